Context: an optimization exercise on an open-source flow, tuned for small area. The choices shown serve that exercise and are no tape-out recipe. At most, simulation tests tie the RTL to the original design; equivalence was not proved. Runs are listed by start time; runs that overlapped did not see each other's results, and the first one shown may already differ from the original design. Some runs may be left out. An edit can pass the tests and still lose a function that they never use. Function not checked in runs 4 to 6, 10 and 16 to 18: the RTL went through the layout flow alone. The clock cells of runs 14 to 30 come from the design's own scripts or RTL, not from TritonCTS. The clock port is modelled as an ideal driver, which makes a skipped or thinned clock tree look cheaper than it is; a real chip needs a root buffer or a tree. No activity file was given, so power comes from the tool's default toggle rates.

==> flow/design.v <==
module axi4_master
(
    input  logic          clk,
    input  logic          arst,
    input  logic          io_interrupt,
    input  logic          i_write_req,
    input  logic          i_read_req,
    input  logic [ 31:0 ] i_addr,
    input  logic [ 63:0 ] i_write_data,
    input  logic [  7:0 ] i_axi_len,
    input  logic [  2:0 ] i_axi_size,
    input  logic [  1:0 ] i_axi_burst,
    input  logic [  7:0 ] i_axi_strb,
    output logic [ 63:0 ] o_read_data,
    output logic          o_axi_done,
    output logic          o_axi_handshake,
    input  logic          i_awready,
    output logic          o_awvalid,
    output logic [  3:0 ] o_awid,
    output logic [ 31:0 ] o_awaddr,
    output logic [  7:0 ] o_awlen,
    output logic [  2:0 ] o_awsize,
    output logic [  1:0 ] o_awburst,
    input  logic          i_wready,
    output logic          o_wvalid,
    output logic [ 63:0 ] o_wdata,
    output logic [  7:0 ] o_wstrb, 
    output logic          o_wlast,
    output logic          o_bready,
    input  logic          i_bvalid,
    input  logic [  3:0 ] i_bid,
    input  logic [  1:0 ] i_bresp,
    input  logic          i_arready,
    output logic          o_arvalid,
    output logic [  3:0 ] o_arid,
    output logic [ 31:0 ] o_araddr,
    output logic [  7:0 ] o_arlen,
    output logic [  2:0 ] o_arsize,
    output logic [  1:0 ] o_arburst,
    output logic          o_rready,
    input  logic          i_rvalid,
    input  logic [  3:0 ] i_rid, 
    input  logic [  1:0 ] i_rresp,
    input  logic [ 63:0 ] i_rdata,
    input  logic          i_rlast
);
    logic s_wlast;
    assign o_read_data = i_rdata;
    assign o_arlen     = i_axi_len;
    assign o_arsize    = i_axi_size;
    assign o_arburst   = i_axi_burst;
    assign o_awlen     = i_axi_len;
    assign o_awsize    = i_axi_size;
    assign o_awburst   = i_axi_burst;
    assign o_wdata     = i_write_data;
    typedef enum logic [ 2:0 ] {
        IDLE      = 3'b000,
        AW_WRITE  = 3'b001,
        WRITE     = 3'b010,
        BRESP     = 3'b011,
        AR_READ   = 3'b100,
        READ      = 3'b101
    } t_state;
    t_state PS;
    t_state NS;
    always_ff @( posedge clk, posedge arst ) begin 
        if ( arst ) begin
            PS <= IDLE;
        end
        else PS <= NS;
    end
    always_comb begin
        NS = PS;
        case ( PS )
            IDLE    : if ( i_write_req           ) NS = AW_WRITE;
                 else if ( i_read_req            ) NS = AR_READ;
            AW_WRITE: if ( o_awvalid & i_awready ) NS = WRITE;
            WRITE   : if ( o_wlast & i_wready    ) NS = BRESP;
            BRESP   : if ( i_bvalid & o_bready   ) NS = IDLE;
            AR_READ : if ( o_arvalid & i_arready ) NS = READ;
            READ    : if ( s_rlast               ) NS = IDLE;
            default : NS = PS;
        endcase
    end
    always_ff @( posedge clk, posedge arst ) begin
        if ( arst ) begin
            o_awvalid <= 1'b0;
            o_awid    <= '0;
            o_awaddr  <= '0;
            o_wvalid  <= 1'b0;
            o_wstrb   <= '0;
            o_bready  <= 1'b0;
            o_arvalid <= 1'b0;
            o_arid    <= '0;
            o_araddr  <= '0;
            o_rready  <= 1'b0;
        end
        else begin
            case ( PS )
                IDLE: begin
                    o_awvalid <= 1'b0;
                    o_awaddr  <= '0;
                    o_wvalid  <= 1'b0;
                    o_wstrb   <= i_axi_strb;
                    o_bready  <= 1'b0;
                    o_arvalid <= 1'b0;
                    o_araddr  <= '0;
                    o_rready  <= 1'b0;
                    if ( i_write_req ) begin
                        o_awvalid <= 1'b1;
                        o_awaddr  <= i_addr;
                    end
                    else if  ( i_read_req ) begin
                        o_arvalid <= 1'b1;
                        o_araddr  <= i_addr; 
                    end 
                end
                AW_WRITE: begin
                    if ( i_awready ) o_awvalid <= 1'b0;
                    o_wvalid  <= 1'b1;
                end 
                WRITE: begin
                    if ( o_wlast & i_wready ) begin
                        o_wvalid <= 1'b0;
                        o_bready <= 1'b1;
                    end
                end 
                BRESP: if ( i_bvalid ) begin 
                    o_bready <= 1'b0;
                    o_awid   <= o_awid + 4'b1;
                end
                AR_READ: begin
                    if ( i_arready ) o_arvalid <= 1'b0;
                    o_rready  <= 1'b1;
                end
                READ: if ( s_rlast ) begin
                    o_rready  <= 1'b0; 
                    o_arid    <= o_arid + 4'b1; 
                end
                default: begin
                    o_awvalid <= 1'b0;
                    o_awid    <= '0;
                    o_awaddr  <= '0;
                    o_wvalid  <= 1'b0;
                    o_wstrb   <= '0;
                    o_bready  <= 1'b0;
                    o_arvalid <= 1'b0;
                    o_arid    <= '0;
                    o_araddr  <= '0;
                    o_rready  <= 1'b0;
                end
            endcase
        end
    end
    logic [ 7:0 ] s_count;
    always_ff @( posedge clk ) begin
        if      (PS == AW_WRITE) s_count <= i_axi_len + 8'd0;
        else if (i_wready & o_wvalid) s_count <= s_count - 8'b1;
    end
    assign s_wlast = ( s_count == 8'b0 ) & ( PS == WRITE );
    assign o_wlast = s_wlast | ( ( i_axi_len == 8'b0 ) & ( PS == WRITE ) );
    assign o_axi_done = ( ( i_bvalid ) & ( i_bresp == 2'b0 ) & ( o_bready ) ) | ( ( s_rlast ) );
    assign o_axi_handshake = ( i_wready & o_wvalid ) | ( o_rready & i_rvalid );
    logic s_rlast;
    always_ff @( posedge clk ) begin
        s_rlast <= i_rlast;
    end
endmodule
==> flow/run.sh <==
#!/bin/bash
# synth_recipe.tcl (not shown) runs the flow's synth.tcl, then flattens the netlist and writes it again
# the make line also repeats each setting of config.mk as NAME=value (left out here)
make -C /OpenROAD-flow-scripts/flow DESIGN_CONFIG=/design/flow/config.mk WORK_HOME=/design/flow/orfs CLKGATE_MAP_FILE= SYNTH_SCRIPT=/design/flow/synth_recipe.tcl finish
==> flow/config.mk <==
export PLATFORM = sky130hd
export DESIGN_NAME = axi4_master
export DESIGN_NICKNAME = axi4_master
export VERILOG_FILES = /design/flow/design.v
export SDC_FILE = /design/flow/constraint.sdc
export NUM_CORES = 4
export LEC_CHECK = 0
export CAP_MARGIN = 20
export CORE_AREA = 5 5 175 175
export DIE_AREA = 0 0 180 180
export SLEW_MARGIN = 20
==> flow/constraint.sdc <==
create_clock -name core_clock -period 5.0 [get_ports {clk}]
set_input_delay 1.0000 -clock core_clock [delete_from_list [all_inputs] [get_ports {clk}]]
set_output_delay 1.0000 -clock core_clock [all_outputs]
set_load 0.01 [all_outputs]
==> results of run 1 <==
[where the power goes]
group	internal, mW	switching, mW	leakage, nW
Sequential	1.14	0.257	1.23
Combinational	0.900	0.776	1.27
Clock	0.451	0.354	0.164
Total	2.49	1.39	2.66
[synthesized netlist by cell type (all sizes together)]
cell type | n | area share [%]
and2 | 1 | 0.12
dfrtp | 88 | 42
nor2b | 2 | 0.24
ha | 4 | 0.96
or4b | 1 | 0.19
nand2 | 22 | 1.6
a311o | 1 | 0.22
o22ai | 8 | 0.96
mux2i | 1 | 0.19
a32o | 1 | 0.19
o41ai | 1 | 0.17
buf | 165 | 23
nor3 | 5 | 0.48
clkbuf | 14 | 1.0
dfxtp | 1 | 0.39
or3 | 1 | 0.12
nand3 | 3 | 0.29
xor2 | 3 | 0.51
o21ai | 17 | 1.7
or4 | 3 | 0.51
o31ai | 2 | 0.29
nor3b | 4 | 0.67
nor4 | 2 | 0.24
mux2 | 1 | 0.22
o21a | 1 | 0.14
nand2b | 2 | 0.24
xnor2 | 3 | 0.51
edfxtp | 8 | 4.6
a21o | 2 | 0.29
a22o | 74 | 12
and3 | 2 | 0.24
o32ai | 1 | 0.17
nor4b | 1 | 0.46
nor2 | 12 | 0.87
o211a | 1 | 0.19
and3b | 1 | 0.17
inv | 15 | 1.1
a21oi | 13 | 1.3
a22oi | 2 | 0.29
[area by class of cell]
class                           count  area (um2)  share of cell area, %
Clock buffer                        9         225                   3.49
Clock inverter                      7         109                   1.69
Inverter                           15        57.6                  0.892
Multi-Input combinational cell    198        1430                   22.1
Sequential cell                    97        2460                   38.1
Tap cell                          384         480                   7.44
Timing Repair Buffer              171        1690                   26.2
[cell families after synthesis]
kind of cell,after synthesis,share of synthesized area [%]
fa+ha+maj,4,0.964
buf+inv,194,25.4
xor+xnor,6,1.01
flops,97,47.4
simple gates,62,6.43
compound gates,124,18.4
mux,2,0.410
[cells in the final DEF (no fill, tap or decap), types with 3 or more instances in the layout]
| master | Yosys | layout |
|---|---|---|
| a21oi_1 | 13 | 12 |
| xor2_1 | 3 | 3 |
| nor3_1 | 5 | 4 |
| nand3_1 | 3 | 3 |
| nor3b_1 | 3 | 3 |
| nor2_1 | 12 | 12 |
| clkbuf_16 | 0 | 9 |
| clkdlybuf4s50_1 | 0 | 163 |
| a22o_1 | 74 | 74 |
| nand2_1 | 22 | 22 |
| o21ai_0 | 16 | 16 |
| buf_4 | 154 | 8 |
| dfrtp_1 | 88 | 88 |
| xnor2_1 | 3 | 3 |
| inv_1 | 15 | 14 |
| o22ai_1 | 8 | 8 |
| ha_1 | 4 | 4 |
| edfxtp_1 | 8 | 8 |
[metal layers]
layer / track usage (%) / up-vias / wire length (um)
li1: - / 1560 / -
met1: 10.2 / 1698 / 6120
met2: 14.0 / 167 / 6710
met3: 3.98 / 57 / 1340
met4: 4.48 / 0 / 585
met5: 0 / - / 0
[worst max path at each step]
| stage | cells after the start | from | slack, ns | to |
|---|---|---|---|---|
| global route | 6 | i_axi_len[2] | 0.76 | o_wlast |
| finish | 6 | i_axi_len[2] | 0.98 | o_wlast |
| global placement | 6 | i_axi_len[2] | 0.96 | o_wlast |
| CTS | 6 | i_axi_len[2] | 0.94 | o_wlast |
| floorplan | 1 | arst | 1.72 | PS[0]$_DFFE_PP0P_ |
| detailed placement | 6 | i_axi_len[2] | 0.95 | o_wlast |
[sequential cells by signal, indices dropped and copies added (netlist names)]
register   cells
PS             3
o_araddr      32
o_arid         4
o_arvalid      1
o_awaddr      32
o_awid         4
o_awvalid      1
o_bready       1
o_rready       1
o_wstrb        8
o_wvalid       1
s_count        8
s_rlast        1
==> out/metrics.yaml, run 1 <==
outcome:
  status: "timing/DRC/antenna clean"
pwr:
  ir_worst_vdd_mv: 0.244
  powerDensity_mw_per_mm2: 601
  power.total_mw: 3.88
  p_leak_nw: 2.66
logic_synthesis:
  ys_ff_latch: 97
  netlist_instances: 489
  synth_nets: 697
  yosys_warnings: 1
  ys_types: 44
  ys_seq_area_share_pct: 47.4
  syn_avg_cell_area_um2: 10.6
  netlist_area_mm2: 0.00519
worst_setup_path:
  worstSetupPathType: "input pin to primary output"
  slowest_stage: "or4_1"
  reg2reg_depth: 4
  r2r-end: "o_araddr[2]$_DFFE_PP0N_"
  startpoint_type: "input pin"
  path_delay_family: "buffers and inverters"
  cp-end-kind: "primary output"
  cp.required_ns: 4.00
  r2r_slack_ns: 2.29
  cpPeakStageDelay_ns: 0.61
  cp_cell_sequence: "clkdlybuf4s50_1 > or4_1 > nor2_1 > nor2_1 > nor2_1 > clkdlybuf4s50_1"
  cp_num_buf_inv: 2
  rr_startpoint: "PS[1]$_DFFE_PP0P_"
  crit_fanout: 4
  cpMostUsedCell: "nor2_1"
  cp.arrival_ns: 3.02
timing:
  maxSlewHeadroom_pct: 29.6
  clock_skew_ns: 0.0118
  tightest_slew_ns: 1.05
  finalSetupTns_ns: 0
  timing.fmax_ghz: 0.249
  finalHoldViolCount: 0
  fin_crit_ns: 4.02
  setup_violations: 0
  grt_setup_unrepaired: "no"
  worst_slack_ns: 0.976
  slew_viol_final: 0
  timing.final.crit_share_pct: 80.5
  whs_ns: 0.508
hold_path:
  hold_path.class: "flip-flop to flip-flop"
  worstHoldPathCells: 1
  min_to: "o_wstrb[5]$_DFFE_PP0N_"
  hp-start: "o_wstrb[5]$_DFFE_PP0N_"
floorplan:
  die-area_mm2: 0.0324
  fp.dieW_um: 180
  start_util_pct: 18.1
  pin_count: 446
  die_h_um: 180
  core_mm2: 0.0286
  rows: 62
clocking:
  root_buffer: "clkbuf_16"
  cts-resized-gates: 0
  cts_max_path_buffers: 2
  numCtsBuffers: 9
  postCtsHoldBufs: 0
  cts_tree: "built"
  clk_pin_slew_ns: 0.07
  post-cts-setup-buffers: 0
  h-tree-depth: 3
  worstSkewPairLatency_ns: 0.36
  cts_num_sinks: 97
placed_design:
  dpl_cell_area_mm2: 0.00612
  portBuffers: 163
  post-place-ws_ns: 0.949
  post-place-cells: 865
  dpl.hpwl_um: 10300
  routabilityCongestion: 0.729
route:
  drt_iter0_markers: 128
  drc: 0
  vias_per_cell: 3.95
  vias: 3482
  drt_first_pass_iters: 4
  finalWirelength_um: 14800
  antenna_left: 0
  wire_per_inst_um: 16.7
job:
  drv_cap: 0
finish:
  fin_util_pct: 22.6
  finalNonFillerCells: 881
  fin_area_mm2: 0.00645
  n_fill_cell: 3018
  syn_to_final_growth_pct: 24.3
  diodes: 0
  drive_gt1_share_pct: 6.84
  fin_nets: 700
global_route:
  grt_pass1_wl_um: 22600
  gr-usage-all-layers_pct: 8.86
  grt_max_degree: 36
  overflow: 0
  grt_antenna_before_repair: 0
  grt_pass1_vias: 3796
==> run 2, diff against run 1 <==
==> flow/design.v (replaced) <==
module axi4_master
(
    input  logic          clk,
    input  logic          arst,
    input  logic          io_interrupt,
    input  logic          i_write_req,
    input  logic          i_read_req,
    input  logic [ 31:0 ] i_addr,
    input  logic [ 63:0 ] i_write_data,
    input  logic [  7:0 ] i_axi_len,
    input  logic [  2:0 ] i_axi_size,
    input  logic [  1:0 ] i_axi_burst,
    input  logic [  7:0 ] i_axi_strb,
    output logic [ 63:0 ] o_read_data,
    output logic          o_axi_done,
    output logic          o_axi_handshake,
    input  logic          i_awready,
    output logic          o_awvalid,
    output logic [  3:0 ] o_awid,
    output logic [ 31:0 ] o_awaddr,
    output logic [  7:0 ] o_awlen,
    output logic [  2:0 ] o_awsize,
    output logic [  1:0 ] o_awburst,
    input  logic          i_wready,
    output logic          o_wvalid,
    output logic [ 63:0 ] o_wdata,
    output logic [  7:0 ] o_wstrb, 
    output logic          o_wlast,
    output logic          o_bready,
    input  logic          i_bvalid,
    input  logic [  3:0 ] i_bid,
    input  logic [  1:0 ] i_bresp,
    input  logic          i_arready,
    output logic          o_arvalid,
    output logic [  3:0 ] o_arid,
    output logic [ 31:0 ] o_araddr,
    output logic [  7:0 ] o_arlen,
    output logic [  2:0 ] o_arsize,
    output logic [  1:0 ] o_arburst,
    output logic          o_rready,
    input  logic          i_rvalid,
    input  logic [  3:0 ] i_rid, 
    input  logic [  1:0 ] i_rresp,
    input  logic [ 63:0 ] i_rdata,
    input  logic          i_rlast
);
    assign o_read_data = i_rdata;
    assign o_arlen     = i_axi_len;
    assign o_arsize    = i_axi_size;
    assign o_arburst   = i_axi_burst;
    assign o_awlen     = i_axi_len;
    assign o_awsize    = i_axi_size;
    assign o_awburst   = i_axi_burst;
    assign o_wdata     = i_write_data;
    logic s_idle;
    logic s_write;
    logic s_read;
    logic s_rlast;
    logic [ 7:0 ] s_count;
    logic [ 31:0 ] s_addr;
    assign s_idle  = ~( o_awvalid | o_wvalid | o_bready | o_arvalid | o_rready );
    assign s_write = o_wvalid & ~o_awvalid;
    assign s_read  = o_rready & ~o_arvalid;
    always_ff @( posedge clk, posedge arst ) begin
        if ( arst ) begin
            o_awvalid <= 1'b0;
            o_wvalid  <= 1'b0;
            o_bready  <= 1'b0;
            o_arvalid <= 1'b0;
            o_rready  <= 1'b0;
            o_awid    <= '0;
            o_arid    <= '0;
        end
        else begin
            o_awvalid <= ( s_idle & i_write_req ) | ( o_awvalid & ~i_awready );
            o_arvalid <= ( s_idle & ~i_write_req & i_read_req ) | ( o_arvalid & ~i_arready );
            o_wvalid  <= o_awvalid | ( o_wvalid & ~( o_wlast & i_wready ) );
            o_bready  <= ( o_wlast & i_wready ) | ( o_bready & ~i_bvalid );
            o_rready  <= o_arvalid | ( o_rready & ~s_rlast );
            if ( o_bready & i_bvalid ) o_awid <= o_awid + 4'b1;
            if ( s_read & s_rlast    ) o_arid <= o_arid + 4'b1;
        end
    end
    always_ff @( posedge clk ) begin
        if ( s_idle ) begin
            s_addr  <= i_addr;
            o_wstrb <= i_axi_strb;
        end
    end
    assign o_awaddr = s_addr;
    assign o_araddr = s_addr;
    always_ff @( posedge clk ) begin
        if      ( o_awvalid           ) s_count <= i_axi_len;
        else if ( i_wready & o_wvalid ) s_count <= s_count - 8'b1;
    end
    assign o_wlast = s_write & ( s_count == 8'b0 );
    assign o_axi_done = ( ( i_bvalid ) & ( i_bresp == 2'b0 ) & ( o_bready ) ) | ( ( s_rlast ) );
    assign o_axi_handshake = ( i_wready & o_wvalid ) | ( o_rready & i_rvalid );
    always_ff @( posedge clk ) begin
        s_rlast <= i_rlast;
    end
endmodule
==> run 2 against run 1 <==
  * Register-to-register slack gained 0.71 ns
  * Core utilization decreased by 6.0 points
  * Total power decreased by 39%
  * First-iteration DRC count shrank 84%
  * Sequential share of layout area is 0.35 points lower
  * Cell area shrank 27%
  * Hold slack got worse by 0.033 ns
==> out/metrics.yaml, run 2 <==
outcome:
  status: "timing/DRC/antenna clean"
hold_path:
  worstHoldPathCells: 1
  hold_path.class: "flip-flop to flip-flop"
finish:
  largest_reg_flops: 32
  final_cell_mix: "163 x clkdlybuf4s50_1, 48 x edfxtp_1, 13 x dfrtp_1"
  reg.largest.list: "s_addr (32), o_wstrb (8), s_count (8)"
  regArea_mm2: 0.00179
  regMostFlops: "s_addr"
  syn_to_final_growth_pct: 28.2
  fin_nets: 522
  drive_gt1_share_pct: 6.58
  fin_util_pct: 16.5
  n_fill_cell: 3142
  layout_commonest_cell: "clkdlybuf4s50_1"
  diodes: 0
  multi_input_area_um2: 457
logic_synthesis:
  synth_edf_count: 48
  synth_flop_cell: "edfxtp_1"
  synth_nets: 534
  ys_types: 29
  yosysTopAreaCellShare_pct: 39.1
  async_reset_ff_share_pct: 21.0
  ys_ff_latch: 62
  syn_avg_cell_area_um2: 11.3
  synth_most_common_cell: "buf_4"
  netlist_instances: 326
  yosysTopAreaCell: "edfxtp_1"
  yosys_warnings: 1
  ys_top_cells_by_count: "186 x buf_4, 48 x edfxtp_1, 13 x dfrtp_1"
  netlist_area_mm2: 0.00369
  ys_seq_area_share_pct: 48.4
  synth_area_leaders: "edfxtp_1 39%, buf_4 38%, dfrtp_1 8.8%, xnor2_1 1.7%, ha_1 1.4%"
route:
  drt_first_pass_iters: 4
  vias: 1994
  vias_per_cell: 2.84
  drt_iter0_markers: 20
  wire_per_inst_um: 14.5
  drc: 0
  antenna_left: 0
  finalWirelength_um: 10200
pwr:
  powerDensity_mw_per_mm2: 496
  ir_worst_vdd_mv: 0.152
  p_leak_nw: 1.65
timing:
  finalSetupTns_ns: 0
  fin_crit_ns: 3.54
  slew_viol_final: 0
  setup_violations: 0
  finalHoldViolCount: 0
  maxSlewHeadroom_pct: 58.5
  grt_setup_unrepaired: "no"
  timing.final.crit_share_pct: 70.9
  clock_skew_ns: 0.00682
  timing.fmax_ghz: 0.282
  tightest_slew_ns: 0.623
global_route:
  grt_antenna_before_repair: 0
  gr-usage-all-layers_pct: 6.22
  grt_max_degree: 42
  overflow: 0
  grt_pass1_vias: 2165
  grt_pass1_wl_um: 14500
floorplan:
  pin_count: 446
  die_h_um: 180
  start_util_pct: 12.9
  fp.dieW_um: 180
  rows: 62
  die-area_mm2: 0.0324
  core_mm2: 0.0286
clocking:
  cts_num_sinks: 62
  h-tree-depth: 3
  cts_tree: "built"
  root_buffer: "clkbuf_16"
  cts_max_path_buffers: 2
  numCtsBuffers: 9
  cts-resized-gates: 0
  worstSkewPairLatency_ns: 0.34
  clk_pin_slew_ns: 0.06
  post-cts-setup-buffers: 0
  postCtsHoldBufs: 0
placed_design:
  portBuffers: 163
  routabilityCongestion: 0.653
  dpl.hpwl_um: 8050
worst_setup_path:
  crit_fanout: 4
  cp.arrival_ns: 2.54
  cp.required_ns: 4.00
  cp-end-kind: "primary output"
  reg2reg_depth: 3
  worstSetupPathType: "input pin to primary output"
  startpoint_type: "input pin"
job:
  drv_cap: 0
## run 2: power breakdown
| part | internal, mW | switching (mW) |
|---|---|---|
| clock | 0.436 | 0.251 |
| combinational | 0.429 | 0.351 |
| sequential | 0.765 | 0.114 |
## run 2: final timing paths
kind	startpoint	endpoint	slack (ns)
min in group asynchronous	arst	o_arid[3]$_DFFE_PP0P_	1.01
worst max register to register	o_wvalid$_DFF_PP0_	s_addr[16]$_DFFE_PN_	3.00
worst min-delay path	o_arid[3]$_DFFE_PP0P_	o_arid[3]$_DFFE_PP0P_	0.47
max in group asynchronous	arst	o_awvalid$_DFF_PP0_	3.62
worst min register to register	o_arid[3]$_DFFE_PP0P_	o_arid[3]$_DFFE_PP0P_	0.47
worst max-delay path	i_bvalid	o_axi_done	1.46
## run 2: final cells by class
class,count,area share (%)
Tap cell,384,10.2
Timing Repair Buffer,165,34.8
Multi-Input combinational cell,65,9.66
Inverter,11,0.873
Sequential cell,62,37.8
Clock inverter,6,1.83
Clock buffer,10,4.84
## run 2: worst max-delay path, cell delays in order
cell and delay, ns:
clkdlybuf4s50_1 0.50, nand2_1 0.19, o31ai_1 0.26, clkdlybuf4s50_1 0.58
## run 2: cell families (layout without fill, tap and decap cells)
kind of cell / count (synthesis) / after routing / share of synthesized area (%)
flip-flops: 62 / 62 / 48.4
multiplexers: 2 / 2 / 0.611
AND/OR/NAND/NOR: 34 / 34 / 5.19
AO/OA/AOI/OAI: 16 / 16 / 3.09
XOR/XNOR: 9 / 9 / 2.14
buffers and inverters: 199 / 192 / 39.2
adder cells (fa/ha/maj): 4 / 4 / 1.36
## run 2: per-layer routing
metal	wire length [um]	global-route usage [%]	share of wire, %
met2	4250	8.71	42
met1	3770	6.28	37
met3	1630	4.83	16
met5	0	0	0
met4	545	4.42	5.3
## run 2: stage by stage
step	std cells	cell area (um2)	setup slack (ns)	power [mW]	hold slack, ns
2_1_floorplan	326	3690	2.56	1.39	0.471
3_3_place_gp	687	4410	1.45	1.68	0.462
3_5_place_dp	687	4410	1.45	1.70	0.465
4_1_cts	703	4730	1.44	2.42	0.474
5_1_grt	703	4730	1.40	2.51	0.486
6_report	703	4730	1.46	2.35	0.474
==> run 3, diff against run 2 <==
==> flow/flow/run.sh (new file) <==
#!/bin/bash
# Standard layout, with the port buffers made from the smallest buffer cell.
cp standard.sh standard.sh.txt
export BUFFER_PORTS_ARGS="-buffer_cell sky130_fd_sc_hd__buf_1"
bash standard.sh > standard.log 2>&1
==> flow/standard.sh (new file) <==
#!/bin/bash
# synth_recipe.tcl (not shown) runs the flow's synth.tcl, then flattens the netlist and writes it again
# the make line also repeats each setting of config.mk as NAME=value (left out here)
make -C /OpenROAD-flow-scripts/flow DESIGN_CONFIG=/design/flow/config.mk WORK_HOME=/design/flow/orfs CLKGATE_MAP_FILE= SYNTH_SCRIPT=/design/flow/synth_recipe.tcl "${@:-finish}"
removed: flow/run.sh
==> run 3 against run 2 <==
  * Still clean
  * Clock skew rose by 0.0036 ns
  * Maximum frequency is 29% higher
  * Sequential share of layout area increased by 11 points
  * Count of clock-buffer cells in the layout is 4 higher
  * Synthesized cell count unchanged
  * Critical path type unchanged
  * Critical endpoint unchanged
  * Highest routed layer unchanged
==> out/metrics.yaml, run 3 <==
worst_setup_path:
  worstSetupPathType: "input pin to primary output"
  cp.arrival_ns: 1.74
  cp.required_ns: 4.00
  cp-end-kind: "primary output"
  startpoint_type: "input pin"
  crit_fanout: 4
clocking:
  worstSkewPairLatency_ns: 0.34
  numCtsBuffers: 9
  cts_max_path_buffers: 2
  post-cts-setup-buffers: 0
  postCtsHoldBufs: 0
  root_buffer: "clkbuf_16"
  cts-resized-gates: 0
  clk_pin_slew_ns: 0.05
  h-tree-depth: 3
  cts_num_sinks: 62
  cts_tree: "built"
logic_synthesis:
  yosysTopAreaCellShare_pct: 39.1
  async_reset_ff_share_pct: 21.0
  synth_flop_cell: "edfxtp_1"
  synth_nets: 534
  netlist_instances: 326
  synth_edf_count: 48
  netlist_area_mm2: 0.00369
  yosysTopAreaCell: "edfxtp_1"
  ys_ff_latch: 62
  yosys_warnings: 1
  ys_top_cells_by_count: "186 x buf_4, 48 x edfxtp_1, 13 x dfrtp_1"
  ys_types: 29
  synth_area_leaders: "edfxtp_1 39%, buf_4 38%, dfrtp_1 8.8%, xnor2_1 1.7%, ha_1 1.4%"
  ys_seq_area_share_pct: 48.4
  synth_most_common_cell: "buf_4"
  syn_avg_cell_area_um2: 11.3
pwr:
  pwr-share-clk_pct: 28.5
  p_comb_share_pct: 27.2
  swShare_pct: 34.9
  p_leak_nw: 1.18
  sequentialPowerShare_pct: 44.3
  cell_internal_pwr_mw: 1.29
  switchingPower_mw: 0.691
  ir_worst_vdd_mv: 0.216
  powerDensity_mw_per_mm2: 544
route:
  vias_per_cell: 2.83
  wire_per_inst_um: 14.1
  drt_iter0_markers: 35
  vias: 1992
  finalWirelength_um: 9900
  antenna_left: 0
  drc: 0
  drt_first_pass_iters: 4
finish:
  regMostFlops: "s_addr"
  drive_gt1_share_pct: 5.02
  reg.largest.list: "s_addr (32), o_wstrb (8), s_count (8)"
  fin_nets: 522
  diodes: 0
  n_fill_cell: 3255
  layout_commonest_cell: "buf_1"
  final_cell_mix: "163 x buf_1, 48 x edfxtp_1, 13 x dfrtp_1"
  largest_reg_flops: 32
  syn_to_final_growth_pct: -1.19
  fin_area_mm2: 0.00364
global_route:
  grt_pass1_vias: 1978
  overflow: 0
  grt_pass1_wl_um: 13600
  grt_antenna_before_repair: 0
  grt_max_degree: 42
  gr-usage-all-layers_pct: 5.97
placed_design:
  dpl_cell_area_mm2: 0.00339
  portBuffers: 163
  routabilityCongestion: 0.641
  post-place-ws_ns: 2.22
  dpl.hpwl_um: 7900
floorplan:
  fp.dieW_um: 180
  start_util_pct: 12.9
  pin_count: 446
  die-area_mm2: 0.0324
  core_mm2: 0.0286
  rows: 62
  die_h_um: 180
timing:
  finalHoldViolCount: 0
  slew_viol_final: 0
  maxSlewHeadroom_pct: 59.0
  timing.final.crit_share_pct: 54.8
  setup_violations: 0
  grt_setup_unrepaired: "no"
  clock_skew_ns: 0.0105
  worst_slack_ns: 2.26
  finalSetupTns_ns: 0
  tightest_slew_ns: 0.615
  timing.fmax_ghz: 0.365
  fin_crit_ns: 2.74
job:
  drv_cap: 0
outcome:
  status: "timing/DRC/antenna clean"
hold_path:
  hold_path.class: "flip-flop to flip-flop"
run 3: cells by family (layout without fill, tap and decap cells):
family                   count (synthesis)  in the layout  synth area share (%)
adder cells (fa/ha/maj)                  4              4                  1.36
AND/OR/NAND/NOR                         34             34                  5.19
flip-flops                              62             62                  48.4
AO/OA/AOI/OAI                           16             16                  3.09
XOR/XNOR                                 9              9                  2.14
buffers and inverters                  199            192                  39.2
multiplexers                             2              2                 0.611
run 3: layer usage:
| layer | up-vias | share of wire [%] | global-route usage [%] |
|---|---|---|---|
| met5 | - | 0 | 0 |
| met4 | 0 | 5.1 | 4.05 |
| met3 | 45 | 18 | 5.34 |
| met2 | 190 | 41 | 8.00 |
| met1 | 894 | 35 | 5.96 |
| li1 | 863 | - | - |
run 3: power by group through the flow:
stage,Clock [mW],Sequential (mW),Combinational (mW)
after floorplan,0,0.924,0.468
after global placement,0,0.887,0.551
after detailed placement,0,0.891,0.559
after CTS,0.604,0.882,0.561
after global routing,0.619,0.902,0.605
final,0.564,0.878,0.539
run 3: per-stage QoR:
step | hold WS [ns] | total power [mW] | utilization (%) | cells
floorplan | 0.471 | 1.39 | - | 326
global placement | 0.468 | 1.44 | 11.8 | 687
detailed placement | 0.473 | 1.45 | 11.8 | 687
CTS | 0.480 | 2.05 | 12.7 | 703
global route | 0.508 | 2.13 | 12.7 | 703
finish | 0.472 | 1.98 | 12.7 | 703
run 3: worst max-delay path, stage by stage:
cell and delay [ns]:
buf_1 0.12, nand2_1 0.19, o31ai_1 0.24, buf_1 0.18
run 3: final cells by class:
| cell class | count | area, um2 | share of cell area (%) |
|---|---|---|---|
| Multi-Input combinational cell | 65 | 457 | 12.5 |
| Timing Repair Buffer | 165 | 627 | 17.2 |
| Sequential cell | 62 | 1790 | 49.0 |
| Clock buffer | 14 | 244 | 6.69 |
| Tap cell | 384 | 480 | 13.2 |
| Clock inverter | 2 | 8.76 | 0.240 |
| Inverter | 11 | 41.3 | 1.13 |
run 3: worst paths after layout:
check / start / endpoint / slack [ns] / depth (start not counted)
min: o_arid[3]$_DFFE_PP0P_ / o_arid[3]$_DFFE_PP0P_ / 0.47 / 1
max reg2reg: o_wvalid$_DFF_PP0_ / s_addr[15]$_DFFE_PN_ / 2.97 / 3
min reg2reg: o_arid[3]$_DFFE_PP0P_ / o_arid[3]$_DFFE_PP0P_ / 0.47 / 1
min in group asynchronous: arst / o_awid[0]$_DFFE_PP0P_ / 0.69 / 2
max: i_bvalid / o_axi_done / 2.26 / 4
max in group asynchronous: arst / o_arid[2]$_DFFE_PP0P_ / 3.92 / 2
==> run 4, diff against run 3 <==
--- a/flow/design.v
+++ b/flow/design.v
@@ -82,17 +82,19 @@
         end
     end
     always_ff @( posedge clk ) begin
-        if ( s_idle ) begin
-            s_addr  <= i_addr;
-            o_wstrb <= i_axi_strb;
-        end
+        if ( s_idle ) o_wstrb <= i_axi_strb;
+    end
+    always_ff @( posedge clk ) begin
+        if ( s_idle ) s_addr[ 31:8 ] <= i_addr[ 31:8 ];
+    end
+    always_ff @( posedge clk ) begin
+        if      ( s_idle                ) s_addr[ 7:0 ] <= i_addr[ 7:0 ];
+        else if ( o_awvalid & i_awready ) s_addr[ 7:0 ] <= i_axi_len;
+        else if ( i_wready & o_wvalid   ) s_addr[ 7:0 ] <= s_addr[ 7:0 ] - 8'b1;
     end
     assign o_awaddr = s_addr;
     assign o_araddr = s_addr;
-    always_ff @( posedge clk ) begin
-        if      ( o_awvalid           ) s_count <= i_axi_len;
-        else if ( i_wready & o_wvalid ) s_count <= s_count - 8'b1;
-    end
+    assign s_count  = s_addr[ 7:0 ];
     assign o_wlast = s_write & ( s_count == 8'b0 );
     assign o_axi_done = ( ( i_bvalid ) & ( i_bresp == 2'b0 ) & ( o_bready ) ) | ( ( s_rlast ) );
     assign o_axi_handshake = ( i_wready & o_wvalid ) | ( o_rready & i_rvalid );
--- a/flow/config.mk
+++ b/flow/config.mk
@@ -7,5 +7,6 @@
 export LEC_CHECK = 0
 export CAP_MARGIN = 20
 export CORE_AREA = 5 5 175 175
+export CTS_BUF_LIST = sky130_fd_sc_hd__clkbuf_8
 export DIE_AREA = 0 0 180 180
 export SLEW_MARGIN = 20
==> run 4 against run 3 <==
  * Hold slack improved by 0.0091 ns
  * Cell count decreased by 0.14%
  * Setup slack got worse by 0.48 ns
  * Largest power group unchanged
==> out/metrics.yaml, run 4 <==
finish:
  fin_nets: 525
  final_cell_mix: "163 x buf_1, 40 x edfxtp_1, 18 x nand2_1"
  drive_gt1_share_pct: 4.10
  regMostFlops: "s_addr"
  layout_commonest_cell: "buf_1"
  syn_to_final_growth_pct: -6.13
  largest_reg_flops: 32
  finalNonFillerCells: 702
  reg.largest.list: "s_addr (32), o_wstrb (8)"
route:
  vias_per_cell: 2.92
  drt_first_pass_iters: 4
  wire_per_inst_um: 14.6
  drt_iter0_markers: 68
  vias: 2048
  antenna_left: 0
  drc: 0
  finalWirelength_um: 10300
floorplan:
  fp.dieW_um: 180
  start_util_pct: 12.3
  core_mm2: 0.0286
  rows: 62
  die_h_um: 180
  pin_count: 446
  die-area_mm2: 0.0324
timing:
  setup_violations: 0
  fin_crit_ns: 3.22
  whs_ns: 0.482
  finalHoldViolCount: 0
  clock_skew_ns: 0.0168
  tightest_slew_ns: 0.515
  finalSetupTns_ns: 0
  timing.fmax_ghz: 0.310
  timing.final.crit_share_pct: 64.4
  slew_viol_final: 0
  grt_setup_unrepaired: "no"
  maxSlewHeadroom_pct: 65.6
logic_synthesis:
  synth_most_common_cell: "buf_4"
  synth_nets: 541
  ys_types: 29
  yosys_warnings: 1
  ys_ff_latch: 54
  netlist_area_mm2: 0.00351
  yosysTopAreaCellShare_pct: 39.8
  netlist_instances: 333
  synth_edf_count: 40
  synth_area_leaders: "buf_4 40%, edfxtp_1 34%, dfrtp_1 9.3%, xnor2_1 2.2%, nand2_1 1.9%"
  yosysTopAreaCell: "buf_4"
  syn_avg_cell_area_um2: 10.5
  ys_seq_area_share_pct: 44.0
  ys_top_cells_by_count: "186 x buf_4, 40 x edfxtp_1, 18 x nand2_1"
  async_reset_ff_share_pct: 24.1
  synth_flop_cell: "edfxtp_1"
job:
  drv_cap: 0
global_route:
  grt_antenna_before_repair: 2
  grt_pass1_wl_um: 14200
  grt_pass1_vias: 2110
  gr-usage-all-layers_pct: 6.10
  grt_max_degree: 39
  overflow: 0
placed_design:
  portBuffers: 163
  dpl.hpwl_um: 8660
  post-place-cells: 694
  routabilityCongestion: 0.733
clocking:
  postCtsHoldBufs: 0
  worstSkewPairLatency_ns: 0.32
  post-cts-setup-buffers: 0
  clk_pin_slew_ns: 0.10
  cts-resized-gates: 0
  h-tree-depth: 2
  cts_num_sinks: 54
  root_buffer: "clkbuf_8"
  cts_tree: "built"
  numCtsBuffers: 5
  cts_max_path_buffers: 2
worst_setup_path:
  worstSetupPathType: "flip-flop to primary output"
  cp.arrival_ns: 2.22
  startpoint: "s_addr[4]$_DFFE_PP_"
  cp.required_ns: 4.00
  cp-end-kind: "primary output"
  crit_fanout: 5
  startpoint_type: "flip-flop"
  rr_startpoint: "o_awvalid$_DFF_PP0_"
outcome:
  status: "timing/DRC/antenna clean"
pwr:
  powerDensity_mw_per_mm2: 437
  p_leak_nw: 1.01
  ir_worst_vdd_mv: 0.0740
hold_path:
  hp-start: "o_arid[3]$_DFFE_PP0P_"
  hold_path.class: "flip-flop to flip-flop"
-- run 4: cell count changes in the layout (fill, tap and decap cells not counted), moves of 6 or more --
cell       before  now
clkbuf_16       9    0
a21oi_1         0    7
o21ai_1         6    0
edfxtp_1       48   40
nand2_1        10   18
o21ai_0         0   10
-- run 4: stage by stage --
step | worst slack [ns] | cell area (um2) | utilization [%] | power (mW)
floorplan | 2.48 | 3510 | - | 1.19
global placement | 2.04 | 3210 | 11.2 | 1.23
detailed placement | 2.02 | 3210 | 11.2 | 1.24
finish | 1.78 | 3300 | 11.5 | 1.44
global route | 1.61 | 3290 | 11.5 | 1.57
CTS | 1.64 | 3290 | 11.5 | 1.50
-- run 4: routing by layer --
layer / share of wire [%] / track usage [%]
met5: 0.13 / 0
met4: 5.6 / 3.96
met3: 16 / 4.14
met2: 46 / 10.1
met1: 32 / 5.42
-- run 4: worst max-delay path, cell delays in order, from the launching register on --
cell and delay (ns):
edfxtp_1 0.52, or4_4 0.63, nor4_4 0.37, and2_2 0.20, buf_1 0.19
-- run 4: worst paths after layout --
kind / end / slack, ns / cells past startpoint
max in group asynchronous: o_wvalid$_DFF_PP0_ / 3.99 / 2
setup / recovery: o_wlast / 1.78 / 4
hold reg to reg: o_arid[3]$_DFFE_PP0P_ / 0.48 / 1
min in group asynchronous: o_arid[3]$_DFFE_PP0P_ / 0.67 / 2
setup reg to reg: s_addr[6]$_DFFE_PP_ / 2.96 / 6
hold / removal: o_arid[3]$_DFFE_PP0P_ / 0.48 / 1
-- run 4: final cells by class --
cell class | count | area (um2)
diodes | 1 | 2.50
clock buffers | 5 | 68.8
clock inverters | 2 | 11.3
fillers | 3307 | 25300
inverters | 10 | 37.5
multi-input cells | 81 | 522
flip-flops and latches | 54 | 1550
well taps | 384 | 480
repair buffers | 165 | 627
-- run 4: cell families after synthesis --
kind of cell,Yosys count,synth area share [%]
compound gates,25,4.06
xor+xnor,11,2.74
fa+ha+maj,4,1.43
buf+inv,198,41.1
flops,54,44.0
mux,1,0.321
simple gates,40,6.31
-- run 4: power breakdown --
part	total (mW)	switching (mW)	internal [mW]
Clock	0.238	0.143	0.0944
Combinational	0.466	0.295	0.171
Sequential	0.738	0.118	0.620
Total	1.44	0.557	0.885
==> run 5, diff against run 4 <==
--- a/flow/config.mk
+++ b/flow/config.mk
@@ -6,7 +6,7 @@
 export NUM_CORES = 4
 export LEC_CHECK = 0
 export CAP_MARGIN = 20
-export CORE_AREA = 5 5 175 175
-export CTS_BUF_LIST = sky130_fd_sc_hd__clkbuf_8
-export DIE_AREA = 0 0 180 180
+export CORE_AREA = 5 5 95 95
+export CTS_BUF_LIST = sky130_fd_sc_hd__clkbuf_4
+export DIE_AREA = 0 0 100 100
 export SLEW_MARGIN = 20
==> run 5 against run 4 <==
  * The flow now stops in I/O pin placement
  * Synthesized cell count unchanged
  * Area after synthesis unchanged
==> out/metrics.yaml, run 5 <==
outcome:
  stop_stage: "I/O pin placement"
  status: "aborted with a tool error"
  error_line: "[ERROR PPL-0024] Number of IO pins (446) exceeds maximum number of available positions (354). Increase the die perimeter from 400.00um to 606.56um."
logic_synthesis:
  yosysTopAreaCell: "buf_4"
  ys_ff_latch: 54
  netlist_instances: 333
  synth_nets: 541
  synth_edf_count: 40
  ys_seq_area_share_pct: 44.0
  yosysTopAreaCellShare_pct: 39.8
  ys_top_cells_by_count: "186 x buf_4, 40 x edfxtp_1, 18 x nand2_1"
  yosys_warnings: 1
  syn_avg_cell_area_um2: 10.5
  async_reset_ff_share_pct: 24.1
  synth_most_common_cell: "buf_4"
  synth_flop_cell: "edfxtp_1"
  netlist_area_mm2: 0.00351
  ys_types: 29
  synth_area_leaders: "buf_4 40%, edfxtp_1 34%, dfrtp_1 9.3%, xnor2_1 2.2%, nand2_1 1.9%"
floorplan:
  fp.dieW_um: 100
  die_h_um: 100
  rows: 32
  start_util_pct: 45.0
[run 5: cell counts after synthesis]
No cell type changed its count.
[run 5: cells by family after synthesis]
logic type,after synthesis,synth area share (%)
buffers and inverters,198,41.1
xor gates and xnor gates,11,2.74
and+or+nand+nor,40,6.31
adders and majority gates,4,1.43
AOI/OAI and AO/OA,25,4.06
muxes,1,0.321
DFF,54,44.0
==> run 6, diff against run 5 <==
--- a/flow/config.mk
+++ b/flow/config.mk
@@ -6,7 +6,7 @@
 export NUM_CORES = 4
 export LEC_CHECK = 0
 export CAP_MARGIN = 20
-export CORE_AREA = 5 5 95 95
+export CORE_AREA = 5 5 115 115
 export CTS_BUF_LIST = sky130_fd_sc_hd__clkbuf_4
-export DIE_AREA = 0 0 100 100
+export DIE_AREA = 0 0 120 120
 export SLEW_MARGIN = 20
==> run 6 against run 5 <==
  * The run again fails in I/O pin placement
  * Area after synthesis unchanged
  * Synthesized cell count unchanged
==> out/metrics.yaml, run 6 <==
logic_synthesis:
  synth_nets: 541
  ys_seq_area_share_pct: 44.0
  synth_most_common_cell: "buf_4"
  ys_top_cells_by_count: "186 x buf_4, 40 x edfxtp_1, 18 x nand2_1"
  synth_flop_cell: "edfxtp_1"
  ys_ff_latch: 54
  yosys_warnings: 1
  async_reset_ff_share_pct: 24.1
  synth_area_leaders: "buf_4 40%, edfxtp_1 34%, dfrtp_1 9.3%, xnor2_1 2.2%, nand2_1 1.9%"
  syn_avg_cell_area_um2: 10.5
  synth_edf_count: 40
  ys_types: 29
  netlist_instances: 333
  yosysTopAreaCell: "buf_4"
  netlist_area_mm2: 0.00351
  yosysTopAreaCellShare_pct: 39.8
outcome:
  stop_stage: "I/O pin placement"
  error_line: "[ERROR PPL-0024] Number of IO pins (446) exceeds maximum number of available positions (426). Increase the die perimeter from 480.00um to 606.56um."
  status: "aborted with a tool error"
floorplan:
  fp.dieW_um: 120
  rows: 40
  start_util_pct: 29.4
  die_h_um: 120
run 6: cell counts after synthesis:
Identical to the previous run, type by type.
run 6: cells by family after synthesis:
family	count (synthesis)	synth area share [%]
buffers and inverters	198	41.1
flip-flops	54	44.0
AND/OR/NAND/NOR	40	6.31
AO/OA/AOI/OAI	25	4.06
XOR/XNOR	11	2.74
adder cells (fa/ha/maj)	4	1.43
multiplexers	1	0.321
==> run 7, diff against run 6 <==
--- a/flow/design.v
+++ b/flow/design.v
@@ -52,33 +52,35 @@
     assign o_awsize    = i_axi_size;
     assign o_awburst   = i_axi_burst;
     assign o_wdata     = i_write_data;
+    logic s_w;
+    logic s_a;
+    logic s_d;
     logic s_idle;
     logic s_write;
-    logic s_read;
     logic s_rlast;
     logic [ 7:0 ] s_count;
     logic [ 31:0 ] s_addr;
-    assign s_idle  = ~( o_awvalid | o_wvalid | o_bready | o_arvalid | o_rready );
-    assign s_write = o_wvalid & ~o_awvalid;
-    assign s_read  = o_rready & ~o_arvalid;
+    assign s_idle    = ~( s_w | s_a | s_d );
+    assign s_write   = s_w & ~s_a & s_d;
+    assign o_awvalid = s_w & s_a;
+    assign o_wvalid  = s_w & s_d;
+    assign o_bready  = s_w & ~s_a & ~s_d;
+    assign o_arvalid = ~s_w & s_a;
+    assign o_rready  = ~s_w & s_d;
     always_ff @( posedge clk, posedge arst ) begin
         if ( arst ) begin
-            o_awvalid <= 1'b0;
-            o_wvalid  <= 1'b0;
-            o_bready  <= 1'b0;
-            o_arvalid <= 1'b0;
-            o_rready  <= 1'b0;
-            o_awid    <= '0;
-            o_arid    <= '0;
+            s_w    <= 1'b0;
+            s_a    <= 1'b0;
+            s_d    <= 1'b0;
+            o_awid <= '0;
+            o_arid <= '0;
         end
         else begin
-            o_awvalid <= ( s_idle & i_write_req ) | ( o_awvalid & ~i_awready );
-            o_arvalid <= ( s_idle & ~i_write_req & i_read_req ) | ( o_arvalid & ~i_arready );
-            o_wvalid  <= o_awvalid | ( o_wvalid & ~( o_wlast & i_wready ) );
-            o_bready  <= ( o_wlast & i_wready ) | ( o_bready & ~i_bvalid );
-            o_rready  <= o_arvalid | ( o_rready & ~s_rlast );
-            if ( o_bready & i_bvalid ) o_awid <= o_awid + 4'b1;
-            if ( s_read & s_rlast    ) o_arid <= o_arid + 4'b1;
+            s_w <= ( s_idle & i_write_req ) | ( s_w & ~( o_bready & i_bvalid ) );
+            s_a <= ( s_idle & ( i_write_req | i_read_req ) ) | ( s_a & ~( s_w ? i_awready : i_arready ) );
+            s_d <= s_a | ( s_d & ~( s_w ? ( o_wlast & i_wready ) : s_rlast ) );
+            if ( o_bready & i_bvalid          ) o_awid <= o_awid + 4'b1;
+            if ( o_rready & ~s_a & s_rlast    ) o_arid <= o_arid + 4'b1;
         end
     end
     always_ff @( posedge clk ) begin
--- a/flow/config.mk
+++ b/flow/config.mk
@@ -6,7 +6,7 @@
 export NUM_CORES = 4
 export LEC_CHECK = 0
 export CAP_MARGIN = 20
-export CORE_AREA = 5 5 115 115
-export CTS_BUF_LIST = sky130_fd_sc_hd__clkbuf_4
-export DIE_AREA = 0 0 120 120
+export CORE_AREA = 5 5 175 175
+export CTS_BUF_LIST = sky130_fd_sc_hd__clkbuf_8
+export DIE_AREA = 0 0 180 180
 export SLEW_MARGIN = 20
==> run 7 against run 6 <==
  * Now clean on timing, DRC and antenna
  * Area after synthesis up 0.18%
  * Synthesized cell count unchanged
==> out/metrics.yaml, run 7 <==
outcome:
  status: "timing/DRC/antenna clean"
logic_synthesis:
  synth_compound_area_share_pct: 3.49
  async_reset_ff_share_pct: 21.2
  synth_edf_count: 40
  syn_avg_cell_area_um2: 10.6
  synth_area_leaders: "buf_4 40%, edfxtp_1 34%, dfrtp_1 7.8%, xor2_1 1.5%, ha_1 1.4%"
  ys_seq_area_share_pct: 42.5
  synthXorXnorAreaFrac_pct: 2.74
  synth_top_family_by_area: "buffers and inverters"
  synth_flop_cell: "edfxtp_1"
  netlist_instances: 333
  yosys_warnings: 1
  synthSimpleGateAreaFrac_pct: 6.76
  synthAdderAreaFrac_pct: 1.42
  synthMuxAreaShare_pct: 1.49
  ys_ff_latch: 52
  ys_top_cells_by_count: "186 x buf_4, 40 x edfxtp_1, 13 x nand2_1"
  synth_nets: 541
  synth_most_common_cell: "buf_4"
  netlist_area_mm2: 0.00352
  yosysTopAreaCell: "buf_4"
  ys_types: 36
  yosysTopAreaCellShare_pct: 39.7
pwr:
  powerDensity_mw_per_mm2: 524
  ir_worst_vdd_mv: 0.152
  p_leak_nw: 1.01
global_route:
  grt_antenna_before_repair: 0
  grt_pass1_vias: 1908
  met1_usage_pct: 6.23
  grt_max_degree: 40
  busiest_layer: "met2"
  gr-usage-all-layers_pct: 5.78
  grt_pass1_wl_um: 13400
  overflow: 0
  use_met3_pct: 3.33
  use_met2_pct: 8.42
timing:
  setup_violations: 0
  fin_crit_ns: 2.97
  tightest_slew_ns: 0.680
  timing.final.crit_share_pct: 59.3
  grt_setup_unrepaired: "no"
  maxSlewHeadroom_pct: 54.6
  finalHoldViolCount: 0
  clock_skew_ns: 0.0208
  finalSetupTns_ns: 0
  slew_viol_final: 0
  timing.fmax_ghz: 0.337
clocking:
  post-cts-setup-buffers: 0
  cts-resized-gates: 0
  clk_pin_slew_ns: 0.12
  cts_tree: "built"
  numCtsBuffers: 5
  cts_max_path_buffers: 2
  worstSkewPairLatency_ns: 0.33
  h-tree-depth: 2
  cts_num_sinks: 52
  root_buffer: "clkbuf_8"
  postCtsHoldBufs: 0
worst_setup_path:
  crit_fanout: 5
  cp.required_ns: 4.00
  cp.arrival_ns: 1.97
  cp_cell_sequence: "nor4_2 > nand3_1 > nor3b_1 > buf_1"
  worstSetupPathType: "flip-flop to primary output"
  startpoint_type: "flip-flop"
  cp-end-kind: "primary output"
  slowest_stage: "nor4_2"
  cpPeakStageDelay_ns: 0.50
  r2r_slack_ns: 2.50
placed_design:
  dpl.hpwl_um: 7930
  portBuffers: 163
  routabilityCongestion: 0.713
  dpl_cell_area_mm2: 0.00318
route:
  drc: 0
  finalWirelength_um: 9830
  drt_iter0_markers: 56
  vias_per_cell: 2.81
  drt_first_pass_iters: 4
  wire_per_inst_um: 14.1
  antenna_left: 0
  vias: 1963
hold_path:
  hold_path.class: "flip-flop to flip-flop"
finish:
  n_fill_cell: 3299
  diodes: 0
  layout_commonest_cell: "buf_1"
  drive_gt1_share_pct: 3.82
  syn_to_final_growth_pct: -7.11
  fin_area_mm2: 0.00327
  regMostFlops: "s_addr"
  reg.largest.list: "s_addr (32), o_wstrb (8)"
  largest_reg_flops: 32
  fin_nets: 521
  final_cell_mix: "163 x buf_1, 40 x edfxtp_1, 13 x nand2_1"
floorplan:
  fp.dieW_um: 180
  core_mm2: 0.0286
  pin_count: 446
  rows: 62
  die_h_um: 180
  start_util_pct: 12.3
  die-area_mm2: 0.0324
job:
  drv_cap: 0
[run 7: cell types whose count changed after synthesis, moves of 3 or more]
cell / change
nand2_1: -5
xor2_1: +4
nand3_1: -3
inv_1: -7
nor2_1: +3
and2_1: +3
xnor2_1: -4
mux2i_1: +3
[run 7: final cells by class]
class                           count  area [um2]  area share [%]
Inverter                            4        27.5           0.843
Clock inverter                      3        15.0           0.460
Timing Repair Buffer              164         619            19.0
Multi-Input combinational cell     86         559            17.1
Clock buffer                        5        68.8            2.11
Tap cell                          384         480            14.7
Sequential cell                    52        1500            45.8
[run 7: path summary, 6_finish.rpt]
check,start,endpoint,depth (start not counted)
setup / recovery,s_addr[4]$_DFFE_PP_,o_wlast,4
hold / removal,o_arid[3]$_DFFE_PP0P_,o_arid[3]$_DFFE_PP0P_,1
setup reg to reg,s_a$_DFF_PP0_,s_addr[2]$_DFFE_PP_,4
hold reg to reg,o_arid[3]$_DFFE_PP0P_,o_arid[3]$_DFFE_PP0P_,1
max in group asynchronous,arst,s_w$_DFF_PP0_,2
min in group asynchronous,arst,o_awid[1]$_DFFE_PP0P_,2
[run 7: per-stage QoR]
step / setup WS, ns / hold slack, ns / power [mW] / util [%] / std cells
after floorplan: 2.54 / 0.508 / 1.39 / - / 333
after global placement: 2.20 / 0.460 / 1.49 / 11.1 / 690
after detailed placement: 2.24 / 0.469 / 1.50 / 11.1 / 690
after CTS: 1.82 / 0.487 / 1.78 / 11.4 / 698
after global routing: 1.77 / 0.512 / 1.87 / 11.4 / 698
final: 2.03 / 0.485 / 1.71 / 11.4 / 698
[run 7: per-layer routing]
layer	wire length, um	share of wire, %
met5	0	0
met4	622	6.3
met3	1280	13
met2	4140	42
met1	3790	39
[run 7: report_power, final]
group	switching, mW	internal (mW)	leakage (nW)
clock network	0.167	0.0961	0.0430
registers	0.142	0.651	0.512
logic	0.424	0.231	0.453
[run 7: kinds of logic (layout without fill, tap and decap cells)]
family,Yosys count,count (layout)
compound gates,21,21
flops,52,52
buf+inv,195,176
mux,5,5
simple gates,45,45
fa+ha+maj,4,4
xor+xnor,11,11
[run 7: worst max-delay path: cells and delay by family, from the launching register on]
| family | cells | cell delay, ns |
|---|---|---|
| buffers and inverters | 1 | 0.18 |
| AND/OR/NAND/NOR | 3 | 0.96 |
| flip-flops | 1 | 0.49 |
==> run 8, diff against run 7 <==
==> flow/flow/run.sh (replaced) <==
#!/bin/bash
# Standard layout with: port buffers of the smallest buffer cell, logic cells downsized after
# placement, and a clock tree built from one buffer size without dummy loads.
export BUFFER_PORTS_ARGS="-buffer_cell sky130_fd_sc_hd__buf_1"
export POST_RESIZE_TCL=$PWD/flow/downsize.tcl
export CTS_ARGS="-sink_clustering_enable -repair_clock_nets -buf_list sky130_fd_sc_hd__clkbuf_8 -dont_use_dummy_load"
bash standard.sh > standard.log 2>&1
==> flow/flow/downsize.tcl (new file) <==
# Swap each logic cell for the smallest-area cell of the same function (same name, lowest drive),
# then let repair_design fix any slew or capacitance limit this breaks.
proc my_downsize {} {
  set db [ord::get_db]
  set block [ord::get_db_block]
  set n 0
  foreach inst [$block getInsts] {
    set master [$inst getMaster]
    set name [$master getName]
    if {![regexp {^(sky130_fd_sc_hd__[a-z0-9]+)_([0-9]+)$} $name -> base drive]} { continue }
    if {[regexp {clkbuf|clkinv|clkdly|dly|tap|fill|decap|conb|diode} $base]} { continue }
    if {[$inst isFixed]} { continue }
    set best $master
    set best_area [expr {[$master getWidth] * [$master getHeight]}]
    foreach d {0 1 2 4} {
      set m [$db findMaster ${base}_$d]
      if {$m eq "NULL" || $m eq ""} { continue }
      set a [expr {[$m getWidth] * [$m getHeight]}]
      if {$a < $best_area} { set best $m; set best_area $a }
    }
    if {$best ne $master} {
      replace_cell [$inst getName] [$best getName]
      incr n
    }
  }
  puts "my_downsize: replaced $n cells"
}
my_downsize
estimate_parasitics -placement
repair_design
report_worst_slack -max
report_worst_slack -min
==> run 8 against run 7 <==
  * Combinational power shrank 0.9%
  * Largest power group unchanged
  * Count of clock-buffer cells in the layout is the same
  * Via count shrank 0.51%
  * Register-to-register slack lost 0.21 ns
  * Critical path depth is the same
  * Still clean
  * Critical path type unchanged
==> out/metrics.yaml, run 8 <==
outcome:
  status: "timing/DRC/antenna clean"
global_route:
  gr-usage-all-layers_pct: 5.82
  overflow: 0
  grt_pass1_wl_um: 13500
  grt_antenna_before_repair: 0
  grt_pass1_vias: 1955
  grt_max_degree: 40
clocking:
  postCtsHoldBufs: 0
  post-cts-setup-buffers: 0
  cts_tree: "built"
  h-tree-depth: 2
  clk_pin_slew_ns: 0.12
  cts_num_sinks: 52
  root_buffer: "clkbuf_8"
  cts_max_path_buffers: 2
  worstSkewPairLatency_ns: 0.33
  numCtsBuffers: 5
  cts-resized-gates: 0
finish:
  diodes: 0
  n_fill_cell: 3296
  drive_gt1_share_pct: 1.93
  regMostFlops: "s_addr"
  reg.largest.list: "s_addr (32), o_wstrb (8)"
  layout_commonest_cell: "buf_1"
  final_cell_mix: "164 x buf_1, 40 x edfxtp_1, 13 x nand2_1"
  largest_reg_flops: 32
  fin_nets: 521
  syn_to_final_growth_pct: -8.15
timing:
  setup_violations: 0
  timing.fmax_ghz: 0.317
  finalHoldViolCount: 0
  whs_ns: 0.484
  maxSlewHeadroom_pct: 49.4
  tightest_slew_ns: 0.760
  timing.final.crit_share_pct: 63.1
  slew_viol_final: 0
  grt_setup_unrepaired: "no"
  finalSetupTns_ns: 0
  clock_skew_ns: 0.0223
  fin_crit_ns: 3.16
placed_design:
  routabilityCongestion: 0.713
  dpl.hpwl_um: 7920
  portBuffers: 163
route:
  vias_per_cell: 2.81
  finalWirelength_um: 9830
  antenna_left: 0
  drt_first_pass_iters: 4
  wire_per_inst_um: 14.1
  drt_iter0_markers: 48
  vias: 1953
  drc: 0
pwr:
  ir_worst_vdd_mv: 0.142
  power.total_mw: 1.68
  p_leak_nw: 0.994
  powerDensity_mw_per_mm2: 521
worst_setup_path:
  cp.required_ns: 4.00
  reg2reg_depth: 4
  worstSetupPathType: "flip-flop to primary output"
  rr_startpoint: "s_a$_DFF_PP0_"
  crit_fanout: 7
  cp.arrival_ns: 2.16
  r2r-end: "s_addr[2]$_DFFE_PP_"
  r2r_slack_ns: 2.29
  cpPeakStageDelay_ns: 0.63
  slowest_stage: "nor4_1"
  startpoint_type: "flip-flop"
  cp_cell_sequence: "nor4_1 > nand3_1 > nor3b_1 > buf_1"
  cp-end-kind: "primary output"
hold_path:
  hold_path.class: "flip-flop to flip-flop"
  min_to: "o_arid[3]$_DFFE_PP0P_"
  worstHoldPathCells: 1
  hp-start: "o_arid[3]$_DFFE_PP0P_"
logic_synthesis:
  ys_top_cells_by_count: "186 x buf_4, 40 x edfxtp_1, 13 x nand2_1"
  netlist_instances: 333
  synth_edf_count: 40
  synth_most_common_cell: "buf_4"
  synth_nets: 541
  yosys_warnings: 1
  syn_avg_cell_area_um2: 10.6
  yosysTopAreaCellShare_pct: 39.7
  synth_flop_cell: "edfxtp_1"
  ys_seq_area_share_pct: 42.5
  ys_ff_latch: 52
  synth_area_leaders: "buf_4 40%, edfxtp_1 34%, dfrtp_1 7.8%, xor2_1 1.5%, ha_1 1.4%"
  yosysTopAreaCell: "buf_4"
  ys_types: 36
  netlist_area_mm2: 0.00352
  async_reset_ff_share_pct: 21.2
job:
  drv_cap: 0
floorplan:
  die_h_um: 180
  pin_count: 446
  core_mm2: 0.0286
  die-area_mm2: 0.0324
  start_util_pct: 12.3
  rows: 62
  fp.dieW_um: 180
-- run 8: logic make-up (layout without fill, tap and decap cells) --
logic type / count (synthesis) / in the layout / synth area share, %
xor gates and xnor gates: 11 / 11 / 2.74
buffers and inverters: 195 / 173 / 41.6
DFF: 52 / 52 / 42.5
and+or+nand+nor: 45 / 45 / 6.76
AOI/OAI and AO/OA: 21 / 21 / 3.49
adders and majority gates: 4 / 4 / 1.42
muxes: 5 / 5 / 1.49
-- run 8: worst max path at each step --
stage,start,endpoint,slack [ns],cells past startpoint
final,s_addr[2]$_DFFE_PP_,o_wlast,1.84,4
after global routing,s_addr[4]$_DFFE_PP_,o_wlast,1.49,4
after CTS,s_addr[2]$_DFFE_PP_,o_wlast,1.58,4
after detailed placement,s_addr[2]$_DFFE_PP_,o_wlast,1.98,4
after global placement,s_addr[4]$_DFFE_PP_,o_wlast,2.20,4
after floorplan,i_bvalid,o_axi_done,2.54,3
-- run 8: metal layers --
metal  routed length, um  GRT usage [%]  vias up
met2                4100           8.53      194
met1                3800           6.25      845
met3                1310           3.38       51
li1                    -              -      863
met5                   0              0        -
met4                 622           4.18        0
-- run 8: final cells by class --
class	count	area, um2	share of cell area (%)
Sequential cell	52	1500	46.3
Clock buffer	5	68.8	2.13
Inverter	4	27.5	0.852
Multi-Input combinational cell	86	542	16.8
Tap cell	384	480	14.9
Timing Repair Buffer	164	616	19.1
-- run 8: power breakdown --
group | leakage, nW | total (mW) | switching [mW] | internal [mW]
registers | 0.512 | 0.790 | 0.139 | 0.651
clock network | 0.0359 | 0.246 | 0.154 | 0.0914
logic | 0.447 | 0.649 | 0.425 | 0.223
-- run 8: worst max-delay path: cells and delay by family, from the launching register on --
family / cells / cell delay (ns)
AND/OR/NAND/NOR: 3 / 1.13
flip-flops: 1 / 0.52
buffers and inverters: 1 / 0.18
-- run 8: per-stage QoR --
stage / std cells / util (%) / setup WS, ns / instance area, um2
final: 695 / 11.3 / 1.84 / 3230
after detailed placement: 690 / 11.0 / 1.98 / 3160
after CTS: 695 / 11.3 / 1.58 / 3230
after global routing: 695 / 11.3 / 1.49 / 3230
after floorplan: 333 / - / 2.54 / 3520
after global placement: 690 / 11.1 / 2.20 / 3180
==> run 9, diff against run 8 <==
--- a/flow/flow/downsize.tcl
+++ b/flow/flow/downsize.tcl
@@ -8,7 +8,7 @@
     set master [$inst getMaster]
     set name [$master getName]
     if {![regexp {^(sky130_fd_sc_hd__[a-z0-9]+)_([0-9]+)$} $name -> base drive]} { continue }
-    if {[regexp {clkbuf|clkinv|clkdly|dly|tap|fill|decap|conb|diode} $base]} { continue }
+    if {[regexp {clkdly|dly|tap|fill|decap|conb|diode} $base]} { continue }
     if {[$inst isFixed]} { continue }
     set best $master
     set best_area [expr {[$master getWidth] * [$master getHeight]}]
==> run 9 against run 8 <==
  * Core utilization is essentially flat
  * Critical path depth unchanged
  * Largest power group unchanged
  * Combinational power down 1%
  * Hold slack barely moved
  * Non-clock buffer count unchanged
  * Register-to-register slack lost 0.24 ns
  * Via count grew 1.7%
  * First-iteration DRC count up 46%
  * Die area did not move
  * Still clean on timing, DRC and antenna
  * Cell area shrank 0.39%
  * Total power down 0.31%
  * Cell count unchanged
==> out/metrics.yaml, run 9 <==
outcome:
  status: "timing/DRC/antenna clean"
logic_synthesis:
  ys_seq_area_share_pct: 42.5
  syn_avg_cell_area_um2: 10.6
  netlist_instances: 333
  yosys_warnings: 1
  synth_area_leaders: "buf_4 40%, edfxtp_1 34%, dfrtp_1 7.8%, xor2_1 1.5%, ha_1 1.4%"
  synth_nets: 541
  synth_top_family_by_area: "buffers and inverters"
  synthXorXnorAreaFrac_pct: 2.74
  synthSimpleGateAreaFrac_pct: 6.76
  synthAdderAreaFrac_pct: 1.42
  synth_flop_cell: "edfxtp_1"
  synth_compound_area_share_pct: 3.49
  async_reset_ff_share_pct: 21.2
  ys_top_cells_by_count: "186 x buf_4, 40 x edfxtp_1, 13 x nand2_1"
  ys_ff_latch: 52
  ys_types: 36
  yosysTopAreaCellShare_pct: 39.7
  synth_most_common_cell: "buf_4"
  yosysTopAreaCell: "buf_4"
  netlist_area_mm2: 0.00352
  synth_edf_count: 40
  synthMuxAreaShare_pct: 1.49
clocking:
  postCtsHoldBufs: 0
  cts_max_path_buffers: 2
  cts_num_sinks: 52
  h-tree-depth: 2
  cts_tree: "built"
  post-cts-setup-buffers: 0
  cts-resized-gates: 0
  root_buffer: "clkbuf_8"
  clk_pin_slew_ns: 0.12
  numCtsBuffers: 5
  worstSkewPairLatency_ns: 0.33
timing:
  fin_crit_ns: 3.16
  timing.fmax_ghz: 0.316
  timing.final.crit_share_pct: 63.3
  worst_slack_ns: 1.84
  grt_setup_unrepaired: "no"
  finalHoldViolCount: 0
  slew_viol_final: 0
  finalSetupTns_ns: 0
  clock_skew_ns: 0.0200
  setup_violations: 0
  tightest_slew_ns: 0.867
  maxSlewHeadroom_pct: 42.2
global_route:
  grt_pass1_vias: 1959
  grt_max_degree: 40
  gr-usage-all-layers_pct: 5.85
  grt_antenna_before_repair: 0
  overflow: 0
  grt_pass1_wl_um: 13600
pwr:
  p_comb_share_pct: 38.2
  p_leak_nw: 0.993
  powerDensity_mw_per_mm2: 522
  power.total_mw: 1.68
  ir_worst_vdd_mv: 0.143
  switchingPower_mw: 0.714
  swShare_pct: 42.5
  pwr-share-clk_pct: 14.7
  cell_internal_pwr_mw: 0.965
  sequentialPowerShare_pct: 47.1
route:
  drt_first_pass_iters: 4
  vias: 1986
  antenna_left: 0
  vias_per_cell: 2.86
  drc: 0
  finalWirelength_um: 9820
  wire_per_inst_um: 14.1
  drt_iter0_markers: 70
placed_design:
  portBuffers: 163
  dpl.hpwl_um: 7930
  routabilityCongestion: 0.713
  dpl_cell_area_mm2: 0.00315
  post-place-ws_ns: 1.83
finish:
  syn_to_final_growth_pct: -8.50
  diodes: 0
  regArea_mm2: 0.00150
  n_fill_cell: 3314
  fin_util_pct: 11.2
  multi_input_area_um2: 542
  drive_gt1_share_pct: 1.93
  fin_area_mm2: 0.00322
  largest_reg_flops: 32
  layout_commonest_cell: "buf_1"
  regMostFlops: "s_addr"
  reg.largest.list: "s_addr (32), o_wstrb (8)"
  fin_nets: 521
  final_cell_mix: "164 x buf_1, 40 x edfxtp_1, 13 x nand2_1"
worst_setup_path:
  startpoint_type: "flip-flop"
  cp.required_ns: 4.00
  worstSetupPathType: "flip-flop to primary output"
  crit_fanout: 7
  cp-end-kind: "primary output"
  cp.arrival_ns: 2.16
floorplan:
  core_mm2: 0.0286
  rows: 62
  start_util_pct: 12.3
  die_h_um: 180
  die-area_mm2: 0.0324
  pin_count: 446
  fp.dieW_um: 180
job:
  drv_cap: 0
hold_path:
  hold_path.class: "flip-flop to flip-flop"
## run 9: cell counts after synthesis
No cell type changed its count.
## run 9: power by group through the flow
stage / clock, mW / sequential, mW / combinational [mW]
6_report: 0.246 / 0.790 / 0.642
4_1_cts: 0.275 / 0.795 / 0.673
3_5_place_dp: 0 / 0.806 / 0.671
2_1_floorplan: 0 / 0.823 / 0.567
5_1_grt: 0.288 / 0.821 / 0.727
3_3_place_gp: 0 / 0.801 / 0.684
## run 9: routing by layer
metal	vias up	track usage (%)	wire length, um
met5	-	0	0
met4	0	4.18	621
met3	51	3.31	1280
met2	197	8.59	4160
met1	874	6.33	3760
li1	864	-	-
## run 9: cell families (layout without fill, tap and decap cells)
group,Yosys count,in the layout
AO/OA/AOI/OAI,21,21
XOR/XNOR,11,11
adder cells (fa/ha/maj),4,4
buffers and inverters,195,173
flip-flops,52,52
multiplexers,5,5
AND/OR/NAND/NOR,45,45
## run 9: worst paths after layout
check	start	slack [ns]	cells past startpoint	endpoint
setup / recovery	s_addr[2]$_DFFE_PP_	1.84	4	o_wlast
hold / removal	o_arid[3]$_DFFE_PP0P_	0.48	1	o_arid[3]$_DFFE_PP0P_
setup reg to reg	s_a$_DFF_PP0_	2.05	4	s_addr[2]$_DFFE_PP_
hold reg to reg	o_arid[3]$_DFFE_PP0P_	0.48	1	o_arid[3]$_DFFE_PP0P_
max in group asynchronous	arst	4.02	2	s_w$_DFF_PP0_
min in group asynchronous	arst	0.65	2	o_awid[1]$_DFFE_PP0P_
## run 9: worst max-delay path: stages, from the launching register on
cell	delay, ns
edfxtp_1	0.52
nor4_1	0.64
nand3_1	0.26
nor3b_1	0.24
buf_1	0.19
## run 9: final cells by class
class | count | share of cell area, %
Inverter | 4 | 0.467
Tap cell | 384 | 14.9
Clock buffer | 5 | 2.14
Timing Repair Buffer | 164 | 19.1
Multi-Input combinational cell | 86 | 16.8
Sequential cell | 52 | 46.5
## run 9: per-stage QoR
step                      hold WS (ns)  instances
after floorplan                  0.508        333
after global placement           0.460        690
after detailed placement         0.469        690
after CTS                        0.486        695
after global routing             0.513        695
final                            0.484        695
==> run 10, diff against run 9 <==
--- a/flow/design.v
+++ b/flow/design.v
@@ -56,12 +56,10 @@
     logic s_a;
     logic s_d;
     logic s_idle;
-    logic s_write;
     logic s_rlast;
     logic [ 7:0 ] s_count;
     logic [ 31:0 ] s_addr;
     assign s_idle    = ~( s_w | s_a | s_d );
-    assign s_write   = s_w & ~s_a & s_d;
     assign o_awvalid = s_w & s_a;
     assign o_wvalid  = s_w & s_d;
     assign o_bready  = s_w & ~s_a & ~s_d;
@@ -76,11 +74,11 @@
             o_arid <= '0;
         end
         else begin
-            s_w <= ( s_idle & i_write_req ) | ( s_w & ~( o_bready & i_bvalid ) );
+            s_w <= ( s_idle & i_write_req ) | ( s_w & ~i_bvalid );
             s_a <= ( s_idle & ( i_write_req | i_read_req ) ) | ( s_a & ~( s_w ? i_awready : i_arready ) );
-            s_d <= s_a | ( s_d & ~( s_w ? ( o_wlast & i_wready ) : s_rlast ) );
-            if ( o_bready & i_bvalid          ) o_awid <= o_awid + 4'b1;
-            if ( o_rready & ~s_a & s_rlast    ) o_arid <= o_arid + 4'b1;
+            s_d <= s_a | ( s_d & ~( ( s_count == 8'b0 ) & i_wready ) & ~s_rlast );
+            if ( i_bvalid ) o_awid <= o_awid + 4'b1;
+            if ( s_rlast  ) o_arid <= o_arid + 4'b1;
         end
     end
     always_ff @( posedge clk ) begin
@@ -92,14 +90,14 @@
     always_ff @( posedge clk ) begin
         if      ( s_idle                ) s_addr[ 7:0 ] <= i_addr[ 7:0 ];
         else if ( o_awvalid & i_awready ) s_addr[ 7:0 ] <= i_axi_len;
-        else if ( i_wready & o_wvalid   ) s_addr[ 7:0 ] <= s_addr[ 7:0 ] - 8'b1;
+        else if ( i_wready              ) s_addr[ 7:0 ] <= s_addr[ 7:0 ] - 8'b1;
     end
     assign o_awaddr = s_addr;
     assign o_araddr = s_addr;
     assign s_count  = s_addr[ 7:0 ];
-    assign o_wlast = s_write & ( s_count == 8'b0 );
-    assign o_axi_done = ( ( i_bvalid ) & ( i_bresp == 2'b0 ) & ( o_bready ) ) | ( ( s_rlast ) );
-    assign o_axi_handshake = ( i_wready & o_wvalid ) | ( o_rready & i_rvalid );
+    assign o_wlast = ~s_a & ( s_count == 8'b0 );
+    assign o_axi_done = ( i_bvalid & ( i_bresp == 2'b0 ) ) | s_rlast;
+    assign o_axi_handshake = i_wready | i_rvalid;
     always_ff @( posedge clk ) begin
         s_rlast <= i_rlast;
     end
==> run 10 against run 9 <==
  * Core utilization shrank 0.092 points
  * Combinational power increased by 18%
  * Still clean
  * Non-clock buffer count unchanged
  * Clock power shrank 3%
  * Highest routed layer is now met5
  * Setup slack better by 0.11 ns
  * Sequential power up 12%
  * Clock skew down 0.0069 ns
  * Maximum frequency increased by 3.7%
==> out/metrics.yaml, run 10 <==
outcome:
  status: "timing/DRC/antenna clean"
finish:
  regMostFlops: "s_addr"
  layout_commonest_cell: "buf_1"
  reg.largest.list: "s_addr (32), o_wstrb (8)"
  largest_reg_flops: 32
  fin_nets: 515
  regArea_mm2: 0.00150
  final_cell_mix: "163 x buf_1, 40 x edfxtp_1, 11 x dfrtp_1"
  multi_input_area_um2: 507
  fin_util_pct: 11.2
  drive_gt1_share_pct: 3.61
  finalNonFillerCells: 689
  n_fill_cell: 3272
  diodes: 0
  syn_to_final_growth_pct: -7.81
logic_synthesis:
  netlist_instances: 327
  ys_seq_area_share_pct: 43.2
  async_reset_ff_share_pct: 21.2
  ys_top_cells_by_count: "186 x buf_4, 40 x edfxtp_1, 11 x dfrtp_1"
  synth_nets: 535
  yosysTopAreaCellShare_pct: 40.3
  yosysTopAreaCell: "buf_4"
  netlist_area_mm2: 0.00346
  synth_edf_count: 40
  syn_avg_cell_area_um2: 10.6
  synth_most_common_cell: "buf_4"
  synth_area_leaders: "buf_4 40%, edfxtp_1 35%, dfrtp_1 8.0%, xnor2_1 1.5%, ha_1 1.4%"
  yosys_warnings: 1
  ys_types: 37
  synth_flop_cell: "edfxtp_1"
  ys_ff_latch: 52
route:
  vias: 2006
  vias_per_cell: 2.91
  antenna_left: 0
  drt_first_pass_iters: 4
  drt_iter0_markers: 26
  wire_per_inst_um: 15.0
  drc: 0
  finalWirelength_um: 10300
hold_path:
  hold_path.class: "flip-flop to flip-flop"
timing:
  finalSetupTns_ns: 0
  tightest_slew_ns: 0.831
  clock_skew_ns: 0.0131
  slew_viol_final: 0
  setup_violations: 0
  whs_ns: 0.485
  fin_crit_ns: 3.05
  timing.final.crit_share_pct: 61.0
  maxSlewHeadroom_pct: 44.6
  grt_setup_unrepaired: "no"
  finalHoldViolCount: 0
  timing.fmax_ghz: 0.328
worst_setup_path:
  cp_cell_sequence: "or4_1 > nor4_1 > buf_1"
  cp.arrival_ns: 2.05
  cpPeakStageDelay_ns: 0.65
  cp-end-kind: "primary output"
  cp.required_ns: 4.00
  slowest_stage: "or4_1"
  crit_fanout: 6
  startpoint_type: "flip-flop"
  worstSetupPathType: "flip-flop to primary output"
clocking:
  root_buffer: "clkbuf_8"
  cts_tree: "built"
  numCtsBuffers: 5
  h-tree-depth: 2
  postCtsHoldBufs: 0
  clk_pin_slew_ns: 0.11
  post-cts-setup-buffers: 0
  worstSkewPairLatency_ns: 0.32
  cts-resized-gates: 0
  cts_max_path_buffers: 2
  cts_num_sinks: 52
pwr:
  ir_worst_vdd_mv: 0.104
  powerDensity_mw_per_mm2: 588
  p_leak_nw: 0.969
global_route:
  gr-usage-all-layers_pct: 6.11
  met1_usage_pct: 5.53
  grt_pass1_vias: 2020
  busiest_layer: "met2"
  grt_antenna_before_repair: 2
  use_met2_pct: 9.89
  use_met3_pct: 3.80
  grt_pass1_wl_um: 14200
  overflow: 0
  grt_max_degree: 32
placed_design:
  routabilityCongestion: 0.736
  post-place-cells: 684
  portBuffers: 163
  dpl.hpwl_um: 8530
job:
  drv_cap: 0
floorplan:
  rows: 62
  pin_count: 446
  fp.dieW_um: 180
  die_h_um: 180
  start_util_pct: 12.1
  die-area_mm2: 0.0324
  core_mm2: 0.0286
run 10: cell types whose count changed in the layout (fill, tap and decap cells not counted), moves of 2 or more:
cell | previous run | this run
mux2i_1 | 3 | 1
mux2_2 | 0 | 2
inv_1 | 3 | 5
nor4_1 | 2 | 4
o21ai_1 | 0 | 2
mux2_1 | 2 | 0
nor2_1 | 10 | 6
a31oi_1 | 0 | 2
nand2_1 | 13 | 10
o21ai_0 | 8 | 6
a21oi_1 | 7 | 4
run 10: worst max-delay path, delay by kind of cell (launching register included):
family | cells | cell delay [ns]
flip-flops | 1 | 0.51
buffers and inverters | 1 | 0.28
AND/OR/NAND/NOR | 2 | 0.92
run 10: logic make-up after synthesis:
kind of cell    synth area share, %
buf+inv                        41.6
fa+ha+maj                      1.45
compound gates                 3.58
simple gates                   6.47
xor+xnor                       2.78
flops                          43.2
mux                           0.940
run 10: final timing paths:
path	startpoint	to	slack [ns]	cells after the start
max	s_addr[4]$_DFFE_PP_	o_wlast	1.95	3
min reg2reg	o_awid[3]$_DFFE_PP0P_	o_awid[3]$_DFFE_PP0P_	0.49	1
min in group asynchronous	arst	o_awid[0]$_DFFE_PP0P_	0.63	2
min	o_awid[3]$_DFFE_PP0P_	o_awid[3]$_DFFE_PP0P_	0.49	1
max in group asynchronous	arst	o_arid[2]$_DFFE_PP0P_	4.06	2
max reg2reg	s_a$_DFF_PP0_	s_a$_DFF_PP0_	2.34	5
run 10: cell type report:
cell class                 instances  area share [%]
clock buffer                       5            2.16
sequential                        52            46.9
multi-input combinational         78            15.9
tap                              384            15.1
inverter                           6           0.706
timing repair buffer             164            19.3
run 10: metal layers:
metal / routed length (um) / part of all wire, %
met5: 21 / 0.20
met4: 604 / 5.8
met3: 1450 / 14
met2: 4850 / 47
met1: 3420 / 33
run 10: per-stage QoR:
| step | power [mW] | cell area (um2) | setup slack, ns |
|---|---|---|---|
| 2_1_floorplan | 1.53 | 3460 | 2.51 |
| 3_3_place_gp | 1.68 | 3150 | 2.30 |
| 3_5_place_dp | 1.68 | 3120 | 2.25 |
| 6_report | 1.88 | 3190 | 1.95 |
| 4_1_cts | 1.94 | 3190 | 1.91 |
| 5_1_grt | 2.03 | 3190 | 1.86 |
run 10: where the power goes:
part	total, mW	switching, mW	internal [mW]
combinational	0.756	0.505	0.251
clock	0.238	0.147	0.0910
sequential	0.881	0.176	0.705
==> run 11, diff against run 10 <==
--- a/flow/design.v
+++ b/flow/design.v
@@ -76,7 +76,7 @@
         else begin
             s_w <= ( s_idle & i_write_req ) | ( s_w & ~i_bvalid );
             s_a <= ( s_idle & ( i_write_req | i_read_req ) ) | ( s_a & ~( s_w ? i_awready : i_arready ) );
-            s_d <= s_a | ( s_d & ~( ( s_count == 8'b0 ) & i_wready ) & ~s_rlast );
+            s_d <= s_a | ( s_d & ~( ( s_count == i_axi_len ) & i_wready ) & ~s_rlast );
             if ( i_bvalid ) o_awid <= o_awid + 4'b1;
             if ( s_rlast  ) o_arid <= o_arid + 4'b1;
         end
@@ -89,13 +89,13 @@
     end
     always_ff @( posedge clk ) begin
         if      ( s_idle                ) s_addr[ 7:0 ] <= i_addr[ 7:0 ];
-        else if ( o_awvalid & i_awready ) s_addr[ 7:0 ] <= i_axi_len;
-        else if ( i_wready              ) s_addr[ 7:0 ] <= s_addr[ 7:0 ] - 8'b1;
+        else if ( o_awvalid & i_awready ) s_addr[ 7:0 ] <= 8'b0;
+        else if ( i_wready              ) s_addr[ 7:0 ] <= s_addr[ 7:0 ] + 8'b1;
     end
     assign o_awaddr = s_addr;
     assign o_araddr = s_addr;
     assign s_count  = s_addr[ 7:0 ];
-    assign o_wlast = ~s_a & ( s_count == 8'b0 );
+    assign o_wlast = ~s_a & ( s_count == i_axi_len );
     assign o_axi_done = ( i_bvalid & ( i_bresp == 2'b0 ) ) | s_rlast;
     assign o_axi_handshake = i_wready | i_rvalid;
     always_ff @( posedge clk ) begin
==> run 11 against run 10 <==
  * Still clean on timing, DRC and antenna
  * Clock skew increased by 0.0056 ns
  * Core utilization about the same
  * Global-route usage decreased by 0.25 points
  * Sequential share of layout area about the same
  * Non-clock buffer count increased by 1
  * Setup slack got worse by 0.43 ns
  * Synthesized cell count decreased by 3.1%
  * Hold slack got worse by 0.0086 ns
  * Total power about the same
  * Maximum frequency decreased by 12%
  * Critical path type is now input pin to primary output
  * Largest power group unchanged
  * Highest routed layer unchanged
==> out/metrics.yaml, run 11 <==
clocking:
  post-cts-setup-buffers: 0
  numCtsBuffers: 5
  worstSkewPairLatency_ns: 0.32
  cts_num_sinks: 52
  cts_tree: "built"
  h-tree-depth: 2
  root_buffer: "clkbuf_8"
  clk_pin_slew_ns: 0.09
  cts_max_path_buffers: 2
  postCtsHoldBufs: 0
  cts-resized-gates: 0
timing:
  clock_skew_ns: 0.0187
  tightest_slew_ns: 0.613
  fin_crit_ns: 3.48
  slew_viol_final: 0
  maxSlewHeadroom_pct: 59.1
  finalSetupTns_ns: 0
  setup_violations: 0
  timing.fmax_ghz: 0.287
  whs_ns: 0.477
  grt_setup_unrepaired: "no"
  finalHoldViolCount: 0
  timing.final.crit_share_pct: 69.6
  worst_slack_ns: 1.52
finish:
  fin_area_mm2: 0.00319
  layout_commonest_cell: "buf_1"
  largest_reg_flops: 32
  fin_nets: 508
  multi_input_area_um2: 489
  final_cell_mix: "163 x buf_1, 40 x edfxtp_1, 12 x nand2_1"
  finalNonFillerCells: 683
  regMostFlops: "s_addr"
  reg.largest.list: "s_addr (32), o_wstrb (8)"
  regArea_mm2: 0.00150
  fin_util_pct: 11.1
  n_fill_cell: 3292
  syn_to_final_growth_pct: -6.63
  drive_gt1_share_pct: 3.68
  diodes: 0
logic_synthesis:
  synth_flop_cell: "edfxtp_1"
  ys_top_cells_by_count: "186 x buf_4, 40 x edfxtp_1, 12 x nand2_1"
  yosysTopAreaCellShare_pct: 40.9
  ys_seq_area_share_pct: 43.8
  yosys_warnings: 1
  syn_avg_cell_area_um2: 10.8
  synth_area_leaders: "buf_4 41%, edfxtp_1 35%, dfrtp_1 8.1%, xor2_1 2.6%, xnor2_1 2.3%"
  synth_nets: 524
  async_reset_ff_share_pct: 21.2
  ys_ff_latch: 52
  yosysTopAreaCell: "buf_4"
  ys_types: 31
  netlist_area_mm2: 0.00342
  netlist_instances: 317
  synth_edf_count: 40
  synth_most_common_cell: "buf_4"
pwr:
  ir_worst_vdd_mv: 0.180
  powerDensity_mw_per_mm2: 588
  power.total_mw: 1.88
  p_leak_nw: 0.963
route:
  drt_iter0_markers: 40
  drc: 0
  drt_first_pass_iters: 3
  wire_per_inst_um: 14.7
  vias: 1903
  antenna_left: 0
  vias_per_cell: 2.79
  finalWirelength_um: 10100
floorplan:
  pin_count: 446
  fp.dieW_um: 180
  core_mm2: 0.0286
  die_h_um: 180
  die-area_mm2: 0.0324
  start_util_pct: 11.9
  rows: 62
global_route:
  grt_max_degree: 26
  grt_pass1_wl_um: 13700
  gr-usage-all-layers_pct: 5.86
  grt_pass1_vias: 1889
  overflow: 0
  grt_antenna_before_repair: 2
placed_design:
  dpl_cell_area_mm2: 0.00312
  routabilityCongestion: 0.727
  portBuffers: 163
  post-place-ws_ns: 1.34
  dpl.hpwl_um: 8370
  post-place-cells: 678
job:
  drv_cap: 0
worst_setup_path:
  worstSetupPathType: "input pin to primary output"
  startpoint_type: "input pin"
  cp.arrival_ns: 2.48
  cp.required_ns: 4.00
  cp-end-kind: "primary output"
  crit_fanout: 3
hold_path:
  hold_path.class: "flip-flop to flip-flop"
outcome:
  status: "timing/DRC/antenna clean"
==> run 11: report_power, final <==
part / total [mW] / leakage (nW) / switching, mW / internal (mW)
Combinational: 0.749 / 0.405 / 0.485 / 0.265
Clock: 0.247 / 0.0359 / 0.156 / 0.0915
Sequential: 0.881 / 0.522 / 0.180 / 0.700
==> run 11: routing by layer <==
layer / share of wire, % / wire, um / vias up / global-route usage (%)
met1: 36 / 3680 / 864 / 6.04
met5: 0.25 / 25 / - / 0
li1: - / - / 812 / -
met4: 4.8 / 486 / 4 / 3.23
met2: 45 / 4490 / 168 / 9.00
met3: 14 / 1400 / 55 / 3.88
==> run 11: layout make-up <==
class                      count  area share, %
timing repair buffer         165           20.0
tap                          384           15.1
multi-input combinational     72           15.3
sequential                    52           46.9
clock buffer                   5           2.16
inverter                       5          0.588
==> run 11: cell families (layout without fill, tap and decap cells) <==
family	after synthesis	count (layout)	synth area share, %
xor gates and xnor gates	19	19	4.87
adders and majority gates	3	3	1.10
buffers and inverters	193	175	41.7
and+or+nand+nor	31	31	4.80
DFF	52	52	43.8
AOI/OAI and AO/OA	16	16	2.82
muxes	3	3	0.952
==> run 11: worst paths after layout <==
check | start | to | slack [ns] | cells past startpoint
max | i_axi_len[1] | o_wlast | 1.52 | 5
min | o_awid[3]$_DFFE_PP0P_ | o_awid[3]$_DFFE_PP0P_ | 0.48 | 1
max reg2reg | s_a$_DFF_PP0_ | s_addr[3]$_DFFE_PP_ | 2.61 | 4
min reg2reg | o_awid[3]$_DFFE_PP0P_ | o_awid[3]$_DFFE_PP0P_ | 0.48 | 1
max in group asynchronous | arst | s_d$_DFF_PP0_ | 4.01 | 2
min in group asynchronous | arst | o_arid[1]$_DFFE_PP0P_ | 0.67 | 2
==> run 11: worst max-delay path, cell delays in order <==
cell and delay [ns]:
buf_1 0.12, xor2_1 0.15, a2111o_1 0.41, nor4_1 0.53, buf_1 0.27
==> run 12, diff against run 11 <==
--- a/flow/flow/run.sh
+++ b/flow/flow/run.sh
@@ -4,4 +4,6 @@
 export BUFFER_PORTS_ARGS="-buffer_cell sky130_fd_sc_hd__buf_1"
 export POST_RESIZE_TCL=$PWD/flow/downsize.tcl
 export CTS_ARGS="-sink_clustering_enable -repair_clock_nets -buf_list sky130_fd_sc_hd__clkbuf_8 -dont_use_dummy_load"
+export POST_GLOBAL_PLACE_TCL=$PWD/flow/squeeze.tcl
+export FLOW_SQUEEZE=0.3
 bash standard.sh > standard.log 2>&1
==> flow/flow/squeeze.tcl (new file) <==
# Pull the design's own cells (not the port buffers) toward the middle of the core, so that the
# registers sit close together and a small clock tree reaches them all.
set block [ord::get_db_block]
set core [$block getCoreArea]
set cx [expr {([$core xMin] + [$core xMax]) / 2}]
set cy [expr {([$core yMin] + [$core yMax]) / 2}]
set f $::env(FLOW_SQUEEZE)
set n 0
foreach inst [$block getInsts] {
  if {[$inst isFixed]} { continue }
  if {[regexp {^(input|output)[0-9]+$} [$inst getName]]} { continue }
  if {[[$inst getMaster] getType] ne "CORE"} { continue }
  set loc [$inst getLocation]
  set x [expr {int($cx + $f * ([lindex $loc 0] - $cx))}]
  set y [expr {int($cy + $f * ([lindex $loc 1] - $cy))}]
  $inst setLocation $x $y
  incr n
}
puts "squeeze: moved $n cells by $f toward ($cx, $cy)"
==> run 12 against run 11 <==
  * Die area unchanged
  * First-iteration DRC count decreased by 18%
  * Via count increased by 4.7%
  * Non-clock buffer count decreased by 1
  * Routed wire length increased by 41%
  * Global-route usage increased by 2.4 points
  * Register-to-register slack got worse by 0.09 ns
  * Maximum frequency decreased by 2.1%
  * Synthesized cell count unchanged
  * Highest routed layer unchanged
==> out/metrics.yaml, run 12 <==
logic_synthesis:
  async_reset_ff_share_pct: 21.2
  synth_most_common_cell: "buf_4"
  synthXorXnorAreaFrac_pct: 4.87
  netlist_instances: 317
  ys_seq_area_share_pct: 43.8
  synth_nets: 524
  yosysTopAreaCellShare_pct: 40.9
  synthAdderAreaFrac_pct: 1.10
  ys_ff_latch: 52
  yosys_warnings: 1
  synth_top_family_by_area: "buffers and inverters"
  synth_flop_cell: "edfxtp_1"
  synth_area_leaders: "buf_4 41%, edfxtp_1 35%, dfrtp_1 8.1%, xor2_1 2.6%, xnor2_1 2.3%"
  synthSimpleGateAreaFrac_pct: 4.80
  netlist_area_mm2: 0.00342
  syn_avg_cell_area_um2: 10.8
  synth_compound_area_share_pct: 2.82
  yosysTopAreaCell: "buf_4"
  synth_edf_count: 40
  synthMuxAreaShare_pct: 0.952
  ys_types: 31
  ys_top_cells_by_count: "186 x buf_4, 40 x edfxtp_1, 12 x nand2_1"
route:
  vias: 1992
  finalWirelength_um: 14200
  drt_first_pass_iters: 4
  drt_iter0_markers: 33
  wire_per_inst_um: 20.9
  vias_per_cell: 2.92
  antenna_left: 0
  drc: 0
finish:
  largest_reg_flops: 32
  reg.largest.list: "s_addr (32), o_wstrb (8)"
  fin_area_mm2: 0.00317
  layout_commonest_cell: "buf_1"
  final_cell_mix: "163 x buf_1, 40 x edfxtp_1, 12 x nand2_1"
  diodes: 0
  fin_nets: 507
  syn_to_final_growth_pct: -7.21
  drive_gt1_share_pct: 3.36
  regMostFlops: "s_addr"
worst_setup_path:
  worstSetupPathType: "input pin to primary output"
  crit_fanout: 3
  startpoint_type: "input pin"
  cp.required_ns: 4.00
  cp.arrival_ns: 2.55
  r2r_slack_ns: 2.52
  cp-end-kind: "primary output"
clocking:
  cts-resized-gates: 0
  root_buffer: "clkbuf_8"
  post-cts-setup-buffers: 0
  postCtsHoldBufs: 0
  numCtsBuffers: 5
  h-tree-depth: 2
  worstSkewPairLatency_ns: 0.29
  clk_pin_slew_ns: 0.08
  cts_max_path_buffers: 2
  cts_num_sinks: 52
  cts_tree: "built"
timing:
  finalHoldViolCount: 0
  slew_viol_final: 0
  timing.final.crit_share_pct: 71.1
  finalSetupTns_ns: 0
  fin_crit_ns: 3.55
  tightest_slew_ns: 1.01
  setup_violations: 0
  timing.fmax_ghz: 0.281
  clock_skew_ns: 0.00731
  grt_setup_unrepaired: "no"
  maxSlewHeadroom_pct: 32.7
pwr:
  p_leak_nw: 0.954
  switchingPower_mw: 0.837
  power.total_mw: 1.88
  cell_internal_pwr_mw: 1.05
  ir_worst_vdd_mv: 0.143
  swShare_pct: 44.5
  p_comb_share_pct: 38.2
  pwr-share-clk_pct: 11.1
  powerDensity_mw_per_mm2: 594
  sequentialPowerShare_pct: 50.7
floorplan:
  die_h_um: 180
  fp.dieW_um: 180
  rows: 62
  die-area_mm2: 0.0324
  pin_count: 446
  start_util_pct: 11.9
  core_mm2: 0.0286
hold_path:
  hold_path.class: "flip-flop to flip-flop"
global_route:
  grt_pass1_vias: 2114
  grt_antenna_before_repair: 1
  grt_max_degree: 44
  overflow: 0
  grt_pass1_wl_um: 18300
  gr-usage-all-layers_pct: 8.25
placed_design:
  portBuffers: 163
  dpl.hpwl_um: 12700
  dpl_cell_area_mm2: 0.00310
outcome:
  status: "timing/DRC/antenna clean"
job:
  drv_cap: 0
## run 12: cell types whose count changed in the layout (fill, tap and decap cells not counted)
cell    change
buf_12      -1
## run 12: cells by family after synthesis
| kind of cell | Yosys count |
|---|---|
| xor gates and xnor gates | 19 |
| adders and majority gates | 3 |
| AOI/OAI and AO/OA | 16 |
| and+or+nand+nor | 31 |
| muxes | 3 |
| DFF | 52 |
| buffers and inverters | 193 |
## run 12: path summary, 6_finish.rpt
check                                       from  cells past startpoint                     to
setup / recovery                    i_axi_len[1]                      5                o_wlast
hold / removal             o_awid[3]$_DFFE_PP0P_                      1  o_awid[3]$_DFFE_PP0P_
setup reg to reg                   s_a$_DFF_PP0_                      4    s_addr[4]$_DFFE_PP_
hold reg to reg            o_awid[3]$_DFFE_PP0P_                      1  o_awid[3]$_DFFE_PP0P_
max in group asynchronous                   arst                      2          s_a$_DFF_PP0_
min in group asynchronous                   arst                      2  o_arid[2]$_DFFE_PP0P_
## run 12: cell type report
class | count | area (um2)
Clock buffer | 5 | 68.8
Fill cell | 3318 | 25500
Inverter | 5 | 18.8
Multi-Input combinational cell | 72 | 489
Sequential cell | 52 | 1500
Tap cell | 384 | 480
Timing Repair Buffer | 164 | 617
## run 12: worst max-delay path, cell delays in order
cell and delay [ns]:
buf_1 0.20, xor2_1 0.12, a2111o_1 0.39, nor4_1 0.57
buf_1 0.28
## run 12: metrics by stage
stage	util (%)	hold slack (ns)	instances	worst slack, ns
detailed placement	10.8	0.520	677	1.41
finish	11.1	0.526	682	1.45
global placement	10.9	0.464	677	1.58
floorplan	-	0.494	317	2.10
CTS	11.1	0.535	682	1.40
global route	11.1	0.569	682	1.33
## run 12: power groups by stage
stage | Combinational [mW] | Clock (mW) | Sequential, mW
2_1_floorplan | 0.593 | 0 | 0.913
3_3_place_gp | 0.760 | 0 | 0.893
3_5_place_dp | 0.746 | 0 | 0.987
4_1_cts | 0.749 | 0.218 | 0.978
5_1_grt | 0.783 | 0.239 | 0.999
6_report | 0.720 | 0.209 | 0.954
## run 12: per-layer routing
layer	GRT usage [%]	up-vias	wire length, um
met4	3.41	2	525
met2	13.5	172	6710
met1	9.48	953	5630
met3	3.52	56	1360
met5	0	-	13
li1	-	809	-
==> run 13, diff against run 12 <==
--- a/flow/flow/run.sh
+++ b/flow/flow/run.sh
@@ -5,5 +5,5 @@
 export POST_RESIZE_TCL=$PWD/flow/downsize.tcl
 export CTS_ARGS="-sink_clustering_enable -repair_clock_nets -buf_list sky130_fd_sc_hd__clkbuf_8 -dont_use_dummy_load"
 export POST_GLOBAL_PLACE_TCL=$PWD/flow/squeeze.tcl
-export FLOW_SQUEEZE=0.3
+export FLOW_SQUEEZE=0.5
 bash standard.sh > standard.log 2>&1
==> run 13 against run 12 <==
  * Flip-flop and latch count did not move
  * Sequential power shrank 3.7%
  * First-iteration DRC count up 67%
  * Clock power is 5% higher
  * Cell area up 0.95%
  * Area after synthesis is the same
  * Synthesized cell count is the same
  * Global-route usage fell by 0.95 points
  * Non-clock buffer count grew 1
  * Via count down 3.8%
  * Setup slack improved by 0.13 ns
  * Combinational power up 4.6%
  * Critical endpoint unchanged
  * Largest cell class unchanged
==> out/metrics.yaml, run 13 <==
outcome:
  status: "timing/DRC/antenna clean"
worst_setup_path:
  cp-end-kind: "primary output"
  startpoint_type: "input pin"
  cpPeakStageDelay_ns: 0.47
  cp.required_ns: 4.00
  slowest_stage: "nor4_1"
  cp_cell_sequence: "buf_1 > xor2_1 > a2111o_1 > nor4_1 > buf_1"
  cp.arrival_ns: 2.43
  worstSetupPathType: "input pin to primary output"
  cpMostUsedCell: "buf_1"
  crit_fanout: 3
logic_synthesis:
  synth_flop_cell: "edfxtp_1"
  yosys_warnings: 1
  yosysTopAreaCellShare_pct: 40.9
  synth_area_leaders: "buf_4 41%, edfxtp_1 35%, dfrtp_1 8.1%, xor2_1 2.6%, xnor2_1 2.3%"
  netlist_area_mm2: 0.00342
  yosysTopAreaCell: "buf_4"
  ys_top_cells_by_count: "186 x buf_4, 40 x edfxtp_1, 12 x nand2_1"
  async_reset_ff_share_pct: 21.2
  ys_types: 31
  synth_edf_count: 40
  syn_avg_cell_area_um2: 10.8
  ys_seq_area_share_pct: 43.8
  ys_ff_latch: 52
  netlist_instances: 317
  synth_nets: 524
  synth_most_common_cell: "buf_4"
route:
  finalWirelength_um: 12600
  antenna_left: 0
  drt_iter0_markers: 55
  drt_first_pass_iters: 4
  wire_per_inst_um: 18.5
  vias_per_cell: 2.80
  drc: 0
  vias: 1916
global_route:
  grt_pass1_wl_um: 16600
  overflow: 0
  gr-usage-all-layers_pct: 7.31
  grt_antenna_before_repair: 3
  grt_pass1_vias: 2048
  grt_max_degree: 26
timing:
  finalSetupTns_ns: 0
  clock_skew_ns: 0.00856
  maxSlewHeadroom_pct: 63.4
  timing.fmax_ghz: 0.292
  fin_crit_ns: 3.43
  slew_viol_final: 0
  grt_setup_unrepaired: "no"
  timing.final.crit_share_pct: 68.5
  finalHoldViolCount: 0
  setup_violations: 0
  tightest_slew_ns: 0.549
  whs_ns: 0.501
finish:
  fin_nets: 508
  drive_gt1_share_pct: 3.68
  regArea_mm2: 0.00150
  multi_input_area_um2: 489
  reg.largest.list: "s_addr (32), o_wstrb (8)"
  layout_commonest_cell: "buf_1"
  final_cell_mix: "163 x buf_1, 40 x edfxtp_1, 12 x nand2_1"
  finalNonFillerCells: 684
  fin_area_mm2: 0.00320
  n_fill_cell: 3303
  largest_reg_flops: 32
  syn_to_final_growth_pct: -6.33
  regMostFlops: "s_addr"
floorplan:
  pin_count: 446
  core_mm2: 0.0286
  die-area_mm2: 0.0324
  fp.dieW_um: 180
  die_h_um: 180
  rows: 62
  start_util_pct: 11.9
clocking:
  cts-resized-gates: 0
  cts_num_sinks: 52
  h-tree-depth: 2
  root_buffer: "clkbuf_8"
  clk_pin_slew_ns: 0.08
  cts_max_path_buffers: 2
  postCtsHoldBufs: 0
  numCtsBuffers: 5
  cts_tree: "built"
  post-cts-setup-buffers: 0
  worstSkewPairLatency_ns: 0.29
placed_design:
  dpl_cell_area_mm2: 0.00313
  portBuffers: 163
  post-place-cells: 678
  dpl.hpwl_um: 11200
job:
  drv_cap: 0
hold_path:
  hold_path.class: "flip-flop to flip-flop"
pwr:
  p_leak_nw: 0.966
  power.total_mw: 1.89
  powerDensity_mw_per_mm2: 591
  ir_worst_vdd_mv: 0.135
==> run 13: cell counts after synthesis <==
No cell type changed its count.
==> run 13: logic make-up (layout without fill, tap and decap cells) <==
| group | Yosys count | after routing | synth area share (%) |
|---|---|---|---|
| other cells | 0 | 1 | 0 |
| fa+ha+maj | 3 | 3 | 1.10 |
| mux | 3 | 3 | 0.952 |
| buf+inv | 193 | 175 | 41.7 |
| simple gates | 31 | 31 | 4.80 |
| flops | 52 | 52 | 43.8 |
| xor+xnor | 19 | 19 | 4.87 |
| compound gates | 16 | 16 | 2.82 |
==> run 13: final cells by class <==
cell class / count / share of cell area, %
flip-flops and latches: 52 / 46.8
inverters: 5 / 0.586
clock buffers: 5 / 2.15
multi-input cells: 72 / 15.3
diodes: 1 / 0.0782
well taps: 384 / 15.0
repair buffers: 165 / 20.1
==> run 13: worst max-delay path, delay by kind of cell <==
family                    cells  cell delay [ns]
and+or+nand+nor               1             0.47
AOI/OAI and AO/OA             1             0.40
buffers and inverters         2             0.39
xor gates and xnor gates      1             0.16
==> run 13: path summary, 6_finish.rpt <==
path                                            start                    end  slack [ns]  cells past startpoint
worst max register to register          s_a$_DFF_PP0_    s_addr[4]$_DFFE_PP_        2.82                      4
worst min-delay path            o_awid[3]$_DFFE_PP0P_  o_awid[3]$_DFFE_PP0P_        0.50                      1
max in group asynchronous                        arst          s_d$_DFF_PP0_        3.98                      2
worst max-delay path                     i_axi_len[1]                o_wlast        1.57                      5
worst min register to register  o_awid[3]$_DFFE_PP0P_  o_awid[3]$_DFFE_PP0P_        0.50                      1
min in group asynchronous                        arst  o_arid[2]$_DFFE_PP0P_        0.71                      2
==> run 13: routing by layer <==
layer / vias to the layer above / track usage (%) / wire length, um
met5: - / 0 / 27
met4: 4 / 3.38 / 556
met3: 58 / 4.08 / 1450
met2: 168 / 11.6 / 5810
met1: 878 / 7.93 / 4790
li1: 808 / - / -
==> run 13: per-stage QoR <==
step / setup slack (ns) / util [%]
global route: 1.38 / 11.2
floorplan: 2.10 / -
global placement: 1.58 / 10.9
finish: 1.57 / 11.2
CTS: 1.44 / 11.2
detailed placement: 1.44 / 10.9
==> run 13: power breakdown <==
part / total [mW] / switching, mW / internal (mW)
clock network: 0.220 / 0.129 / 0.0909
registers: 0.919 / 0.215 / 0.704
logic: 0.753 / 0.481 / 0.272
==> run 14, diff against run 13 <==
==> flow/flow/run.sh (replaced) <==
#!/bin/bash
# Standard layout (standard.sh) with these changes:
#  - port buffers made from the smallest buffer cell (buf_1);
#  - after global placement the design's own cells are pulled toward the core's centre;
#  - after placement resizing, logic cells are swapped for their smallest-area variant;
#  - the clock reaches the registers through a few clock buffers, one per group of registers,
#    driven from the clock port (clkbuf.tcl), instead of TritonCTS's tree.
export FLOW_FLOW_DIR=$PWD/flow
export BUFFER_PORTS_ARGS="-buffer_cell sky130_fd_sc_hd__buf_1"
export POST_GLOBAL_PLACE_TCL=$FLOW_FLOW_DIR/squeeze.tcl
export FLOW_SQUEEZE=0.3
export POST_RESIZE_TCL=$FLOW_FLOW_DIR/downsize.tcl
export PRE_CTS_TCL=$FLOW_FLOW_DIR/cts_hook.tcl
export FLOW_CLK_CELL=sky130_fd_sc_hd__clkbuf_8
export FLOW_CLK_K=4
bash standard.sh > standard.log 2>&1
==> flow/flow/clkbuf.tcl (new file) <==
proc my_clock_tree {cell k} {
  set db [ord::get_db]
  set block [ord::get_db_block]
  set clknet [$block findNet clk]
  $clknet setSigType CLOCK
  set master [$db findMaster $cell]
  set its {}
  set xs {}
  set ys {}
  foreach it [$clknet getITerms] {
    set loc [[$it getInst] getLocation]
    lappend its $it
    lappend xs [lindex $loc 0]
    lappend ys [lindex $loc 1]
  }
  set n [llength $its]
  # initial centres: spread along the sorted x order
  set order [lsort -integer -indices $xs]
  set cxs {}; set cys {}
  for {set c 0} {$c < $k} {incr c} {
    set i [lindex $order [expr {int(($c + 0.5) * $n / $k)}]]
    lappend cxs [lindex $xs $i]; lappend cys [lindex $ys $i]
  }
  for {set iter 0} {$iter < 50} {incr iter} {
    set asg {}
    for {set i 0} {$i < $n} {incr i} {
      set best 0; set bd 1e30
      for {set c 0} {$c < $k} {incr c} {
        set d [expr {abs([lindex $xs $i] - [lindex $cxs $c]) + abs([lindex $ys $i] - [lindex $cys $c])}]
        if {$d < $bd} { set bd $d; set best $c }
      }
      lappend asg $best
    }
    set ncx {}; set ncy {}
    for {set c 0} {$c < $k} {incr c} {
      set sx 0; set sy 0; set m 0
      for {set i 0} {$i < $n} {incr i} {
        if {[lindex $asg $i] == $c} { set sx [expr {$sx + [lindex $xs $i]}]; set sy [expr {$sy + [lindex $ys $i]}]; incr m }
      }
      if {$m == 0} { lappend ncx [lindex $cxs $c]; lappend ncy [lindex $cys $c] } else { lappend ncx [expr {$sx / $m}]; lappend ncy [expr {$sy / $m}] }
    }
    set cxs $ncx; set cys $ncy
  }
  for {set c 0} {$c < $k} {incr c} {
    set inst [odb::dbInst_create $block $master clkbuf_leaf_$c]
    set net [odb::dbNet_create $block clk_leaf_$c]
    $net setSigType CLOCK
    [$inst findITerm A] connect $clknet
    [$inst findITerm X] connect $net
    $inst setLocation [lindex $cxs $c] [lindex $cys $c]
    $inst setPlacementStatus PLACED
    set m 0
    for {set i 0} {$i < $n} {incr i} {
      if {[lindex $asg $i] == $c} { set it [lindex $its $i]; $it disconnect; $it connect $net; incr m }
    }
    puts "my_clock_tree: $cell clkbuf_leaf_$c drives $m clock pins"
  }
}
==> flow/flow/cts_hook.tcl (new file) <==
# Build the clock distribution with my_clock_tree (clkbuf.tcl) instead of TritonCTS: cts.tcl
# calls clock_tree_synthesis, so that command is replaced here; the rest of cts.tcl (placement
# legalisation and timing repair) runs as usual.
source $::env(FLOW_FLOW_DIR)/clkbuf.tcl
rename clock_tree_synthesis my_tritoncts
proc clock_tree_synthesis {args} {
  my_clock_tree $::env(FLOW_CLK_CELL) $::env(FLOW_CLK_K)
  set_propagated_clock [all_clocks]
}
==> run 14 against run 13 <==
  * Flip-flop and latch count did not move
  * Area after synthesis did not move
  * Core utilization fell by 0.15 points
  * Via count rose by 3.2%
  * Sequential share of layout area rose by 0.65 points
  * Maximum frequency fell by 2.5%
  * Die area did not move
  * Critical path type unchanged
  * Largest cell class unchanged
  * Highest routed layer unchanged
==> out/metrics.yaml, run 14 <==
outcome:
  status: "timing/DRC/antenna clean"
route:
  vias_per_cell: 2.90
  finalWirelength_um: 14100
  route.met2.wl_um: 6690
  top_layer_used: "met5"
  antenna_left: 0
  drt_first_pass_iters: 4
  wl_met1_um: 5540
  dr_wl_met3_um: 1360
  drt_iter0_markers: 32
  drc: 0
  wire_per_inst_um: 20.8
  vias: 1978
worst_setup_path:
  startpoint_type: "input pin"
  cpPeakStageDelay_ns: 0.53
  crit_fanout: 3
  cp.required_ns: 4.00
  cpMostUsedCell: "buf_1"
  cp_num_buf_inv: 2
  cp_cell_sequence: "buf_1 > xor2_1 > a2111o_1 > nor4_1 > buf_1"
  reg2reg_depth: 4
  path_delay_family: "simple AND/OR/NAND/NOR gates"
  cp-end-kind: "primary output"
  cp.arrival_ns: 2.52
  crit_cells: 5
  worstSetupPathType: "input pin to primary output"
  slowest_stage: "nor4_1"
timing:
  finalHoldViolCount: 0
  setup_violations: 0
  finalSetupTns_ns: 0
  grt_setup_unrepaired: "no"
  slew_viol_final: 0
  worst_slack_ns: 1.48
  maxSlewHeadroom_pct: 32.3
  tightest_slew_ns: 1.02
  timing.final.crit_share_pct: 70.3
  fin_crit_ns: 3.52
  timing.fmax_ghz: 0.284
  clock_skew_ns: 0.0232
logic_synthesis:
  synth_edf_count: 40
  yosys_warnings: 1
  synth_flop_cell: "edfxtp_1"
  synthAdderAreaFrac_pct: 1.10
  synthSimpleGateAreaFrac_pct: 4.80
  netlist_instances: 317
  netlist_area_mm2: 0.00342
  syn_avg_cell_area_um2: 10.8
  synth_most_common_cell: "buf_4"
  ys_seq_area_share_pct: 43.8
  ys_top_cells_by_count: "186 x buf_4, 40 x edfxtp_1, 12 x nand2_1"
  synth_area_leaders: "buf_4 41%, edfxtp_1 35%, dfrtp_1 8.1%, xor2_1 2.6%, xnor2_1 2.3%"
  ys_ff_latch: 52
  synth_compound_area_share_pct: 2.82
  yosysTopAreaCellShare_pct: 40.9
  synthXorXnorAreaFrac_pct: 4.87
  synth_nets: 524
  synthMuxAreaShare_pct: 0.952
  ys_types: 31
  async_reset_ff_share_pct: 21.2
  synth_top_family_by_area: "buffers and inverters"
  yosysTopAreaCell: "buf_4"
finish:
  drive_gt1_share_pct: 3.03
  diodes: 0
  reg.largest.list: "s_addr (32), o_wstrb (8)"
  largest_reg_flops: 32
  n_fill_cell: 3315
  regMostFlops: "s_addr"
  final_cell_mix: "163 x buf_1, 40 x edfxtp_1, 12 x nand2_1"
  fin_nets: 506
  layout_commonest_cell: "buf_1"
  syn_to_final_growth_pct: -7.62
floorplan:
  fp.dieW_um: 180
  die-area_mm2: 0.0324
  pin_count: 446
  core_mm2: 0.0286
  start_util_pct: 11.9
  die_h_um: 180
  rows: 62
clocking:
  cts-resized-gates: 0
  post-cts-setup-buffers: 0
  clk_pin_slew_ns: 0.06
  worstSkewPairLatency_ns: 0.15
  postCtsHoldBufs: 0
global_route:
  gr-usage-all-layers_pct: 7.97
  grt_pass1_wl_um: 18100
  grt_pass1_vias: 2086
  grt_antenna_before_repair: 1
  overflow: 0
  grt_max_degree: 44
job:
  drv_cap: 0
pwr:
  p_leak_nw: 0.947
  powerDensity_mw_per_mm2: 584
  ir_worst_vdd_mv: 0.188
placed_design:
  portBuffers: 163
  post-place-ws_ns: 1.41
  dpl.hpwl_um: 12700
hold_path:
  worstHoldPathCells: 1
  hold_path.class: "flip-flop to flip-flop"
[run 14: worst paths after layout]
path / slack, ns / end / startpoint
max reg2reg: 2.53 / s_addr[4]$_DFFE_PP_ / s_a$_DFF_PP0_
min in group asynchronous: 0.87 / o_awid[0]$_DFFE_PP0P_ / arst
min reg2reg: 0.52 / o_awid[3]$_DFFE_PP0P_ / o_awid[3]$_DFFE_PP0P_
max in group asynchronous: 3.83 / s_a$_DFF_PP0_ / arst
min: 0.52 / o_awid[3]$_DFFE_PP0P_ / o_awid[3]$_DFFE_PP0P_
max: 1.48 / o_wlast / i_axi_len[1]
[run 14: final cells by class]
class,instances,area (um2),share of cell area (%)
Sequential cell,52,1500,47.4
Timing Repair Buffer,164,617,19.5
Multi-Input combinational cell,72,489,15.5
Tap cell,384,480,15.2
Buffer,4,55.1,1.74
Inverter,5,18.8,0.595
[run 14: logic make-up after synthesis]
family	Yosys count
compound gates	16
xor+xnor	19
fa+ha+maj	3
buf+inv	193
flops	52
mux	3
simple gates	31
[run 14: where the power goes]
group | total (mW) | switching (mW) | internal (mW)
clock | 0.170 | 0.0968 | 0.0733
sequential | 0.954 | 0.245 | 0.709
combinational | 0.720 | 0.474 | 0.246
total | 1.84 | 0.816 | 1.03
[run 14: worst reg2reg max path, stage by stage (launching register included)]
cell	delay [ns]
dfrtp_1	0.46
nor3_1	0.19
clkbuf_2	0.80
a31o_2	0.34
or2_1	0.35
[run 14: per-layer routing]
layer  GRT usage, %  vias up
met1           9.36      940
met5              0        -
met3           2.87       58
li1               -      805
met2           13.5      173
met4           2.68        2
[run 14: per-stage QoR]
stage / instances / total power, mW / area (um2) / util (%) / hold slack (ns)
floorplan: 317 / 1.51 / 3420 / - / 0.494
detailed placement: 677 / 1.73 / 3100 / 10.8 / 0.520
CTS: 681 / 1.90 / 3160 / 11.0 / 0.532
finish: 681 / 1.84 / 3160 / 11.0 / 0.523
global route: 681 / 1.98 / 3160 / 11.0 / 0.565
global placement: 677 / 1.65 / 3120 / 10.9 / 0.464
==> run 15, diff against run 14 <==
--- a/flow/flow/run.sh
+++ b/flow/flow/run.sh
@@ -11,6 +11,6 @@
 export FLOW_SQUEEZE=0.3
 export POST_RESIZE_TCL=$FLOW_FLOW_DIR/downsize.tcl
 export PRE_CTS_TCL=$FLOW_FLOW_DIR/cts_hook.tcl
-export FLOW_CLK_CELL=sky130_fd_sc_hd__clkbuf_8
-export FLOW_CLK_K=4
+export FLOW_CLK_CELL=sky130_fd_sc_hd__clkbuf_16
+export FLOW_CLK_K=2
 bash standard.sh > standard.log 2>&1
==> run 15 against run 14 <==
  * Still clean
  * Synthesized cell count did not move
  * Cell area fell by 0.16%
  * Sequential power barely moved
  * Setup slack got worse by 0.083 ns
  * Hold slack got worse by 0.0050 ns
  * Register-to-register slack got worse by 0.02 ns
  * Global-route usage barely moved
  * Cell count fell by 0.29%
==> out/metrics.yaml, run 15 <==
outcome:
  status: "timing/DRC/antenna clean"
floorplan:
  fp.dieW_um: 180
  rows: 62
  pin_count: 446
  core_mm2: 0.0286
  die-area_mm2: 0.0324
  die_h_um: 180
  start_util_pct: 11.9
logic_synthesis:
  yosys_warnings: 1
  yosysTopAreaCell: "buf_4"
  syn_avg_cell_area_um2: 10.8
  netlist_instances: 317
  synth_flop_cell: "edfxtp_1"
  ys_seq_area_share_pct: 43.8
  synth_area_leaders: "buf_4 41%, edfxtp_1 35%, dfrtp_1 8.1%, xor2_1 2.6%, xnor2_1 2.3%"
  synth_most_common_cell: "buf_4"
  ys_types: 31
  async_reset_ff_share_pct: 21.2
  synth_nets: 524
  ys_ff_latch: 52
  netlist_area_mm2: 0.00342
  synth_edf_count: 40
  ys_top_cells_by_count: "186 x buf_4, 40 x edfxtp_1, 12 x nand2_1"
  yosysTopAreaCellShare_pct: 40.9
worst_setup_path:
  crit_fanout: 3
  cp.arrival_ns: 2.60
  cpMostUsedCell: "buf_1"
  cp_num_buf_inv: 2
  cp.required_ns: 4.00
  startpoint_type: "input pin"
  path_delay_family: "simple AND/OR/NAND/NOR gates"
  cpPeakStageDelay_ns: 0.60
  cp_cell_sequence: "buf_1 > xor2_1 > a2111o_1 > nor4_1 > buf_1"
  slowest_stage: "nor4_1"
  worstSetupPathType: "input pin to primary output"
  cp-end-kind: "primary output"
timing:
  slew_viol_final: 0
  worst_slack_ns: 1.40
  maxSlewHeadroom_pct: 31.9
  finalSetupTns_ns: 0
  clock_skew_ns: 0.0200
  finalHoldViolCount: 0
  grt_setup_unrepaired: "no"
  setup_violations: 0
  timing.final.crit_share_pct: 72.0
  tightest_slew_ns: 1.02
  timing.fmax_ghz: 0.278
  whs_ns: 0.518
  fin_crit_ns: 3.60
finish:
  finalNonFillerCells: 679
  largest_reg_flops: 32
  n_fill_cell: 3315
  reg.largest.list: "s_addr (32), o_wstrb (8)"
  regMostFlops: "s_addr"
  syn_to_final_growth_pct: -7.76
  final_cell_mix: "163 x buf_1, 40 x edfxtp_1, 12 x nand2_1"
  diodes: 0
  drive_gt1_share_pct: 2.37
  fin_nets: 504
  layout_commonest_cell: "buf_1"
clocking:
  clk_pin_slew_ns: 0.08
  post-cts-setup-buffers: 0
  worstSkewPairLatency_ns: 0.17
  postCtsHoldBufs: 0
  cts-resized-gates: 0
placed_design:
  post-place-cells: 677
  dpl.hpwl_um: 12700
  post-place-ws_ns: 1.41
  portBuffers: 163
route:
  antenna_left: 0
  vias: 1952
  vias_per_cell: 2.87
  drt_first_pass_iters: 4
  drt_iter0_markers: 36
  drc: 0
  finalWirelength_um: 14200
  wire_per_inst_um: 20.8
global_route:
  grt_pass1_vias: 2081
  gr-usage-all-layers_pct: 7.97
  grt_pass1_wl_um: 18200
  overflow: 0
  grt_antenna_before_repair: 0
  grt_max_degree: 44
pwr:
  power.total_mw: 1.85
  p_leak_nw: 0.943
  ir_worst_vdd_mv: 0.165
  powerDensity_mw_per_mm2: 586
hold_path:
  hold_path.class: "flip-flop to flip-flop"
job:
  drv_cap: 0
## run 15: cell counts after synthesis
No cell type changed its count.
## run 15: final cells by class
| type | instances | area, um2 | area share, % |
|---|---|---|---|
| Inverter | 5 | 18.8 | 0.595 |
| Buffer | 2 | 50.0 | 1.59 |
| Timing Repair Buffer | 164 | 617 | 19.6 |
| Tap cell | 384 | 480 | 15.2 |
| Sequential cell | 52 | 1500 | 47.5 |
| Multi-Input combinational cell | 72 | 489 | 15.5 |
## run 15: worst reg2reg max path, stage by stage (launching register included)
cell	delay [ns]
dfrtp_1	0.47
nor3_1	0.19
clkbuf_2	0.80
a31o_2	0.34
or2_1	0.35
## run 15: logic make-up after synthesis
logic type      count (synthesis)  synth area share, %
buf+inv                       193                 41.7
flops                          52                 43.8
simple gates                   31                 4.80
xor+xnor                       19                 4.87
compound gates                 16                 2.82
mux                             3                0.952
fa+ha+maj                       3                 1.10
## run 15: worst paths after layout
path                                        from               endpoint  slack, ns  cells past startpoint
max                                 i_axi_len[1]                o_wlast       1.40                      5
min                        o_awid[3]$_DFFE_PP0P_  o_awid[3]$_DFFE_PP0P_       0.52                      1
max reg2reg                        s_a$_DFF_PP0_    s_addr[3]$_DFFE_PP_       2.51                      4
min reg2reg                o_awid[3]$_DFFE_PP0P_  o_awid[3]$_DFFE_PP0P_       0.52                      1
max in group asynchronous                   arst          s_a$_DFF_PP0_       3.86                      2
min in group asynchronous                   arst  o_arid[2]$_DFFE_PP0P_       0.85                      2
## run 15: metrics by stage
step	util, %	instance area, um2
2_1_floorplan	-	3420
3_3_place_gp	10.9	3120
3_5_place_dp	10.8	3100
4_1_cts	11.0	3150
5_1_grt	11.0	3150
6_report	11.0	3150
## run 15: where the power goes
part	switching (mW)	internal (mW)	leakage (nW)	total, mW
combinational	0.475	0.246	0.396	0.721
sequential	0.245	0.709	0.522	0.953
clock	0.0983	0.0735	0.0246	0.172
## run 15: metal layers
metal  global-route usage [%]  share of wire, %  up-vias  wire (um)
li1                         -                 -      800          -
met3                     2.75               9.6       50       1360
met5                        0                 0        -          0
met1                     9.44                39      936       5560
met2                     13.6                48      166       6740
met4                     2.50               3.5        0        498
==> run 16, diff against run 15 <==
--- a/flow/design.v
+++ b/flow/design.v
@@ -77,8 +77,8 @@
             s_w <= ( s_idle & i_write_req ) | ( s_w & ~i_bvalid );
             s_a <= ( s_idle & ( i_write_req | i_read_req ) ) | ( s_a & ~( s_w ? i_awready : i_arready ) );
             s_d <= s_a | ( s_d & ~( ( s_count == i_axi_len ) & i_wready ) & ~s_rlast );
-            if ( i_bvalid ) o_awid <= o_awid + 4'b1;
-            if ( s_rlast  ) o_arid <= o_arid + 4'b1;
+            o_awid <= o_awid + { 3'b0, i_bvalid };
+            o_arid <= o_arid + { 3'b0, s_rlast };
         end
     end
     always_ff @( posedge clk ) begin
@@ -90,7 +90,7 @@
     always_ff @( posedge clk ) begin
         if      ( s_idle                ) s_addr[ 7:0 ] <= i_addr[ 7:0 ];
         else if ( o_awvalid & i_awready ) s_addr[ 7:0 ] <= 8'b0;
-        else if ( i_wready              ) s_addr[ 7:0 ] <= s_addr[ 7:0 ] + 8'b1;
+        else                              s_addr[ 7:0 ] <= s_addr[ 7:0 ] + { 7'b0, i_wready };
     end
     assign o_awaddr = s_addr;
     assign o_araddr = s_addr;
==> run 16 against run 15 <==
  * Sequential power decreased by 5.5%
  * Cell count fell by 1.8%
  * Flip-flop and latch count is the same
  * Maximum frequency decreased by 0.81%
  * Core utilization decreased by 0.37 points
  * Total power shrank 4.5%
==> out/metrics.yaml, run 16 <==
worst_setup_path:
  startpoint: "i_axi_len[0]"
  rr_startpoint: "s_a$_DFF_PP0_"
  cp_cell_sequence: "buf_1 > xor2_1 > or4_1 > nor4_1 > buf_1"
  r2r_slack_ns: 2.82
  worstSetupPathType: "input pin to primary output"
  cp-end-kind: "primary output"
  startpoint_type: "input pin"
  cpPeakStageDelay_ns: 0.57
  crit_fanout: 3
  cp.arrival_ns: 2.63
  cp.required_ns: 4.00
  slowest_stage: "nor4_1"
  cpMostUsedCell: "buf_1"
global_route:
  overflow: 0
  grt_pass1_vias: 2088
  gr-usage-all-layers_pct: 8.16
  grt_max_degree: 29
  grt_pass1_wl_um: 18400
  grt_antenna_before_repair: 0
hold_path:
  hold_path.class: "flip-flop to flip-flop"
  hp-start: "s_rlast$_DFF_P_"
floorplan:
  die-area_mm2: 0.0324
  core_mm2: 0.0286
  start_util_pct: 11.6
  die_h_um: 180
  rows: 62
  fp.dieW_um: 180
  pin_count: 446
clocking:
  post-cts-setup-buffers: 0
  postCtsHoldBufs: 0
  worstSkewPairLatency_ns: 0.17
  cts-resized-gates: 0
  clk_pin_slew_ns: 0.11
timing:
  setup_violations: 0
  worst_slack_ns: 1.37
  timing.final.crit_share_pct: 72.6
  finalHoldViolCount: 0
  tightest_slew_ns: 0.907
  maxSlewHeadroom_pct: 39.5
  finalSetupTns_ns: 0
  fin_crit_ns: 3.63
  clock_skew_ns: 0.0129
  grt_setup_unrepaired: "no"
  slew_viol_final: 0
  timing.fmax_ghz: 0.276
pwr:
  switchingPower_mw: 0.783
  p_leak_nw: 0.954
  cell_internal_pwr_mw: 0.979
  p_comb_share_pct: 38.7
  swShare_pct: 44.5
  pwr-share-clk_pct: 10.1
  sequentialPowerShare_pct: 51.1
  ir_worst_vdd_mv: 0.155
  powerDensity_mw_per_mm2: 578
route:
  drc: 0
  vias_per_cell: 2.81
  wire_per_inst_um: 21.4
  finalWirelength_um: 14300
  antenna_left: 0
  drt_first_pass_iters: 4
  drt_iter0_markers: 37
  vias: 1877
finish:
  regMostFlops: "s_addr"
  fin_nets: 495
  drive_gt1_share_pct: 1.41
  layout_commonest_cell: "buf_1"
  largest_reg_flops: 32
  syn_to_final_growth_pct: -7.90
  diodes: 0
  final_cell_mix: "164 x buf_1, 32 x edfxtp_1, 11 x dfrtp_1"
  reg.largest.list: "s_addr (32), o_wstrb (8)"
placed_design:
  portBuffers: 163
  dpl.hpwl_um: 12900
  post-place-ws_ns: 1.24
logic_synthesis:
  yosysTopAreaCell: "buf_4"
  yosysTopAreaCellShare_pct: 42.2
  synth_most_common_cell: "buf_4"
  synth_flop_cell: "edfxtp_1"
  syn_avg_cell_area_um2: 10.9
  async_reset_ff_share_pct: 21.2
  netlist_instances: 304
  synth_nets: 514
  netlist_area_mm2: 0.00331
  ys_ff_latch: 52
  yosys_warnings: 1
  synth_edf_count: 32
  ys_top_cells_by_count: "186 x buf_4, 32 x edfxtp_1, 11 x dfrtp_1"
  synth_area_leaders: "buf_4 42%, edfxtp_1 29%, dfrtp_1 8.3%, dfxtp_1 5.4%, xor2_1 2.6%"
  ys_types: 26
  ys_seq_area_share_pct: 42.8
outcome:
  status: "timing/DRC/antenna clean"
job:
  drv_cap: 0
[run 16: final cells by class]
cell class                      instances  area [um2]
Sequential cell                        52        1420
Buffer                                  2        50.0
Multi-Input combinational cell         61         468
Inverter                                3        11.3
Timing Repair Buffer                  165         621
Tap cell                              384         480
Fill cell                            3294       25600
[run 16: power by group through the flow]
stage	Combinational (mW)	Sequential, mW	Clock [mW]
after floorplan	0.557	0.863	0
after global placement	0.704	0.831	0
after detailed placement	0.702	0.933	0
after CTS	0.704	0.925	0.183
after global routing	0.748	0.937	0.197
final	0.682	0.901	0.179
[run 16: cells by family (layout without fill, tap and decap cells)]
| kind of cell | after synthesis | after routing | synth area share (%) |
|---|---|---|---|
| compound gates | 14 | 14 | 3.25 |
| xor+xnor | 18 | 18 | 4.77 |
| fa+ha+maj | 6 | 6 | 2.27 |
| buf+inv | 191 | 170 | 42.9 |
| flops | 52 | 52 | 42.8 |
| mux | 1 | 1 | 0.303 |
| simple gates | 22 | 22 | 3.74 |
[run 16: critical path, delay by kind of cell]
family | cells | cell delay [ns]
XOR/XNOR | 1 | 0.11
AND/OR/NAND/NOR | 2 | 1.04
buffers and inverters | 2 | 0.48
[run 16: stage by stage]
stage | hold WS [ns] | util [%] | instance area [um2] | power (mW) | instances
final | 0.513 | 10.6 | 3050 | 1.76 | 667
after global routing | 0.554 | 10.6 | 3050 | 1.88 | 667
after CTS | 0.521 | 10.6 | 3050 | 1.81 | 667
after detailed placement | 0.493 | 10.5 | 3000 | 1.63 | 665
after global placement | 0.460 | 10.5 | 3010 | 1.54 | 665
after floorplan | 0.449 | - | 3310 | 1.42 | 304
[run 16: worst paths after layout]
check	endpoint	cells after the start
setup / recovery	o_wlast	5
hold / removal	o_arid[0]$_DFF_PP0_	1
setup reg to reg	s_addr[0]$_DFF_P_	4
hold reg to reg	o_arid[0]$_DFF_PP0_	1
max in group asynchronous	o_arid[2]$_DFF_PP0_	2
min in group asynchronous	s_d$_DFF_PP0_	2
[run 16: layer usage]
metal | wire length (um) | up-vias | global-route usage [%] | share of wire (%)
li1 | - | 765 | - | -
met1 | 5660 | 861 | 9.83 | 40
met2 | 6550 | 188 | 13.4 | 46
met3 | 1560 | 63 | 3.23 | 11
met4 | 512 | 0 | 2.56 | 3.6
met5 | 0 | - | 0 | 0
==> run 17, diff against run 16 <==
--- a/flow/flow/run.sh
+++ b/flow/flow/run.sh
@@ -8,9 +8,9 @@
 export FLOW_FLOW_DIR=$PWD/flow
 export BUFFER_PORTS_ARGS="-buffer_cell sky130_fd_sc_hd__buf_1"
 export POST_GLOBAL_PLACE_TCL=$FLOW_FLOW_DIR/squeeze.tcl
-export FLOW_SQUEEZE=0.3
+export FLOW_SQUEEZE=0.15
 export POST_RESIZE_TCL=$FLOW_FLOW_DIR/downsize.tcl
 export PRE_CTS_TCL=$FLOW_FLOW_DIR/cts_hook.tcl
-export FLOW_CLK_CELL=sky130_fd_sc_hd__clkbuf_16
-export FLOW_CLK_K=2
+export FLOW_CLK_CELL=sky130_fd_sc_hd__clkbuf_8
+export FLOW_CLK_K=3
 bash standard.sh > standard.log 2>&1
==> run 17 against run 16 <==
  * Cell area down 0.29%
  * Clock skew down 0.0011 ns
  * Die area unchanged
  * Routed wire length up 7.2%
  * Synthesized cell count unchanged
  * First-iteration DRC count up 95%
  * Via count up 1.4%
  * Area after synthesis unchanged
  * Critical path type unchanged
  * Highest routed layer unchanged
==> out/metrics.yaml, run 17 <==
pwr:
  pwr-share-clk_pct: 8.8
  swShare_pct: 45.2
  power.total_mw: 1.75
  ir_worst_vdd_mv: 0.166
  p_comb_share_pct: 39.0
  cell_internal_pwr_mw: 0.960
  powerDensity_mw_per_mm2: 577
  sequentialPowerShare_pct: 52.3
  p_leak_nw: 0.951
  switchingPower_mw: 0.793
placed_design:
  post-place-ws_ns: 1.17
  dpl_cell_area_mm2: 0.00300
  portBuffers: 163
  dpl.hpwl_um: 14000
  post-place-cells: 665
worst_setup_path:
  cp_num_buf_inv: 2
  crit_cells: 5
  path_delay_family: "simple AND/OR/NAND/NOR gates"
  rr_startpoint: "s_addr[1]$_DFF_P_"
  crit_fanout: 3
  slowest_stage: "nor4_1"
  startpoint_type: "input pin"
  r2r_slack_ns: 2.81
  reg2reg_depth: 4
  r2r-end: "s_d$_DFF_PP0_"
  cp-end-kind: "primary output"
  cpMostUsedCell: "buf_1"
  cp.arrival_ns: 2.81
  worstSetupPathType: "input pin to primary output"
  cp.required_ns: 4.00
  cp_cell_sequence: "buf_1 > xor2_1 > or4_1 > nor4_1 > buf_1"
  cpPeakStageDelay_ns: 0.78
logic_synthesis:
  synth_nets: 514
  synth_edf_count: 32
  synth_flop_cell: "edfxtp_1"
  yosysTopAreaCellShare_pct: 42.2
  yosysTopAreaCell: "buf_4"
  ys_top_cells_by_count: "186 x buf_4, 32 x edfxtp_1, 11 x dfrtp_1"
  ys_types: 26
  ys_ff_latch: 52
  synth_most_common_cell: "buf_4"
  synth_area_leaders: "buf_4 42%, edfxtp_1 29%, dfrtp_1 8.3%, dfxtp_1 5.4%, xor2_1 2.6%"
  netlist_instances: 304
  async_reset_ff_share_pct: 21.2
  yosys_warnings: 1
  netlist_area_mm2: 0.00331
  ys_seq_area_share_pct: 42.8
  syn_avg_cell_area_um2: 10.9
route:
  vias_per_cell: 2.85
  drt_first_pass_iters: 4
  drt_iter0_markers: 72
  antenna_left: 0
  wire_per_inst_um: 22.9
  drc: 0
  finalWirelength_um: 15300
  vias: 1904
finish:
  drive_gt1_share_pct: 1.76
  layout_commonest_cell: "buf_1"
  finalNonFillerCells: 668
  reg.largest.list: "s_addr (32), o_wstrb (8)"
  final_cell_mix: "164 x buf_1, 32 x edfxtp_1, 11 x dfrtp_1"
  regMostFlops: "s_addr"
  multi_input_area_um2: 468
  syn_to_final_growth_pct: -8.17
  diodes: 0
  fin_nets: 496
  largest_reg_flops: 32
  fin_area_mm2: 0.00304
  n_fill_cell: 3317
  regArea_mm2: 0.00142
global_route:
  gr-usage-all-layers_pct: 8.77
  grt_max_degree: 26
  grt_antenna_before_repair: 0
  grt_pass1_vias: 2087
  overflow: 0
  busiest_layer: "met2"
  met1_usage_pct: 10.8
  use_met2_pct: 14.1
  use_met3_pct: 3.25
  grt_pass1_wl_um: 19400
hold_path:
  min_to: "o_arid[0]$_DFF_PP0_"
  hold_path.class: "flip-flop to flip-flop"
  worstHoldPathCells: 1
  hp-start: "s_rlast$_DFF_P_"
clocking:
  post-cts-setup-buffers: 0
  cts-resized-gates: 0
  worstSkewPairLatency_ns: 0.16
  clk_pin_slew_ns: 0.10
  postCtsHoldBufs: 0
timing:
  worst_slack_ns: 1.19
  fin_crit_ns: 3.81
  timing.final.crit_share_pct: 76.2
  setup_violations: 0
  tightest_slew_ns: 1.01
  timing.fmax_ghz: 0.263
  finalSetupTns_ns: 0
  grt_setup_unrepaired: "no"
  maxSlewHeadroom_pct: 31.7
  finalHoldViolCount: 0
  clock_skew_ns: 0.0118
  slew_viol_final: 0
floorplan:
  pin_count: 446
  core_mm2: 0.0286
  start_util_pct: 11.6
  fp.dieW_um: 180
  die-area_mm2: 0.0324
  rows: 62
  die_h_um: 180
outcome:
  status: "timing/DRC/antenna clean"
job:
  drv_cap: 0
[run 17: cell counts after synthesis]
Identical to the previous run, type by type.
[run 17: cells by family (layout without fill, tap and decap cells)]
group | after synthesis | in the layout | share of synthesized area (%)
AO/OA/AOI/OAI | 14 | 14 | 3.25
XOR/XNOR | 18 | 18 | 4.77
buffers and inverters | 191 | 171 | 42.9
AND/OR/NAND/NOR | 22 | 22 | 3.74
flip-flops | 52 | 52 | 42.8
multiplexers | 1 | 1 | 0.303
adder cells (fa/ha/maj) | 6 | 6 | 2.27
[run 17: worst max-delay path by stage]
| stage | start | to |
|---|---|---|
| 6_report | i_axi_len[0] | o_wlast |
| 5_1_grt | i_axi_len[1] | o_wlast |
| 4_1_cts | i_axi_len[0] | o_wlast |
| 3_5_place_dp | i_axi_len[0] | o_wlast |
| 3_3_place_gp | i_axi_len[0] | o_wlast |
| 2_1_floorplan | i_axi_len[1] | o_wlast |
[run 17: per-layer routing]
metal  part of all wire (%)  vias up  wire length, um
li1                       -      764                -
met1                     41      883             6250
met2                     45      193             6940
met3                     10       64             1540
met4                    3.9        0              592
met5                      0        -                0
[run 17: cell type report]
cell class / instances / share of cell area [%]
well taps: 384 / 15.8
plain buffers: 3 / 1.36
multi-input cells: 61 / 15.4
flip-flops and latches: 52 / 46.6
repair buffers: 165 / 20.4
inverters: 3 / 0.371
[run 17: metrics by stage]
step           util, %  hold WS, ns
2_1_floorplan        -        0.449
3_3_place_gp      10.5        0.460
3_5_place_dp      10.5        0.473
4_1_cts           10.6        0.494
5_1_grt           10.6        0.511
6_report          10.6        0.494
[run 17: power groups by stage]
stage / Sequential (mW) / Clock [mW] / Combinational (mW)
2_1_floorplan: 0.863 / 0 / 0.557
3_3_place_gp: 0.831 / 0 / 0.704
3_5_place_dp: 0.951 / 0 / 0.699
4_1_cts: 0.943 / 0.158 / 0.702
5_1_grt: 0.954 / 0.174 / 0.750
6_report: 0.916 / 0.154 / 0.683
==> run 18, diff against run 17 <==
--- a/flow/flow/run.sh
+++ b/flow/flow/run.sh
@@ -8,7 +8,7 @@
 export FLOW_FLOW_DIR=$PWD/flow
 export BUFFER_PORTS_ARGS="-buffer_cell sky130_fd_sc_hd__buf_1"
 export POST_GLOBAL_PLACE_TCL=$FLOW_FLOW_DIR/squeeze.tcl
-export FLOW_SQUEEZE=0.15
+export FLOW_SQUEEZE=0.3
 export POST_RESIZE_TCL=$FLOW_FLOW_DIR/downsize.tcl
 export PRE_CTS_TCL=$FLOW_FLOW_DIR/cts_hook.tcl
 export FLOW_CLK_CELL=sky130_fd_sc_hd__clkbuf_8
==> run 18 against run 17 <==
  * Clock power about the same
  * Routed wire length down 6.7%
  * Global-route usage down 0.62 points
  * Flip-flop and latch count stayed put
  * Register-to-register slack better by 0.02 ns
  * Area after synthesis unchanged
  * Critical path depth unchanged
  * Hold slack improved by 0.020 ns
  * Combinational power barely moved
  * Sequential share of layout area unchanged
  * Core utilization unchanged
  * Setup slack better by 0.18 ns
  * Largest cell class unchanged
==> out/metrics.yaml, run 18 <==
logic_synthesis:
  yosys_warnings: 1
  synth_nets: 514
  ys_top_cells_by_count: "186 x buf_4, 32 x edfxtp_1, 11 x dfrtp_1"
  ys_types: 26
  synth_most_common_cell: "buf_4"
  netlist_instances: 304
  synth_area_leaders: "buf_4 42%, edfxtp_1 29%, dfrtp_1 8.3%, dfxtp_1 5.4%, xor2_1 2.6%"
  netlist_area_mm2: 0.00331
  syn_avg_cell_area_um2: 10.9
  async_reset_ff_share_pct: 21.2
  synth_edf_count: 32
  yosysTopAreaCellShare_pct: 42.2
  ys_ff_latch: 52
  yosysTopAreaCell: "buf_4"
  ys_seq_area_share_pct: 42.8
  synth_flop_cell: "edfxtp_1"
placed_design:
  portBuffers: 163
  post-place-cells: 665
  dpl.hpwl_um: 12900
floorplan:
  fp.dieW_um: 180
  rows: 62
  core_mm2: 0.0286
  pin_count: 446
  die_h_um: 180
  start_util_pct: 11.6
  die-area_mm2: 0.0324
global_route:
  grt_pass1_vias: 2099
  overflow: 0
  grt_max_degree: 26
  grt_antenna_before_repair: 0
  grt_pass1_wl_um: 18400
  gr-usage-all-layers_pct: 8.16
worst_setup_path:
  slowest_stage: "nor4_1"
  cpMostUsedCell: "buf_1"
  cp_cell_sequence: "buf_1 > xor2_1 > or4_1 > nor4_1 > buf_1"
  cp-end-kind: "primary output"
  cp.arrival_ns: 2.63
  startpoint_type: "input pin"
  cpPeakStageDelay_ns: 0.57
  worstSetupPathType: "input pin to primary output"
  crit_fanout: 3
  cp.required_ns: 4.00
route:
  drt_first_pass_iters: 4
  drc: 0
  finalWirelength_um: 14300
  wire_per_inst_um: 21.4
  antenna_left: 0
  vias_per_cell: 2.83
  vias: 1891
  drt_iter0_markers: 38
timing:
  timing.fmax_ghz: 0.276
  clock_skew_ns: 0.0193
  setup_violations: 0
  timing.final.crit_share_pct: 72.6
  grt_setup_unrepaired: "no"
  fin_crit_ns: 3.63
  finalHoldViolCount: 0
  finalSetupTns_ns: 0
  slew_viol_final: 0
  tightest_slew_ns: 0.902
  maxSlewHeadroom_pct: 39.9
pwr:
  pwr-share-clk_pct: 9.0
  p_leak_nw: 0.951
  swShare_pct: 44.7
  switchingPower_mw: 0.775
  powerDensity_mw_per_mm2: 571
  p_comb_share_pct: 39.2
  sequentialPowerShare_pct: 51.8
  cell_internal_pwr_mw: 0.961
  ir_worst_vdd_mv: 0.154
finish:
  diodes: 0
  finalNonFillerCells: 668
  syn_to_final_growth_pct: -8.17
  reg.largest.list: "s_addr (32), o_wstrb (8)"
  fin_nets: 496
  drive_gt1_share_pct: 1.76
  regMostFlops: "s_addr"
  largest_reg_flops: 32
  layout_commonest_cell: "buf_1"
  final_cell_mix: "164 x buf_1, 32 x edfxtp_1, 11 x dfrtp_1"
hold_path:
  hold_path.class: "flip-flop to flip-flop"
clocking:
  clk_pin_slew_ns: 0.11
  worstSkewPairLatency_ns: 0.17
  cts-resized-gates: 0
  post-cts-setup-buffers: 0
  postCtsHoldBufs: 0
outcome:
  status: "timing/DRC/antenna clean"
job:
  drv_cap: 0
[run 18: cell counts after synthesis]
No cell type changed its count.
[run 18: final timing paths]
kind                                      start                  end  slack [ns]  depth (start not counted)
worst min register to register  s_rlast$_DFF_P_  o_arid[0]$_DFF_PP0_        0.51                          1
min in group asynchronous                  arst  o_awid[0]$_DFF_PP0_        0.82                          2
worst max register to register    s_a$_DFF_PP0_    s_addr[0]$_DFF_P_        2.83                          4
worst max-delay path               i_axi_len[0]              o_wlast        1.37                          5
worst min-delay path            s_rlast$_DFF_P_  o_arid[0]$_DFF_PP0_        0.51                          1
max in group asynchronous                  arst  o_arid[2]$_DFF_PP0_        3.88                          2
[run 18: cell type report]
type,instances,area [um2]
fill,3296,25600
sequential,52,1420
tap,384,480
timing repair buffer,165,621
buffer,3,41.3
multi-input combinational,61,468
inverter,3,11.3
[run 18: through the flow]
step | hold slack [ns] | power (mW) | instance area (um2) | utilization [%] | worst slack [ns]
final | 0.514 | 1.74 | 3040 | 10.6 | 1.37
after global routing | 0.557 | 1.86 | 3040 | 10.6 | 1.15
after CTS | 0.524 | 1.79 | 3040 | 10.6 | 1.22
after detailed placement | 0.493 | 1.63 | 3000 | 10.5 | 1.24
after global placement | 0.460 | 1.54 | 3010 | 10.5 | 1.66
after floorplan | 0.449 | 1.42 | 3310 | - | 2.08
[run 18: cells by family (layout without fill, tap and decap cells)]
kind of cell             after synthesis  in the layout  share of synthesized area [%]
AO/OA/AOI/OAI                         14             14                           3.25
flip-flops                            52             52                           42.8
multiplexers                           1              1                          0.303
buffers and inverters                191            171                           42.9
XOR/XNOR                              18             18                           4.77
AND/OR/NAND/NOR                       22             22                           3.74
adder cells (fa/ha/maj)                6              6                           2.27
[run 18: worst max-delay path, delay by kind of cell]
| kind | cells | cell delay, ns |
|---|---|---|
| and+or+nand+nor | 2 | 1.04 |
| buffers and inverters | 2 | 0.39 |
| xor gates and xnor gates | 1 | 0.19 |
[run 18: metal layers]
metal,share of wire [%],global-route usage (%)
met1,40,9.74
met2,46,13.5
met3,11,3.25
met4,3.5,2.50
met5,0,0
[run 18: power groups by stage]
stage	sequential [mW]	clock (mW)	combinational, mW
finish	0.899	0.157	0.681
global route	0.937	0.179	0.748
CTS	0.925	0.163	0.704
detailed placement	0.933	0	0.702
global placement	0.831	0	0.704
floorplan	0.863	0	0.557
==> run 19, diff against run 18 <==
--- a/flow/design.v
+++ b/flow/design.v
@@ -56,10 +56,12 @@
     logic s_a;
     logic s_d;
     logic s_idle;
+    logic s_hold;
     logic s_rlast;
     logic [ 7:0 ] s_count;
     logic [ 31:0 ] s_addr;
     assign s_idle    = ~( s_w | s_a | s_d );
+    assign s_hold    = ~( s_idle & ( i_write_req | i_read_req ) );
     assign o_awvalid = s_w & s_a;
     assign o_wvalid  = s_w & s_d;
     assign o_bready  = s_w & ~s_a & ~s_d;
@@ -82,10 +84,10 @@
         end
     end
     always_ff @( posedge clk ) begin
-        if ( s_idle ) o_wstrb <= i_axi_strb;
+        o_wstrb <= ( i_axi_strb & { 8{ s_idle } } ) | ( o_wstrb & { 8{ s_hold } } );
     end
     always_ff @( posedge clk ) begin
-        if ( s_idle ) s_addr[ 31:8 ] <= i_addr[ 31:8 ];
+        s_addr[ 31:8 ] <= ( i_addr[ 31:8 ] & { 24{ s_idle } } ) | ( s_addr[ 31:8 ] & { 24{ s_hold } } );
     end
     always_ff @( posedge clk ) begin
         if      ( s_idle                ) s_addr[ 7:0 ] <= i_addr[ 7:0 ];
==> run 19 against run 18 <==
  * Sequential share of layout area shrank 10 points
  * Sequential power grew 6.8%
  * Hold slack lost 0.0032 ns
  * Maximum frequency grew 3.7%
  * Combinational power grew 48%
  * Global-route usage grew 0.51 points
  * Cell count grew 5.4%
  * Routed wire length grew 6.7%
  * Cell area shrank 0.78%
  * Critical path depth is the same
  * Flip-flop and latch count is the same
  * First-iteration DRC count grew to 2.9 times the previous value
==> out/metrics.yaml, run 19 <==
outcome:
  status: "timing/DRC/antenna clean"
finish:
  largest_reg_flops: 32
  regMostFlops: "s_addr"
  n_fill_cell: 3343
  reg.largest.list: "s_addr (32), o_wstrb (8)"
  layout_commonest_cell: "buf_1"
  final_cell_mix: "164 x buf_1, 41 x dfxtp_1, 40 x a22o_1"
  syn_to_final_growth_pct: -8.61
  fin_util_pct: 10.5
  diodes: 0
  fin_nets: 532
  drive_gt1_share_pct: 2.19
  regArea_mm2: 0.00110
  multi_input_area_um2: 738
logic_synthesis:
  netlist_area_mm2: 0.00330
  ys_ff_latch: 52
  synth_area_leaders: "buf_4 42%, dfxtp_1 25%, a22o_1 11%, dfrtp_1 8.3%, xnor2_1 2.9%"
  ys_types: 26
  ys_seq_area_share_pct: 33.2
  netlist_instances: 344
  async_reset_ff_share_pct: 21.2
  synth_edf_count: 0
  ys_top_cells_by_count: "186 x buf_4, 41 x dfxtp_1, 40 x a22o_1"
  synth_most_common_cell: "buf_4"
  synth_nets: 554
  syn_avg_cell_area_um2: 9.59
  yosys_warnings: 1
  yosysTopAreaCellShare_pct: 42.3
  synth_flop_cell: "dfxtp_1"
  yosysTopAreaCell: "buf_4"
worst_setup_path:
  rr_startpoint: "s_a$_DFF_PP0_"
  cp.arrival_ns: 2.50
  cp-end-kind: "primary output"
  cpPeakStageDelay_ns: 0.53
  cpMostUsedCell: "buf_1"
  cp.required_ns: 4.00
  startpoint: "i_axi_len[7]"
  cp_cell_sequence: "buf_1 > xor2_1 > a2111o_1 > nor4_1 > buf_1"
  crit_fanout: 3
  slowest_stage: "nor4_1"
  worstSetupPathType: "input pin to primary output"
  startpoint_type: "input pin"
route:
  finalWirelength_um: 15300
  vias_per_cell: 3.11
  vias: 2186
  drt_iter0_markers: 112
  drt_first_pass_iters: 4
  drc: 0
  wire_per_inst_um: 21.7
  antenna_left: 0
timing:
  slew_viol_final: 0
  worst_slack_ns: 1.50
  maxSlewHeadroom_pct: 43.3
  setup_violations: 0
  finalSetupTns_ns: 0
  fin_crit_ns: 3.50
  grt_setup_unrepaired: "no"
  timing.fmax_ghz: 0.286
  finalHoldViolCount: 0
  tightest_slew_ns: 0.851
  clock_skew_ns: 0.0328
  timing.final.crit_share_pct: 70.0
clocking:
  clk_pin_slew_ns: 0.12
  post-cts-setup-buffers: 0
  cts-resized-gates: 0
  postCtsHoldBufs: 0
  worstSkewPairLatency_ns: 0.18
floorplan:
  die_h_um: 180
  core_mm2: 0.0286
  die-area_mm2: 0.0324
  fp.dieW_um: 180
  pin_count: 446
  rows: 62
  start_util_pct: 11.5
pwr:
  power.total_mw: 2.13
  p_leak_nw: 1.08
  powerDensity_mw_per_mm2: 706
  ir_worst_vdd_mv: 0.134
global_route:
  gr-usage-all-layers_pct: 8.67
  grt_pass1_vias: 2309
  use_met2_pct: 15.6
  grt_pass1_wl_um: 19900
  busiest_layer: "met2"
  grt_max_degree: 43
  overflow: 0
  use_met3_pct: 1.96
  grt_antenna_before_repair: 1
  met1_usage_pct: 9.68
job:
  drv_cap: 0
hold_path:
  hold_path.class: "flip-flop to flip-flop"
  hp-start: "s_rlast$_DFF_P_"
placed_design:
  portBuffers: 163
  dpl.hpwl_um: 13600
  post-place-ws_ns: 1.35
==> run 19: cell count changes after synthesis, sizes merged, moves of 2 or more <==
cell and delta:
inv +3, a22o +31, o21ai +2, xor2 -4, clkbuf +4, nand3 +2, dfxtp +32, xnor2 +3
edfxtp -32
==> run 19: per-layer routing <==
layer	wire length [um]	up-vias
li1	-	904
met1	5840	1010
met2	7390	192
met3	1150	78
met4	852	2
met5	13	-
==> run 19: worst paths after layout <==
path | to | slack, ns | cells after the start
worst max-delay path | o_wlast | 1.50 | 5
worst min-delay path | o_arid[0]$_DFF_PP0_ | 0.51 | 1
worst max register to register | s_addr[5]$_DFF_P_ | 2.76 | 5
worst min register to register | o_arid[0]$_DFF_PP0_ | 0.51 | 1
max in group asynchronous | o_awid[2]$_DFF_PP0_ | 3.87 | 2
min in group asynchronous | o_arid[3]$_DFF_PP0_ | 0.84 | 2
==> run 19: area by class of cell <==
cell class                      instances  share of cell area [%]
Buffer                                  3                    1.37
Inverter                                6                   0.747
Multi-Input combinational cell         93                    24.5
Sequential cell                        52                    36.4
Tap cell                              384                    15.9
Timing Repair Buffer                  166                    21.1
==> run 19: power breakdown <==
group	switching, mW	internal, mW	total, mW
Sequential	0.319	0.641	0.960
Clock	0.101	0.0558	0.157
Combinational	0.601	0.410	1.01
==> run 19: through the flow <==
stage	hold slack [ns]	cell area [um2]	std cells
3_5_place_dp	0.475	2970	701
3_3_place_gp	0.456	2990	700
4_1_cts	0.503	3010	704
2_1_floorplan	0.449	3300	344
6_report	0.511	3010	704
5_1_grt	0.538	3010	704
==> run 19: critical path: cells and delay by family <==
kind            cells  cell delay (ns)
compound gates      1             0.39
xor+xnor            1             0.20
buf+inv             2             0.38
simple gates        1             0.53
==> run 19: kinds of logic after synthesis <==
group | Yosys count | synth area share [%]
buffers and inverters | 199 | 43.9
XOR/XNOR | 17 | 4.51
AO/OA/AOI/OAI | 48 | 12.1
adder cells (fa/ha/maj) | 6 | 2.28
AND/OR/NAND/NOR | 22 | 3.91
flip-flops | 52 | 33.2
==> run 20, diff against run 19 <==
--- a/flow/flow/run.sh
+++ b/flow/flow/run.sh
@@ -5,12 +5,15 @@
 #  - after placement resizing, logic cells are swapped for their smallest-area variant;
 #  - the clock reaches the registers through a few clock buffers, one per group of registers,
 #    driven from the clock port (clkbuf.tcl), instead of TritonCTS's tree.
+#  - after placement resizing and after the clock step, cells are downsized further as long as
+#    slew, capacitance and setup keep a margin (downsize2.tcl).
 export FLOW_FLOW_DIR=$PWD/flow
 export BUFFER_PORTS_ARGS="-buffer_cell sky130_fd_sc_hd__buf_1"
 export POST_GLOBAL_PLACE_TCL=$FLOW_FLOW_DIR/squeeze.tcl
 export FLOW_SQUEEZE=0.3
 export POST_RESIZE_TCL=$FLOW_FLOW_DIR/downsize.tcl
 export PRE_CTS_TCL=$FLOW_FLOW_DIR/cts_hook.tcl
+export POST_CTS_TCL=$FLOW_FLOW_DIR/post_cts.tcl
 export FLOW_CLK_CELL=sky130_fd_sc_hd__clkbuf_8
 export FLOW_CLK_K=3
 bash standard.sh > standard.log 2>&1
--- a/flow/flow/downsize.tcl
+++ b/flow/flow/downsize.tcl
@@ -30,3 +30,5 @@
 repair_design
 report_worst_slack -max
 report_worst_slack -min
+source $::env(FLOW_FLOW_DIR)/downsize2.tcl
+my_downsize2
==> flow/flow/downsize2.tcl (new file) <==
# Swap cells for smaller cells of the same function while the design keeps a margin on slew,
# capacitance and setup timing; a swap that breaks the margin is undone.
proc my_margin_ok {} {
  if {[sta::max_slew_check_slack_limit] < 0.25} { return 0 }
  if {[sta::max_capacitance_check_slack_limit] < 0.25} { return 0 }
  if {[worst_slack -max] < 0.5} { return 0 }
  return 1
}
proc my_downsize2 {} {
  set db [ord::get_db]
  set block [ord::get_db_block]
  estimate_parasitics -placement
  set n 0
  set saved 0
  foreach inst [$block getInsts] {
    set master [$inst getMaster]
    if {[$master getType] ne "CORE"} { continue }
    set name [$master getName]
    if {![regexp {^(sky130_fd_sc_hd__[a-z0-9]+)_([0-9]+)$} $name -> base drive]} { continue }
    if {[regexp {^sky130_fd_sc_hd__(clkdly|dly|tap|fill|decap|conb|diode|df|edf|sdf)} $base]} { continue }
    if {[string match clkbuf_leaf_* [$inst getName]]} { continue }
    set area [expr {[$master getWidth] * [$master getHeight]}]
    set cands {}
    foreach d {0 1 2 4 6 8 12 16} {
      set m [$db findMaster ${base}_$d]
      if {$m eq "NULL" || $m eq ""} { continue }
      set a [expr {[$m getWidth] * [$m getHeight]}]
      if {$a < $area} { lappend cands [list $a $m] }
    }
    foreach c [lsort -real -index 0 $cands] {
      set m [lindex $c 1]
      replace_cell [$inst getName] [$m getName]
      if {[my_margin_ok]} {
        set saved [expr {$saved + $area - [lindex $c 0]}]
        incr n
        break
      }
      replace_cell [$inst getName] $name
    }
  }
  puts "my_downsize2: swapped $n cells, saved [expr {$saved / 1e6}] um2"
}
==> flow/flow/post_cts.tcl (new file) <==
source $::env(FLOW_FLOW_DIR)/downsize2.tcl
my_downsize2
==> run 20 against run 19 <==
  * Still clean
  * Via count is essentially flat
  * Sequential share of layout area is 0.17 points higher
  * Global-route usage about the same
  * Hold slack got worse by 0.0055 ns
  * Register-to-register slack improved by 0.08 ns
  * Sequential power up 0.6%
  * Critical path type unchanged
==> out/metrics.yaml, run 20 <==
outcome:
  status: "timing/DRC/antenna clean"
global_route:
  grt_pass1_vias: 2347
  overflow: 0
  grt_antenna_before_repair: 1
  gr-usage-all-layers_pct: 8.65
  grt_max_degree: 43
  grt_pass1_wl_um: 19800
route:
  drt_first_pass_iters: 4
  drt_iter0_markers: 138
  vias_per_cell: 3.11
  finalWirelength_um: 15200
  antenna_left: 0
  wire_per_inst_um: 21.5
  vias: 2188
  drc: 0
worst_setup_path:
  slowest_stage: "nor4_1"
  startpoint_type: "input pin"
  crit_cells: 5
  crit_path_end: "o_wlast"
  rr_startpoint: "s_a$_DFF_PP0_"
  cpMostUsedCell: "buf_1"
  reg2reg_depth: 5
  cp-end-kind: "primary output"
  cp_cell_sequence: "buf_1 > xor2_1 > a2111o_1 > nor4_1 > buf_1"
  r2r-end: "s_addr[5]$_DFF_P_"
  cp.arrival_ns: 2.48
  cp.required_ns: 4.00
  startpoint: "i_axi_len[7]"
  r2r_slack_ns: 2.84
  worstSetupPathType: "input pin to primary output"
  cpPeakStageDelay_ns: 0.52
  path_delay_family: "simple AND/OR/NAND/NOR gates"
  crit_fanout: 3
  cp_num_buf_inv: 2
finish:
  diodes: 0
  layout_commonest_cell: "buf_1"
  reg.largest.list: "s_addr (32), o_wstrb (8)"
  largest_reg_flops: 32
  regMostFlops: "s_addr"
  syn_to_final_growth_pct: -9.03
  fin_nets: 532
  drive_gt1_share_pct: 1.88
  fin_util_pct: 10.5
  finalNonFillerCells: 704
  n_fill_cell: 3338
  final_cell_mix: "164 x buf_1, 41 x dfxtp_1, 40 x a22o_1"
timing:
  fin_crit_ns: 3.48
  maxSlewHeadroom_pct: 44.1
  finalHoldViolCount: 0
  setup_violations: 0
  timing.fmax_ghz: 0.288
  tightest_slew_ns: 0.838
  grt_setup_unrepaired: "no"
  timing.final.crit_share_pct: 69.5
  clock_skew_ns: 0.0309
  slew_viol_final: 0
  whs_ns: 0.505
  finalSetupTns_ns: 0
  worst_slack_ns: 1.52
logic_synthesis:
  netlist_instances: 344
  yosysTopAreaCellShare_pct: 42.3
  async_reset_ff_share_pct: 21.2
  synth_most_common_cell: "buf_4"
  synth_area_leaders: "buf_4 42%, dfxtp_1 25%, a22o_1 11%, dfrtp_1 8.3%, xnor2_1 2.9%"
  synth_edf_count: 0
  ys_ff_latch: 52
  ys_top_cells_by_count: "186 x buf_4, 41 x dfxtp_1, 40 x a22o_1"
  yosys_warnings: 1
  ys_types: 26
  synth_nets: 554
  syn_avg_cell_area_um2: 9.59
  synth_flop_cell: "dfxtp_1"
  netlist_area_mm2: 0.00330
  ys_seq_area_share_pct: 33.2
  yosysTopAreaCell: "buf_4"
hold_path:
  hold_path.class: "flip-flop to flip-flop"
  hp-start: "s_rlast$_DFF_P_"
pwr:
  p_leak_nw: 1.07
  ir_worst_vdd_mv: 0.160
  powerDensity_mw_per_mm2: 707
placed_design:
  portBuffers: 163
  dpl.hpwl_um: 13500
  post-place-cells: 701
  post-place-ws_ns: 1.36
floorplan:
  die-area_mm2: 0.0324
  start_util_pct: 11.5
  rows: 62
  die_h_um: 180
  fp.dieW_um: 180
  core_mm2: 0.0286
  pin_count: 446
job:
  drv_cap: 0
clocking:
  worstSkewPairLatency_ns: 0.18
  clk_pin_slew_ns: 0.12
[run 20: cell counts after synthesis]
No cell type changed its count.
[run 20: routing by layer]
layer | vias up | part of all wire, % | GRT usage, %
met5 | - | 0.086 | 0
met2 | 202 | 48 | 15.2
met3 | 86 | 8.2 | 1.96
met1 | 996 | 37 | 9.64
li1 | 902 | - | -
met4 | 2 | 6.4 | 4.75
[run 20: final cells by class]
type | count | area (um2) | share of cell area, %
timing repair buffer | 166 | 626 | 20.9
buffer | 3 | 41.3 | 1.38
sequential | 52 | 1100 | 36.5
tap | 384 | 480 | 16.0
multi-input combinational | 93 | 734 | 24.5
inverter | 6 | 22.5 | 0.751
[run 20: cell families after synthesis]
logic type	synth area share, %
AOI/OAI and AO/OA	12.1
adders and majority gates	2.28
buffers and inverters	43.9
DFF	33.2
xor gates and xnor gates	4.51
and+or+nand+nor	3.91
[run 20: how the worst min path moves through the flow]
stage | to | slack (ns) | cells after the start
floorplan | o_arid[0]$_DFF_PP0_ | 0.45 | 1
detailed placement | o_arid[0]$_DFF_PP0_ | 0.48 | 1
global placement | o_wstrb[1]$_DFF_P_ | 0.46 | 1
finish | o_arid[0]$_DFF_PP0_ | 0.51 | 1
global route | o_arid[0]$_DFF_PP0_ | 0.54 | 1
[run 20: per-stage QoR]
step	area [um2]	power (mW)
2_1_floorplan	3300	1.72
3_3_place_gp	2990	1.93
3_5_place_dp	2960	2.03
5_1_grt	3000	2.30
6_report	3000	2.12
[run 20: report_power, final]
| part | switching [mW] | internal, mW | leakage [nW] |
|---|---|---|---|
| clock network | 0.102 | 0.0558 | 0.0216 |
| registers | 0.325 | 0.641 | 0.476 |
| logic | 0.597 | 0.402 | 0.575 |
[run 20: worst reg2reg max path: stages (launching register included)]
cell and delay [ns]:
dfrtp_1 0.48, nor3_1 0.28, clkbuf_2 0.70, a21oi_1 0.08, buf_1 0.25, a22o_1 0.23
==> run 21, diff against run 20 <==
--- a/flow/flow/clkbuf.tcl
+++ b/flow/flow/clkbuf.tcl
@@ -21,15 +21,32 @@
     set i [lindex $order [expr {int(($c + 0.5) * $n / $k)}]]
     lappend cxs [lindex $xs $i]; lappend cys [lindex $ys $i]
   }
+  # balanced k-means: each group takes at most ceil(n/k) pins; pins whose nearest and
+  # second-nearest centres differ most choose first
+  set cap [expr {($n + $k - 1) / $k}]
   for {set iter 0} {$iter < 50} {incr iter} {
-    set asg {}
+    set prefs {}
     for {set i 0} {$i < $n} {incr i} {
-      set best 0; set bd 1e30
+      set ds {}
       for {set c 0} {$c < $k} {incr c} {
-        set d [expr {abs([lindex $xs $i] - [lindex $cxs $c]) + abs([lindex $ys $i] - [lindex $cys $c])}]
-        if {$d < $bd} { set bd $d; set best $c }
+        lappend ds [list [expr {abs([lindex $xs $i] - [lindex $cxs $c]) + abs([lindex $ys $i] - [lindex $cys $c])}] $c]
       }
-      lappend asg $best
+      set ds [lsort -real -index 0 $ds]
+      set regret [expr {$k > 1 ? [lindex $ds 1 0] - [lindex $ds 0 0] : 0}]
+      lappend prefs [list $regret $i $ds]
+    }
+    set asg [lrepeat $n 0]
+    set used [lrepeat $k 0]
+    foreach p [lsort -real -decreasing -index 0 $prefs] {
+      set i [lindex $p 1]
+      foreach d [lindex $p 2] {
+        set c [lindex $d 1]
+        if {[lindex $used $c] < $cap} {
+          lset asg $i $c
+          lset used $c [expr {[lindex $used $c] + 1}]
+          break
+        }
+      }
     }
     set ncx {}; set ncy {}
     for {set c 0} {$c < $k} {incr c} {
==> run 21 against run 20 <==
  * Clock skew down 0.028 ns
  * Via count grew 0.59%
  * Critical path type unchanged
  * Sequential share of layout area unchanged
  * Cell count did not move
  * Highest routed layer unchanged
  * Total power grew 0.51%
  * Die area unchanged
  * Combinational power is essentially flat
==> out/metrics.yaml, run 21 <==
floorplan:
  die_h_um: 180
  rows: 62
  die-area_mm2: 0.0324
  pin_count: 446
  core_mm2: 0.0286
  start_util_pct: 11.5
  fp.dieW_um: 180
timing:
  timing.fmax_ghz: 0.288
  clock_skew_ns: 0.00254
  finalHoldViolCount: 0
  tightest_slew_ns: 0.848
  fin_crit_ns: 3.47
  whs_ns: 0.526
  slew_viol_final: 0
  maxSlewHeadroom_pct: 43.5
  grt_setup_unrepaired: "no"
  timing.final.crit_share_pct: 69.5
  setup_violations: 0
  finalSetupTns_ns: 0
logic_synthesis:
  yosysTopAreaCellShare_pct: 42.3
  yosys_warnings: 1
  ys_seq_area_share_pct: 33.2
  syn_avg_cell_area_um2: 9.59
  ys_top_cells_by_count: "186 x buf_4, 41 x dfxtp_1, 40 x a22o_1"
  synth_edf_count: 0
  synth_most_common_cell: "buf_4"
  synth_nets: 554
  ys_types: 26
  yosysTopAreaCell: "buf_4"
  netlist_instances: 344
  synth_area_leaders: "buf_4 42%, dfxtp_1 25%, a22o_1 11%, dfrtp_1 8.3%, xnor2_1 2.9%"
  async_reset_ff_share_pct: 21.2
  ys_ff_latch: 52
  netlist_area_mm2: 0.00330
  synth_flop_cell: "dfxtp_1"
global_route:
  grt_pass1_vias: 2342
  overflow: 0
  grt_pass1_wl_um: 20000
  grt_antenna_before_repair: 1
  gr-usage-all-layers_pct: 8.73
  grt_max_degree: 43
worst_setup_path:
  cp.arrival_ns: 2.47
  crit_fanout: 3
  startpoint_type: "input pin"
  cp-end-kind: "primary output"
  worstSetupPathType: "input pin to primary output"
  cp.required_ns: 4.00
finish:
  layout_commonest_cell: "buf_1"
  n_fill_cell: 3337
  final_cell_mix: "164 x buf_1, 41 x dfxtp_1, 40 x a22o_1"
  drive_gt1_share_pct: 1.88
  regMostFlops: "s_addr"
  diodes: 0
  reg.largest.list: "s_addr (32), o_wstrb (8)"
  largest_reg_flops: 32
  syn_to_final_growth_pct: -9.03
  fin_nets: 532
hold_path:
  hold_path.class: "flip-flop to flip-flop"
pwr:
  sequentialPowerShare_pct: 45.4
  p_comb_share_pct: 47.2
  powerDensity_mw_per_mm2: 711
  switchingPower_mw: 1.03
  swShare_pct: 48.5
  cell_internal_pwr_mw: 1.10
  pwr-share-clk_pct: 7.4
  ir_worst_vdd_mv: 0.164
  p_leak_nw: 1.07
outcome:
  status: "timing/DRC/antenna clean"
job:
  drv_cap: 0
route:
  vias_per_cell: 3.13
  finalWirelength_um: 15300
  drt_first_pass_iters: 4
  drt_iter0_markers: 133
  drc: 0
  antenna_left: 0
  vias: 2201
  wire_per_inst_um: 21.7
placed_design:
  dpl.hpwl_um: 13500
  portBuffers: 163
clocking:
  worstSkewPairLatency_ns: 0.16
  clk_pin_slew_ns: 0.10
==> run 21: cell counts after synthesis <==
No cell type changed its count.
==> run 21: cells by family after synthesis <==
group                      after synthesis  synth area share [%]
xor gates and xnor gates                17                  4.51
and+or+nand+nor                         22                  3.91
buffers and inverters                  199                  43.9
DFF                                     52                  33.2
adders and majority gates                6                  2.28
AOI/OAI and AO/OA                       48                  12.1
==> run 21: cell type report <==
cell class	instances	area [um2]	area share, %
Sequential cell	52	1100	36.5
Multi-Input combinational cell	93	734	24.5
Timing Repair Buffer	166	626	20.9
Tap cell	384	480	16.0
Buffer	3	41.3	1.38
Inverter	6	22.5	0.751
==> run 21: metrics by stage <==
stage	total power, mW	setup slack [ns]	std cells	util [%]	instance area [um2]
2_1_floorplan	1.72	2.08	344	-	3300
3_3_place_gp	1.93	1.73	700	10.4	2990
3_5_place_dp	2.03	1.36	701	10.3	2960
5_1_grt	2.30	1.28	704	10.5	3000
6_report	2.13	1.53	704	10.5	3000
==> run 21: path summary, 6_finish.rpt <==
path                       slack [ns]                  end  cells after the start                start
setup / recovery                 1.53              o_wlast                      5         i_axi_len[7]
hold / removal                   0.53  o_arid[3]$_DFF_PP0_                      1  o_arid[3]$_DFF_PP0_
setup reg to reg                 2.86    s_addr[5]$_DFF_P_                      5        s_a$_DFF_PP0_
hold reg to reg                  0.53  o_arid[3]$_DFF_PP0_                      1  o_arid[3]$_DFF_PP0_
max in group asynchronous        3.87  o_arid[0]$_DFF_PP0_                      2                 arst
min in group asynchronous        0.85        s_d$_DFF_PP0_                      2                 arst
==> run 21: worst max-delay path: stages <==
cell and delay, ns:
buf_1 0.15, xor2_1 0.19, a2111o_1 0.39, nor4_1 0.52, buf_1 0.23
==> run 21: power by group through the flow <==
| stage | clock [mW] | sequential, mW | combinational, mW |
|---|---|---|---|
| floorplan | 0 | 0.914 | 0.811 |
| global placement | 0 | 0.885 | 1.04 |
| detailed placement | 0 | 1.00 | 1.03 |
| global route | 0.179 | 1.02 | 1.10 |
| finish | 0.159 | 0.968 | 1.01 |
==> run 21: layer usage <==
| layer | global-route usage [%] | vias up | share of wire (%) | wire (um) |
|---|---|---|---|---|
| met3 | 2.00 | 80 | 7.8 | 1190 |
| met1 | 9.80 | 1013 | 38 | 5790 |
| met4 | 4.42 | 2 | 6.1 | 936 |
| li1 | - | 902 | - | - |
| met5 | 0 | - | 0.085 | 13 |
| met2 | 15.5 | 204 | 48 | 7350 |
==> run 22, diff against run 21 <==
==> flow/flow/run.sh (replaced) <==
#!/bin/bash
# Standard layout (standard.sh) with these changes:
#  - after the standard synthesis, its combinational logic is re-mapped for area with ABC; the
#    registers stay exactly as the standard synthesis made them (reopt.sh);
#  - port buffers made from the smallest buffer cell (buf_1);
#  - after global placement the design's own cells are pulled toward the core's centre;
#  - after placement resizing, logic cells are swapped for their smallest-area variant, then
#    downsized further as long as slew, capacitance and setup keep a margin (downsize2.tcl);
#  - the clock reaches the registers through a few clock buffers, one per group of registers,
#    driven from the clock port (clkbuf.tcl), instead of TritonCTS's tree.
set -euo pipefail
export FLOW_FLOW_DIR=$PWD/flow
export BUFFER_PORTS_ARGS="-buffer_cell sky130_fd_sc_hd__buf_1"
export POST_GLOBAL_PLACE_TCL=$FLOW_FLOW_DIR/squeeze.tcl
export FLOW_SQUEEZE=0.3
export POST_RESIZE_TCL=$FLOW_FLOW_DIR/downsize.tcl
export PRE_CTS_TCL=$FLOW_FLOW_DIR/cts_hook.tcl
export POST_CTS_TCL=$FLOW_FLOW_DIR/post_cts.tcl
export FLOW_CLK_CELL=sky130_fd_sc_hd__clkbuf_8
export FLOW_CLK_K=3
bash standard.sh synth > standard_synth.log 2>&1
res=$PWD/orfs/results/sky130hd/axi4_master/base
cp $res/1_2_yosys.v $PWD/standard_synth_netlist.v
bash $FLOW_FLOW_DIR/reopt.sh $PWD/standard_synth_netlist.v $PWD/reopt_netlist.v $PWD
cp $PWD/reopt_netlist.v $res/1_2_yosys.v
rm -f $res/1_synth.odb $res/1_synth.sdc
bash standard.sh > standard.log 2>&1
==> flow/flow/reopt.sh (new file) <==
#!/bin/bash
# Re-map the combinational logic of the standard synthesis netlist for area with ABC (strash; dch;
# amap). Registers are kept as they are (same instances, names and cell types): they are treated
# as black boxes, so only the logic between them is re-mapped.
# usage: reopt.sh IN.v OUT.v WORKDIR
set -euo pipefail
in=$1; out=$2; w=$3
lib=$FLOW_HOME/platforms/sky130hd/lib/sky130_fd_sc_hd__tt_025C_1v80.lib
du=""
for c in sky130_fd_sc_hd__probe_p_8 sky130_fd_sc_hd__probec_p_8 $(grep -o 'sky130_fd_sc_hd__lpflow_[a-z0-9_]*' $FLOW_HOME/platforms/sky130hd/config.mk | sort -u); do
  du="$du -dont_use $c"
done
flops=$(grep -o 'sky130_fd_sc_hd__[a-z0-9_]*' $in | sort -u | grep -E '__(df|edf|sdf|dl)' | tr '\n' ' ')
cat > $w/reopt1.ys <<EOS
read_liberty -ignore_miss_func -ignore_miss_dir $lib
read_verilog $in
hierarchy -top axi4_master
setattr -mod -set blackbox 1 $flops
flatten
opt_clean -purge
abc -liberty $lib $du -script "+strash; dch; amap"
opt_clean -purge
rename -enumerate -pattern ro_% axi4_master
select axi4_master
write_verilog -noattr -selected $w/reopt_mid.v
EOS
cat > $w/reopt2.ys <<EOS
read_liberty -lib $lib
read_verilog $w/reopt_mid.v
hierarchy -top axi4_master
splitnets
opt_clean -purge
insbuf -buf sky130_fd_sc_hd__buf_4 A X
rename -enumerate -pattern rb_%
stat -liberty $lib
check -assert -mapped
write_verilog -noattr $out
EOS
yosys -p "script $w/reopt1.ys" > $w/reopt1.log 2>&1
yosys -p "script $w/reopt2.ys" > $w/reopt2.log 2>&1
==> run 22 against run 21 <==
  * Global-route usage is 1.2 points higher
  * First-iteration DRC count is 12% lower
  * Die area stayed put
  * Cell area stayed put
  * Via count is 9.7% higher
  * Critical endpoint unchanged
  * Hold slack better by 0.015 ns
  * Synthesized cell count is 20% higher
  * Core utilization stayed put
  * Critical path type unchanged
  * Clock skew is 0.0011 ns lower
  * Register-to-register slack worse by 0.19 ns
==> out/metrics.yaml, run 22 <==
logic_synthesis:
  yosys_warnings: 1
  netlist_instances: 414
  syn_avg_cell_area_um2: 8.69
  synth_nets: 618
  netlist_area_mm2: 0.00360
worst_setup_path:
  cp.arrival_ns: 2.49
  cp-end-kind: "primary output"
  startpoint: "i_axi_len[0]"
  crit_fanout: 3
  rr_startpoint: "s_a$_DFF_PP0_"
  startpoint_type: "input pin"
  worstSetupPathType: "input pin to primary output"
  cp.required_ns: 4.00
finish:
  final_cell_mix: "164 x buf_1, 41 x dfxtp_1, 32 x a22o_1"
  diodes: 0
  n_fill_cell: 3359
  syn_to_final_growth_pct: -16.6
  largest_reg_flops: 32
  reg.largest.list: "s_addr (32), o_wstrb (8)"
  finalNonFillerCells: 733
  fin_nets: 555
  regMostFlops: "s_addr"
  layout_commonest_cell: "buf_1"
  drive_gt1_share_pct: 1.72
placed_design:
  post-place-ws_ns: 1.36
  portBuffers: 163
  post-place-cells: 730
  dpl.hpwl_um: 16300
timing:
  setup_violations: 0
  clock_skew_ns: 0.00144
  whs_ns: 0.540
  tightest_slew_ns: 0.776
  fin_crit_ns: 3.49
  slew_viol_final: 0
  timing.final.crit_share_pct: 69.9
  grt_setup_unrepaired: "no"
  worst_slack_ns: 1.51
  maxSlewHeadroom_pct: 48.2
  finalSetupTns_ns: 0
  finalHoldViolCount: 0
  timing.fmax_ghz: 0.286
floorplan:
  core_mm2: 0.0286
  fp.dieW_um: 180
  die-area_mm2: 0.0324
  rows: 62
  die_h_um: 180
  start_util_pct: 12.6
  pin_count: 446
outcome:
  status: "timing/DRC/antenna clean"
pwr:
  powerDensity_mw_per_mm2: 689
  power.total_mw: 2.07
  ir_worst_vdd_mv: 0.158
  p_leak_nw: 0.984
route:
  finalWirelength_um: 17700
  drc: 0
  drt_iter0_markers: 117
  antenna_left: 0
  vias_per_cell: 3.29
  drt_first_pass_iters: 4
  vias: 2415
  wire_per_inst_um: 24.1
global_route:
  grt_antenna_before_repair: 3
  gr-usage-all-layers_pct: 9.91
  grt_pass1_vias: 2350
  overflow: 0
  grt_max_degree: 34
  grt_pass1_wl_um: 22300
clocking:
  worstSkewPairLatency_ns: 0.16
  clk_pin_slew_ns: 0.10
job:
  drv_cap: 0
hold_path:
  hold_path.class: "flip-flop to flip-flop"
  hp-start: "s_rlast$_DFF_P_"
-- run 22: through the flow --
stage                     area, um2  utilization [%]
after floorplan                3600                -
after global placement         2960             10.3
after detailed placement       2960             10.3
after global routing           3000             10.5
final                          3000             10.5
-- run 22: layout make-up --
cell class                 instances  area (um2)  share of cell area, %
tap                              384         480                   16.0
multi-input combinational        113         691                   23.0
inverter                          15        56.3                   1.88
timing repair buffer             166         636                   21.2
buffer                             3        41.3                   1.38
sequential                        52        1100                   36.5
-- run 22: worst paths after layout --
check	endpoint	slack, ns	cells after the start
setup reg to reg	o_wstrb[6]$_DFF_P_	2.67	6
min in group asynchronous	o_awid[0]$_DFF_PP0_	0.79	2
setup / recovery	o_wlast	1.51	6
hold / removal	o_arid[0]$_DFF_PP0_	0.54	2
max in group asynchronous	o_awid[2]$_DFF_PP0_	3.99	2
hold reg to reg	o_arid[0]$_DFF_PP0_	0.54	2
-- run 22: power breakdown --
part	switching, mW	internal (mW)
clock	0.101	0.0558
sequential	0.284	0.631
combinational	0.617	0.378
total	1.00	1.07
-- run 22: per-layer routing --
metal | GRT usage, % | routed length, um | vias to the layer above
li1 | - | - | 998
met1 | 9.11 | 5260 | 1095
met2 | 18.8 | 9100 | 262
met3 | 5.54 | 2750 | 54
met4 | 2.53 | 550 | 6
met5 | 0.444 | 41 | -
-- run 22: critical path: stages --
cell      delay (ns)
buf_1           0.19
clkinv_1        0.12
a221oi_1        0.29
nand3_1         0.11
nor4_1          0.56
buf_1           0.22
==> run 23, diff against run 22 <==
==> flow/flow/run.sh (replaced) <==
#!/bin/bash
# Standard layout (standard.sh) with these changes:
#  - port buffers made from the smallest buffer cell (buf_1);
#  - after global placement the design's own cells are pulled toward the core's centre;
#  - after placement resizing, logic cells are swapped for their smallest-area variant;
#  - the clock reaches the registers through a few clock buffers, one per group of registers,
#    driven from the clock port (clkbuf.tcl), instead of TritonCTS's tree.
#  - after placement resizing and after the clock step, cells are downsized further as long as
#    slew, capacitance and setup keep a margin (downsize2.tcl).
export FLOW_FLOW_DIR=$PWD/flow
export BUFFER_PORTS_ARGS="-buffer_cell sky130_fd_sc_hd__buf_1"
export POST_GLOBAL_PLACE_TCL=$FLOW_FLOW_DIR/squeeze.tcl
export FLOW_SQUEEZE=0.3
export POST_RESIZE_TCL=$FLOW_FLOW_DIR/downsize.tcl
export PRE_CTS_TCL=$FLOW_FLOW_DIR/cts_hook.tcl
export POST_CTS_TCL=$FLOW_FLOW_DIR/post_cts.tcl
export FLOW_CLK_CELL=sky130_fd_sc_hd__clkbuf_8
export FLOW_CLK_K=3
bash standard.sh > standard.log 2>&1
--- a/flow/flow/downsize2.tcl
+++ b/flow/flow/downsize2.tcl
@@ -1,15 +1,20 @@
 # Swap cells for smaller cells of the same function while the design keeps a margin on slew,
 # capacitance and setup timing; a swap that breaks the margin is undone.
+# A swap is kept when slew and capacitance stay at least 15% below their limits (or no worse than
+# before the downsizing, if they already were closer) and setup slack stays at least 0.5 ns.
 proc my_margin_ok {} {
-  if {[sta::max_slew_check_slack_limit] < 0.25} { return 0 }
-  if {[sta::max_capacitance_check_slack_limit] < 0.25} { return 0 }
-  if {[worst_slack -max] < 0.5} { return 0 }
+  if {[sta::max_slew_check_slack_limit] < $::my_slew_thr} { return 0 }
+  if {[sta::max_capacitance_check_slack_limit] < $::my_cap_thr} { return 0 }
+  if {[worst_slack -max] < $::my_setup_thr} { return 0 }
   return 1
 }
 proc my_downsize2 {} {
   set db [ord::get_db]
   set block [ord::get_db_block]
   estimate_parasitics -placement
+  set ::my_slew_thr [expr {min(0.15, [sta::max_slew_check_slack_limit])}]
+  set ::my_cap_thr [expr {min(0.15, [sta::max_capacitance_check_slack_limit])}]
+  set ::my_setup_thr [expr {min(0.5, [worst_slack -max])}]
   set n 0
   set saved 0
   foreach inst [$block getInsts] {
removed: flow/flow/reopt.sh
==> run 23 against run 22 <==
  * Largest power group unchanged
  * Sequential power increased by 5.8%
  * Cell count decreased by 4.0%
  * Highest routed layer unchanged
  * Via count decreased by 8.9%
  * First-iteration DRC count increased by 14%
  * Still clean
  * Total power increased by 3.2%
==> out/metrics.yaml, run 23 <==
outcome:
  status: "timing/DRC/antenna clean"
finish:
  syn_to_final_growth_pct: -9.03
  fin_util_pct: 10.5
  reg.largest.list: "s_addr (32), o_wstrb (8)"
  finalNonFillerCells: 704
  layout_commonest_cell: "buf_1"
  fin_nets: 532
  drive_gt1_share_pct: 1.88
  final_cell_mix: "164 x buf_1, 41 x dfxtp_1, 40 x a22o_1"
  diodes: 0
  regMostFlops: "s_addr"
  n_fill_cell: 3337
  largest_reg_flops: 32
logic_synthesis:
  synth_area_leaders: "buf_4 42%, dfxtp_1 25%, a22o_1 11%, dfrtp_1 8.3%, xnor2_1 2.9%"
  ys_seq_area_share_pct: 33.2
  synth_edf_count: 0
  netlist_area_mm2: 0.00330
  synth_nets: 554
  syn_avg_cell_area_um2: 9.59
  yosys_warnings: 1
  async_reset_ff_share_pct: 21.2
  ys_top_cells_by_count: "186 x buf_4, 41 x dfxtp_1, 40 x a22o_1"
  ys_ff_latch: 52
  ys_types: 26
  synth_flop_cell: "dfxtp_1"
  yosysTopAreaCell: "buf_4"
  yosysTopAreaCellShare_pct: 42.3
  synth_most_common_cell: "buf_4"
  netlist_instances: 344
floorplan:
  start_util_pct: 11.5
  rows: 62
  die_h_um: 180
  fp.dieW_um: 180
  core_mm2: 0.0286
  pin_count: 446
  die-area_mm2: 0.0324
timing:
  grt_setup_unrepaired: "no"
  maxSlewHeadroom_pct: 43.5
  timing.final.crit_share_pct: 69.5
  timing.fmax_ghz: 0.288
  fin_crit_ns: 3.47
  tightest_slew_ns: 0.848
  setup_violations: 0
  whs_ns: 0.526
  slew_viol_final: 0
  finalHoldViolCount: 0
  clock_skew_ns: 0.00254
  worst_slack_ns: 1.53
  finalSetupTns_ns: 0
global_route:
  use_met2_pct: 15.5
  met1_usage_pct: 9.80
  busiest_layer: "met2"
  gr-usage-all-layers_pct: 8.73
  grt_max_degree: 43
  grt_antenna_before_repair: 1
  grt_pass1_vias: 2342
  grt_pass1_wl_um: 20000
  overflow: 0
  use_met3_pct: 2.00
clocking:
  worstSkewPairLatency_ns: 0.16
  clk_pin_slew_ns: 0.10
pwr:
  p_leak_nw: 1.07
  sequentialPowerShare_pct: 45.4
  pwr-share-clk_pct: 7.4
  p_comb_share_pct: 47.2
  switchingPower_mw: 1.03
  ir_worst_vdd_mv: 0.164
  swShare_pct: 48.5
  powerDensity_mw_per_mm2: 711
  cell_internal_pwr_mw: 1.10
worst_setup_path:
  cp.required_ns: 4.00
  cp-end-kind: "primary output"
  startpoint_type: "input pin"
  crit_fanout: 3
  cp.arrival_ns: 2.47
  worstSetupPathType: "input pin to primary output"
route:
  drc: 0
  vias: 2201
  drt_first_pass_iters: 4
  wire_per_inst_um: 21.7
  finalWirelength_um: 15300
  drt_iter0_markers: 133
  vias_per_cell: 3.13
  antenna_left: 0
placed_design:
  post-place-cells: 701
  post-place-ws_ns: 1.36
  portBuffers: 163
  dpl.hpwl_um: 13500
hold_path:
  hold_path.class: "flip-flop to flip-flop"
job:
  drv_cap: 0
-- run 23: worst max-delay path, stage by stage --
cell      delay (ns)
buf_1           0.15
xor2_1          0.19
a2111o_1        0.39
nor4_1          0.52
buf_1           0.23
-- run 23: path summary, 6_finish.rpt --
check | from | to | slack (ns) | cells past startpoint
worst min-delay path | o_arid[3]$_DFF_PP0_ | o_arid[3]$_DFF_PP0_ | 0.53 | 1
worst max-delay path | i_axi_len[7] | o_wlast | 1.53 | 5
worst min register to register | o_arid[3]$_DFF_PP0_ | o_arid[3]$_DFF_PP0_ | 0.53 | 1
max in group asynchronous | arst | o_arid[0]$_DFF_PP0_ | 3.87 | 2
worst max register to register | s_a$_DFF_PP0_ | s_addr[5]$_DFF_P_ | 2.86 | 5
min in group asynchronous | arst | s_d$_DFF_PP0_ | 0.85 | 2
-- run 23: per-stage QoR --
step	instance area [um2]	power [mW]
6_report	3000	2.13
5_1_grt	3000	2.30
3_5_place_dp	2960	2.03
3_3_place_gp	2990	1.93
2_1_floorplan	3300	1.72
-- run 23: layout make-up --
cell class,count,area [um2],area share (%)
Sequential cell,52,1100,36.5
Multi-Input combinational cell,93,734,24.5
Timing Repair Buffer,166,626,20.9
Tap cell,384,480,16.0
Buffer,3,41.3,1.38
Inverter,6,22.5,0.751
-- run 23: logic make-up (layout without fill, tap and decap cells) --
family | Yosys count | after routing | synth area share, %
fa+ha+maj | 6 | 6 | 2.28
compound gates | 48 | 48 | 12.1
flops | 52 | 52 | 33.2
buf+inv | 199 | 175 | 43.9
xor+xnor | 17 | 17 | 4.51
simple gates | 22 | 22 | 3.91
-- run 23: routing by layer --
layer / up-vias / wire length [um]
met5: - / 13
met4: 2 / 936
met3: 80 / 1190
met2: 204 / 7350
met1: 1013 / 5790
li1: 902 / -
-- run 23: power by group through the flow --
stage / clock [mW] / combinational [mW] / sequential (mW)
floorplan: 0 / 0.811 / 0.914
global placement: 0 / 1.04 / 0.885
detailed placement: 0 / 1.03 / 1.00
global route: 0.179 / 1.10 / 1.02
finish: 0.159 / 1.01 / 0.968
==> run 24, diff against run 23 <==
==> flow/flow/run.sh (replaced) <==
#!/bin/bash
# Standard layout (standard.sh) with these changes:
#  - after the standard synthesis, its combinational logic is re-mapped for area with ABC; the
#    registers stay exactly as the standard synthesis made them (reopt.sh);
#  - port buffers made from the smallest buffer cell (buf_1);
#  - after global placement the design's own cells are pulled toward the core's centre;
#  - after placement resizing, logic cells are swapped for their smallest-area variant, then
#    downsized further as long as slew, capacitance and setup keep a margin (downsize2.tcl);
#  - the clock reaches the registers through a few clock buffers, one per group of registers,
#    driven from the clock port (clkbuf.tcl), instead of TritonCTS's tree.
set -euo pipefail
export FLOW_FLOW_DIR=$PWD/flow
export BUFFER_PORTS_ARGS="-buffer_cell sky130_fd_sc_hd__buf_1"
export POST_GLOBAL_PLACE_TCL=$FLOW_FLOW_DIR/squeeze.tcl
export FLOW_SQUEEZE=0.3
export POST_RESIZE_TCL=$FLOW_FLOW_DIR/downsize.tcl
export PRE_CTS_TCL=$FLOW_FLOW_DIR/cts_hook.tcl
export POST_CTS_TCL=$FLOW_FLOW_DIR/post_cts.tcl
export FLOW_CLK_CELL=sky130_fd_sc_hd__clkbuf_8
export FLOW_CLK_K=3
bash standard.sh synth > standard_synth.log 2>&1
res=$PWD/orfs/results/sky130hd/axi4_master/base
cp $res/1_2_yosys.v $PWD/standard_synth_netlist.v
bash $FLOW_FLOW_DIR/reopt.sh $PWD/standard_synth_netlist.v $PWD/reopt_netlist.v $PWD
cp $PWD/reopt_netlist.v $res/1_2_yosys.v
rm -f $res/1_synth.odb $res/1_synth.sdc
bash standard.sh > standard.log 2>&1
==> flow/flow/reopt.sh (new file) <==
#!/bin/bash
# Re-map the combinational logic of the standard synthesis netlist for area with ABC (strash; dch;
# amap). Registers are kept as they are (same instances, names and cell types): they are treated
# as black boxes, so only the logic between them is re-mapped.
# usage: reopt.sh IN.v OUT.v WORKDIR
set -euo pipefail
in=$1; out=$2; w=$3
lib=$FLOW_HOME/platforms/sky130hd/lib/sky130_fd_sc_hd__tt_025C_1v80.lib
du=""
for c in sky130_fd_sc_hd__probe_p_8 sky130_fd_sc_hd__probec_p_8 $(grep -o 'sky130_fd_sc_hd__lpflow_[a-z0-9_]*' $FLOW_HOME/platforms/sky130hd/config.mk | sort -u); do
  du="$du -dont_use $c"
done
flops=$(grep -o 'sky130_fd_sc_hd__[a-z0-9_]*' $in | sort -u | grep -E '__(df|edf|sdf|dl)' | tr '\n' ' ')
cat > $w/reopt1.ys <<EOS
read_liberty -ignore_miss_func -ignore_miss_dir $lib
read_verilog $in
hierarchy -top axi4_master
setattr -mod -set blackbox 1 $flops
flatten
opt_clean -purge
abc -liberty $lib $du -script "+strash; dch; amap"
opt_clean -purge
rename -enumerate -pattern ro_% axi4_master
select axi4_master
write_verilog -noattr -selected $w/reopt_mid.v
EOS
cat > $w/reopt2.ys <<EOS
read_liberty -lib $lib
read_verilog $w/reopt_mid.v
hierarchy -top axi4_master
splitnets
opt_clean -purge
insbuf -buf sky130_fd_sc_hd__buf_4 A X
rename -enumerate -pattern rb_%
stat -liberty $lib
check -assert -mapped
write_verilog -noattr $out
EOS
yosys -p "script $w/reopt1.ys" > $w/reopt1.log 2>&1
yosys -p "script $w/reopt2.ys" > $w/reopt2.log 2>&1
==> run 24 against run 23 <==
  * Core utilization barely moved
  * First-iteration DRC count is 1.5% lower
  * Cell count rose by 4.1%
  * Die area unchanged
  * Via count is 8.9% higher
==> out/metrics.yaml, run 24 <==
global_route:
  grt_pass1_wl_um: 22400
  grt_max_degree: 34
  use_met3_pct: 5.68
  gr-usage-all-layers_pct: 9.93
  overflow: 0
  busiest_layer: "met2"
  use_met2_pct: 18.7
  met1_usage_pct: 9.27
  grt_antenna_before_repair: 3
  grt_pass1_vias: 2330
floorplan:
  rows: 62
  die_h_um: 180
  die-area_mm2: 0.0324
  start_util_pct: 12.6
  pin_count: 446
  fp.dieW_um: 180
  core_mm2: 0.0286
timing:
  finalHoldViolCount: 0
  maxSlewHeadroom_pct: 33.6
  clock_skew_ns: 0.00692
  finalSetupTns_ns: 0
  timing.final.crit_share_pct: 70.5
  whs_ns: 0.534
  tightest_slew_ns: 0.995
  setup_violations: 0
  slew_viol_final: 0
  grt_setup_unrepaired: "no"
  timing.fmax_ghz: 0.283
  fin_crit_ns: 3.53
logic_synthesis:
  synth_nets: 618
  yosys_warnings: 1
  netlist_instances: 414
  syn_avg_cell_area_um2: 8.69
  netlist_area_mm2: 0.00360
placed_design:
  portBuffers: 163
  dpl.hpwl_um: 16400
route:
  vias: 2397
  antenna_left: 0
  drt_iter0_markers: 131
  drt_first_pass_iters: 4
  vias_per_cell: 3.27
  drc: 0
  wire_per_inst_um: 24.1
  finalWirelength_um: 17700
pwr:
  powerDensity_mw_per_mm2: 683
  p_leak_nw: 0.978
  ir_worst_vdd_mv: 0.152
worst_setup_path:
  worstSetupPathType: "input pin to primary output"
  crit_fanout: 3
  rr_startpoint: "s_a$_DFF_PP0_"
  cp.required_ns: 4.00
  startpoint_type: "input pin"
  reg2reg_depth: 5
  r2r-end: "s_addr[25]$_DFF_P_"
  cp-end-kind: "primary output"
  r2r_slack_ns: 2.73
  cp.arrival_ns: 2.53
finish:
  n_fill_cell: 3335
  drive_gt1_share_pct: 1.43
  syn_to_final_growth_pct: -16.9
  reg.largest.list: "s_addr (32), o_wstrb (8)"
  regMostFlops: "s_addr"
  fin_nets: 555
  regArea_mm2: 0.00110
  fin_util_pct: 10.4
  layout_commonest_cell: "buf_1"
  diodes: 0
  largest_reg_flops: 32
  final_cell_mix: "165 x buf_1, 41 x dfxtp_1, 32 x a22o_1"
  multi_input_area_um2: 691
hold_path:
  hp-start: "o_wstrb[2]$_DFF_P_"
  min_to: "o_wstrb[2]$_DFF_P_"
  hold_path.class: "flip-flop to flip-flop"
  worstHoldPathCells: 1
job:
  drv_cap: 0
outcome:
  status: "timing/DRC/antenna clean"
clocking:
  worstSkewPairLatency_ns: 0.16
  clk_pin_slew_ns: 0.10
[run 24: cell types whose count changed in the layout (fill, tap and decap cells not counted), sizes merged, moves of 7 or more]
cell,delta
a22o,-8
o21ai,+8
xnor2,-11
nand3,-7
nor2,+24
clkinv,+15
nand2,+12
[run 24: metrics by stage]
stage / area [um2] / worst slack, ns / instances / power (mW)
final: 2990 / 1.47 / 733 / 2.04
after global routing: 2990 / 1.23 / 733 / 2.20
after detailed placement: 2940 / 1.36 / 730 / 1.93
after global placement: 2960 / 1.32 / 729 / 1.82
after floorplan: 3600 / 1.06 / 414 / 1.91
[run 24: layer usage]
metal  vias up  share of wire [%]
met4         6                2.8
met2       254                 52
met5         -               0.19
li1        992                  -
met3        54                 14
met1      1091                 31
[run 24: report_power, final]
group / internal (mW) / switching [mW]
Combinational: 0.367 / 0.606
Sequential: 0.631 / 0.283
Clock: 0.0558 / 0.100
Total: 1.05 / 0.990
[run 24: cell type report]
| cell class | count | area share [%] |
|---|---|---|
| flip-flops and latches | 52 | 36.7 |
| multi-input cells | 113 | 23.1 |
| repair buffers | 166 | 20.9 |
| well taps | 384 | 16.1 |
| inverters | 15 | 1.88 |
| plain buffers | 3 | 1.38 |
[run 24: worst max-delay path: stages]
cell and delay, ns:
buf_1 0.19, clkinv_1 0.12, a221oi_1 0.29, nand3_1 0.11, nor4_1 0.59, buf_1 0.22
[run 24: worst max-delay path by stage]
stage / start / endpoint / slack (ns) / depth (start not counted)
floorplan: s_a$_DFF_PP0_ / o_wstrb[0]$_DFF_P_ / 1.06 / 5
global placement: i_axi_len[1] / o_wlast / 1.32 / 6
detailed placement: i_axi_len[0] / o_wlast / 1.36 / 6
global route: i_axi_len[0] / o_wlast / 1.23 / 6
finish: i_axi_len[0] / o_wlast / 1.47 / 6
==> run 25, diff against run 24 <==
--- a/flow/flow/reopt.sh
+++ b/flow/flow/reopt.sh
@@ -20,6 +20,7 @@
 opt_clean -purge
 abc -liberty $lib $du -script "+strash; dch; amap"
 opt_clean -purge
+rename -hide w:*.*
 rename -enumerate -pattern ro_% axi4_master
 select axi4_master
 write_verilog -noattr -selected $w/reopt_mid.v
==> run 25 against run 24 <==
  * Critical path type unchanged
  * Maximum frequency rose by 3.0%
  * Routed wire length fell by 1.9%
  * Critical path depth rose by 1
  * Sequential power fell by 2%
  * Largest cell class unchanged
  * Still clean
  * Flip-flop and latch count did not move
  * Critical endpoint unchanged
==> out/metrics.yaml, run 25 <==
finish:
  reg.largest.list: "s_addr (32), o_wstrb (8)"
  drive_gt1_share_pct: 1.43
  largest_reg_flops: 32
  diodes: 0
  regMostFlops: "s_addr"
  fin_nets: 555
  layout_commonest_cell: "buf_1"
  final_cell_mix: "165 x buf_1, 41 x dfxtp_1, 32 x a22o_1"
  syn_to_final_growth_pct: -16.9
logic_synthesis:
  synth_nets: 618
  yosys_warnings: 1
  netlist_area_mm2: 0.00360
  syn_avg_cell_area_um2: 8.69
  netlist_instances: 414
worst_setup_path:
  r2r-end: "s_addr[27]$_DFF_P_"
  startpoint: "i_axi_len[0]"
  cp-end-kind: "primary output"
  worstSetupPathType: "input pin to primary output"
  startpoint_type: "input pin"
  cp.arrival_ns: 2.43
  r2r_slack_ns: 2.65
  rr_startpoint: "s_a$_DFF_PP0_"
  crit_fanout: 3
  cp.required_ns: 4.00
  reg2reg_depth: 6
global_route:
  gr-usage-all-layers_pct: 9.82
  grt_max_degree: 34
  grt_pass1_wl_um: 22500
  grt_antenna_before_repair: 2
  overflow: 0
  met1_usage_pct: 9.01
  busiest_layer: "met2"
  use_met2_pct: 18.5
  grt_pass1_vias: 2374
  use_met3_pct: 5.52
hold_path:
  min_to: "o_wstrb[1]$_DFF_P_"
  worstHoldPathCells: 1
  hold_path.class: "flip-flop to flip-flop"
  hp-start: "o_wstrb[1]$_DFF_P_"
placed_design:
  post-place-ws_ns: 1.48
  portBuffers: 163
  dpl.hpwl_um: 15800
outcome:
  status: "timing/DRC/antenna clean"
timing:
  tightest_slew_ns: 0.969
  fin_crit_ns: 3.43
  slew_viol_final: 0
  finalHoldViolCount: 0
  finalSetupTns_ns: 0
  grt_setup_unrepaired: "no"
  maxSlewHeadroom_pct: 35.4
  worst_slack_ns: 1.57
  setup_violations: 0
  clock_skew_ns: 0.00481
  timing.fmax_ghz: 0.292
  timing.final.crit_share_pct: 68.5
clocking:
  worstSkewPairLatency_ns: 0.16
  clk_pin_slew_ns: 0.10
job:
  drv_cap: 0
route:
  antenna_left: 0
  vias_per_cell: 3.26
  wire_per_inst_um: 23.7
  finalWirelength_um: 17400
  drt_iter0_markers: 88
  drc: 0
  vias: 2387
  drt_first_pass_iters: 4
floorplan:
  start_util_pct: 12.6
  pin_count: 446
  die-area_mm2: 0.0324
  fp.dieW_um: 180
  die_h_um: 180
  rows: 62
  core_mm2: 0.0286
pwr:
  powerDensity_mw_per_mm2: 683
  p_leak_nw: 0.978
  ir_worst_vdd_mv: 0.130
[run 25: critical path, cell delays in order]
cell      delay, ns
buf_1          0.21
clkinv_1       0.15
a221oi_1       0.31
nand3_1        0.12
nor4_1         0.19
buf_1          0.25
buf_1          0.19
[run 25: area by class of cell]
cell class	count	area [um2]
Buffer	3	41.3
Fill cell	3326	25600
Inverter	15	56.3
Multi-Input combinational cell	113	691
Sequential cell	52	1100
Tap cell	384	480
Timing Repair Buffer	166	624
[run 25: metal layers]
| layer | routed length [um] | vias up |
|---|---|---|
| met4 | 613 | 6 |
| met5 | 46 | - |
| met3 | 2520 | 64 |
| met2 | 8890 | 241 |
| li1 | - | 1001 |
| met1 | 5280 | 1075 |
[run 25: how the worst max path moves through the flow]
stage                              end  slack (ns)  depth (start not counted)
floorplan           o_wstrb[0]$_DFF_P_        1.06                          5
global placement               o_wlast        1.62                          7
detailed placement             o_wlast        1.48                          7
global route                   o_wlast        1.24                          7
finish                         o_wlast        1.57                          7
[run 25: report_power, final]
group | switching [mW] | internal (mW) | leakage [nW] | total (mW)
Sequential | 0.267 | 0.631 | 0.475 | 0.898
Combinational | 0.614 | 0.367 | 0.481 | 0.981
Clock | 0.107 | 0.0560 | 0.0216 | 0.163
Total | 0.988 | 1.05 | 0.978 | 2.04
[run 25: through the flow]
stage	hold slack (ns)	instance area (um2)	power (mW)	util [%]	std cells
after floorplan	0.451	3600	1.91	-	414
after global placement	0.461	2960	1.81	10.3	729
after detailed placement	0.537	2940	1.92	10.3	730
after global routing	0.583	2990	2.20	10.4	733
final	0.551	2990	2.04	10.4	733
==> run 26, diff against run 25 <==
--- a/flow/design.v
+++ b/flow/design.v
@@ -78,9 +78,9 @@
         else begin
             s_w <= ( s_idle & i_write_req ) | ( s_w & ~i_bvalid );
             s_a <= ( s_idle & ( i_write_req | i_read_req ) ) | ( s_a & ~( s_w ? i_awready : i_arready ) );
-            s_d <= s_a | ( s_d & ~( ( s_count == i_axi_len ) & i_wready ) & ~s_rlast );
-            o_awid <= o_awid + { 3'b0, i_bvalid };
-            o_arid <= o_arid + { 3'b0, s_rlast };
+            s_d <= s_a | ( s_d & ~( ( s_count == 8'b0 ) & i_wready ) & ~s_rlast );
+            if ( i_bvalid ) o_awid <= o_awid + 4'b1;
+            if ( s_rlast ) o_arid <= o_arid + 4'b1;
         end
     end
     always_ff @( posedge clk ) begin
@@ -90,14 +90,13 @@
         s_addr[ 31:8 ] <= ( i_addr[ 31:8 ] & { 24{ s_idle } } ) | ( s_addr[ 31:8 ] & { 24{ s_hold } } );
     end
     always_ff @( posedge clk ) begin
-        if      ( s_idle                ) s_addr[ 7:0 ] <= i_addr[ 7:0 ];
-        else if ( o_awvalid & i_awready ) s_addr[ 7:0 ] <= 8'b0;
-        else                              s_addr[ 7:0 ] <= s_addr[ 7:0 ] + { 7'b0, i_wready };
+        s_addr[ 7:0 ] <= ( i_addr[ 7:0 ] & { 8{ s_idle } } ) | ( i_axi_len & { 8{ o_awvalid & i_awready } } )
+                       | ( ( s_addr[ 7:0 ] - { 7'b0, i_wready } ) & { 8{ ~s_idle & ~( o_awvalid & i_awready ) } } );
     end
     assign o_awaddr = s_addr;
     assign o_araddr = s_addr;
     assign s_count  = s_addr[ 7:0 ];
-    assign o_wlast = ~s_a & ( s_count == i_axi_len );
+    assign o_wlast = ~s_a & ( s_count == 8'b0 );
     assign o_axi_done = ( i_bvalid & ( i_bresp == 2'b0 ) ) | s_rlast;
     assign o_axi_handshake = i_wready | i_rvalid;
     always_ff @( posedge clk ) begin
==> run 26 against run 25 <==
  * Area after synthesis down 0.83%
  * Setup slack better by 0.45 ns
  * Global-route usage up 0.43 points
  * Clock skew about the same
  * Highest routed layer unchanged
  * Hold slack worse by 0.016 ns
  * Core utilization down 0.11 points
  * Synthesized cell count down 2.4%
==> out/metrics.yaml, run 26 <==
logic_synthesis:
  netlist_area_mm2: 0.00357
  syn_avg_cell_area_um2: 8.83
  netlist_instances: 404
  synth_nets: 608
  yosys_warnings: 1
worst_setup_path:
  reg2reg_depth: 5
  r2r_slack_ns: 2.72
  cp.arrival_ns: 1.98
  crit_fanout: 6
  startpoint_type: "flip-flop"
  cp-end-kind: "primary output"
  worstSetupPathType: "flip-flop to primary output"
  cp.required_ns: 4.00
finish:
  largest_reg_flops: 32
  fin_util_pct: 10.3
  multi_input_area_um2: 677
  diodes: 0
  fin_area_mm2: 0.00296
  reg.largest.list: "s_addr (32), o_wstrb (8)"
  n_fill_cell: 3360
  fin_nets: 545
  final_cell_mix: "164 x buf_1, 41 x dfxtp_1, 32 x a22o_1"
  syn_to_final_growth_pct: -17.1
  regMostFlops: "s_addr"
  layout_commonest_cell: "buf_1"
  drive_gt1_share_pct: 1.47
  regArea_mm2: 0.00110
pwr:
  powerDensity_mw_per_mm2: 686
  ir_worst_vdd_mv: 0.159
  p_leak_nw: 0.964
global_route:
  grt_max_degree: 34
  grt_pass1_vias: 2381
  grt_pass1_wl_um: 23100
  grt_antenna_before_repair: 3
  overflow: 0
  gr-usage-all-layers_pct: 10.3
placed_design:
  dpl.hpwl_um: 16600
  post-place-ws_ns: 2.07
  portBuffers: 163
  dpl_cell_area_mm2: 0.00291
route:
  antenna_left: 0
  vias: 2317
  drt_iter0_markers: 105
  drt_first_pass_iters: 4
  vias_per_cell: 3.20
  finalWirelength_um: 18000
  drc: 0
  wire_per_inst_um: 24.9
timing:
  finalHoldViolCount: 0
  slew_viol_final: 0
  worst_slack_ns: 2.02
  timing.fmax_ghz: 0.336
  finalSetupTns_ns: 0
  whs_ns: 0.535
  tightest_slew_ns: 0.625
  setup_violations: 0
  timing.final.crit_share_pct: 59.6
  clock_skew_ns: 0.00459
  maxSlewHeadroom_pct: 58.3
  fin_crit_ns: 2.98
  grt_setup_unrepaired: "no"
outcome:
  status: "timing/DRC/antenna clean"
floorplan:
  core_mm2: 0.0286
  die_h_um: 180
  rows: 62
  die-area_mm2: 0.0324
  pin_count: 446
  start_util_pct: 12.5
  fp.dieW_um: 180
job:
  drv_cap: 0
clocking:
  clk_pin_slew_ns: 0.10
  worstSkewPairLatency_ns: 0.16
hold_path:
  hold_path.class: "flip-flop to flip-flop"
  worstHoldPathCells: 1
run 26: cell count changes in the layout (fill, tap and decap cells not counted), sizes merged, moves of 2 or more:
cell	delta
nor2	-6
clkinv	-5
nand2	-4
a22oi	+3
nor3	+3
o31ai	-3
or2	+3
a21oi	+2
a221oi	-2
nor4	-2
o211ai	+2
run 26: area by class of cell:
class	count	share of cell area (%)
sequential	52	37.1
multi-input combinational	108	22.9
timing repair buffer	166	21.2
tap	384	16.2
buffer	3	1.40
inverter	10	1.27
run 26: worst paths after layout:
kind,end,start
setup / recovery,o_wlast,s_addr[4]$_DFF_P_
hold / removal,s_d$_DFF_PP0_,s_rlast$_DFF_P_
setup reg to reg,s_addr[22]$_DFF_P_,s_w$_DFF_PP0_
hold reg to reg,s_d$_DFF_PP0_,s_rlast$_DFF_P_
min in group asynchronous,o_awid[3]$_DFFE_PP0P_,arst
max in group asynchronous,s_a$_DFF_PP0_,arst
run 26: routing by layer:
layer	global-route usage, %	vias to the layer above	wire, um
li1	-	967	-
met1	9.58	1049	5750
met2	18.5	227	8850
met3	6.10	66	2590
met4	3.47	8	753
met5	0.444	-	57
run 26: worst max-delay path, stage by stage (launching register included):
cell     delay (ns)
dfxtp_1        0.38
or4_1          0.57
or3_1          0.33
nor3_1         0.25
buf_1          0.29
run 26: power by group:
group	switching (mW)	internal, mW	total (mW)
sequential	0.293	0.631	0.925
combinational	0.585	0.366	0.951
clock	0.0979	0.0557	0.154
run 26: stage by stage:
stage	cells	total power, mW
after floorplan	404	1.90
after global placement	720	1.81
after detailed placement	720	1.92
after global routing	723	2.19
final	723	2.03
==> run 27, diff against run 26 <==
==> flow/flow/reopt.sh (replaced) <==
#!/bin/bash
# Re-map the combinational logic of the standard synthesis netlist for area with ABC. Registers are kept as they are (same instances, names and cell types): they are treated
# as black boxes, so only the logic between them is re-mapped.
# usage: reopt.sh IN.v OUT.v WORKDIR
set -euo pipefail
in=$1; out=$2; w=$3
lib=$FLOW_HOME/platforms/sky130hd/lib/sky130_fd_sc_hd__tt_025C_1v80.lib
du=""
for c in sky130_fd_sc_hd__probe_p_8 sky130_fd_sc_hd__probec_p_8 $(grep -o 'sky130_fd_sc_hd__lpflow_[a-z0-9_]*' $FLOW_HOME/platforms/sky130hd/config.mk | sort -u); do
  du="$du -dont_use $c"
done
flops=$(grep -o 'sky130_fd_sc_hd__[a-z0-9_]*' $in | sort -u | grep -E '__(df|edf|sdf|dl)' | tr '\n' ' ')
# Several ABC scripts are tried; the one giving the smallest cell area is kept.
best=""
best_area=""
i=0
for script in "strash; dch; amap" "strash; dc2; dc2; dch; amap" "strash; dch; amap; strash; dch; amap" \
              "strash; &get -n; &dc2; &dch; &nf -a; &put" "strash; dch; map -a; amap"; do
  i=$((i+1))
  cat > $w/reopt1_$i.ys <<EOS
read_liberty -ignore_miss_func -ignore_miss_dir $lib
read_verilog $in
hierarchy -top axi4_master
setattr -mod -set blackbox 1 $flops
flatten
opt_clean -purge
abc -liberty $lib $du -script "+$script"
opt_clean -purge
rename -hide w:*.*
rename -enumerate -pattern ro_% axi4_master
stat -liberty $lib
select axi4_master
write_verilog -noattr -selected $w/reopt_mid_$i.v
EOS
  if yosys -p "script $w/reopt1_$i.ys" > $w/reopt1_$i.log 2>&1; then
    a=$(grep 'Chip area for module' $w/reopt1_$i.log | tail -1 | awk '{print $NF}')
    echo "reopt: script $i ($script): area $a" >> $w/reopt_choice.log
    if [[ -z "$best_area" ]] || python3 -c "import sys; sys.exit(0 if $a < $best_area else 1)"; then
      best=$i; best_area=$a
    fi
  fi
done
echo "reopt: using script $best" >> $w/reopt_choice.log
cp $w/reopt_mid_$best.v $w/reopt_mid.v
cat > $w/reopt2.ys <<EOS
read_liberty -lib $lib
read_verilog $w/reopt_mid.v
hierarchy -top axi4_master
splitnets
opt_clean -purge
insbuf -buf sky130_fd_sc_hd__buf_4 A X
rename -enumerate -pattern rb_%
stat -liberty $lib
check -assert -mapped
write_verilog -noattr $out
EOS
yosys -p "script $w/reopt2.ys" > $w/reopt2.log 2>&1
==> run 27 against run 26 <==
  * Combinational power fell by 0.4%
  * Still clean
  * Critical endpoint unchanged
  * Cell area is 0.47% lower
  * Global-route usage is 0.23 points lower
  * Sequential power shrank 1%
  * Flip-flop and latch count did not move
  * Core utilization about the same
  * Via count decreased by 0.13%
  * Area after synthesis down 0.28%
==> out/metrics.yaml, run 27 <==
outcome:
  status: "timing/DRC/antenna clean"
global_route:
  gr-usage-all-layers_pct: 10.0
  grt_pass1_wl_um: 22700
  met1_usage_pct: 9.70
  use_met2_pct: 18.3
  grt_antenna_before_repair: 1
  busiest_layer: "met2"
  grt_max_degree: 41
  overflow: 0
  grt_pass1_vias: 2326
  use_met3_pct: 5.42
floorplan:
  fp.dieW_um: 180
  die-area_mm2: 0.0324
  core_mm2: 0.0286
  rows: 62
  start_util_pct: 12.4
  die_h_um: 180
  pin_count: 446
worst_setup_path:
  rr_startpoint: "s_w$_DFF_PP0_"
  reg2reg_depth: 5
  cp_cell_sequence: "or4_1 > or3_1 > nor4_1 > buf_1"
  cp.arrival_ns: 1.97
  r2r-end: "s_addr[7]$_DFF_P_"
  cpPeakStageDelay_ns: 0.58
  r2r_slack_ns: 2.55
  worstSetupPathType: "flip-flop to primary output"
  cp-end-kind: "primary output"
  slowest_stage: "or4_1"
  startpoint_type: "flip-flop"
  crit_fanout: 5
  cp.required_ns: 4.00
finish:
  reg.largest.list: "s_addr (32), o_wstrb (8)"
  syn_to_final_growth_pct: -17.2
  drive_gt1_share_pct: 1.49
  final_cell_mix: "163 x buf_1, 41 x dfxtp_1, 32 x a22o_1"
  n_fill_cell: 3350
  fin_area_mm2: 0.00294
  layout_commonest_cell: "buf_1"
  regMostFlops: "s_addr"
  largest_reg_flops: 32
  diodes: 0
  fin_nets: 541
timing:
  slew_viol_final: 0
  finalSetupTns_ns: 0
  timing.final.crit_share_pct: 59.5
  fin_crit_ns: 2.97
  setup_violations: 0
  timing.fmax_ghz: 0.336
  finalHoldViolCount: 0
  maxSlewHeadroom_pct: 49.9
  tightest_slew_ns: 0.751
  grt_setup_unrepaired: "no"
  clock_skew_ns: 0.0121
job:
  drv_cap: 0
hold_path:
  worstHoldPathCells: 1
  hold_path.class: "flip-flop to flip-flop"
  min_to: "s_d$_DFF_PP0_"
  hp-start: "s_rlast$_DFF_P_"
logic_synthesis:
  netlist_instances: 401
  netlist_area_mm2: 0.00356
  syn_avg_cell_area_um2: 8.87
  synth_nets: 605
  yosys_warnings: 1
placed_design:
  dpl.hpwl_um: 16200
  portBuffers: 163
  dpl_cell_area_mm2: 0.00290
route:
  drc: 0
  antenna_left: 0
  vias_per_cell: 3.22
  finalWirelength_um: 17700
  wire_per_inst_um: 24.6
  drt_first_pass_iters: 4
  drt_iter0_markers: 97
  vias: 2314
pwr:
  powerDensity_mw_per_mm2: 685
  power.total_mw: 2.02
  ir_worst_vdd_mv: 0.155
  p_leak_nw: 0.954
clocking:
  clk_pin_slew_ns: 0.11
  worstSkewPairLatency_ns: 0.16
## run 27: worst max-delay path: cells and delay by family (launching register included)
kind	cells	cell delay (ns)
buffers and inverters	1	0.27
DFF	1	0.38
and+or+nand+nor	3	1.15
## run 27: how the worst max path moves through the flow
| stage | endpoint | slack [ns] | depth (start not counted) | start |
|---|---|---|---|---|
| 2_1_floorplan | o_wstrb[0]$_DFF_P_ | 1.26 | 3 | s_w$_DFF_PP0_ |
| 3_3_place_gp | o_wlast | 2.22 | 4 | s_addr[2]$_DFF_P_ |
| 3_5_place_dp | s_addr[7]$_DFF_P_ | 1.97 | 5 | s_w$_DFF_PP0_ |
| 5_1_grt | o_wlast | 1.81 | 4 | s_addr[2]$_DFF_P_ |
| 6_report | o_wlast | 2.03 | 4 | s_addr[2]$_DFF_P_ |
## run 27: final cells by class
class / count / area [um2] / share of cell area, %
flip-flops and latches: 52 / 1100 / 37.2
repair buffers: 165 / 622 / 21.1
inverters: 13 / 48.8 / 1.66
well taps: 384 / 480 / 16.3
multi-input cells: 102 / 656 / 22.3
plain buffers: 3 / 41.3 / 1.40
## run 27: routing by layer
| layer | wire length, um | vias to the layer above | share of wire (%) |
|---|---|---|---|
| met3 | 2600 | 62 | 15 |
| met1 | 5550 | 1046 | 31 |
| met5 | 9 | - | 0.051 |
| li1 | - | 953 | - |
| met4 | 675 | 2 | 3.8 |
| met2 | 8840 | 251 | 50 |
## run 27: power by group
part	internal, mW	switching, mW
Sequential	0.631	0.281
Clock	0.0558	0.102
Combinational	0.362	0.585
## run 27: stage by stage
stage                     hold WS [ns]  utilization (%)  instances  setup slack [ns]
after floorplan                  0.451                -        401              1.26
after global placement           0.460             10.2        716              2.22
after detailed placement         0.501             10.1        716              1.97
after global routing             0.549             10.3        719              1.81
final                            0.520             10.3        719              2.03
==> run 28, diff against run 27 <==
--- a/flow/flow/reopt.sh
+++ b/flow/flow/reopt.sh
@@ -1,6 +1,7 @@
 #!/bin/bash
-# Re-map the combinational logic of the standard synthesis netlist for area with ABC. Registers are kept as they are (same instances, names and cell types): they are treated
-# as black boxes, so only the logic between them is re-mapped.
+# Re-map the combinational logic of the standard synthesis netlist for area with ABC. Registers
+# are kept as they are (same instances, names and cell types): they are treated as black boxes,
+# so only the logic between them is re-mapped.
 # usage: reopt.sh IN.v OUT.v WORKDIR
 set -euo pipefail
 in=$1; out=$2; w=$3
==> run 28 against run 27 <==
  * Register-to-register slack about the same
  * Clock power about the same
  * Sequential power about the same
  * Largest cell class unchanged
  * Routed wire length unchanged
  * Clock skew unchanged
  * Still clean
  * Maximum frequency unchanged
  * Cell count unchanged
  * Total power unchanged
  * Core utilization unchanged
==> out/metrics.yaml, run 28 <==
outcome:
  status: "timing/DRC/antenna clean"
timing:
  fin_crit_ns: 2.97
  timing.final.crit_share_pct: 59.5
  setup_violations: 0
  grt_setup_unrepaired: "no"
  finalHoldViolCount: 0
  timing.fmax_ghz: 0.336
  slew_viol_final: 0
  tightest_slew_ns: 0.751
  maxSlewHeadroom_pct: 49.9
  clock_skew_ns: 0.0121
  worst_slack_ns: 2.03
  finalSetupTns_ns: 0
logic_synthesis:
  syn_avg_cell_area_um2: 8.87
  netlist_instances: 401
  netlist_area_mm2: 0.00356
  synth_nets: 605
  yosys_warnings: 1
global_route:
  grt_pass1_wl_um: 22700
  grt_pass1_vias: 2326
  overflow: 0
  grt_max_degree: 41
  grt_antenna_before_repair: 1
  gr-usage-all-layers_pct: 10.0
pwr:
  switchingPower_mw: 0.968
  powerDensity_mw_per_mm2: 685
  p_comb_share_pct: 47.0
  ir_worst_vdd_mv: 0.155
  pwr-share-clk_pct: 7.8
  p_leak_nw: 0.954
  power.total_mw: 2.02
  swShare_pct: 48.0
  sequentialPowerShare_pct: 45.2
  cell_internal_pwr_mw: 1.05
finish:
  fin_nets: 541
  largest_reg_flops: 32
  final_cell_mix: "163 x buf_1, 41 x dfxtp_1, 32 x a22o_1"
  diodes: 0
  regMostFlops: "s_addr"
  reg.largest.list: "s_addr (32), o_wstrb (8)"
  multi_input_area_um2: 656
  drive_gt1_share_pct: 1.49
  layout_commonest_cell: "buf_1"
  n_fill_cell: 3350
  syn_to_final_growth_pct: -17.2
  regArea_mm2: 0.00110
worst_setup_path:
  startpoint_type: "flip-flop"
  crit_fanout: 5
  cp.arrival_ns: 1.97
  cp-end-kind: "primary output"
  cp.required_ns: 4.00
  worstSetupPathType: "flip-flop to primary output"
route:
  drc: 0
  antenna_left: 0
  finalWirelength_um: 17700
  vias_per_cell: 3.22
  drt_iter0_markers: 97
  drt_first_pass_iters: 4
  wire_per_inst_um: 24.6
  vias: 2314
floorplan:
  pin_count: 446
  die-area_mm2: 0.0324
  core_mm2: 0.0286
  start_util_pct: 12.4
  rows: 62
  fp.dieW_um: 180
  die_h_um: 180
clocking:
  clk_pin_slew_ns: 0.11
  worstSkewPairLatency_ns: 0.16
job:
  drv_cap: 0
placed_design:
  portBuffers: 163
  post-place-ws_ns: 1.97
  dpl.hpwl_um: 16200
hold_path:
  hold_path.class: "flip-flop to flip-flop"
[run 28: cell counts in the layout (fill, tap and decap cells not counted)]
Identical to the previous run, type by type.
[run 28: path summary, 6_finish.rpt]
check,startpoint,endpoint,slack [ns],cells after the start
worst max-delay path,s_addr[2]$_DFF_P_,o_wlast,2.03,4
worst min-delay path,s_rlast$_DFF_P_,s_d$_DFF_PP0_,0.52,1
worst max register to register,s_w$_DFF_PP0_,s_addr[7]$_DFF_P_,2.55,5
worst min register to register,s_rlast$_DFF_P_,s_d$_DFF_PP0_,0.52,1
max in group asynchronous,arst,o_arid[3]$_DFFE_PP0P_,3.99,2
min in group asynchronous,arst,s_a$_DFF_PP0_,0.79,2
[run 28: cell type report]
cell class	instances	area share, %
inverter	13	1.66
timing repair buffer	165	21.1
buffer	3	1.40
sequential	52	37.2
tap	384	16.3
multi-input combinational	102	22.3
[run 28: critical path, stage by stage (launching register included)]
cell,delay [ns]
dfxtp_1,0.38
or4_1,0.58
or3_1,0.40
nor4_1,0.17
buf_1,0.27
[run 28: per-layer routing]
| layer | up-vias | part of all wire [%] | global-route usage, % | wire length, um |
|---|---|---|---|---|
| li1 | 953 | - | - | - |
| met5 | - | 0.051 | 0.444 | 9 |
| met1 | 1046 | 31 | 9.70 | 5550 |
| met4 | 2 | 3.8 | 3.02 | 675 |
| met3 | 62 | 15 | 5.42 | 2600 |
| met2 | 251 | 50 | 18.3 | 8840 |
[run 28: metrics by stage]
step	cells	util (%)	area, um2	hold WS (ns)
2_1_floorplan	401	-	3560	0.451
3_3_place_gp	716	10.2	2920	0.460
3_5_place_dp	716	10.1	2900	0.501
5_1_grt	719	10.3	2940	0.549
6_report	719	10.3	2940	0.520
[run 28: power groups by stage]
stage          logic [mW]  clock network, mW  registers [mW]
2_1_floorplan        1.13                  0           0.763
3_3_place_gp        0.966                  0           0.830
3_5_place_dp        0.963                  0           0.950
5_1_grt              1.04              0.176           0.965
6_report            0.947              0.158           0.912
==> run 29, diff against run 28 <==
--- a/flow/design.v
+++ b/flow/design.v
@@ -79,7 +79,7 @@
             s_w <= ( s_idle & i_write_req ) | ( s_w & ~i_bvalid );
             s_a <= ( s_idle & ( i_write_req | i_read_req ) ) | ( s_a & ~( s_w ? i_awready : i_arready ) );
             s_d <= s_a | ( s_d & ~( ( s_count == 8'b0 ) & i_wready ) & ~s_rlast );
-            if ( i_bvalid ) o_awid <= o_awid + 4'b1;
+            if ( o_bready & i_bvalid ) o_awid <= o_awid + 4'b1;
             if ( s_rlast ) o_arid <= o_arid + 4'b1;
         end
     end
@@ -97,8 +97,8 @@
     assign o_araddr = s_addr;
     assign s_count  = s_addr[ 7:0 ];
     assign o_wlast = ~s_a & ( s_count == 8'b0 );
-    assign o_axi_done = ( i_bvalid & ( i_bresp == 2'b0 ) ) | s_rlast;
-    assign o_axi_handshake = i_wready | i_rvalid;
+    assign o_axi_done = ( i_bvalid & ( i_bresp == 2'b0 ) & o_bready ) | s_rlast;
+    assign o_axi_handshake = ( i_wready & o_wvalid ) | ( o_rready & i_rvalid );
     always_ff @( posedge clk ) begin
         s_rlast <= i_rlast;
     end
==> run 29 against run 28 <==
  * Via count is 0.13% higher
  * Critical path type is now input pin to flip-flop
  * Hold slack got worse by 0.0016 ns
  * Routed wire length decreased by 5.0%
  * Global-route usage down 0.54 points
  * Sequential share of layout area fell by 0.16 points
  * Maximum frequency shrank 2.8%
  * Critical path depth is 9 higher
  * First-iteration DRC count down 11%
  * Highest routed layer unchanged
  * Largest cell class unchanged
  * Cell count rose by 0.56%
==> out/metrics.yaml, run 29 <==
timing:
  maxSlewHeadroom_pct: 34.7
  timing.final.crit_share_pct: 61.2
  timing.fmax_ghz: 0.327
  grt_setup_unrepaired: "no"
  tightest_slew_ns: 0.972
  whs_ns: 0.519
  finalHoldViolCount: 0
  finalSetupTns_ns: 0
  slew_viol_final: 0
  clock_skew_ns: 0.0128
  setup_violations: 0
  fin_crit_ns: 3.06
finish:
  syn_to_final_growth_pct: -17.2
  fin_nets: 545
  largest_reg_flops: 32
  reg.largest.list: "s_addr (32), o_wstrb (8)"
  layout_commonest_cell: "buf_1"
  drive_gt1_share_pct: 1.47
  regMostFlops: "s_addr"
  diodes: 0
  n_fill_cell: 3324
  final_cell_mix: "163 x buf_1, 41 x dfxtp_1, 33 x a22o_1"
floorplan:
  pin_count: 446
  core_mm2: 0.0286
  fp.dieW_um: 180
  die-area_mm2: 0.0324
  start_util_pct: 12.5
  rows: 62
  die_h_um: 180
route:
  drt_iter0_markers: 86
  antenna_left: 0
  drt_first_pass_iters: 4
  vias_per_cell: 3.20
  drc: 0
  vias: 2317
  wire_per_inst_um: 23.2
  finalWirelength_um: 16800
worst_setup_path:
  cpPeakStageDelay_ns: 0.27
  slowest_stage: "a221o_1"
  cp.required_ns: 5.07
  cp-end-kind: "flip-flop"
  startpoint_type: "input pin"
  cp.arrival_ns: 3.12
  cp_cell_sequence: "buf_1 > clkinv_1 > nor2_1 > clkinv_1 > nor2_1 > clkinv_1 > nor2_1 > nand2_1 > nor2_1 > clkinv_1 > nor2_1 > a211oi_1 > a221o_1"
  crit_fanout: 3
  cpMostUsedCell: "nor2_1"
  startpoint: "i_wready"
  rr_startpoint: "s_d$_DFF_PP0_"
  worstSetupPathType: "input pin to flip-flop"
global_route:
  gr-usage-all-layers_pct: 9.48
  grt_max_degree: 37
  grt_pass1_wl_um: 21600
  grt_pass1_vias: 2386
  grt_antenna_before_repair: 0
  overflow: 0
placed_design:
  dpl.hpwl_um: 15400
  portBuffers: 163
logic_synthesis:
  netlist_instances: 405
  syn_avg_cell_area_um2: 8.81
  yosys_warnings: 1
  synth_nets: 609
  netlist_area_mm2: 0.00357
job:
  drv_cap: 0
clocking:
  clk_pin_slew_ns: 0.11
  worstSkewPairLatency_ns: 0.16
pwr:
  powerDensity_mw_per_mm2: 690
  ir_worst_vdd_mv: 0.140
  power.total_mw: 2.04
  p_leak_nw: 0.971
hold_path:
  hp-start: "o_arid[3]$_DFFE_PP0P_"
  hold_path.class: "flip-flop to flip-flop"
outcome:
  status: "timing/DRC/antenna clean"
[run 29: area by class of cell]
type / instances / area [um2] / area share, %
Inverter: 14 / 52.6 / 1.78
Buffer: 3 / 41.3 / 1.40
Timing Repair Buffer: 165 / 622 / 21.0
Tap cell: 384 / 480 / 16.3
Multi-Input combinational cell: 105 / 664 / 22.5
Sequential cell: 52 / 1100 / 37.1
[run 29: metrics by stage]
step | utilization [%] | cells | cell area, um2 | setup WS, ns
after global routing | 10.3 | 723 | 2960 | 1.60
after global placement | 10.3 | 719 | 2940 | 1.88
after floorplan | - | 405 | 3570 | 1.28
after detailed placement | 10.2 | 720 | 2910 | 1.76
final | 10.3 | 723 | 2960 | 1.94
[run 29: worst paths after layout]
| check | to | slack, ns | cells past startpoint |
|---|---|---|---|
| worst max-delay path | s_addr[7]$_DFF_P_ | 1.94 | 13 |
| worst min-delay path | o_arid[3]$_DFFE_PP0P_ | 0.52 | 1 |
| worst max register to register | s_addr[21]$_DFF_P_ | 2.46 | 4 |
| worst min register to register | o_arid[3]$_DFFE_PP0P_ | 0.52 | 1 |
| max in group asynchronous | o_arid[3]$_DFFE_PP0P_ | 4.00 | 2 |
| min in group asynchronous | o_arid[2]$_DFFE_PP0P_ | 0.78 | 2 |
[run 29: where the power goes]
group / internal [mW] / switching, mW
combinational: 0.366 / 0.606
clock: 0.0558 / 0.102
sequential: 0.634 / 0.276
total: 1.06 / 0.984
[run 29: worst max-delay path: cells and delay by family]
family,cells,cell delay [ns]
compound gates,2,0.38
simple gates,6,1.05
buf+inv,5,0.69
[run 29: per-layer routing]
layer  vias up  GRT usage [%]  routed length, um
li1        964              -                  -
met1      1049           9.18               5500
met2       228           17.3               8310
met3        74           4.73               2220
met4         2           3.44                728
met5         -          0.889                 40
==> run 30, diff against run 29 <==
--- a/flow/design.v
+++ b/flow/design.v
@@ -79,7 +79,7 @@
             s_w <= ( s_idle & i_write_req ) | ( s_w & ~i_bvalid );
             s_a <= ( s_idle & ( i_write_req | i_read_req ) ) | ( s_a & ~( s_w ? i_awready : i_arready ) );
             s_d <= s_a | ( s_d & ~( ( s_count == 8'b0 ) & i_wready ) & ~s_rlast );
-            if ( o_bready & i_bvalid ) o_awid <= o_awid + 4'b1;
+            if ( i_bvalid ) o_awid <= o_awid + 4'b1;
             if ( s_rlast ) o_arid <= o_arid + 4'b1;
         end
     end
@@ -97,8 +97,8 @@
     assign o_araddr = s_addr;
     assign s_count  = s_addr[ 7:0 ];
     assign o_wlast = ~s_a & ( s_count == 8'b0 );
-    assign o_axi_done = ( i_bvalid & ( i_bresp == 2'b0 ) & o_bready ) | s_rlast;
-    assign o_axi_handshake = ( i_wready & o_wvalid ) | ( o_rready & i_rvalid );
+    assign o_axi_done = ( i_bvalid & ( i_bresp == 2'b0 ) ) | s_rlast;
+    assign o_axi_handshake = i_wready | i_rvalid;
     always_ff @( posedge clk ) begin
         s_rlast <= i_rlast;
     end
--- a/flow/config.mk
+++ b/flow/config.mk
@@ -5,8 +5,8 @@
 export SDC_FILE = /design/flow/constraint.sdc
 export NUM_CORES = 4
 export LEC_CHECK = 0
-export CAP_MARGIN = 20
+export CAP_MARGIN = 0
 export CORE_AREA = 5 5 175 175
 export CTS_BUF_LIST = sky130_fd_sc_hd__clkbuf_8
 export DIE_AREA = 0 0 180 180
-export SLEW_MARGIN = 20
+export SLEW_MARGIN = 0
==> run 30 against run 29 <==
  * Still clean on timing, DRC and antenna
  * Sequential share of layout area is 0.17 points higher
  * Combinational power down 2.6%
  * Global-route usage increased by 0.54 points
  * Largest power group unchanged
  * Highest routed layer unchanged
==> out/metrics.yaml, run 30 <==
route:
  drt_first_pass_iters: 4
  drt_iter0_markers: 83
  antenna_left: 0
  finalWirelength_um: 17700
  vias_per_cell: 3.21
  wire_per_inst_um: 24.6
  drc: 0
  vias: 2309
timing:
  timing.final.crit_share_pct: 59.5
  clock_skew_ns: 0.0120
  maxSlewHeadroom_pct: 10.1
  slew_viol_final: 0
  timing.fmax_ghz: 0.336
  tightest_slew_ns: 1.35
  grt_setup_unrepaired: "no"
  finalSetupTns_ns: 0
  setup_violations: 0
  finalHoldViolCount: 0
  fin_crit_ns: 2.97
global_route:
  grt_max_degree: 41
  overflow: 0
  grt_pass1_vias: 2326
  grt_antenna_before_repair: 1
  grt_pass1_wl_um: 22700
  gr-usage-all-layers_pct: 10.0
pwr:
  pwr-share-clk_pct: 7.8
  p_comb_share_pct: 46.9
  cell_internal_pwr_mw: 1.05
  switchingPower_mw: 0.972
  swShare_pct: 48.1
  p_leak_nw: 0.951
  ir_worst_vdd_mv: 0.156
  powerDensity_mw_per_mm2: 686
  sequentialPowerShare_pct: 45.2
finish:
  fin_area_mm2: 0.00294
  largest_reg_flops: 32
  diodes: 0
  regMostFlops: "s_addr"
  drive_gt1_share_pct: 1.19
  syn_to_final_growth_pct: -17.3
  regArea_mm2: 0.00110
  fin_nets: 541
  layout_commonest_cell: "buf_1"
  multi_input_area_um2: 656
  reg.largest.list: "s_addr (32), o_wstrb (8)"
  final_cell_mix: "164 x buf_1, 41 x dfxtp_1, 32 x a22o_1"
  n_fill_cell: 3349
logic_synthesis:
  netlist_instances: 401
  syn_avg_cell_area_um2: 8.87
  yosys_warnings: 1
  netlist_area_mm2: 0.00356
  synth_nets: 605
floorplan:
  die_h_um: 180
  rows: 62
  die-area_mm2: 0.0324
  start_util_pct: 12.4
  pin_count: 446
  fp.dieW_um: 180
  core_mm2: 0.0286
worst_setup_path:
  cp.required_ns: 4.00
  reg2reg_depth: 5
  cp_num_buf_inv: 1
  startpoint_type: "flip-flop"
  cp-end-kind: "primary output"
  cpPeakStageDelay_ns: 0.58
  cp_cell_sequence: "or4_1 > or3_1 > nor4_1 > buf_1"
  rr_startpoint: "s_w$_DFF_PP0_"
  slowest_stage: "or4_1"
  worstSetupPathType: "flip-flop to primary output"
  r2r-end: "s_addr[7]$_DFF_P_"
  path_delay_family: "simple AND/OR/NAND/NOR gates"
  crit_fanout: 5
  cp.arrival_ns: 1.97
  r2r_slack_ns: 2.53
hold_path:
  hold_path.class: "flip-flop to flip-flop"
  min_to: "s_d$_DFF_PP0_"
  worstHoldPathCells: 1
  hp-start: "s_rlast$_DFF_P_"
outcome:
  status: "timing/DRC/antenna clean"
job:
  drv_cap: 0
placed_design:
  dpl_cell_area_mm2: 0.00290
  portBuffers: 163
  dpl.hpwl_um: 16200
clocking:
  clk_pin_slew_ns: 0.11
  worstSkewPairLatency_ns: 0.16
[run 30: cell types whose count changed in the layout (fill, tap and decap cells not counted), moves of 2 or more]
cell     previous run  this run
o21a_1              1         4
o21ai_0             9        11
nand2_1             3         7
a21oi_1             9         5
nor2_1             26        19
[run 30: worst max path at each step]
stage / start / endpoint / slack (ns) / depth (start not counted)
floorplan: s_w$_DFF_PP0_ / o_wstrb[0]$_DFF_P_ / 1.26 / 3
global placement: s_addr[2]$_DFF_P_ / o_wlast / 2.22 / 4
detailed placement: s_w$_DFF_PP0_ / s_addr[7]$_DFF_P_ / 1.97 / 5
global route: s_addr[2]$_DFF_P_ / o_wlast / 1.81 / 4
finish: s_addr[2]$_DFF_P_ / o_wlast / 2.03 / 4
[run 30: per-stage QoR]
stage	utilization [%]	power (mW)	cells	setup slack, ns	hold slack, ns
floorplan	-	1.89	401	1.26	0.451
global placement	10.2	1.80	716	2.22	0.460
detailed placement	10.1	1.91	716	1.97	0.501
global route	10.3	2.18	719	1.81	0.549
finish	10.3	2.02	719	2.03	0.520
[run 30: power by group through the flow]
stage | registers (mW) | clock network, mW | logic (mW)
2_1_floorplan | 0.763 | 0 | 1.13
3_3_place_gp | 0.830 | 0 | 0.966
3_5_place_dp | 0.950 | 0 | 0.963
5_1_grt | 0.965 | 0.176 | 1.04
6_report | 0.914 | 0.158 | 0.948
[run 30: metal layers]
layer	share of wire, %	GRT usage, %	vias up
li1	-	-	951
met1	32	9.70	1049
met2	50	18.3	245
met3	14	5.42	62
met4	3.8	3.02	2
met5	0.051	0.444	-
[run 30: layout make-up]
type | instances | area share (%)
Tap cell | 384 | 16.3
Inverter | 13 | 1.66
Multi-Input combinational cell | 102 | 22.3
Sequential cell | 52 | 37.2
Timing Repair Buffer | 165 | 21.1
Buffer | 3 | 1.40

## separate check: timing with driven ports
Ports are ideal in the flow. The routed layouts listed here were re-timed in OpenROAD. Step 1 (the two cells are an assumption about what drives the block):
set clk [get_ports {clk}]
set_driving_cell -lib_cell sky130_fd_sc_hd__clkbuf_16 $clk
set_driving_cell -lib_cell sky130_fd_sc_hd__buf_2 [delete_from_list [all_inputs] $clk]
Step 2 adds t to the input delays and takes it off the output delays; t is the mean of the earliest and latest rising clock arrival at the registers after step 1. Input paths then give back, and output paths get back, about the clock's delay inside the block. Three values: no drivers, after step 1, after step 2; two values: the first two.
run	t (ns)	setup slack, ns	worst hold slack (ns)	worst register clock-pin slew, ns
run 1	0.389	0.976 / 0.951 / 0.951	0.508 / 0.508 / 0.508	0.09 / 0.09
run 2	0.369	1.457 / 1.431 / 1.431	0.474 / 0.474 / 0.474	0.06 / 0.06
run 3	0.370	2.260 / 2.235 / 2.235	0.472 / 0.472 / 0.472	0.06 / 0.06
run 4	0.350	1.779 / 1.741 / 2.091	0.482 / 0.482 / 0.482	0.10 / 0.10
run 7	0.357	2.033 / 1.995 / 2.265	0.485 / 0.485 / 0.485	0.12 / 0.12
run 8	0.354	1.843 / 1.807 / 2.161	0.484 / 0.484 / 0.484	0.12 / 0.12
run 9	0.354	1.837 / 1.801 / 2.049	0.484 / 0.484 / 0.484	0.12 / 0.12
run 10	0.353	1.951 / 1.921 / 2.273	0.485 / 0.485 / 0.485	0.11 / 0.11
run 11	0.346	1.520 / 1.487 / 1.487	0.477 / 0.477 / 0.477	0.11 / 0.11
run 12	0.325	1.445 / 1.408 / 1.408	0.526 / 0.526 / 0.526	0.09 / 0.09
run 13	0.326	1.574 / 1.543 / 1.543	0.501 / 0.501 / 0.501	0.09 / 0.09
run 14	0.202	1.484 / 1.447 / 1.447	0.523 / 0.523 / 0.523	0.09 / 0.09
run 15	0.215	1.401 / 1.364 / 1.364	0.518 / 0.518 / 0.518	0.10 / 0.10
run 16	0.215	1.372 / 1.348 / 1.348	0.513 / 0.513 / 0.513	0.11 / 0.11
run 17	0.211	1.191 / 1.170 / 1.170	0.494 / 0.494 / 0.494	0.11 / 0.11
run 18	0.209	1.371 / 1.348 / 1.348	0.514 / 0.514 / 0.514	0.11 / 0.11
run 19	0.220	1.501 / 1.478 / 1.478	0.511 / 0.511 / 0.511	0.12 / 0.12
run 20	0.220	1.524 / 1.500 / 1.500	0.505 / 0.505 / 0.505	0.12 / 0.12
run 21	0.218	1.526 / 1.502 / 1.502	0.526 / 0.526 / 0.526	0.10 / 0.10
run 22	0.211	1.506 / 1.475 / 1.475	0.540 / 0.540 / 0.540	0.10 / 0.10
run 23	0.218	1.526 / 1.502 / 1.502	0.526 / 0.526 / 0.526	0.10 / 0.10
run 24	0.213	1.473 / 1.443 / 1.443	0.534 / 0.534 / 0.534	0.10 / 0.10
run 25	0.214	1.574 / 1.549 / 1.549	0.551 / 0.551 / 0.551	0.11 / 0.11
run 26	0.208	2.020 / 1.967 / 2.175	0.535 / 0.535 / 0.535	0.10 / 0.10
run 27	0.214	2.027 / 1.971 / 2.093	0.520 / 0.520 / 0.520	0.11 / 0.11
run 28	0.214	2.027 / 1.971 / 2.093	0.520 / 0.520 / 0.520	0.11 / 0.11
run 29	0.213	1.942 / 1.975 / 1.761	0.519 / 0.519 / 0.519	0.11 / 0.11
run 30	0.214	2.027 / 1.971 / 2.093	0.520 / 0.520 / 0.520	0.11 / 0.11
After both steps every run listed still meets setup and hold. For run 29, which loses most, drivers alone change the setup slack by +0.033 ns; drivers and shift together by -0.181 ns.
